From an optimization exercise on the open Yosys and OpenROAD flow, aimed at small area; shortcuts taken in it are not production practice. RTL that was checked went through simulation tests only; none was proved equivalent to the original. Runs are listed by start time; runs that overlapped did not see each other's results, and the first one shown may already differ from the original design. The series may have gaps, and a smaller design here may also do less where the tests do not look. Only the layout flow was run in run 2; the RTL was not checked for function there. In runs 7 to 13 and 15 to 21 the design's own scripts or RTL, not TritonCTS, make the clock network. The clock input has no modelled driver; a real chip could not lean on it and would need a root buffer or a full tree.

<file path="flow/run.sh">
#!/bin/bash
# synth_recipe.tcl (not shown) runs the flow's synth.tcl, then flattens the netlist and writes it again
# the make line also repeats each setting of config.mk as NAME=value (left out here)
make -C /OpenROAD-flow-scripts/flow DESIGN_CONFIG=/design/flow/config.mk WORK_HOME=/design/flow/orfs CLKGATE_MAP_FILE= SYNTH_SCRIPT=/design/flow/synth_recipe.tcl finish
</file>
<file path="flow/config.mk">
export PLATFORM = sky130hd
export DESIGN_NAME = robot
export DESIGN_NICKNAME = robot
export VERILOG_FILES = /design/flow/design.v
export SDC_FILE = /design/flow/constraint.sdc
export NUM_CORES = 4
export LEC_CHECK = 0
export CAP_MARGIN = 20
export CORE_MARGIN = 2
export CORE_UTILIZATION = 40
export SLEW_MARGIN = 20
</file>
<file path="flow/constraint.sdc">
create_clock -name core_clock -period 10.0 [get_ports {fpgaclk}]
set_input_delay 2.0000 -clock core_clock [delete_from_list [all_inputs] [get_ports {fpgaclk}]]
set_output_delay 2.0000 -clock core_clock [all_outputs]
set_load 0.01 [all_outputs]
</file>
<file path="flow/design.v">
`timescale 1ns / 1ps
module robot(
input fpgaclk,rst,en,
input [2:0] echo,
output [2:0] trigger,led,
output wire [3:0] sig_out_R,sig_out_L
);
localparam [15:0] T_RESET = 16'h2512;    
localparam [15:0] T_JUMP  = 16'hb604;    
localparam [16:0] K_RESET = 17'h19196;   
localparam [16:0] K_TICK  = 17'h08049;   
reg [15:0] t;
reg trig;
wire t_jump = (t == T_JUMP);
always @(posedge fpgaclk or posedge rst)
    if (rst) t <= T_RESET;
    else     t <= {t[14:0], t[15] ^ t[2] ^ t_jump};
always @(posedge fpgaclk or posedge rst)
    if (rst) trig <= 1'b0;
    else     trig <= t_jump | (trig & ~(t[2] & t[6]));
assign trigger = {3{trig}};
reg [14:0] e0, e1, e2;
always @(posedge fpgaclk or posedge rst)
    if (rst) begin
        e0 <= 15'd0; e1 <= 15'd0; e2 <= 15'd0;
    end else if (trig) begin
        e0 <= 15'd0; e1 <= 15'd0; e2 <= 15'd0;
    end else begin
        if (echo[0]) e0 <= e0 + 1'b1;
        if (echo[1]) e1 <= e1 + 1'b1;
        if (echo[2]) e2 <= e2 + 1'b1;
    end
wire [2:0] obs = {e2 < 15'd550, e1 < 15'd550, e0 < 15'd550};
assign led = ~obs;
reg dirR, dirL;
always @(posedge fpgaclk) begin
    dirR <= ~obs[1] & (~obs[2] | obs[0]);
    dirL <= ~obs[1] & (~obs[0] | obs[2]);
end
reg [16:0] k;
wire tick = (k == K_TICK);
always @(posedge fpgaclk or posedge rst)
    if (rst) k <= K_RESET;
    else     k <= {k[15:0], k[16] ^ k[2] ^ tick};
reg on, on_p;                 
reg dR, dL;
reg [1:0] phR_p, phL_p;
wire [1:0] phR = on_p ? {phR_p[1] ^ phR_p[0] ^ ~dR, ~phR_p[0]} : 2'b00;
wire [1:0] phL = on_p ? {phL_p[1] ^ phL_p[0] ^ ~dL, ~phL_p[0]} : 2'b00;
always @(posedge fpgaclk or posedge rst)
    if (rst) begin
        on <= 1'b0; on_p <= 1'b0;
    end else if (tick) begin
        on <= en; on_p <= on;
    end
always @(posedge fpgaclk)
    if (tick) begin
        dR <= dirR; phR_p <= phR;
        dL <= dirL; phL_p <= phL;
    end
assign sig_out_R = {4{on_p}} & (4'b0001 << phR_p);
assign sig_out_L = {4{on_p}} & (4'b0001 << phL_p);
endmodule
</file>
==> results of run 1 <==
final timing paths:
kind / start / endpoint / slack, ns / depth (start not counted)
min reg2reg: k[1] / k[2] / 0.35 / 0
min: k[1] / k[2] / 0.35 / 0
max: e1[3] / led[1] / 5.59 / 5
max in group asynchronous: rst / k[10] / 7.36 / 3
min in group asynchronous: rst / t[7] / 2.15 / 3
max reg2reg: k[2] / phL_p[0] / 8.11 / 3
through the flow:
stage               hold WS (ns)  instance area (µm²)  util (%)
global placement          0.3487                 4096     44.33
global route              0.3532                 4304     46.58
floorplan                 0.3466                 3812         -
CTS                       0.3563                 4300     46.54
detailed placement        0.3572                 4096     44.33
finish                    0.3498                 4304     46.58
final cells by class:
cell class / instances / area (µm²)
multi-input combinational: 214 / 1435
fill: 857 / 4936
tap: 129 / 161.4
timing repair buffer: 21 / 209.0
clock buffer: 10 / 127.6
inverter: 8 / 31.28
sequential: 89 / 2263
clock inverter: 6 / 76.32
registers in the layout (all words and copies together), names as in the netlist, 2 cells and up:
register and count:
phR_p 2, k 17, e0 15, t 16
e1 15, phL_p 2, e2 15
logic make-up after synthesis:
family | synth area share, %
and+or+nand+nor | 19.43
DFF | 59.37
xor gates and xnor gates | 8.959
buffers and inverters | 2.987
AOI/OAI and AO/OA | 3.971
adders and majority gates | 3.610
muxes | 1.674
metal layers:
metal | up-vias | share of wire (%) | GRT usage [%]
met5 | - | 0 | 0
met4 | 0 | 1.3 | 4.990
met3 | 7 | 3.2 | 3.520
met2 | 30 | 45 | 21.36
met1 | 1132 | 50 | 18.30
li1 | 1153 | - | -
cell usage after synthesis, drive strengths merged, types with 2 or more instances:
| cell type | number | area (µm²) |
|---|---|---|
| mux2i | 3 | 30.03 |
| clkbuf | 10 | 37.54 |
| inv | 8 | 30.03 |
| a21oi | 7 | 35.03 |
| mux2 | 3 | 33.78 |
| xnor2 | 16 | 140.1 |
| dfstp | 13 | 341.6 |
| xor2 | 23 | 201.4 |
| o21ai | 4 | 20.02 |
| nor3 | 5 | 25.02 |
| nand2 | 13 | 48.80 |
| ha | 11 | 137.6 |
| and2 | 13 | 81.33 |
| and4 | 8 | 70.07 |
| buf | 7 | 46.29 |
| o31ai | 4 | 30.03 |
| dfxtp | 2 | 40.04 |
| a211o | 3 | 26.28 |
| nor4bb | 2 | 20.02 |
| nor2b | 3 | 18.77 |
| nor2 | 43 | 161.4 |
| edfxtp | 6 | 180.2 |
| and3 | 3 | 18.77 |
| nand3 | 17 | 97.60 |
| nand4 | 13 | 87.58 |
| or3 | 4 | 25.02 |
| dfrtp | 68 | 1702 |
| nor4 | 5 | 31.28 |
| or4 | 3 | 22.52 |
==> impl_summary.txt, run 1 <==
----------------------------------------------------
[Status]
  Status ... finished clean

[Timing]
  Worst-case setup margin in the final layout ... 5.588 ns
  Worst-margin pin slew ... slightly above 0.8 ns
  Shortest period the worst path allows ... 4.412 ns
  Upper clock frequency limit ... 0.2266 GHz
  Part of the cycle the worst path needs ... 44.12%
  Setup TNS Final ... 0 ns
  Unrepaired setup endpoints after global routing ... no
  Relative slew margins ... 45.43%
  Final Slew Violations ... 0
  Final hold violation count ... 0
  Worst clock skew ... 0.01404 ns
  Final setup fails ... 0

[Worst setup path]
  Critical path class ... reg -> out
  Critical Path Max Stage Delay ... around 0.48 ns
  Critical-path maximum fanout ... 7
  Worst-path cell with the longest stage delay ... sky130_fd_sc_hd__clkdlybuf4s50_1
  Startpoint class of the critical path ... flip-flop
  Required time reported for the critical path endpoint ... 8.00 ns
  Top cell family by delay on the critical path ... compound AO/OA/AOI/OAI gates
  Critical-path cell list ... a211o_1 -> a2111o_1 -> a211oi_2 -> inv_1 -> clkdlybuf4s50_1
  CP Data Arrival Time ... 2.41 ns
  Worst Path Buf+Inv ... 2
  Kind of capture point of the worst setup path ... output pin

[GRT]
  GRT Residual Overflow ... 0
  Number of antenna violations at the first check in global routing ... 0
  Maximum number of pins on one net before global-route repair ... 82
  Wire length of the first global-routing pass ... 11080 µm
  Overall Global Routing Usage ... a little over an eighth
  Vias in the first global route ... 2370

[Detailed routing]
  Detailed-route via count ... 2322
  Number of iterations in the first detailed-routing pass ... 4
  Post-detailed-route count of antenna-violating nets ... 0
  Detailed Route Iter0 Violations ... 96
  Routed WL per cell ... 12.99 µm
  Via count normalized by instance count ... 4.868
  # DRC ... 0
  Total length of routed wires ... 6197 µm

[Final layout]
  Share of final-layout standard cells stronger than drive strength 1 ... between 10% and 20%
  Number of non-filler instances in the completed layout ... around 480
  Area growth, synth to finish ... 12.90%
  Top library cells by usage in the layout, fill and taps aside ... sky130_fd_sc_hd__dfrtp_1 (68), sky130_fd_sc_hd__nor2_1 (43), sky130_fd_sc_hd__xor2_1 (23)
  Count of inserted antenna diode cells ... 0
  Final #Nets ... 360
  Most common cell after layout, fill and taps aside ... sky130_fd_sc_hd__dfrtp_1

[Floorplan]
  Starting density of the core ... 41.26%
  Placement Rows ... 35
  Area of the core ... 9240 µm²
  Die extent in x ... 101.6 µm
  IO Count ... 20
  Area enclosed by the die boundary ... 10330 µm²
  Vertical die dimension ... approximately 100 µm

[Clock network]
  Insertion delay of the later-clocked pin in the worst-skew pair ... 0.36 ns
  Clock root buffer ... sky130_fd_sc_hd__clkbuf_8
  Number of gates resized after cts ... 0
  Number of buffers created by CTS ... 9
  Htree depth ... 3
  Bufs on Longest Clock Path ... 2
  CTS sink cnt ... approximately 90
  Cts-stage hold buffer count ... 0
  CTS tree ... yes
  Clock transition at the registers of the reported paths ... 0.10 ns
  Post-CTS setup buffer count ... 0

[Placement]
  Placed instance count ... 461
  Port bufs ... 19
  Dpl ws ... roughly 6 ns
  Placed wire-length estimate after detailed placement ... a little under 4000 µm
  Last weighted congestion value of the routability-driven placer ... 0.7815

[Synthesis]
  Predominant post-synthesis flop cell ... sky130_fd_sc_hd__dfrtp_1
  Synth warnings ... 1
  Number of flops mapped to enable cells by yosys ... 6
  Flops & latches, synth ... 89
  Area of the mapped netlist ... 3812 µm²
  Share of synthesized registers carrying an async set or reset ... 91.01%
  Syn nets ... 345
  Distinct cell type count of the synthesized netlist ... 42
  Average cell area after synthesis ... 11.62 µm²
  Cells after synthesis ... roughly 330
  Sequential-to-total area share from yosys stat ... about three fifths

[Flow run]
  Number of maximum-capacitance violations ... 0

[Min path]
  Class of the worst hold path ... reg -> reg

----------------------------------------------------
Power of run 1 is not shown: the default activity estimate is doubtful for this run.
==> run 2: changes to the inputs <==
--- a/flow/design.v
+++ b/flow/design.v
@@ -20,15 +20,24 @@
     else     trig <= t_jump | (trig & ~(t[2] & t[6]));
 assign trigger = {3{trig}};
 reg [14:0] e0, e1, e2;
+wire [14:0] m0, m1, m2;
+genvar gi;
+generate for (gi = 0; gi < 15; gi = gi + 1) begin : g_m
+    if (gi == 0) begin : g0
+        assign m0[0] = echo[0]; assign m1[0] = echo[1]; assign m2[0] = echo[2];
+    end else begin : gn
+        assign m0[gi] = m0[gi-1] & e0[gi-1];
+        assign m1[gi] = m1[gi-1] & e1[gi-1];
+        assign m2[gi] = m2[gi-1] & e2[gi-1];
+    end
+end endgenerate
 always @(posedge fpgaclk or posedge rst)
     if (rst) begin
         e0 <= 15'd0; e1 <= 15'd0; e2 <= 15'd0;
-    end else if (trig) begin
-        e0 <= 15'd0; e1 <= 15'd0; e2 <= 15'd0;
     end else begin
-        if (echo[0]) e0 <= e0 + 1'b1;
-        if (echo[1]) e1 <= e1 + 1'b1;
-        if (echo[2]) e2 <= e2 + 1'b1;
+        e0 <= {15{~trig}} & (e0 ^ m0);
+        e1 <= {15{~trig}} & (e1 ^ m1);
+        e2 <= {15{~trig}} & (e2 ^ m2);
     end
 wire [2:0] obs = {e2 < 15'd550, e1 < 15'd550, e0 < 15'd550};
 assign led = ~obs;
--- a/flow/config.mk
+++ b/flow/config.mk
@@ -7,5 +7,5 @@
 export LEC_CHECK = 0
 export CAP_MARGIN = 20
 export CORE_MARGIN = 2
-export CORE_UTILIZATION = 40
+export CORE_UTILIZATION = 70
 export SLEW_MARGIN = 20
==> run 2 against run 1 <==
Net effect:
- still clean
- critical path depth grew 12
- fmax shrank 12%
- cell count decreased by 25%
- register-to-register slack got worse by 1.4 ns
- via count decreased by 19%
- utilization up 34 points
- critical endpoint is now e2[14]
==> impl_summary.txt, run 2 <==
----------------------------------------------------
[Detailed routing]
  Post-detailed-route count of antenna-violating nets ... 0 (unchanged)
  Via count normalized by instance count ... 5.295 (+8.8%)
  # DRC ... 0 (unchanged)
  Detailed Route Iter0 Violations ... 120 (+25%)
  Total length of routed wires ... 5154 µm (-17%)
  Number of iterations in the first detailed-routing pass ... 4 (unchanged)
  Routed WL per cell ... 14.48 µm (+11%)
  Detailed-route via count ... 1885 (-19%)

[Flow run]
  Number of maximum-capacitance violations ... 0 (unchanged)

[Clock network]
  Bufs on Longest Clock Path ... 2 (unchanged)
  Htree depth ... 3 (unchanged)
  Cts-stage hold buffer count ... 0 (unchanged)
  Number of gates resized after cts ... 0 (unchanged)
  Clock root buffer ... sky130_fd_sc_hd__clkbuf_8
  CTS tree ... yes
  Insertion delay of the later-clocked pin in the worst-skew pair ... 0.35 ns (about the same)
  CTS sink cnt ... 89 (unchanged)
  Clock transition at the registers of the reported paths ... 0.08 ns (-0.02 ns)
  Post-CTS setup buffer count ... 0 (unchanged)
  Number of buffers created by CTS ... 9 (unchanged)

[Placement]
  Area post-placement ... 3889 µm² (-5.1%)
  Placed wire-length estimate after detailed placement ... 3429 µm (-13%)
  Port bufs ... 19 (unchanged)
  Last weighted congestion value of the routability-driven placer ... 0.7080 (-9.4%)

[Worst setup path]
  Logic depth of the worst register-to-register path ... 16 (+13)
  Critical path endpoint ... e2[14]
  Worst-path cell with the longest stage delay ... sky130_fd_sc_hd__clkdlybuf4s50_1
  Startpoint class of the critical path ... input port
  Endpoint of the worst-slack reg-to-reg timing path ... e2[14]
  Required time reported for the critical path endpoint ... 10.22 ns (+2.22 ns)
  Critical path class ... in -> reg
  CP Data Arrival Time ... 5.21 ns (+2.80 ns)
  Critical-path cell list ... clkdlybuf4s50_1 -> ha_1 -> ha_1 -> ha_1 -> ha_1 -> ha_1 -> ha_1 -> ha_1 -> ha_1 -> ha_1 -> ha_1 -> ha_1 -> ha_1 -> ha_1 -> ha_1 -> xnor2_1 -> nor2_1
  Critical Path Max Stage Delay ... 0.41 ns (-0.07 ns)
  Most repeated library cell on the critical path ... sky130_fd_sc_hd__ha_1
  Startpoint of the worst register-to-register path ... e2[0]
  Setup slack on the worst flop-to-flop path ... 6.71 ns (-1.40 ns)
  Critical path launch point ... echo[2]
  Critical-path maximum fanout ... 1 (-6)
  Kind of capture point of the worst setup path ... flip-flop

[Timing]
  Final hold violation count ... 0 (unchanged)
  Worst clock skew ... 0.01037 ns (-0.003667 ns)
  Upper clock frequency limit ... 0.2003 GHz (-12%)
  Shortest period the worst path allows ... 4.993 ns (+0.5805 ns)
  Setup TNS Final ... 0 ns (unchanged)
  Relative slew margins ... 49.23% (+3.8 points)
  Unrepaired setup endpoints after global routing ... no
  Worst-margin pin slew ... 0.7557 ns (-0.05663 ns)
  Final setup fails ... 0 (unchanged)
  Part of the cycle the worst path needs ... 49.93% (+5.8 points)
  Final Slew Violations ... 0 (unchanged)

[Floorplan]
  Starting density of the core ... 71.75% (+30 points)
  IO Count ... 20 (unchanged)
  Placement Rows ... 26 (-26%)
  Vertical die dimension ... 76.12 µm (-25%)
  Area enclosed by the die boundary ... 5794 µm² (-44%)
  Area of the core ... 5075 µm² (-45%)
  Die extent in x ... 76.12 µm (-25%)

[Synthesis]
  Area share of the leading cell type in the synthesized netlist ... 46.74% (+2.1 points)
  Most common library cells after synthesis ... sky130_fd_sc_hd__dfrtp_1 (68), sky130_fd_sc_hd__ha_1 (50), sky130_fd_sc_hd__nor2b_1 (44)
  Flops & latches, synth ... 89 (unchanged)
  Distinct cell type count of the synthesized netlist ... 32 (-24%)
  Synth warnings ... 1 (unchanged)
  Syn nets ... 313 (-9.3%)
  Area of the mapped netlist ... 3641 µm² (-4.5%)
  Sequential-to-total area share from yosys stat ... 62.16% (+2.8 points)
  Cells after synthesis ... 257 (-22%)
  Share of synthesized registers carrying an async set or reset ... 91.01% (unchanged)
  Predominant post-synthesis flop cell ... sky130_fd_sc_hd__dfrtp_1
  Number of flops mapped to enable cells by yosys ... 6 (unchanged)
  Library cell occupying the most area in the post-synthesis netlist ... sky130_fd_sc_hd__dfrtp_1
  Average cell area after synthesis ... 14.17 µm² (+22%)
  Library cell with the highest instance count after synthesis ... sky130_fd_sc_hd__dfrtp_1
  Leading cell types by total area after synthesis ... sky130_fd_sc_hd__dfrtp_1 (47%), sky130_fd_sc_hd__ha_1 (17%), sky130_fd_sc_hd__dfstp_2 (9.4%), sky130_fd_sc_hd__nor2b_1 (7.6%), sky130_fd_sc_hd__edfxtp_1 (4.9%)

[Final layout]
  Most common cell after layout, fill and taps aside ... sky130_fd_sc_hd__dfrtp_1
  Non-Filler Cell Area, Final ... 4099 µm² (-4.8%)
  Registers with the highest flip-flop counts ... k: 17 flops, t: 16 flops
  Area growth, synth to finish ... 12.58%
  Share of final-layout standard cells stronger than drive strength 1 ... 13.64% (+2.7 points)
  Final #Nets ... 337 (-6.4%)
  Count of inserted antenna diode cells ... 0 (unchanged)
  Flip-flop count of the largest register, all copies and words added ... 17 (unchanged)
  Largest reg by FF count ... k
  Top library cells by usage in the layout, fill and taps aside ... sky130_fd_sc_hd__dfrtp_1 (68), sky130_fd_sc_hd__ha_1 (50), sky130_fd_sc_hd__nor2b_1 (44)

[GRT]
  Overall Global Routing Usage ... 20.33% (+6.7 points)
  Number of antenna violations at the first check in global routing ... 0 (unchanged)
  Maximum number of pins on one net before global-route repair ... 82 (unchanged)
  Vias in the first global route ... 2020 (-15%)
  GRT Residual Overflow ... 0 (unchanged)
  Wire length of the first global-routing pass ... 9128 µm (-18%)

[Min path]
  Class of the worst hold path ... reg -> reg

[Status]
  Status ... finished clean

----------------------------------------------------
-- run 2: cell count changes after synthesis, sizes merged, moves of 8 or more --
cell,before,now
xor2,23,1
nand4,13,1
nor2,43,6
ha,11,50
xnor2,16,6
nor2b,3,44
nand3,17,4
and4,8,0
-- run 2: kinds of logic (layout without fill, tap and decap cells) --
group / count (synthesis) / after routing / share of synthesized area [%]
adder cells (fa/ha/maj): 50 / 50 / 17.18
buffers and inverters: 15 / 44 / 1.856
AO/OA/AOI/OAI: 9 / 9 / 2.268
XOR/XNOR: 7 / 7 / 1.684
flip-flops: 89 / 89 / 62.16
multiplexers: 2 / 2 / 0.6185
AND/OR/NAND/NOR: 85 / 85 / 14.23
-- run 2: worst min path at each step --
stage,start,end,slack (ns),cells past startpoint
final,k[15],k[16],0.37,0
after global routing,k[15],k[16],0.38,0
after CTS,k[15],k[16],0.37,0
after detailed placement,k[15],k[16],0.36,0
after global placement,k[5],k[6],0.35,0
after floorplan,t[9],t[10],0.35,0
-- run 2: routing by layer --
metal	share of wire [%]	global-route usage [%]
met4	1.2	7.636
met3	2.8	4.621
met2	51	33.30
met5	0	0
met1	45	27.00
-- run 2: metrics by stage --
| stage | worst slack, ns | hold slack (ns) | utilization, % | std cells |
|---|---|---|---|---|
| 2_1_floorplan | 5.268 | 0.3466 | - | 257 |
| 3_3_place_gp | 4.709 | 0.3484 | 76.63 | 339 |
| 3_5_place_dp | 4.647 | 0.3596 | 76.63 | 339 |
| 4_1_cts | 5.009 | 0.3720 | 80.23 | 355 |
| 5_1_grt | 4.854 | 0.3797 | 80.77 | 356 |
| 6_report | 5.007 | 0.3701 | 80.77 | 356 |
-- run 2: critical path, delay by kind of cell --
kind	cells	cell delay, ns
xor gates and xnor gates	1	0.18
adders and majority gates	14	2.57
buffers and inverters	1	0.41
and+or+nand+nor	1	0.07
-- run 2: cell type report --
cell class | count | area, µm²
flip-flops and latches | 89 | 2263
multi-input cells | 153 | 1310
well taps | 70 | 87.58
clock inverters | 7 | 58.81
inverters | 6 | 22.52
repair buffers | 22 | 232.7
clock buffers | 9 | 123.9
fillers | 317 | 975.9
Power of run 2 is not shown: the default activity estimate is doubtful for this run.
==> run 3: changes to the inputs <==
--- a/flow/design.v
+++ b/flow/design.v
@@ -67,6 +67,8 @@
         dR <= dirR; phR_p <= phR;
         dL <= dirL; phL_p <= phL;
     end
-assign sig_out_R = {4{on_p}} & (4'b0001 << phR_p);
-assign sig_out_L = {4{on_p}} & (4'b0001 << phL_p);
+assign sig_out_R = {on_p &  phR_p[1] &  phR_p[0], on_p &  phR_p[1] & ~phR_p[0],
+                    on_p & ~phR_p[1] &  phR_p[0], on_p & ~phR_p[1] & ~phR_p[0]};
+assign sig_out_L = {on_p &  phL_p[1] &  phL_p[0], on_p &  phL_p[1] & ~phL_p[0],
+                    on_p & ~phL_p[1] &  phL_p[0], on_p & ~phL_p[1] & ~phL_p[0]};
 endmodule
--- a/flow/config.mk
+++ b/flow/config.mk
@@ -7,5 +7,5 @@
 export LEC_CHECK = 0
 export CAP_MARGIN = 20
 export CORE_MARGIN = 2
-export CORE_UTILIZATION = 70
+export CORE_UTILIZATION = 80
 export SLEW_MARGIN = 20
==> run 3 against run 2 <==
Net effect:
- non-clock buffer count shrank 1
- design area shrank 2.2%
- register-to-register slack lost 0.31 ns
- sequential share of layout area grew 1.2 points
- die area shrank 14%
- synthesized cell count shrank 3.5%
- via count grew 8.8%
- area after synthesis shrank 2.7%
- critical endpoint is now e0[13]
- highest routed layer unchanged
==> impl_summary.txt, run 3 <==
----------------------------------------------------
[Clock network]
  CTS tree ... yes
  Number of gates resized after cts ... 0 (unchanged)
  Number of buffers created by CTS ... 9 (unchanged)
  Htree depth ... 3 (unchanged)
  Clock root buffer ... sky130_fd_sc_hd__clkbuf_8
  Bufs on Longest Clock Path ... 2 (unchanged)
  Cts-stage hold buffer count ... 0 (unchanged)
  Insertion delay of the later-clocked pin in the worst-skew pair ... 0.36 ns (about the same)
  Post-CTS setup buffer count ... 0 (unchanged)
  CTS sink cnt ... 89 (unchanged)
  Clock transition at the registers of the reported paths ... 0.09 ns (about the same)

[Worst setup path]
  Critical path class ... in -> reg
  Worst-path cell with the longest stage delay ... sky130_fd_sc_hd__clkdlybuf4s50_1
  Startpoint of the worst register-to-register path ... e0[0]
  Setup slack on the worst flop-to-flop path ... 6.40 ns (-0.31 ns)
  CP Data Arrival Time ... 5.50 ns (+0.29 ns)
  Critical-path cell list ... clkdlybuf4s50_1 -> ha_1 -> ha_1 -> ha_1 -> ha_1 -> ha_1 -> ha_1 -> ha_1 -> ha_1 -> ha_1 -> ha_1 -> ha_1 -> ha_1 -> ha_1 -> ha_1 -> nor2b_1
  Startpoint class of the critical path ... input port
  Endpoint of the worst-slack reg-to-reg timing path ... e0[13]
  Critical Path Max Stage Delay ... 0.42 ns (about the same)
  Critical-path maximum fanout ... 1 (unchanged)
  Logic depth of the worst register-to-register path ... 15 (-1)
  Kind of capture point of the worst setup path ... flip-flop
  Required time reported for the critical path endpoint ... 10.22 ns (about the same)
  Most repeated library cell on the critical path ... sky130_fd_sc_hd__ha_1

[Synthesis]
  Cells after synthesis ... 248 (-3.5%)
  Distinct cell type count of the synthesized netlist ... 33 (+3.1%)
  Predominant post-synthesis flop cell ... sky130_fd_sc_hd__dfrtp_1
  Average cell area after synthesis ... 14.28 µm² (+0.82%)
  Area share of the leading cell type in the synthesized netlist ... 48.04% (+1.3 points)
  Leading cell types by total area after synthesis ... sky130_fd_sc_hd__dfrtp_1 (48%), sky130_fd_sc_hd__ha_1 (15%), sky130_fd_sc_hd__dfstp_2 (9.6%), sky130_fd_sc_hd__nor2b_1 (8.1%), sky130_fd_sc_hd__edfxtp_1 (5.1%)
  Sequential-to-total area share from yosys stat ... 63.90% (+1.7 points)
  Most common library cells after synthesis ... sky130_fd_sc_hd__dfrtp_1 (68), sky130_fd_sc_hd__nor2b_1 (46), sky130_fd_sc_hd__ha_1 (42)
  Share of synthesized registers carrying an async set or reset ... 91.01% (unchanged)
  Library cell with the highest instance count after synthesis ... sky130_fd_sc_hd__dfrtp_1
  Number of flops mapped to enable cells by yosys ... 6 (unchanged)
  Flops & latches, synth ... 89 (unchanged)
  Library cell occupying the most area in the post-synthesis netlist ... sky130_fd_sc_hd__dfrtp_1
  Area of the mapped netlist ... 3542 µm² (-2.7%)
  Syn nets ... 296 (-5.4%)
  Synth warnings ... 1 (unchanged)

[Floorplan]
  IO Count ... 20 (unchanged)
  Starting density of the core ... 81.92% (+10 points)
  Area of the core ... 4324 µm² (-15%)
  Area enclosed by the die boundary ... 4976 µm² (-14%)
  Placement Rows ... 24 (-7.7%)
  Die extent in x ... 70.54 µm (-7.3%)
  Vertical die dimension ... 70.54 µm (-7.3%)

[Placement]
  Port bufs ... 19 (unchanged)
  Placed wire-length estimate after detailed placement ... 4168 µm (+22%)
  Last weighted congestion value of the routability-driven placer ... 0.7844 (+11%)

[GRT]
  Maximum number of pins on one net before global-route repair ... 82 (unchanged)
  Number of antenna violations at the first check in global routing ... 0 (unchanged)
  Overall Global Routing Usage ... 35.86% (+16 points)
  Vias in the first global route ... 2295 (+14%)
  Wire length of the first global-routing pass ... 12630 µm (+38%)
  GRT Residual Overflow ... 0 (unchanged)

[Detailed routing]
  Post-detailed-route count of antenna-violating nets ... 0 (unchanged)
  # DRC ... 0 (unchanged)
  Total length of routed wires ... 7858 µm (+52%)
  Detailed Route Iter0 Violations ... 158 (+32%)
  Routed WL per cell ... 23.88 µm (+65%)
  Via count normalized by instance count ... 6.231 (+18%)
  Detailed-route via count ... 2050 (+8.8%)
  Number of iterations in the first detailed-routing pass ... 4 (unchanged)

[Min path]
  Worst hold path endpoint ... t[15]
  Number of cells traversed by the worst hold path ... 0 (unchanged)
  Hold path startpoint ... t[14]
  Class of the worst hold path ... reg -> reg

[Timing]
  Final Slew Violations ... 0 (unchanged)
  Relative slew margins ... 35.72% (-14 points)
  Final hold violation count ... 0 (unchanged)
  Upper clock frequency limit ... 0.1891 GHz (-5.6%)
  Final setup fails ... 0 (unchanged)
  Shortest period the worst path allows ... 5.289 ns (+0.2966 ns)
  Worst-margin pin slew ... 0.9642 ns (+0.2086 ns)
  Setup TNS Final ... 0 ns (unchanged)
  Unrepaired setup endpoints after global routing ... no
  Part of the cycle the worst path needs ... 52.89% (+3.0 points)
  Worst clock skew ... 0.01234 ns (+0.001965 ns)

[Final layout]
  Count of inserted antenna diode cells ... 0 (unchanged)
  Final #Nets ... 320 (-5.0%)
  Share of final-layout standard cells stronger than drive strength 1 ... 13.36% (-0.28 points)
  Top library cells by usage in the layout, fill and taps aside ... sky130_fd_sc_hd__dfrtp_1 (68), sky130_fd_sc_hd__nor2b_1 (46), sky130_fd_sc_hd__ha_1 (42)
  Largest reg by FF count ... k
  Finished Core Util ... 92.71% (+12 points)
  Flip-flop count of the largest register, all copies and words added ... 17 (unchanged)
  Filler instances ... 155 (-51%)
  Registers with the highest flip-flop counts ... k: 17 flops, t: 16 flops
  Area growth, synth to finish ... 13.18%
  Most common cell after layout, fill and taps aside ... sky130_fd_sc_hd__dfrtp_1

[Flow run]
  Number of maximum-capacitance violations ... 0 (unchanged)

[Status]
  Status ... finished clean

----------------------------------------------------
-- run 3: how the worst max path moves through the flow --
stage / start / to
finish: echo[0] / e0[13]
global placement: echo[0] / e0[13]
global route: echo[0] / e0[13]
floorplan: echo[0] / e0[13]
CTS: echo[0] / e0[13]
detailed placement: echo[2] / e2[13]
-- run 3: critical path: cells and delay by family --
| kind | cells | cell delay (ns) |
|---|---|---|
| fa+ha+maj | 14 | 2.89 |
| buf+inv | 1 | 0.42 |
| simple gates | 1 | 0.16 |
-- run 3: kinds of logic after synthesis --
logic type	count (synthesis)	synth area share, %
mux	2	0.6358
simple gates	87	14.70
flops	89	63.90
xor+xnor	9	2.225
compound gates	9	2.331
buf+inv	10	1.378
fa+ha+maj	42	14.84
-- run 3: layout make-up --
cell class	instances	area, µm²	area share (%)
multi-input cells	149	1230	30.68
clock buffers	11	152.6	3.808
well taps	52	65.06	1.623
clock inverters	5	85.08	2.122
inverters	2	7.507	0.1873
repair buffers	21	205.2	5.119
flip-flops and latches	89	2263	56.46
-- run 3: routing by layer --
| metal | vias up | share of wire (%) | global-route usage [%] |
|---|---|---|---|
| li1 | 892 | - | - |
| met2 | 85 | 52 | 59.43 |
| met1 | 1034 | 38 | 43.86 |
| met5 | - | 0 | 0 |
| met4 | 0 | 4.9 | 18.45 |
| met3 | 39 | 5.3 | 9.829 |
-- run 3: stage by stage --
step                instances  instance area, µm²  hold WS [ns]  worst slack, ns
global route              329                4009        0.3792            4.567
CTS                       329                4009        0.3790            4.756
floorplan                 248                3542        0.3466            5.268
global placement          313                3771        0.3488            4.679
finish                    329                4009        0.3693            4.711
detailed placement        313                3771        0.3600            4.581
Power of run 3 is not shown: the default activity estimate is doubtful for this run.
==> run 4: changes to the inputs <==
==> flow/flow/run.sh (new file) <==
#!/bin/bash
# Standard layout with two changes: port buffers use the smallest buffer
# (buf_1), and CTS inserts no dummy loads.
set -euo pipefail
cat >> config.mk <<'EOC'
export BUFFER_PORTS_ARGS = -buffer_cell sky130_fd_sc_hd__buf_1
export CTS_ARGS = -sink_clustering_enable -repair_clock_nets -dont_use_dummy_load -buf_list sky130_fd_sc_hd__clkbuf_8
EOC
bash standard.sh finish > standard_flow.log 2>&1
==> flow/standard.sh (new file) <==
#!/bin/bash
# synth_recipe.tcl (not shown) runs the flow's synth.tcl, then flattens the netlist and writes it again
# the make line also repeats each setting of config.mk as NAME=value (left out here)
make -C /OpenROAD-flow-scripts/flow DESIGN_CONFIG=/design/flow/config.mk WORK_HOME=/design/flow/orfs CLKGATE_MAP_FILE= SYNTH_SCRIPT=/design/flow/synth_recipe.tcl "${@:-finish}"
--- a/flow/config.mk
+++ b/flow/config.mk
@@ -9,3 +9,5 @@
 export CORE_MARGIN = 2
 export CORE_UTILIZATION = 80
 export SLEW_MARGIN = 20
+export BUFFER_PORTS_ARGS = -buffer_cell sky130_fd_sc_hd__buf_1
+export CTS_ARGS = -sink_clustering_enable -repair_clock_nets -dont_use_dummy_load -buf_list sky130_fd_sc_hd__clkbuf_8
removed: flow/run.sh
==> run 4 against run 3 <==
Net effect:
- cell count down 2.1%
- global-route usage is 12 points lower
- setup slack improved by 0.64 ns
- design area fell by 5.8%
- area after synthesis unchanged
- register-to-register slack better by 0.36 ns
- first-iteration DRC count down 22%
- sequential cell count is the same
- utilization down 5.4 points
- via count shrank 10%
==> impl_summary.txt, run 4 <==
----------------------------------------------------
[Final layout]
  Most common cell after layout, fill and taps aside ... sky130_fd_sc_hd__dfrtp_1
  Share of final-layout standard cells stronger than drive strength 1 ... 11.48% (-1.9 points)
  Count of inserted antenna diode cells ... 0 (unchanged)
  Final #Nets ... 320 (unchanged)
  Area growth, synth to finish ... 6.605%
  Top library cells by usage in the layout, fill and taps aside ... sky130_fd_sc_hd__dfrtp_1 (68), sky130_fd_sc_hd__nor2b_1 (46), sky130_fd_sc_hd__ha_1 (42)
  Largest reg by FF count ... k
  Flip-flop count of the largest register, all copies and words added ... 17 (unchanged)
  Registers with the highest flip-flop counts ... k: 17 flops, t: 16 flops

[Detailed routing]
  Detailed Route Iter0 Violations ... 123 (-22%)
  # DRC ... 0 (unchanged)
  Post-detailed-route count of antenna-violating nets ... 0 (unchanged)
  Total length of routed wires ... 5150 µm (-34%)
  Number of iterations in the first detailed-routing pass ... 4 (unchanged)
  Detailed-route via count ... 1837 (-10%)
  Via count normalized by instance count ... 5.705 (-8.4%)
  Routed WL per cell ... 15.99 µm (-33%)

[Placement]
  Port bufs ... 19 (unchanged)
  Placed wire-length estimate after detailed placement ... 3496 µm (-16%)
  Last weighted congestion value of the routability-driven placer ... 0.7490 (-4.5%)

[Timing]
  Final hold violation count ... 0 (unchanged)
  Setup TNS Final ... 0 ns (unchanged)
  Unrepaired setup endpoints after global routing ... no
  Upper clock frequency limit ... 0.2151 GHz (+14%)
  Part of the cycle the worst path needs ... 46.50% (-6.4 points)
  Relative slew margins ... 36.73% (+1.0 points)
  Final setup fails ... 0 (unchanged)
  Final Slew Violations ... 0 (unchanged)
  Worst-margin pin slew ... 0.9491 ns (-0.01513 ns)
  Shortest period the worst path allows ... 4.650 ns (-0.6395 ns)
  Worst clock skew ... 0.02099 ns (+0.008656 ns)

[Floorplan]
  Placement Rows ... 24 (unchanged)
  Area of the core ... 4324 µm² (unchanged)
  Starting density of the core ... 81.92% (unchanged)
  IO Count ... 20 (unchanged)
  Die extent in x ... 70.54 µm (unchanged)
  Area enclosed by the die boundary ... 4976 µm² (unchanged)
  Vertical die dimension ... 70.54 µm (unchanged)

[Synthesis]
  Flops & latches, synth ... 89 (unchanged)
  Number of flops mapped to enable cells by yosys ... 6 (unchanged)
  Library cell with the highest instance count after synthesis ... sky130_fd_sc_hd__dfrtp_1
  Most common library cells after synthesis ... sky130_fd_sc_hd__dfrtp_1 (68), sky130_fd_sc_hd__nor2b_1 (46), sky130_fd_sc_hd__ha_1 (42)
  Leading cell types by total area after synthesis ... sky130_fd_sc_hd__dfrtp_1 (48%), sky130_fd_sc_hd__ha_1 (15%), sky130_fd_sc_hd__dfstp_2 (9.6%), sky130_fd_sc_hd__nor2b_1 (8.1%), sky130_fd_sc_hd__edfxtp_1 (5.1%)
  Synth warnings ... 1 (unchanged)
  Share of synthesized registers carrying an async set or reset ... 91.01% (unchanged)
  Library cell occupying the most area in the post-synthesis netlist ... sky130_fd_sc_hd__dfrtp_1
  Average cell area after synthesis ... 14.28 µm² (unchanged)
  Predominant post-synthesis flop cell ... sky130_fd_sc_hd__dfrtp_1
  Cells after synthesis ... 248 (unchanged)
  Syn nets ... 296 (unchanged)
  Area share of the leading cell type in the synthesized netlist ... 48.04% (unchanged)
  Sequential-to-total area share from yosys stat ... 63.90% (unchanged)
  Area of the mapped netlist ... 3542 µm² (unchanged)
  Distinct cell type count of the synthesized netlist ... 33 (unchanged)

[GRT]
  GRT Residual Overflow ... 0 (unchanged)
  Vias in the first global route ... 1897 (-17%)
  Number of antenna violations at the first check in global routing ... 0 (unchanged)
  Wire length of the first global-routing pass ... 8914 µm (-29%)
  Maximum number of pins on one net before global-route repair ... 82 (unchanged)
  Overall Global Routing Usage ... 24.04% (-12 points)

[Worst setup path]
  Kind of capture point of the worst setup path ... flip-flop
  CP Data Arrival Time ... 4.87 ns (-0.63 ns)
  Critical path class ... in -> reg
  Required time reported for the critical path endpoint ... 10.22 ns (about the same)
  Startpoint class of the critical path ... input port
  Critical-path maximum fanout ... 1 (unchanged)

[Clock network]
  Bufs on Longest Clock Path ... 2 (unchanged)
  Cts-stage hold buffer count ... 0 (unchanged)
  Number of gates resized after cts ... 0 (unchanged)
  Clock root buffer ... sky130_fd_sc_hd__clkbuf_8
  CTS tree ... yes
  Htree depth ... 3 (unchanged)
  Insertion delay of the later-clocked pin in the worst-skew pair ... 0.34 ns (-0.02 ns)
  Clock transition at the registers of the reported paths ... 0.08 ns (about the same)
  Post-CTS setup buffer count ... 0 (unchanged)
  CTS sink cnt ... 89 (unchanged)
  Number of buffers created by CTS ... 9 (unchanged)

[Min path]
  Class of the worst hold path ... reg -> reg

[Status]
  Status ... finished clean

[Flow run]
  Number of maximum-capacitance violations ... 0 (unchanged)

----------------------------------------------------
-- run 4: final timing paths --
| path | cells after the start | startpoint | slack, ns | endpoint |
|---|---|---|---|---|
| max reg2reg | 16 | e0[0] | 6.76 | e0[14] |
| max | 17 | echo[0] | 5.35 | e0[14] |
| max in group asynchronous | 3 | rst | 7.44 | e0[9] |
| min in group asynchronous | 3 | rst | 1.92 | e0[6] |
| min reg2reg | 0 | k[15] | 0.36 | k[16] |
| min | 0 | k[15] | 0.36 | k[16] |
-- run 4: kinds of logic (layout without fill, tap and decap cells) --
family,Yosys count,count (layout),share of synthesized area (%)
AOI/OAI and AO/OA,9,9,2.331
xor gates and xnor gates,9,9,2.225
adders and majority gates,42,42,14.84
buffers and inverters,10,32,1.378
DFF,89,89,63.90
muxes,2,2,0.6358
and+or+nand+nor,87,87,14.70
-- run 4: area by class of cell --
| cell class | instances | area [µm²] |
|---|---|---|
| clock buffer | 9 | 123.9 |
| inverter | 2 | 7.507 |
| tap | 52 | 65.06 |
| multi-input combinational | 149 | 1230 |
| fill | 208 | 548.0 |
| timing repair buffer | 21 | 86.33 |
| sequential | 89 | 2263 |
-- run 4: worst max-delay path: stages --
cell                      delay [ns]
sky130_fd_sc_hd__buf_1          0.08
sky130_fd_sc_hd__ha_1           0.19
sky130_fd_sc_hd__ha_1           0.18
sky130_fd_sc_hd__ha_1           0.18
sky130_fd_sc_hd__ha_1           0.18
sky130_fd_sc_hd__ha_1           0.19
sky130_fd_sc_hd__ha_1           0.18
sky130_fd_sc_hd__ha_1           0.18
sky130_fd_sc_hd__ha_1           0.19
sky130_fd_sc_hd__ha_1           0.19
sky130_fd_sc_hd__ha_1           0.18
sky130_fd_sc_hd__ha_1           0.18
sky130_fd_sc_hd__ha_1           0.18
sky130_fd_sc_hd__ha_1           0.18
sky130_fd_sc_hd__ha_1           0.20
sky130_fd_sc_hd__xnor2_1        0.16
sky130_fd_sc_hd__nor2_1         0.06
-- run 4: metrics by stage --
step                      setup slack [ns]  hold WS (ns)  util [%]  instance area, µm²  std cells
final                                5.350        0.3572     87.33                3776        322
after global routing                 5.183        0.3649     87.33                3776        322
after floorplan                      5.268        0.3466         -                3542        248
after global placement               5.045        0.3486     84.46                3652        313
after detailed placement             4.993        0.3546     84.46                3652        313
after CTS                            5.350        0.3610     87.33                3776        322
-- run 4: per-layer routing --
layer / vias to the layer above / share of wire, % / track usage, %
met3: 10 / 4.2 / 9.259
met5: - / 0 / 0
li1: 889 / - / -
met4: 0 / 1.7 / 7.338
met1: 905 / 44 / 30.66
met2: 33 / 50 / 39.10
Power of run 4 is not shown: the default activity estimate is doubtful for this run.
==> run 5: changes to the inputs <==
==> flow/flow/run.sh (replaced) <==
#!/bin/bash
# Standard layout with two changes: port buffers use the smallest buffer
# (buf_1), and CTS inserts no dummy loads.
set -euo pipefail
cat >> config.mk <<'EOC'
export BUFFER_PORTS_ARGS = -buffer_cell sky130_fd_sc_hd__buf_1
export CTS_ARGS = -sink_clustering_enable -repair_clock_nets -dont_use_dummy_load
EOC
bash standard.sh finish > standard_flow.log 2>&1
--- a/flow/config.mk
+++ b/flow/config.mk
@@ -10,4 +10,4 @@
 export CORE_UTILIZATION = 80
 export SLEW_MARGIN = 20
 export BUFFER_PORTS_ARGS = -buffer_cell sky130_fd_sc_hd__buf_1
-export CTS_ARGS = -sink_clustering_enable -repair_clock_nets -dont_use_dummy_load -buf_list sky130_fd_sc_hd__clkbuf_8
+export CTS_ARGS = -sink_clustering_enable -repair_clock_nets -dont_use_dummy_load
==> run 5 against run 4 <==
Net effect:
- fmax unchanged
- global-route usage unchanged
- non-clock buffer count unchanged
- synthesized cell count unchanged
- sequential cell count unchanged
- design area unchanged
- die area unchanged
- via count unchanged
- first-iteration DRC count unchanged
==> impl_summary.txt, run 5 <==
----------------------------------------------------
[Worst setup path]
  Most repeated library cell on the critical path ... sky130_fd_sc_hd__ha_1
  Worst-path cell with the longest stage delay ... sky130_fd_sc_hd__ha_1
  Logic depth of the worst register-to-register path ... 16 (unchanged)
  Endpoint of the worst-slack reg-to-reg timing path ... e0[14]
  Startpoint class of the critical path ... input port
  Critical-path cell list ... buf_1 -> ha_1 -> ha_1 -> ha_1 -> ha_1 -> ha_1 -> ha_1 -> ha_1 -> ha_1 -> ha_1 -> ha_1 -> ha_1 -> ha_1 -> ha_1 -> ha_1 -> xnor2_1 -> nor2_1
  Required time reported for the critical path endpoint ... 10.22 ns (about the same)
  Critical Path Max Stage Delay ... 0.20 ns (about the same)
  Startpoint of the worst register-to-register path ... e0[0]
  Setup slack on the worst flop-to-flop path ... 6.76 ns (about the same)
  Critical path class ... in -> reg
  Critical-path maximum fanout ... 1 (unchanged)
  Kind of capture point of the worst setup path ... flip-flop
  CP Data Arrival Time ... 4.87 ns (about the same)

[Synthesis]
  Library cell with the highest instance count after synthesis ... sky130_fd_sc_hd__dfrtp_1
  Average cell area after synthesis ... 14.28 µm² (unchanged)
  Distinct cell type count of the synthesized netlist ... 33 (unchanged)
  Number of flops mapped to enable cells by yosys ... 6 (unchanged)
  Predominant post-synthesis flop cell ... sky130_fd_sc_hd__dfrtp_1
  Synth warnings ... 1 (unchanged)
  Cells after synthesis ... 248 (unchanged)
  Share of synthesized registers carrying an async set or reset ... 91.01% (unchanged)
  Library cell occupying the most area in the post-synthesis netlist ... sky130_fd_sc_hd__dfrtp_1
  Area of the mapped netlist ... 3542 µm² (unchanged)
  Sequential-to-total area share from yosys stat ... 63.90% (unchanged)
  Area share of the leading cell type in the synthesized netlist ... 48.04% (unchanged)
  Leading cell types by total area after synthesis ... sky130_fd_sc_hd__dfrtp_1 (48%), sky130_fd_sc_hd__ha_1 (15%), sky130_fd_sc_hd__dfstp_2 (9.6%), sky130_fd_sc_hd__nor2b_1 (8.1%), sky130_fd_sc_hd__edfxtp_1 (5.1%)
  Syn nets ... 296 (unchanged)
  Flops & latches, synth ... 89 (unchanged)
  Most common library cells after synthesis ... sky130_fd_sc_hd__dfrtp_1 (68), sky130_fd_sc_hd__nor2b_1 (46), sky130_fd_sc_hd__ha_1 (42)

[Timing]
  Relative slew margins ... 36.73% (unchanged)
  Worst-margin pin slew ... 0.9491 ns (unchanged)
  Part of the cycle the worst path needs ... 46.50% (unchanged)
  Final setup fails ... 0 (unchanged)
  Setup TNS Final ... 0 ns (unchanged)
  Final hold violation count ... 0 (unchanged)
  Upper clock frequency limit ... 0.2151 GHz (unchanged)
  Final Slew Violations ... 0 (unchanged)
  Shortest period the worst path allows ... 4.650 ns (unchanged)
  Worst clock skew ... 0.02099 ns (unchanged)
  Unrepaired setup endpoints after global routing ... no

[Detailed routing]
  Total length of routed wires ... 5150 µm (unchanged)
  Detailed-route via count ... 1837 (unchanged)
  Via count normalized by instance count ... 5.705 (unchanged)
  Number of iterations in the first detailed-routing pass ... 4 (unchanged)
  Post-detailed-route count of antenna-violating nets ... 0 (unchanged)
  Routed WL per cell ... 15.99 µm (unchanged)
  Detailed Route Iter0 Violations ... 123 (unchanged)
  # DRC ... 0 (unchanged)

[GRT]
  Wire length of the first global-routing pass ... 8914 µm (unchanged)
  Overall Global Routing Usage ... 24.04% (unchanged)
  Vias in the first global route ... 1897 (unchanged)
  GRT Residual Overflow ... 0 (unchanged)
  Number of antenna violations at the first check in global routing ... 0 (unchanged)
  Maximum number of pins on one net before global-route repair ... 82 (unchanged)

[Clock network]
  Number of gates resized after cts ... 0 (unchanged)
  Clock transition at the registers of the reported paths ... 0.08 ns (about the same)
  Number of buffers created by CTS ... 9 (unchanged)
  Post-CTS setup buffer count ... 0 (unchanged)
  Insertion delay of the later-clocked pin in the worst-skew pair ... 0.34 ns (about the same)
  Htree depth ... 3 (unchanged)
  Bufs on Longest Clock Path ... 2 (unchanged)
  Clock root buffer ... sky130_fd_sc_hd__clkbuf_8
  CTS tree ... yes
  Cts-stage hold buffer count ... 0 (unchanged)
  CTS sink cnt ... 89 (unchanged)

[Floorplan]
  Starting density of the core ... 81.92% (unchanged)
  Area enclosed by the die boundary ... 4976 µm² (unchanged)
  Placement Rows ... 24 (unchanged)
  IO Count ... 20 (unchanged)
  Area of the core ... 4324 µm² (unchanged)
  Die extent in x ... 70.54 µm (unchanged)
  Vertical die dimension ... 70.54 µm (unchanged)

[Final layout]
  Area growth, synth to finish ... 6.605% (unchanged)
  Filler instances ... 208 (unchanged)
  Share of final-layout standard cells stronger than drive strength 1 ... 11.48% (unchanged)
  Top library cells by usage in the layout, fill and taps aside ... sky130_fd_sc_hd__dfrtp_1 (68), sky130_fd_sc_hd__nor2b_1 (46), sky130_fd_sc_hd__ha_1 (42)
  Area of all sequential standard cells ... 2263 µm² (unchanged)
  Flip-flop count of the largest register, all copies and words added ... 17 (unchanged)
  Count of inserted antenna diode cells ... 0 (unchanged)
  Final #Nets ... 320 (unchanged)
  Registers with the highest flip-flop counts ... k: 17 flops, t: 16 flops
  Largest reg by FF count ... k
  Combined area of the multi-input logic cells ... 1230 µm² (unchanged)
  Most common cell after layout, fill and taps aside ... sky130_fd_sc_hd__dfrtp_1

[Min path]
  Number of cells traversed by the worst hold path ... 0 (unchanged)
  Worst hold path endpoint ... k[16]
  Hold path startpoint ... k[15]
  Class of the worst hold path ... reg -> reg

[Placement]
  Port bufs ... 19 (unchanged)
  Last weighted congestion value of the routability-driven placer ... 0.7490 (unchanged)
  Placed wire-length estimate after detailed placement ... 3496 µm (unchanged)

[Status]
  Status ... finished clean

[Flow run]
  Number of maximum-capacitance violations ... 0 (unchanged)

----------------------------------------------------
-- run 5: cell counts after synthesis --
Identical to the previous run, type by type.
-- run 5: worst max path at each step --
stage	startpoint	endpoint	slack, ns	cells after the start
final	echo[0]	e0[14]	5.35	17
after global routing	echo[0]	e0[14]	5.18	17
after CTS	echo[0]	e0[14]	5.35	17
after detailed placement	echo[0]	e0[14]	4.99	17
after global placement	echo[0]	e0[14]	5.05	17
after floorplan	echo[0]	e0[13]	5.27	15
-- run 5: final cells by class --
cell class | instances | area share, %
clock buffer | 9 | 3.280
sequential | 89 | 59.94
inverter | 2 | 0.1988
timing repair buffer | 21 | 2.286
tap | 52 | 1.723
multi-input combinational | 149 | 32.57
-- run 5: cell families after synthesis --
kind of cell	Yosys count	synth area share (%)
XOR/XNOR	9	2.225
adder cells (fa/ha/maj)	42	14.84
flip-flops	89	63.90
multiplexers	2	0.6358
AO/OA/AOI/OAI	9	2.331
buffers and inverters	10	1.378
AND/OR/NAND/NOR	87	14.70
-- run 5: metrics by stage --
step	instance area, µm²	std cells	hold WS (ns)	utilization (%)	setup slack (ns)
3_3_place_gp	3652	313	0.3486	84.46	5.045
5_1_grt	3776	322	0.3649	87.33	5.183
4_1_cts	3776	322	0.3610	87.33	5.350
2_1_floorplan	3542	248	0.3466	-	5.268
6_report	3776	322	0.3572	87.33	5.350
3_5_place_dp	3652	313	0.3546	84.46	4.993
-- run 5: metal layers --
metal | vias up | GRT usage (%) | routed length [µm]
met2 | 33 | 39.10 | 2565
li1 | 889 | - | -
met4 | 0 | 7.338 | 85
met3 | 10 | 9.259 | 216
met1 | 905 | 30.66 | 2283
met5 | - | 0 | 0
-- run 5: critical path: cells and delay by family --
kind	cells	cell delay, ns
adders and majority gates	14	2.58
and+or+nand+nor	1	0.06
buffers and inverters	1	0.08
xor gates and xnor gates	1	0.16
Power of run 5 is not shown: the default activity estimate is doubtful for this run.
==> run 6: changes to the inputs <==
--- a/flow/design.v
+++ b/flow/design.v
@@ -31,16 +31,15 @@
         assign m2[gi] = m2[gi-1] & e2[gi-1];
     end
 end endgenerate
-always @(posedge fpgaclk or posedge rst)
-    if (rst) begin
-        e0 <= 15'd0; e1 <= 15'd0; e2 <= 15'd0;
-    end else begin
-        e0 <= {15{~trig}} & (e0 ^ m0);
-        e1 <= {15{~trig}} & (e1 ^ m1);
-        e2 <= {15{~trig}} & (e2 ^ m2);
+wire eclr = trig | rst;
+always @(posedge fpgaclk)
+    begin
+        e0 <= {15{~eclr}} & (e0 ^ m0);
+        e1 <= {15{~eclr}} & (e1 ^ m1);
+        e2 <= {15{~eclr}} & (e2 ^ m2);
     end
 wire [2:0] obs = {e2 < 15'd550, e1 < 15'd550, e0 < 15'd550};
-assign led = ~obs;
+assign led = ~obs & {3{~rst}};
 reg dirR, dirL;
 always @(posedge fpgaclk) begin
     dirR <= ~obs[1] & (~obs[2] | obs[0]);
==> run 6 against run 5 <==
Net effect:
- still clean
- critical path depth did not move
- die area fell by 5.6%
- fmax fell by 3.6%
- sequential share of layout area fell by 2.8 points
- wire length rose by 7.6%
- area after synthesis fell by 5.9%
- setup slack got worse by 0.17 ns
==> impl_summary.txt, run 6 <==
----------------------------------------------------
[Status]
  Status ... finished clean

[Synthesis]
  Distinct cell type count of the synthesized netlist ... 32 (-3.0%)
  Library cell with the highest instance count after synthesis ... sky130_fd_sc_hd__dfxtp_1
  Post-synthesis adder-cell area fraction ... 15.77% (+0.93 points)
  Area share of the leading cell type in the synthesized netlist ... 28.23% (-20 points)
  Flops & latches, synth ... 89 (unchanged)
  Simple-gate share of the synthesized area ... 16.44% (+1.7 points)
  Share of synthesized registers carrying an async set or reset ... 40.45% (-51 points)
  Combinational family with the most area after synthesis ... simple AND/OR/NAND/NOR gates
  Most common library cells after synthesis ... sky130_fd_sc_hd__dfxtp_1 (47), sky130_fd_sc_hd__and2_1 (46), sky130_fd_sc_hd__ha_1 (42)
  Average cell area after synthesis ... 13.23 µm² (-7.4%)
  XOR/XNOR Fraction of Synth Area ... 2.365% (+0.14 points)
  Predominant post-synthesis flop cell ... sky130_fd_sc_hd__dfxtp_1
  Synth warnings ... 1 (unchanged)
  Share of synthesized area spent on multiplexers ... 0.6757% (+0.040 points)
  Area of the mapped netlist ... 3333 µm² (-5.9%)
  Sequential-to-total area share from yosys stat ... 61.15% (-2.8 points)
  Syn nets ... 300 (+1.4%)
  Cells after synthesis ... 252 (+1.6%)
  Number of flops mapped to enable cells by yosys ... 6 (unchanged)
  Library cell occupying the most area in the post-synthesis netlist ... sky130_fd_sc_hd__dfxtp_1
  Post-synthesis compound-gate area fraction ... 2.252% (-0.079 points)
  Leading cell types by total area after synthesis ... sky130_fd_sc_hd__dfxtp_1 (28%), sky130_fd_sc_hd__dfrtp_1 (17%), sky130_fd_sc_hd__ha_1 (16%), sky130_fd_sc_hd__dfstp_2 (10%), sky130_fd_sc_hd__and2_1 (8.6%)

[Floorplan]
  Vertical die dimension ... 68.55 µm (-2.8%)
  Area of the core ... 4000 µm² (-7.5%)
  Area enclosed by the die boundary ... 4699 µm² (-5.6%)
  Placement Rows ... 23 (-4.2%)
  Die extent in x ... 68.55 µm (-2.8%)
  IO Count ... 20 (unchanged)
  Starting density of the core ... 83.33% (+1.4 points)

[Final layout]
  Registers with the highest flip-flop counts ... k: 17 flops, t: 16 flops
  Area growth, synth to finish ... 6.944%
  Final #Nets ... 324 (+1.3%)
  Most common cell after layout, fill and taps aside ... sky130_fd_sc_hd__dfxtp_1
  Number of non-filler instances in the completed layout ... 324 (+0.62%)
  Top library cells by usage in the layout, fill and taps aside ... sky130_fd_sc_hd__dfxtp_1 (47), sky130_fd_sc_hd__and2_1 (46), sky130_fd_sc_hd__ha_1 (42)
  Largest reg by FF count ... k
  Count of inserted antenna diode cells ... 0 (unchanged)
  Flip-flop count of the largest register, all copies and words added ... 17 (unchanged)
  Filler instances ... 170 (-18%)
  Combined area of the multi-input logic cells ... 1250 µm² (+1.6%)
  Share of final-layout standard cells stronger than drive strength 1 ... 10.22% (-1.3 points)
  Area of all sequential standard cells ... 2038 µm² (-10%)

[Clock network]
  Htree depth ... 3 (unchanged)
  Clock transition at the registers of the reported paths ... 0.08 ns (about the same)
  Cts-stage hold buffer count ... 0 (unchanged)
  CTS tree ... yes
  Number of buffers created by CTS ... 9 (unchanged)
  Clock root buffer ... sky130_fd_sc_hd__clkbuf_8
  CTS sink cnt ... 89 (unchanged)
  Bufs on Longest Clock Path ... 2 (unchanged)
  Post-CTS setup buffer count ... 0 (unchanged)
  Insertion delay of the later-clocked pin in the worst-skew pair ... 0.35 ns (about the same)
  Number of gates resized after cts ... 0 (unchanged)

[Worst setup path]
  Critical path class ... in -> reg
  Critical-path maximum fanout ... 1 (unchanged)
  CP Data Arrival Time ... 5.03 ns (+0.16 ns)
  Kind of capture point of the worst setup path ... flip-flop
  Setup slack on the worst flop-to-flop path ... 6.63 ns (-0.13 ns)
  Required time reported for the critical path endpoint ... 10.21 ns (about the same)
  Startpoint class of the critical path ... input port

[Flow run]
  Number of maximum-capacitance violations ... 0 (unchanged)

[Timing]
  Relative slew margins ... 42.48% (+5.7 points)
  Final Slew Violations ... 0 (unchanged)
  Setup TNS Final ... 0 ns (unchanged)
  Worst clock skew ... 0.01643 ns (-0.004566 ns)
  Shortest period the worst path allows ... 4.825 ns (+0.1748 ns)
  Part of the cycle the worst path needs ... 48.25% (+1.7 points)
  Upper clock frequency limit ... 0.2073 GHz (-3.6%)
  Worst-margin pin slew ... 0.8563 ns (-0.09283 ns)
  Final hold violation count ... 0 (unchanged)
  Unrepaired setup endpoints after global routing ... no
  Final setup fails ... 0 (unchanged)

[GRT]
  Vias in the first global route ... 1914 (+0.90%)
  Overall Global Routing Usage ... 27.40% (+3.4 points)
  GRT Residual Overflow ... 0 (unchanged)
  Number of antenna violations at the first check in global routing ... 0 (unchanged)
  Maximum number of pins on one net before global-route repair ... 25 (-70%)
  Wire length of the first global-routing pass ... 8763 µm (-1.7%)

[Min path]
  Class of the worst hold path ... reg -> reg

[Detailed routing]
  Routed WL per cell ... 17.10 µm (+6.9%)
  Total length of routed wires ... 5539 µm (+7.6%)
  Detailed Route Iter0 Violations ... 102 (-17%)
  Via count normalized by instance count ... 5.756 (+0.90%)
  Detailed-route via count ... 1865 (+1.5%)
  Post-detailed-route count of antenna-violating nets ... 0 (unchanged)
  # DRC ... 0 (unchanged)
  Number of iterations in the first detailed-routing pass ... 6 (+2)

[Placement]
  Placed instance count ... 315 (+0.64%)
  Port bufs ... 19 (unchanged)
  Last weighted congestion value of the routability-driven placer ... 0.7659 (+2.3%)
  Placed wire-length estimate after detailed placement ... 3795 µm (+8.5%)

----------------------------------------------------
-- run 6: cell count changes after synthesis, sizes merged, moves of 3 or more --
cell / before / now
dfrtp: 68 / 23
dfxtp: 2 / 47
and2: 4 / 46
nor2b: 46 / 4
nor3: 2 / 5
-- run 6: critical path, stage by stage --
cell	delay [ns]
sky130_fd_sc_hd__buf_1	0.08
sky130_fd_sc_hd__ha_1	0.19
sky130_fd_sc_hd__ha_1	0.18
sky130_fd_sc_hd__ha_1	0.18
sky130_fd_sc_hd__ha_1	0.18
sky130_fd_sc_hd__ha_1	0.18
sky130_fd_sc_hd__ha_1	0.19
sky130_fd_sc_hd__ha_1	0.18
sky130_fd_sc_hd__ha_1	0.18
sky130_fd_sc_hd__ha_1	0.19
sky130_fd_sc_hd__ha_1	0.20
sky130_fd_sc_hd__ha_1	0.20
sky130_fd_sc_hd__ha_1	0.20
sky130_fd_sc_hd__ha_1	0.18
sky130_fd_sc_hd__ha_1	0.19
sky130_fd_sc_hd__xnor2_1	0.25
sky130_fd_sc_hd__nor3_1	0.09
-- run 6: stage by stage --
stage	utilization [%]	hold WS [ns]	cell area, µm²	setup slack [ns]
global placement	86.02	0.3523	3441	5.041
detailed placement	86.02	0.3510	3441	4.938
finish	89.11	0.3507	3565	5.175
CTS	89.11	0.3568	3565	5.197
floorplan	-	0.3454	3333	5.271
global route	89.11	0.3627	3565	5.058
-- run 6: per-layer routing --
layer | GRT usage, % | up-vias | wire length (µm)
li1 | - | 908 | -
met1 | 30.21 | 888 | 2298
met2 | 45.79 | 51 | 2772
met3 | 9.416 | 18 | 264
met4 | 16.00 | 0 | 203
met5 | 0 | - | 0
-- run 6: final timing paths --
check	startpoint	end	depth (start not counted)
max reg2reg	e1[0]	e1[14]	16
min reg2reg	t[14]	t[15]	0
max	echo[1]	e1[14]	17
max in group asynchronous	rst	k[15]	3
min	t[14]	t[15]	0
min in group asynchronous	rst	t[3]	2
-- run 6: layout make-up --
class / instances / area share [%]
Sequential cell: 89 / 57.18
Multi-Input combinational cell: 154 / 35.06
Clock buffer: 9 / 3.475
Timing Repair Buffer: 21 / 2.422
Tap cell: 50 / 1.755
Inverter: 1 / 0.1053
-- run 6: cells by family (layout without fill, tap and decap cells) --
logic type	count (synthesis)	count (layout)
AO/OA/AOI/OAI	9	9
XOR/XNOR	9	9
adder cells (fa/ha/maj)	42	42
buffers and inverters	9	31
flip-flops	89	89
multiplexers	2	2
AND/OR/NAND/NOR	92	92
Power of run 6 is not shown: the default activity estimate is doubtful for this run.
==> run 7: changes to the inputs <==
==> flow/flow/run.sh (replaced) <==
#!/bin/bash
# Standard layout with these changes: port buffers use the smallest buffer
# (buf_1); CTS inserts no dummy loads; and after CTS, flow/merge_clk.tcl
# replaces the clock tree with 3 clkbuf_16 leaf buffers fed from the clock port.
set -euo pipefail
cat >> config.mk <<EOC
export BUFFER_PORTS_ARGS = -buffer_cell sky130_fd_sc_hd__buf_1
export CTS_ARGS = -sink_clustering_enable -repair_clock_nets -dont_use_dummy_load
export POST_CTS_TCL = $PWD/flow/merge_clk.tcl
export CLK_GROUPS = 3
export CLK_LEAF_CELL = sky130_fd_sc_hd__clkbuf_16
EOC
bash standard.sh finish > standard_flow.log 2>&1
==> flow/flow/merge_clk.tcl (new file) <==
set ngroups $::env(CLK_GROUPS)
set leafcell $::env(CLK_LEAF_CELL)
set block [ord::get_db_block]
set db [ord::get_db]
set root ""
set leaves {}
foreach inst [$block getInsts] {
  set n [$inst getName]
  if {[string match "clkbuf_0_*" $n]} { set root $inst }
  if {[string match "clkbuf_*__f_*" $n]} { lappend leaves $inst }
}
puts "merge_clk: root [$root getName], [llength $leaves] leaves"
set clknet [[$root findITerm A] getNet]
set sinks {}
foreach l $leaves {
  foreach it [[[$l findITerm X] getNet] getITerms] {
    if {[$it getIoType] == "INPUT"} { lappend sinks $it }
  }
}
puts "merge_clk: [llength $sinks] sinks"
proc iterm_xy {it} {
  set r [$it getBBox]
  return [list [expr {([$r xMin] + [$r xMax]) / 2}] [expr {([$r yMin] + [$r yMax]) / 2}]]
}
set pts {}
foreach it $sinks { lappend pts [concat [iterm_xy $it] [list $it]] }
proc split_by {pts k idx} {
  set s [lsort -integer -index $idx $pts]
  set n [llength $s]
  set out {}
  for {set g 0} {$g < $k} {incr g} {
    lappend out [lrange $s [expr {$g * $n / $k}] [expr {($g + 1) * $n / $k - 1}]]
  }
  return $out
}
if {$ngroups == 4} {
  set groups {}
  foreach h [split_by $pts 2 0] { foreach q [split_by $h 2 1] { lappend groups $q } }
} else {
  set groups [split_by $pts $ngroups 0]
}
set master [$db findMaster $leafcell]
foreach l $leaves { odb::dbInst_destroy $l }
odb::dbInst_destroy $root
set gi 0
foreach g $groups {
  set sx 0
  set sy 0
  foreach p $g { set sx [expr {$sx + [lindex $p 0]}]; set sy [expr {$sy + [lindex $p 1]}] }
  set inst [odb::dbInst_create $block $master "clkleaf_$gi"]
  set net [odb::dbNet_create $block "clkleaf_net_$gi"]
  $net setSigType CLOCK
  [$inst findITerm X] connect $net
  [$inst findITerm A] connect $clknet
  foreach p $g { set it [lindex $p 2]; $it disconnect; $it connect $net }
  $inst setLocation [expr {$sx / [llength $g]}] [expr {$sy / [llength $g]}]
  $inst setPlacementStatus PLACED
  incr gi
}
foreach net [$block getNets] {
  if {[llength [$net getITerms]] == 0 && [llength [$net getBTerms]] == 0} { odb::dbNet_destroy $net }
}
detailed_placement
check_placement -verbose
estimate_parasitics -placement
set worst 0
foreach pin [get_pins -hierarchical */CLK] {
  set s [get_property $pin slew_max]
  if {$s > $worst} { set worst $s }
}
puts "merge_clk: worst flip-flop clock slew $worst"
report_clock_skew
--- a/flow/config.mk
+++ b/flow/config.mk
@@ -11,3 +11,6 @@
 export SLEW_MARGIN = 20
 export BUFFER_PORTS_ARGS = -buffer_cell sky130_fd_sc_hd__buf_1
 export CTS_ARGS = -sink_clustering_enable -repair_clock_nets -dont_use_dummy_load
+export POST_CTS_TCL = /design/flow/flow/merge_clk.tcl
+export CLK_GROUPS = 3
+export CLK_LEAF_CELL = sky130_fd_sc_hd__clkbuf_16
==> run 7 against run 6 <==
Net effect:
- die area unchanged
- sequential cell count did not move
- clock skew shrank 0.0087 ns
- global-route usage grew 0.071 points
- fmax decreased by 3.4%
- setup slack worse by 0.17 ns
- sequential share of layout area is 0.79 points higher
- critical path depth is the same
- utilization is 1.2 points lower
- area after synthesis stayed put
- critical path type unchanged
==> impl_summary.txt, run 7 <==
----------------------------------------------------
[Status]
  Status ... finished clean

[Flow run]
  Number of maximum-capacitance violations ... 0 (unchanged)

[Final layout]
  Filler instances ... 166 (-2.4%)
  Area growth, synth to finish ... 5.480%
  Flip-flop count of the largest register, all copies and words added ... 17 (unchanged)
  Top library cells by usage in the layout, fill and taps aside ... sky130_fd_sc_hd__dfxtp_1 (47), sky130_fd_sc_hd__and2_1 (46), sky130_fd_sc_hd__ha_1 (42)
  Count of inserted antenna diode cells ... 0 (unchanged)
  Largest reg by FF count ... k
  Most common cell after layout, fill and taps aside ... sky130_fd_sc_hd__dfxtp_1
  Final #Nets ... 318 (-1.9%)
  Registers with the highest flip-flop counts ... k: 17 flops, t: 16 flops
  Share of final-layout standard cells stronger than drive strength 1 ... 8.209% (-2.0 points)

[Worst setup path]
  Critical Path Max Stage Delay ... 0.24 ns (about the same)
  Critical-path maximum fanout ... 1 (unchanged)
  Most repeated library cell on the critical path ... sky130_fd_sc_hd__ha_1
  Worst Path Buf+Inv ... 1 (unchanged)
  Critical path launch point ... echo[1]
  Critical path class ... in -> reg
  Startpoint class of the critical path ... input port
  Critical-path cell list ... buf_1 -> ha_1 -> ha_1 -> ha_1 -> ha_1 -> ha_1 -> ha_1 -> ha_1 -> ha_1 -> ha_1 -> ha_1 -> ha_1 -> ha_1 -> ha_1 -> ha_1 -> xnor2_1 -> nor3_1
  Kind of capture point of the worst setup path ... flip-flop
  Top cell family by delay on the critical path ... adder cells
  Worst-path cell with the longest stage delay ... sky130_fd_sc_hd__xnor2_1
  Logic depth of the worst register-to-register path ... 16 (unchanged)
  Required time reported for the critical path endpoint ... 10.04 ns (-0.17 ns)
  Endpoint of the worst-slack reg-to-reg timing path ... e1[14]
  CP Data Arrival Time ... 5.03 ns (about the same)
  Startpoint of the worst register-to-register path ... e1[0]
  Setup slack on the worst flop-to-flop path ... 6.61 ns (-0.02 ns)

[Timing]
  Final Slew Violations ... 0 (unchanged)
  Upper clock frequency limit ... 0.2003 GHz (-3.4%)
  Worst-margin pin slew ... 0.8326 ns (-0.02367 ns)
  Relative slew margins ... 44.07% (+1.6 points)
  Setup TNS Final ... 0 ns (unchanged)
  Final hold violation count ... 0 (unchanged)
  Final setup fails ... 0 (unchanged)
  Shortest period the worst path allows ... 4.993 ns (+0.1681 ns)
  Part of the cycle the worst path needs ... 49.93% (+1.7 points)
  Unrepaired setup endpoints after global routing ... no
  Worst clock skew ... 0.007693 ns (-0.008734 ns)

[Synthesis]
  Leading cell types by total area after synthesis ... sky130_fd_sc_hd__dfxtp_1 (28%), sky130_fd_sc_hd__dfrtp_1 (17%), sky130_fd_sc_hd__ha_1 (16%), sky130_fd_sc_hd__dfstp_2 (10%), sky130_fd_sc_hd__and2_1 (8.6%)
  Most common library cells after synthesis ... sky130_fd_sc_hd__dfxtp_1 (47), sky130_fd_sc_hd__and2_1 (46), sky130_fd_sc_hd__ha_1 (42)
  Area share of the leading cell type in the synthesized netlist ... 28.23% (unchanged)
  Sequential-to-total area share from yosys stat ... 61.15% (unchanged)
  Number of flops mapped to enable cells by yosys ... 6 (unchanged)
  Area of the mapped netlist ... 3333 µm² (unchanged)
  Predominant post-synthesis flop cell ... sky130_fd_sc_hd__dfxtp_1
  Library cell with the highest instance count after synthesis ... sky130_fd_sc_hd__dfxtp_1
  Synth warnings ... 1 (unchanged)
  Library cell occupying the most area in the post-synthesis netlist ... sky130_fd_sc_hd__dfxtp_1
  Syn nets ... 300 (unchanged)
  Distinct cell type count of the synthesized netlist ... 32 (unchanged)
  Cells after synthesis ... 252 (unchanged)
  Average cell area after synthesis ... 13.23 µm² (unchanged)
  Flops & latches, synth ... 89 (unchanged)
  Share of synthesized registers carrying an async set or reset ... 40.45% (unchanged)

[Floorplan]
  Starting density of the core ... 83.33% (unchanged)
  Die extent in x ... 68.55 µm (unchanged)
  Placement Rows ... 23 (unchanged)
  Vertical die dimension ... 68.55 µm (unchanged)
  IO Count ... 20 (unchanged)
  Area enclosed by the die boundary ... 4699 µm² (unchanged)
  Area of the core ... 4000 µm² (unchanged)

[Min path]
  Hold path startpoint ... k[7]
  Number of cells traversed by the worst hold path ... 0 (unchanged)
  Worst hold path endpoint ... k[8]
  Class of the worst hold path ... reg -> reg

[Detailed routing]
  Detailed Route Iter0 Violations ... 95 (-6.9%)
  Total length of routed wires ... 5671 µm (+2.4%)
  Post-detailed-route count of antenna-violating nets ... 0 (unchanged)
  Routed WL per cell ... 17.83 µm (+4.3%)
  # DRC ... 0 (unchanged)
  Detailed-route via count ... 1885 (+1.1%)
  Via count normalized by instance count ... 5.928 (+3.0%)
  Number of iterations in the first detailed-routing pass ... 4 (-2)

[GRT]
  Wire length of the first global-routing pass ... 9128 µm (+4.2%)
  Vias in the first global route ... 1971 (+3.0%)
  Met1 track utilization from global routing ... 30.99% (+0.78 points)
  Maximum number of pins on one net before global-route repair ... 31 (+24%)
  Overall Global Routing Usage ... 27.47% (+0.071 points)
  Gr busiest metal ... met2
  Number of antenna violations at the first check in global routing ... 0 (unchanged)
  Met3 Use GR ... 6.006% (-3.4 points)
  Met2 Track Usage GR ... 49.40% (+3.6 points)
  GRT Residual Overflow ... 0 (unchanged)

[Clock network]
  CTS sink cnt ... 89 (unchanged)
  Insertion delay of the later-clocked pin in the worst-skew pair ... 0.16 ns (-0.19 ns)
  Clock transition at the registers of the reported paths ... 0.10 ns (+0.02 ns)

[Placement]
  Last weighted congestion value of the routability-driven placer ... 0.7659 (unchanged)
  Placed wire-length estimate after detailed placement ... 3795 µm (unchanged)
  Port bufs ... 19 (unchanged)

----------------------------------------------------
==> run 7: cell counts after synthesis <==
Identical to the previous run, type by type.
==> run 7: worst register-to-register path, cell delays in order, from the launching register on <==
cell and delay, ns:
sky130_fd_sc_hd__dfxtp_1 0.32, sky130_fd_sc_hd__ha_1 0.18, sky130_fd_sc_hd__ha_1 0.18, sky130_fd_sc_hd__ha_1 0.18
sky130_fd_sc_hd__ha_1 0.18, sky130_fd_sc_hd__ha_1 0.18, sky130_fd_sc_hd__ha_1 0.19, sky130_fd_sc_hd__ha_1 0.18
sky130_fd_sc_hd__ha_1 0.18, sky130_fd_sc_hd__ha_1 0.19, sky130_fd_sc_hd__ha_1 0.20, sky130_fd_sc_hd__ha_1 0.20
sky130_fd_sc_hd__ha_1 0.20, sky130_fd_sc_hd__ha_1 0.18, sky130_fd_sc_hd__ha_1 0.19, sky130_fd_sc_hd__xnor2_1 0.24
sky130_fd_sc_hd__nor3_1 0.09
==> run 7: kinds of logic (layout without fill, tap and decap cells) <==
logic type	Yosys count	in the layout	synth area share, %
xor gates and xnor gates	9	9	2.365
adders and majority gates	42	42	15.77
and+or+nand+nor	92	92	16.44
DFF	89	89	61.15
buffers and inverters	9	25	1.351
AOI/OAI and AO/OA	9	9	2.252
muxes	2	2	0.6756
==> run 7: final cells by class <==
| class | instances | area [µm²] | area share, % |
|---|---|---|---|
| buffer | 3 | 75.07 | 2.135 |
| inverter | 1 | 3.754 | 0.1068 |
| sequential | 89 | 2038 | 57.97 |
| timing repair buffer | 21 | 86.33 | 2.456 |
| tap | 50 | 62.56 | 1.779 |
| multi-input combinational | 154 | 1250 | 35.55 |
==> run 7: how the worst max path moves through the flow <==
| stage | end | depth (start not counted) | slack [ns] |
|---|---|---|---|
| after floorplan | e2[14] | 16 | 5.27 |
| after global placement | e1[14] | 17 | 5.04 |
| after detailed placement | e1[14] | 17 | 4.94 |
| after global routing | e1[14] | 17 | 4.89 |
| final | e1[14] | 17 | 5.01 |
==> run 7: through the flow <==
| step | setup slack (ns) | std cells | utilization (%) | hold WS, ns | area [µm²] |
|---|---|---|---|---|---|
| global route | 4.886 | 318 | 87.89 | 0.3809 | 3516 |
| floorplan | 5.271 | 252 | - | 0.3454 | 3333 |
| finish | 5.007 | 318 | 87.89 | 0.3706 | 3516 |
| global placement | 5.041 | 315 | 86.02 | 0.3523 | 3441 |
| detailed placement | 4.938 | 315 | 86.02 | 0.3510 | 3441 |
==> run 7: metal layers <==
metal  share of wire (%)  vias to the layer above
met5                   0                        -
met4                 3.5                        0
met3                 4.0                       18
met2                  53                       55
met1                  40                      914
li1                    -                      898
Power of run 7 is not shown: the default activity estimate is doubtful for this run.
==> run 8: changes to the inputs <==
==> flow/flow/run.sh (replaced) <==
#!/bin/bash
# Standard layout with these changes: port buffers use the smallest buffer
# (buf_1); CTS inserts no dummy loads; and after CTS, flow/merge_clk.tcl
# replaces the clock tree with 4 buf_8 leaf buffers fed from the clock port.
set -euo pipefail
cat >> config.mk <<EOC
export BUFFER_PORTS_ARGS = -buffer_cell sky130_fd_sc_hd__buf_1
export CTS_ARGS = -sink_clustering_enable -repair_clock_nets -dont_use_dummy_load
export POST_CTS_TCL = $PWD/flow/merge_clk.tcl
export CLK_GROUPS = 4
export CLK_LEAF_CELL = sky130_fd_sc_hd__buf_8
EOC
bash standard.sh finish > standard_flow.log 2>&1
--- a/flow/config.mk
+++ b/flow/config.mk
@@ -12,5 +12,5 @@
 export BUFFER_PORTS_ARGS = -buffer_cell sky130_fd_sc_hd__buf_1
 export CTS_ARGS = -sink_clustering_enable -repair_clock_nets -dont_use_dummy_load
 export POST_CTS_TCL = /design/flow/flow/merge_clk.tcl
-export CLK_GROUPS = 3
-export CLK_LEAF_CELL = sky130_fd_sc_hd__clkbuf_16
+export CLK_GROUPS = 4
+export CLK_LEAF_CELL = sky130_fd_sc_hd__buf_8
==> run 8 against run 7 <==
Net effect:
- still clean on timing, DRC and antenna
- via count decreased by 3.6%
- setup slack got worse by 0.078 ns
- synthesized cell count unchanged
- sequential cell count unchanged
- utilization down 0.38 points
- critical endpoint unchanged
- highest routed layer unchanged
==> impl_summary.txt, run 8 <==
----------------------------------------------------
[Status]
  Status ... finished clean

[Synthesis]
  Number of flops mapped to enable cells by yosys ... 6 (unchanged)
  Most common library cells after synthesis ... sky130_fd_sc_hd__dfxtp_1 (47), sky130_fd_sc_hd__and2_1 (46), sky130_fd_sc_hd__ha_1 (42)
  Flops & latches, synth ... 89 (unchanged)
  Area of the mapped netlist ... 3333 µm² (unchanged)
  Library cell occupying the most area in the post-synthesis netlist ... sky130_fd_sc_hd__dfxtp_1
  Sequential-to-total area share from yosys stat ... 61.15% (unchanged)
  Synth warnings ... 1 (unchanged)
  Syn nets ... 300 (unchanged)
  Area share of the leading cell type in the synthesized netlist ... 28.23% (unchanged)
  Library cell with the highest instance count after synthesis ... sky130_fd_sc_hd__dfxtp_1
  Leading cell types by total area after synthesis ... sky130_fd_sc_hd__dfxtp_1 (28%), sky130_fd_sc_hd__dfrtp_1 (17%), sky130_fd_sc_hd__ha_1 (16%), sky130_fd_sc_hd__dfstp_2 (10%), sky130_fd_sc_hd__and2_1 (8.6%)
  Distinct cell type count of the synthesized netlist ... 32 (unchanged)
  Share of synthesized registers carrying an async set or reset ... 40.45% (unchanged)
  Average cell area after synthesis ... 13.23 µm² (unchanged)
  Cells after synthesis ... 252 (unchanged)
  Predominant post-synthesis flop cell ... sky130_fd_sc_hd__dfxtp_1

[Placement]
  Last weighted congestion value of the routability-driven placer ... 0.7659 (unchanged)
  Placed wire-length estimate after detailed placement ... 3795 µm (unchanged)
  Port bufs ... 19 (unchanged)

[Detailed routing]
  Routed WL per cell ... 16.89 µm (-5.3%)
  Via count normalized by instance count ... 5.699 (-3.9%)
  Detailed-route via count ... 1818 (-3.6%)
  Detailed Route Iter0 Violations ... 95 (unchanged)
  # DRC ... 0 (unchanged)
  Post-detailed-route count of antenna-violating nets ... 0 (unchanged)
  Number of iterations in the first detailed-routing pass ... 4 (unchanged)
  Total length of routed wires ... 5389 µm (-5.0%)

[GRT]
  Number of antenna violations at the first check in global routing ... 0 (unchanged)
  GRT Residual Overflow ... 0 (unchanged)
  Vias in the first global route ... 1855 (-5.9%)
  Gr busiest metal ... met2
  Maximum number of pins on one net before global-route repair ... 25 (-19%)
  Met1 track utilization from global routing ... 30.99% (unchanged)
  Met3 Use GR ... 5.844% (-0.16 points)
  Wire length of the first global-routing pass ... 8597 µm (-5.8%)
  Met2 Track Usage GR ... 46.03% (-3.4 points)
  Overall Global Routing Usage ... 25.98% (-1.5 points)

[Timing]
  Final setup fails ... 0 (unchanged)
  Relative slew margins ... 41.58% (-2.5 points)
  Unrepaired setup endpoints after global routing ... no
  Upper clock frequency limit ... 0.1972 GHz (-1.5%)
  Final Slew Violations ... 0 (unchanged)
  Worst clock skew ... 0.01180 ns (+0.004104 ns)
  Setup TNS Final ... 0 ns (unchanged)
  Part of the cycle the worst path needs ... 50.71% (+0.78 points)
  Shortest period the worst path allows ... 5.071 ns (+0.07807 ns)
  Final hold violation count ... 0 (unchanged)
  Worst-margin pin slew ... 0.8696 ns (+0.03696 ns)

[Worst setup path]
  Kind of capture point of the worst setup path ... flip-flop
  Startpoint class of the critical path ... input port
  Critical-path maximum fanout ... 1 (unchanged)
  CP Data Arrival Time ... 5.09 ns (+0.06 ns)
  Critical path class ... in -> reg
  Required time reported for the critical path endpoint ... 10.02 ns (-0.02 ns)

[Floorplan]
  Area enclosed by the die boundary ... 4699 µm² (unchanged)
  Starting density of the core ... 83.33% (unchanged)
  Placement Rows ... 23 (unchanged)
  Area of the core ... 4000 µm² (unchanged)
  Die extent in x ... 68.55 µm (unchanged)
  IO Count ... 20 (unchanged)
  Vertical die dimension ... 68.55 µm (unchanged)

[Final layout]
  Area growth, synth to finish ... 5.030%
  Filler instances ... 175 (+5.4%)
  Top library cells by usage in the layout, fill and taps aside ... sky130_fd_sc_hd__dfxtp_1 (47), sky130_fd_sc_hd__and2_1 (46), sky130_fd_sc_hd__ha_1 (42)
  Count of inserted antenna diode cells ... 0 (unchanged)
  Largest reg by FF count ... k
  Registers with the highest flip-flop counts ... k: 17 flops, t: 16 flops
  Flip-flop count of the largest register, all copies and words added ... 17 (unchanged)
  Most common cell after layout, fill and taps aside ... sky130_fd_sc_hd__dfxtp_1
  Final #Nets ... 319 (+0.31%)
  Share of final-layout standard cells stronger than drive strength 1 ... 8.550% (+0.34 points)

[Min path]
  Class of the worst hold path ... reg -> reg

[Clock network]
  Insertion delay of the later-clocked pin in the worst-skew pair ... 0.14 ns (-0.02 ns)
  CTS sink cnt ... 89 (unchanged)
  Clock transition at the registers of the reported paths ... 0.11 ns (about the same)

[Flow run]
  Number of maximum-capacitance violations ... 0 (unchanged)

----------------------------------------------------
run 8: stage by stage:
step	cell area, µm²	hold slack, ns	worst slack, ns	cells	utilization, %
2_1_floorplan	3333	0.3454	5.271	252	-
3_3_place_gp	3441	0.3523	5.041	315	86.02
6_report	3501	0.3721	4.929	319	87.52
5_1_grt	3501	0.3807	4.826	319	87.52
3_5_place_dp	3441	0.3510	4.938	315	86.02
run 8: path summary, 6_finish.rpt:
path | startpoint | end | slack, ns | depth (start not counted)
min reg2reg | k[7] | k[8] | 0.37 | 0
min in group asynchronous | rst | t[6] | 2.03 | 2
min | k[7] | k[8] | 0.37 | 0
max | echo[1] | e1[14] | 4.93 | 17
max in group asynchronous | rst | k[1] | 7.26 | 3
max reg2reg | e1[0] | e1[14] | 6.55 | 16
run 8: layout make-up:
class	instances	area, µm²	share of cell area [%]
timing repair buffer	21	86.33	2.466
sequential	89	2038	58.22
multi-input combinational	154	1250	35.70
tap	50	62.56	1.787
buffer	4	60.06	1.716
inverter	1	3.754	0.1072
run 8: kinds of logic after synthesis:
group / synth area share (%)
buffers and inverters: 1.351
multiplexers: 0.6756
AND/OR/NAND/NOR: 16.44
AO/OA/AOI/OAI: 2.252
flip-flops: 61.15
XOR/XNOR: 2.365
adder cells (fa/ha/maj): 15.77
run 8: critical path: stages:
cell and delay [ns]:
sky130_fd_sc_hd__buf_1 0.08, sky130_fd_sc_hd__ha_1 0.19, sky130_fd_sc_hd__ha_1 0.18, sky130_fd_sc_hd__ha_1 0.18
sky130_fd_sc_hd__ha_1 0.18, sky130_fd_sc_hd__ha_1 0.18, sky130_fd_sc_hd__ha_1 0.19, sky130_fd_sc_hd__ha_1 0.18
sky130_fd_sc_hd__ha_1 0.18, sky130_fd_sc_hd__ha_1 0.19, sky130_fd_sc_hd__ha_1 0.20, sky130_fd_sc_hd__ha_1 0.20
sky130_fd_sc_hd__ha_1 0.20, sky130_fd_sc_hd__ha_1 0.18, sky130_fd_sc_hd__ha_1 0.20, sky130_fd_sc_hd__xnor2_1 0.28
sky130_fd_sc_hd__nor3_1 0.09
run 8: per-layer routing:
layer	routed length [µm]	share of wire [%]	up-vias
met5	0	0	-
met4	140	2.6	0
met3	187	3.5	10
met2	2746	51	43
met1	2315	43	866
li1	-	-	899
Power of run 8 is not shown: the default activity estimate is doubtful for this run.
==> run 9: changes to the inputs <==
--- a/flow/config.mk
+++ b/flow/config.mk
@@ -5,10 +5,10 @@
 export SDC_FILE = /design/flow/constraint.sdc
 export NUM_CORES = 4
 export LEC_CHECK = 0
-export CAP_MARGIN = 20
+export CAP_MARGIN = 0
 export CORE_MARGIN = 2
 export CORE_UTILIZATION = 80
-export SLEW_MARGIN = 20
+export SLEW_MARGIN = 0
 export BUFFER_PORTS_ARGS = -buffer_cell sky130_fd_sc_hd__buf_1
 export CTS_ARGS = -sink_clustering_enable -repair_clock_nets -dont_use_dummy_load
 export POST_CTS_TCL = /design/flow/flow/merge_clk.tcl
==> run 9 against run 8 <==
Net effect:
- sequential share of layout area unchanged
- largest cell class unchanged
- global-route usage stayed put
- critical endpoint unchanged
- register-to-register slack about the same
- still clean
==> impl_summary.txt, run 9 <==
----------------------------------------------------
[Synthesis]
  Area share of the leading cell type in the synthesized netlist ... 28.23% (unchanged)
  Syn nets ... 300 (unchanged)
  Area of the mapped netlist ... 3333 µm² (unchanged)
  Predominant post-synthesis flop cell ... sky130_fd_sc_hd__dfxtp_1
  Leading cell types by total area after synthesis ... sky130_fd_sc_hd__dfxtp_1 (28%), sky130_fd_sc_hd__dfrtp_1 (17%), sky130_fd_sc_hd__ha_1 (16%), sky130_fd_sc_hd__dfstp_2 (10%), sky130_fd_sc_hd__and2_1 (8.6%)
  Average cell area after synthesis ... 13.23 µm² (unchanged)
  Most common library cells after synthesis ... sky130_fd_sc_hd__dfxtp_1 (47), sky130_fd_sc_hd__and2_1 (46), sky130_fd_sc_hd__ha_1 (42)
  Sequential-to-total area share from yosys stat ... 61.15% (unchanged)
  Share of synthesized registers carrying an async set or reset ... 40.45% (unchanged)
  Number of flops mapped to enable cells by yosys ... 6 (unchanged)
  Synth warnings ... 1 (unchanged)
  Flops & latches, synth ... 89 (unchanged)
  Library cell occupying the most area in the post-synthesis netlist ... sky130_fd_sc_hd__dfxtp_1
  Library cell with the highest instance count after synthesis ... sky130_fd_sc_hd__dfxtp_1
  Distinct cell type count of the synthesized netlist ... 32 (unchanged)
  Cells after synthesis ... 252 (unchanged)

[Worst setup path]
  Logic depth of the worst register-to-register path ... 16 (unchanged)
  Critical-path maximum fanout ... 1 (unchanged)
  Worst-path cell with the longest stage delay ... sky130_fd_sc_hd__xnor2_1
  Critical Path Max Stage Delay ... 0.28 ns (about the same)
  Startpoint of the worst register-to-register path ... e1[0]
  Critical path launch point ... echo[1]
  Startpoint class of the critical path ... input port
  Kind of capture point of the worst setup path ... flip-flop
  Required time reported for the critical path endpoint ... 10.02 ns (about the same)
  Most repeated library cell on the critical path ... sky130_fd_sc_hd__ha_1
  Setup slack on the worst flop-to-flop path ... 6.55 ns (about the same)
  Critical-path cell list ... buf_1 -> ha_1 -> ha_1 -> ha_1 -> ha_1 -> ha_1 -> ha_1 -> ha_1 -> ha_1 -> ha_1 -> ha_1 -> ha_1 -> ha_1 -> ha_1 -> ha_1 -> xnor2_1 -> nor3_1
  Critical path class ... in -> reg
  Endpoint of the worst-slack reg-to-reg timing path ... e1[14]
  CP Data Arrival Time ... 5.09 ns (about the same)

[Timing]
  Final Slew Violations ... 0 (unchanged)
  Unrepaired setup endpoints after global routing ... no
  Worst clock skew ... 0.01180 ns (unchanged)
  Worst hold slack ... 0.3721 ns (unchanged)
  Part of the cycle the worst path needs ... 50.71% (unchanged)
  Upper clock frequency limit ... 0.1972 GHz (unchanged)
  Final hold violation count ... 0 (unchanged)
  Worst-margin pin slew ... 0.8696 ns (unchanged)
  Setup TNS Final ... 0 ns (unchanged)
  Relative slew margins ... 41.58% (unchanged)
  Final setup fails ... 0 (unchanged)
  Shortest period the worst path allows ... 5.071 ns (unchanged)

[GRT]
  Maximum number of pins on one net before global-route repair ... 25 (unchanged)
  Wire length of the first global-routing pass ... 8597 µm (unchanged)
  Vias in the first global route ... 1855 (unchanged)
  GRT Residual Overflow ... 0 (unchanged)
  Number of antenna violations at the first check in global routing ... 0 (unchanged)
  Overall Global Routing Usage ... 25.98% (unchanged)

[Detailed routing]
  Detailed-route via count ... 1818 (unchanged)
  Via count normalized by instance count ... 5.699 (unchanged)
  # DRC ... 0 (unchanged)
  Detailed Route Iter0 Violations ... 95 (unchanged)
  Total length of routed wires ... 5389 µm (unchanged)
  Post-detailed-route count of antenna-violating nets ... 0 (unchanged)
  Number of iterations in the first detailed-routing pass ... 4 (unchanged)
  Routed WL per cell ... 16.89 µm (unchanged)

[Floorplan]
  Area of the core ... 4000 µm² (unchanged)
  Placement Rows ... 23 (unchanged)
  Area enclosed by the die boundary ... 4699 µm² (unchanged)
  Starting density of the core ... 83.33% (unchanged)
  IO Count ... 20 (unchanged)
  Vertical die dimension ... 68.55 µm (unchanged)
  Die extent in x ... 68.55 µm (unchanged)

[Min path]
  Class of the worst hold path ... reg -> reg
  Worst hold path endpoint ... k[8]
  Number of cells traversed by the worst hold path ... 0 (unchanged)
  Hold path startpoint ... k[7]

[Final layout]
  Final #Nets ... 319 (unchanged)
  Largest reg by FF count ... k
  Area growth, synth to finish ... 5.030% (unchanged)
  Flip-flop count of the largest register, all copies and words added ... 17 (unchanged)
  Filler instances ... 175 (unchanged)
  Top library cells by usage in the layout, fill and taps aside ... sky130_fd_sc_hd__dfxtp_1 (47), sky130_fd_sc_hd__and2_1 (46), sky130_fd_sc_hd__ha_1 (42)
  Share of final-layout standard cells stronger than drive strength 1 ... 8.550% (unchanged)
  Registers with the highest flip-flop counts ... k: 17 flops, t: 16 flops
  Most common cell after layout, fill and taps aside ... sky130_fd_sc_hd__dfxtp_1
  Count of inserted antenna diode cells ... 0 (unchanged)

[Clock network]
  CTS sink cnt ... 89 (unchanged)
  Insertion delay of the later-clocked pin in the worst-skew pair ... 0.14 ns (about the same)
  Clock transition at the registers of the reported paths ... 0.11 ns (about the same)

[Placement]
  Port bufs ... 19 (unchanged)
  Placed wire-length estimate after detailed placement ... 3795 µm (unchanged)
  Last weighted congestion value of the routability-driven placer ... 0.7659 (unchanged)

[Flow run]
  Number of maximum-capacitance violations ... 0 (unchanged)

[Status]
  Status ... finished clean

----------------------------------------------------
## run 9: layout make-up
cell class	instances	area [µm²]	share of cell area (%)
Timing Repair Buffer	21	86.33	2.466
Inverter	1	3.754	0.1072
Sequential cell	89	2038	58.22
Buffer	4	60.06	1.716
Multi-Input combinational cell	154	1250	35.70
Tap cell	50	62.56	1.787
## run 9: how the worst max path moves through the flow
stage                     slack [ns]     end  cells past startpoint
after detailed placement        4.94  e1[14]                     17
final                           4.93  e1[14]                     17
after global routing            4.83  e1[14]                     17
after floorplan                 5.27  e2[14]                     16
after global placement          5.04  e1[14]                     17
## run 9: logic make-up after synthesis
logic type,synth area share [%]
buffers and inverters,1.351
flip-flops,61.15
XOR/XNOR,2.365
adder cells (fa/ha/maj),15.77
AND/OR/NAND/NOR,16.44
AO/OA/AOI/OAI,2.252
multiplexers,0.6756
## run 9: routing by layer
| metal | track usage, % | share of wire, % | vias to the layer above |
|---|---|---|---|
| met2 | 46.03 | 51 | 43 |
| li1 | - | - | 899 |
| met4 | 9.250 | 2.6 | 0 |
| met1 | 30.99 | 43 | 866 |
| met5 | 0 | 0 | - |
| met3 | 5.844 | 3.5 | 10 |
## run 9: worst max-delay path: cells and delay by family
| kind | cells | cell delay, ns |
|---|---|---|
| buffers and inverters | 1 | 0.08 |
| AND/OR/NAND/NOR | 1 | 0.09 |
| XOR/XNOR | 1 | 0.28 |
| adder cells (fa/ha/maj) | 14 | 2.63 |
## run 9: metrics by stage
| step | util [%] | std cells | setup WS (ns) | area, µm² |
|---|---|---|---|---|
| after global routing | 87.52 | 319 | 4.826 | 3501 |
| final | 87.52 | 319 | 4.929 | 3501 |
| after global placement | 86.02 | 315 | 5.041 | 3441 |
| after floorplan | - | 252 | 5.271 | 3333 |
| after detailed placement | 86.02 | 315 | 4.938 | 3441 |
Power of run 9 is not shown: the default activity estimate is doubtful for this run.
==> run 10: changes to the inputs <==
--- a/flow/config.mk
+++ b/flow/config.mk
@@ -5,10 +5,11 @@
 export SDC_FILE = /design/flow/constraint.sdc
 export NUM_CORES = 4
 export LEC_CHECK = 0
-export CAP_MARGIN = 0
+export CAP_MARGIN = 20
 export CORE_MARGIN = 2
 export CORE_UTILIZATION = 80
-export SLEW_MARGIN = 0
+export GPL_TIMING_DRIVEN = 0
+export SLEW_MARGIN = 20
 export BUFFER_PORTS_ARGS = -buffer_cell sky130_fd_sc_hd__buf_1
 export CTS_ARGS = -sink_clustering_enable -repair_clock_nets -dont_use_dummy_load
 export POST_CTS_TCL = /design/flow/flow/merge_clk.tcl
==> run 10 against run 9 <==
Net effect:
- wire length increased by 9.1%
- design area is 0.64% higher
- synthesized cell count stayed put
- first-iteration DRC count rose by 3.2%
- setup slack improved by 0.092 ns
- worst hold slack about the same
- via count grew 4.6%
- die area unchanged
- largest cell class unchanged
==> impl_summary.txt, run 10 <==
----------------------------------------------------
[Timing]
  Worst hold slack ... 0.3725 ns (+0.0003410 ns)
  Setup TNS Final ... 0 ns (unchanged)
  Upper clock frequency limit ... 0.2009 GHz (+1.9%)
  Shortest period the worst path allows ... 4.978 ns (-0.09239 ns)
  Final hold violation count ... 0 (unchanged)
  Worst clock skew ... 0.008532 ns (-0.003265 ns)
  Final Slew Violations ... 0 (unchanged)
  Worst-margin pin slew ... 0.9100 ns (+0.04039 ns)
  Unrepaired setup endpoints after global routing ... no
  Final setup fails ... 0 (unchanged)
  Relative slew margins ... 38.87% (-2.7 points)
  Part of the cycle the worst path needs ... 49.78% (-0.92 points)

[Detailed routing]
  Post-detailed-route count of antenna-violating nets ... 0 (unchanged)
  Number of iterations in the first detailed-routing pass ... 4 (unchanged)
  Routed WL per cell ... 18.14 µm (+7.4%)
  Via count normalized by instance count ... 5.867 (+3.0%)
  # DRC ... 0 (unchanged)
  Detailed Route Iter0 Violations ... 98 (+3.2%)
  Total length of routed wires ... 5878 µm (+9.1%)
  Detailed-route via count ... 1901 (+4.6%)

[Worst setup path]
  Critical path class ... in -> reg
  Worst Path Buf+Inv ... 1 (unchanged)
  Logic depth of the worst register-to-register path ... 16 (unchanged)
  Critical-path maximum fanout ... 1 (unchanged)
  Worst-path cell with the longest stage delay ... sky130_fd_sc_hd__ha_1
  Endpoint of the worst-slack reg-to-reg timing path ... e1[14]
  CP Data Arrival Time ... 5.00 ns (-0.09 ns)
  Required time reported for the critical path endpoint ... 10.02 ns (about the same)
  CP Depth ... 17 (unchanged)
  Critical Path Max Stage Delay ... 0.21 ns (-0.07 ns)
  Setup slack on the worst flop-to-flop path ... 6.65 ns (+0.10 ns)
  Top cell family by delay on the critical path ... adder cells
  Kind of capture point of the worst setup path ... flip-flop
  Startpoint class of the critical path ... input port
  Startpoint of the worst register-to-register path ... e1[0]
  Most repeated library cell on the critical path ... sky130_fd_sc_hd__ha_1
  Critical-path cell list ... buf_1 -> ha_1 -> ha_1 -> ha_1 -> ha_1 -> ha_1 -> ha_1 -> ha_1 -> ha_1 -> ha_1 -> ha_1 -> ha_1 -> ha_1 -> ha_1 -> ha_1 -> xnor2_1 -> nor3_1

[Final layout]
  Area of all sequential standard cells ... 2038 µm² (unchanged)
  Combined area of the multi-input logic cells ... 1250 µm² (unchanged)
  Flip-flop count of the largest register, all copies and words added ... 17 (unchanged)
  Top library cells by usage in the layout, fill and taps aside ... sky130_fd_sc_hd__dfxtp_1 (47), sky130_fd_sc_hd__and2_1 (46), sky130_fd_sc_hd__ha_1 (42)
  Registers with the highest flip-flop counts ... k: 17 flops, t: 16 flops
  Final #Nets ... 324 (+1.6%)
  Most common cell after layout, fill and taps aside ... sky130_fd_sc_hd__dfxtp_1
  Finished Core Util ... 88.08% (+0.56 points)
  Area growth, synth to finish ... 5.706%
  Share of final-layout standard cells stronger than drive strength 1 ... 9.124% (+0.57 points)
  Largest reg by FF count ... k
  Count of inserted antenna diode cells ... 0 (unchanged)
  Filler instances ... 179 (+2.3%)

[Min path]
  Number of cells traversed by the worst hold path ... 0 (unchanged)
  Hold path startpoint ... k[1]
  Class of the worst hold path ... reg -> reg
  Worst hold path endpoint ... k[2]

[Floorplan]
  Placement Rows ... 23 (unchanged)
  Area of the core ... 4000 µm² (unchanged)
  Area enclosed by the die boundary ... 4699 µm² (unchanged)
  IO Count ... 20 (unchanged)
  Vertical die dimension ... 68.55 µm (unchanged)
  Die extent in x ... 68.55 µm (unchanged)
  Starting density of the core ... 83.33% (unchanged)

[GRT]
  Number of antenna violations at the first check in global routing ... 0 (unchanged)
  GRT Residual Overflow ... 0 (unchanged)
  Overall Global Routing Usage ... 27.43% (+1.4 points)
  Maximum number of pins on one net before global-route repair ... 37 (+48%)
  Wire length of the first global-routing pass ... 8921 µm (+3.8%)
  Vias in the first global route ... 1894 (+2.1%)

[Synthesis]
  Most common library cells after synthesis ... sky130_fd_sc_hd__dfxtp_1 (47), sky130_fd_sc_hd__and2_1 (46), sky130_fd_sc_hd__ha_1 (42)
  Distinct cell type count of the synthesized netlist ... 32 (unchanged)
  Sequential-to-total area share from yosys stat ... 61.15% (unchanged)
  Cells after synthesis ... 252 (unchanged)
  Area of the mapped netlist ... 3333 µm² (unchanged)
  Average cell area after synthesis ... 13.23 µm² (unchanged)
  Syn nets ... 300 (unchanged)
  Predominant post-synthesis flop cell ... sky130_fd_sc_hd__dfxtp_1
  Share of synthesized registers carrying an async set or reset ... 40.45% (unchanged)
  Number of flops mapped to enable cells by yosys ... 6 (unchanged)
  Area share of the leading cell type in the synthesized netlist ... 28.23% (unchanged)
  Synth warnings ... 1 (unchanged)
  Library cell with the highest instance count after synthesis ... sky130_fd_sc_hd__dfxtp_1
  Library cell occupying the most area in the post-synthesis netlist ... sky130_fd_sc_hd__dfxtp_1
  Flops & latches, synth ... 89 (unchanged)
  Leading cell types by total area after synthesis ... sky130_fd_sc_hd__dfxtp_1 (28%), sky130_fd_sc_hd__dfrtp_1 (17%), sky130_fd_sc_hd__ha_1 (16%), sky130_fd_sc_hd__dfstp_2 (10%), sky130_fd_sc_hd__and2_1 (8.6%)

[Placement]
  Last weighted congestion value of the routability-driven placer ... 0.7486 (-2.3%)
  Port bufs ... 18 (-1)
  Placed wire-length estimate after detailed placement ... 4112 µm (+8.4%)

[Clock network]
  Insertion delay of the later-clocked pin in the worst-skew pair ... 0.14 ns (about the same)
  Clock transition at the registers of the reported paths ... 0.11 ns (about the same)
  CTS sink cnt ... 89 (unchanged)

[Flow run]
  Number of maximum-capacitance violations ... 0 (unchanged)

[Status]
  Status ... finished clean

----------------------------------------------------
[run 10: cell families (layout without fill, tap and decap cells)]
kind of cell	after synthesis	count (layout)	share of synthesized area, %
adder cells (fa/ha/maj)	42	42	15.77
AND/OR/NAND/NOR	92	92	16.44
buffers and inverters	9	31	1.351
AO/OA/AOI/OAI	9	9	2.252
flip-flops	89	89	61.15
XOR/XNOR	9	9	2.365
multiplexers	2	2	0.6756
[run 10: worst reg2reg max path, stage by stage, from the launching register on]
cell                      delay, ns
sky130_fd_sc_hd__dfxtp_1       0.32
sky130_fd_sc_hd__ha_1          0.18
sky130_fd_sc_hd__ha_1          0.19
sky130_fd_sc_hd__ha_1          0.18
sky130_fd_sc_hd__ha_1          0.18
sky130_fd_sc_hd__ha_1          0.18
sky130_fd_sc_hd__ha_1          0.19
sky130_fd_sc_hd__ha_1          0.19
sky130_fd_sc_hd__ha_1          0.19
sky130_fd_sc_hd__ha_1          0.20
sky130_fd_sc_hd__ha_1          0.19
sky130_fd_sc_hd__ha_1          0.20
sky130_fd_sc_hd__ha_1          0.19
sky130_fd_sc_hd__ha_1          0.18
sky130_fd_sc_hd__ha_1          0.21
sky130_fd_sc_hd__xnor2_1       0.19
sky130_fd_sc_hd__nor3_1        0.07
[run 10: how the worst max path moves through the flow]
| stage | from | slack, ns | to |
|---|---|---|---|
| floorplan | echo[2] | 5.27 | e2[14] |
| global placement | echo[1] | 5.05 | e1[14] |
| detailed placement | echo[1] | 4.88 | e1[14] |
| global route | echo[1] | 4.85 | e1[14] |
| finish | echo[1] | 5.02 | e1[14] |
[run 10: metal layers]
layer / vias to the layer above / GRT usage, % / wire (µm)
met5: - / 0 / 0
met4: 0 / 8.750 / 120
met3: 11 / 4.383 / 161
met2: 35 / 52.16 / 3175
met1: 947 / 31.10 / 2421
li1: 908 / - / -
[run 10: through the flow]
step | cells | setup WS [ns] | cell area [µm²]
floorplan | 252 | 5.271 | 3333
global placement | 320 | 5.047 | 3463
finish | 324 | 5.022 | 3523
global route | 324 | 4.853 | 3523
detailed placement | 320 | 4.878 | 3463
[run 10: area by class of cell]
| class | instances | area share [%] |
|---|---|---|
| Multi-Input combinational cell | 154 | 35.48 |
| Inverter | 1 | 0.1065 |
| Sequential cell | 89 | 57.85 |
| Tap cell | 50 | 1.776 |
| Timing Repair Buffer | 18 | 1.918 |
| Buffer | 12 | 2.876 |
Power of run 10 is not shown: the default activity estimate is doubtful for this run.
==> run 11: changes to the inputs <==
--- a/flow/flow/run.sh
+++ b/flow/flow/run.sh
@@ -7,6 +7,7 @@
 export BUFFER_PORTS_ARGS = -buffer_cell sky130_fd_sc_hd__buf_1
 export CTS_ARGS = -sink_clustering_enable -repair_clock_nets -dont_use_dummy_load
 export POST_CTS_TCL = $PWD/flow/merge_clk.tcl
+export PRE_GLOBAL_PLACE_TCL = $PWD/flow/remove_bufs.tcl
 export CLK_GROUPS = 4
 export CLK_LEAF_CELL = sky130_fd_sc_hd__buf_8
 EOC
==> flow/flow/remove_bufs.tcl (new file) <==
# PRE_GLOBAL_PLACE hook: with timing-driven placement off, global_place.tcl
# does not remove the buffers synthesis inserted; remove them here.
remove_buffers
--- a/flow/config.mk
+++ b/flow/config.mk
@@ -13,5 +13,6 @@
 export BUFFER_PORTS_ARGS = -buffer_cell sky130_fd_sc_hd__buf_1
 export CTS_ARGS = -sink_clustering_enable -repair_clock_nets -dont_use_dummy_load
 export POST_CTS_TCL = /design/flow/flow/merge_clk.tcl
+export PRE_GLOBAL_PLACE_TCL = /design/flow/flow/remove_bufs.tcl
 export CLK_GROUPS = 4
 export CLK_LEAF_CELL = sky130_fd_sc_hd__buf_8
==> run 11 against run 10 <==
Net effect:
- via count is 0.11% lower
- still clean
- wire length up 4.4%
- fmax is 0.19% lower
==> impl_summary.txt, run 11 <==
----------------------------------------------------
[Status]
  Status ... finished clean

[Synthesis]
  Share of synthesized registers carrying an async set or reset ... 40.45% (unchanged)
  Number of flops mapped to enable cells by yosys ... 6 (unchanged)
  Library cell with the highest instance count after synthesis ... sky130_fd_sc_hd__dfxtp_1
  Cells after synthesis ... 252 (unchanged)
  Average cell area after synthesis ... 13.23 µm² (unchanged)
  Sequential-to-total area share from yosys stat ... 61.15% (unchanged)
  Area of the mapped netlist ... 3333 µm² (unchanged)
  Library cell occupying the most area in the post-synthesis netlist ... sky130_fd_sc_hd__dfxtp_1
  Predominant post-synthesis flop cell ... sky130_fd_sc_hd__dfxtp_1
  Area share of the leading cell type in the synthesized netlist ... 28.23% (unchanged)
  Synth warnings ... 1 (unchanged)
  Most common library cells after synthesis ... sky130_fd_sc_hd__dfxtp_1 (47), sky130_fd_sc_hd__and2_1 (46), sky130_fd_sc_hd__ha_1 (42)
  Leading cell types by total area after synthesis ... sky130_fd_sc_hd__dfxtp_1 (28%), sky130_fd_sc_hd__dfrtp_1 (17%), sky130_fd_sc_hd__ha_1 (16%), sky130_fd_sc_hd__dfstp_2 (10%), sky130_fd_sc_hd__and2_1 (8.6%)
  Flops & latches, synth ... 89 (unchanged)
  Syn nets ... 300 (unchanged)
  Distinct cell type count of the synthesized netlist ... 32 (unchanged)

[Floorplan]
  Vertical die dimension ... 68.55 µm (unchanged)
  Area enclosed by the die boundary ... 4699 µm² (unchanged)
  Placement Rows ... 23 (unchanged)
  Area of the core ... 4000 µm² (unchanged)
  IO Count ... 20 (unchanged)
  Starting density of the core ... 83.33% (unchanged)
  Die extent in x ... 68.55 µm (unchanged)

[Clock network]
  Insertion delay of the later-clocked pin in the worst-skew pair ... 0.14 ns (about the same)
  CTS sink cnt ... 89 (unchanged)
  Clock transition at the registers of the reported paths ... 0.11 ns (about the same)

[Worst setup path]
  Startpoint class of the critical path ... input port
  Critical path class ... in -> reg
  Critical path launch point ... echo[1]
  CP Data Arrival Time ... 5.03 ns (+0.03 ns)
  Critical-path maximum fanout ... 1 (unchanged)
  Startpoint of the worst register-to-register path ... e1[0]
  Kind of capture point of the worst setup path ... flip-flop
  Required time reported for the critical path endpoint ... 10.04 ns (+0.02 ns)

[Placement]
  Placed wire-length estimate after detailed placement ... 3935 µm (-4.3%)
  Area post-placement ... 3433 µm² (-0.87%)
  Port bufs ... 19 (+1)
  Last weighted congestion value of the routability-driven placer ... 0.7435 (-0.68%)

[Final layout]
  Combined area of the multi-input logic cells ... 1257 µm² (+0.60%)
  Share of final-layout standard cells stronger than drive strength 1 ... 8.614% (-0.51 points)
  Filler instances ... 192 (+7.3%)
  Final #Nets ... 317 (-2.2%)
  Area of all sequential standard cells ... 2038 µm² (unchanged)
  Count of inserted antenna diode cells ... 0 (unchanged)
  Flip-flop count of the largest register, all copies and words added ... 17 (unchanged)
  Most common cell after layout, fill and taps aside ... sky130_fd_sc_hd__dfxtp_1
  Area growth, synth to finish ... 4.805%
  Largest reg by FF count ... k
  Non-Filler Cell Area, Final ... 3493 µm² (-0.85%)
  Top library cells by usage in the layout, fill and taps aside ... sky130_fd_sc_hd__dfxtp_1 (47), sky130_fd_sc_hd__and2_1 (46), sky130_fd_sc_hd__ha_1 (42)
  Registers with the highest flip-flop counts ... k: 17 flops, t: 16 flops

[Timing]
  Upper clock frequency limit ... 0.2005 GHz (-0.19%)
  Final hold violation count ... 0 (unchanged)
  Shortest period the worst path allows ... 4.988 ns (+0.009720 ns)
  Unrepaired setup endpoints after global routing ... no
  Worst clock skew ... 0.01318 ns (+0.004647 ns)
  Setup TNS Final ... 0 ns (unchanged)
  Relative slew margins ... 40.69% (+1.8 points)
  Worst-margin pin slew ... 0.8829 ns (-0.02707 ns)
  Final Slew Violations ... 0 (unchanged)
  Final setup fails ... 0 (unchanged)
  Part of the cycle the worst path needs ... 49.88% (+0.097 points)

[Detailed routing]
  Detailed-route via count ... 1899 (-0.11%)
  Detailed Route Iter0 Violations ... 147 (+50%)
  Post-detailed-route count of antenna-violating nets ... 0 (unchanged)
  Total length of routed wires ... 6137 µm (+4.4%)
  Routed WL per cell ... 19.36 µm (+6.7%)
  Via count normalized by instance count ... 5.991 (+2.1%)
  # DRC ... 0 (unchanged)
  Number of iterations in the first detailed-routing pass ... 4 (unchanged)

[Min path]
  Class of the worst hold path ... reg -> reg
  Hold path startpoint ... k[13]

[GRT]
  GRT Residual Overflow ... 0 (unchanged)
  Maximum number of pins on one net before global-route repair ... 43 (+16%)
  Vias in the first global route ... 1930 (+1.9%)
  Number of antenna violations at the first check in global routing ... 0 (unchanged)
  Overall Global Routing Usage ... 28.70% (+1.3 points)
  Wire length of the first global-routing pass ... 9315 µm (+4.4%)

[Flow run]
  Number of maximum-capacitance violations ... 0 (unchanged)

----------------------------------------------------
==> run 11: final timing paths <==
kind | cells past startpoint | end | slack (ns)
setup / recovery | 16 | e1[13] | 5.01
hold / removal | 0 | k[14] | 0.38
min in group asynchronous | 2 | k[0] | 2.20
max in group asynchronous | 2 | t[9] | 7.34
setup reg to reg | 15 | e1[13] | 6.64
hold reg to reg | 0 | k[14] | 0.38
==> run 11: worst max-delay path, cell delays in order <==
cell and delay (ns):
sky130_fd_sc_hd__buf_1 0.09, sky130_fd_sc_hd__ha_1 0.21, sky130_fd_sc_hd__ha_1 0.19, sky130_fd_sc_hd__ha_1 0.19, sky130_fd_sc_hd__ha_1 0.18, sky130_fd_sc_hd__ha_1 0.18
sky130_fd_sc_hd__ha_1 0.19, sky130_fd_sc_hd__ha_1 0.20, sky130_fd_sc_hd__ha_1 0.19, sky130_fd_sc_hd__ha_1 0.20, sky130_fd_sc_hd__ha_1 0.19, sky130_fd_sc_hd__ha_1 0.19
sky130_fd_sc_hd__ha_1 0.20, sky130_fd_sc_hd__ha_1 0.19, sky130_fd_sc_hd__ha_1 0.29, sky130_fd_sc_hd__and2_1 0.15
==> run 11: cells by family (layout without fill, tap and decap cells) <==
| logic type | count (synthesis) | count (layout) | synth area share [%] |
|---|---|---|---|
| AND/OR/NAND/NOR | 92 | 92 | 16.44 |
| flip-flops | 89 | 89 | 61.15 |
| adder cells (fa/ha/maj) | 42 | 42 | 15.77 |
| AO/OA/AOI/OAI | 9 | 9 | 2.252 |
| XOR/XNOR | 9 | 9 | 2.365 |
| buffers and inverters | 9 | 24 | 1.351 |
| multiplexers | 2 | 2 | 0.6756 |
==> run 11: cell type report <==
type	count	share of cell area, %
buffer	4	1.719
inverter	1	0.1074
multi-input combinational	154	36.00
sequential	89	58.35
tap	50	1.791
timing repair buffer	19	2.042
==> run 11: metrics by stage <==
stage	cells	util, %	setup slack, ns	hold slack [ns]
after floorplan	252	-	5.271	0.3454
after global placement	313	85.64	5.039	0.3515
after detailed placement	313	85.83	4.970	0.3511
after global routing	317	87.33	4.878	0.3831
final	317	87.33	5.012	0.3796
==> run 11: metal layers <==
metal  wire [µm]  up-vias  GRT usage (%)
met5           0        -              0
met4         274        0          16.00
met3         259       21          5.032
met2        3111       67          50.12
met1        2491      920          33.30
li1            -      891              -
Power of run 11 is not shown: the default activity estimate is doubtful for this run.
==> run 12: changes to the inputs <==
--- a/flow/flow/run.sh
+++ b/flow/flow/run.sh
@@ -1,7 +1,10 @@
 #!/bin/bash
-# Standard layout with these changes: port buffers use the smallest buffer
-# (buf_1); CTS inserts no dummy loads; and after CTS, flow/merge_clk.tcl
-# replaces the clock tree with 4 buf_8 leaf buffers fed from the clock port.
+# Standard layout (standard.sh, with the standard flow's synthesis) with these changes:
+# - port buffers use the smallest buffer (buf_1);
+# - CTS inserts no dummy loads, and after CTS flow/merge_clk.tcl replaces the
+#   clock tree with 4 buf_8 leaf buffers fed from the clock port.
+# The make output goes to standard_flow.log; each ORFS step keeps its own log
+# under orfs/logs.
 set -euo pipefail
 cat >> config.mk <<EOC
 export BUFFER_PORTS_ARGS = -buffer_cell sky130_fd_sc_hd__buf_1
==> run 12 against run 11 <==
Net effect:
- still clean
- die area did not move
- wire length did not move
- sequential share of layout area did not move
- global-route usage did not move
- register-to-register slack barely moved
- design area did not move
- cell count did not move
- synthesized cell count did not move
- highest routed layer unchanged
==> impl_summary.txt, run 12 <==
----------------------------------------------------
[Synthesis]
  Library cell occupying the most area in the post-synthesis netlist ... sky130_fd_sc_hd__dfxtp_1
  Library cell with the highest instance count after synthesis ... sky130_fd_sc_hd__dfxtp_1
  Flops & latches, synth ... 89 (unchanged)
  Distinct cell type count of the synthesized netlist ... 32 (unchanged)
  Share of synthesized registers carrying an async set or reset ... 40.45% (unchanged)
  Synth warnings ... 1 (unchanged)
  Most common library cells after synthesis ... sky130_fd_sc_hd__dfxtp_1 (47), sky130_fd_sc_hd__and2_1 (46), sky130_fd_sc_hd__ha_1 (42)
  Sequential-to-total area share from yosys stat ... 61.15% (unchanged)
  Area of the mapped netlist ... 3333 µm² (unchanged)
  Post-synthesis adder-cell area fraction ... 15.77% (unchanged)
  Area share of the leading cell type in the synthesized netlist ... 28.23% (unchanged)
  Syn nets ... 300 (unchanged)
  Leading cell types by total area after synthesis ... sky130_fd_sc_hd__dfxtp_1 (28%), sky130_fd_sc_hd__dfrtp_1 (17%), sky130_fd_sc_hd__ha_1 (16%), sky130_fd_sc_hd__dfstp_2 (10%), sky130_fd_sc_hd__and2_1 (8.6%)
  Number of flops mapped to enable cells by yosys ... 6 (unchanged)
  Combinational family with the most area after synthesis ... simple AND/OR/NAND/NOR gates
  Post-synthesis compound-gate area fraction ... 2.252% (unchanged)
  Share of synthesized area spent on multiplexers ... 0.6757% (unchanged)
  XOR/XNOR Fraction of Synth Area ... 2.365% (unchanged)
  Cells after synthesis ... 252 (unchanged)
  Simple-gate share of the synthesized area ... 16.44% (unchanged)
  Average cell area after synthesis ... 13.23 µm² (unchanged)
  Predominant post-synthesis flop cell ... sky130_fd_sc_hd__dfxtp_1

[Floorplan]
  Area of the core ... 4000 µm² (unchanged)
  Area enclosed by the die boundary ... 4699 µm² (unchanged)
  Placement Rows ... 23 (unchanged)
  IO Count ... 20 (unchanged)
  Die extent in x ... 68.55 µm (unchanged)
  Vertical die dimension ... 68.55 µm (unchanged)
  Starting density of the core ... 83.33% (unchanged)

[Worst setup path]
  Endpoint of the worst-slack reg-to-reg timing path ... e1[13]
  Kind of capture point of the worst setup path ... flip-flop
  Logic depth of the worst register-to-register path ... 15 (unchanged)
  Most repeated library cell on the critical path ... sky130_fd_sc_hd__ha_1
  Critical-path maximum fanout ... 1 (unchanged)
  Critical-path cell list ... buf_1 -> ha_1 -> ha_1 -> ha_1 -> ha_1 -> ha_1 -> ha_1 -> ha_1 -> ha_1 -> ha_1 -> ha_1 -> ha_1 -> ha_1 -> ha_1 -> ha_1 -> and2_1
  Setup slack on the worst flop-to-flop path ... 6.64 ns (about the same)
  Critical path endpoint ... e1[13]
  Critical path class ... in -> reg
  Top cell family by delay on the critical path ... adder cells
  Worst-path cell with the longest stage delay ... sky130_fd_sc_hd__ha_1
  CP Data Arrival Time ... 5.03 ns (about the same)
  Worst Path Buf+Inv ... 1 (unchanged)
  Critical Path Max Stage Delay ... 0.29 ns (about the same)
  Required time reported for the critical path endpoint ... 10.04 ns (about the same)
  CP Depth ... 16 (unchanged)
  Critical path launch point ... echo[1]
  Startpoint of the worst register-to-register path ... e1[0]
  Startpoint class of the critical path ... input port

[Timing]
  Relative slew margins ... 40.69% (unchanged)
  Upper clock frequency limit ... 0.2005 GHz (unchanged)
  Unrepaired setup endpoints after global routing ... no
  Setup TNS Final ... 0 ns (unchanged)
  Worst-margin pin slew ... 0.8829 ns (unchanged)
  Final Slew Violations ... 0 (unchanged)
  Worst clock skew ... 0.01318 ns (unchanged)
  Shortest period the worst path allows ... 4.988 ns (unchanged)
  Part of the cycle the worst path needs ... 49.88% (unchanged)
  Final hold violation count ... 0 (unchanged)
  Final setup fails ... 0 (unchanged)

[Placement]
  Last weighted congestion value of the routability-driven placer ... 0.7435 (unchanged)
  Port bufs ... 19 (unchanged)
  Placed wire-length estimate after detailed placement ... 3935 µm (unchanged)

[Detailed routing]
  Total length of routed wires ... 6137 µm (unchanged)
  Number of iterations in the first detailed-routing pass ... 4 (unchanged)
  Via count normalized by instance count ... 5.991 (unchanged)
  Detailed Route Iter0 Violations ... 147 (unchanged)
  Routed WL per cell ... 19.36 µm (unchanged)
  # DRC ... 0 (unchanged)
  Post-detailed-route count of antenna-violating nets ... 0 (unchanged)
  Detailed-route via count ... 1899 (unchanged)

[Final layout]
  Share of final-layout standard cells stronger than drive strength 1 ... 8.614% (unchanged)
  Flip-flop count of the largest register, all copies and words added ... 17 (unchanged)
  Area growth, synth to finish ... 4.805% (unchanged)
  Count of inserted antenna diode cells ... 0 (unchanged)
  Most common cell after layout, fill and taps aside ... sky130_fd_sc_hd__dfxtp_1
  Final #Nets ... 317 (unchanged)
  Top library cells by usage in the layout, fill and taps aside ... sky130_fd_sc_hd__dfxtp_1 (47), sky130_fd_sc_hd__and2_1 (46), sky130_fd_sc_hd__ha_1 (42)
  Largest reg by FF count ... k
  Registers with the highest flip-flop counts ... k: 17 flops, t: 16 flops

[GRT]
  Vias in the first global route ... 1930 (unchanged)
  Overall Global Routing Usage ... 28.70% (unchanged)
  GRT Residual Overflow ... 0 (unchanged)
  Maximum number of pins on one net before global-route repair ... 43 (unchanged)
  Wire length of the first global-routing pass ... 9315 µm (unchanged)
  Number of antenna violations at the first check in global routing ... 0 (unchanged)

[Clock network]
  CTS sink cnt ... 89 (unchanged)
  Clock transition at the registers of the reported paths ... 0.11 ns (about the same)
  Insertion delay of the later-clocked pin in the worst-skew pair ... 0.14 ns (about the same)

[Status]
  Status ... finished clean

[Flow run]
  Number of maximum-capacitance violations ... 0 (unchanged)

[Min path]
  Class of the worst hold path ... reg -> reg

----------------------------------------------------
-- run 12: logic make-up after synthesis --
family | after synthesis
AND/OR/NAND/NOR | 92
buffers and inverters | 9
flip-flops | 89
multiplexers | 2
XOR/XNOR | 9
adder cells (fa/ha/maj) | 42
AO/OA/AOI/OAI | 9
-- run 12: worst min path at each step --
stage | start | endpoint | depth (start not counted)
after floorplan | k[13] | k[14] | 0
after global placement | k[5] | k[6] | 0
after detailed placement | k[13] | k[14] | 0
after global routing | k[1] | k[2] | 0
final | k[13] | k[14] | 0
-- run 12: final cells by class --
type	count	area (µm²)
well taps	50	62.56
repair buffers	19	71.32
multi-input cells	154	1257
plain buffers	4	60.06
flip-flops and latches	89	2038
inverters	1	3.754
fillers	192	506.7
-- run 12: through the flow --
| step | hold slack (ns) | instance area, µm² | util (%) | cells | setup WS (ns) |
|---|---|---|---|---|---|
| 2_1_floorplan | 0.3454 | 3333 | - | 252 | 5.271 |
| 3_3_place_gp | 0.3515 | 3426 | 85.64 | 313 | 5.039 |
| 3_5_place_dp | 0.3511 | 3433 | 85.83 | 313 | 4.970 |
| 5_1_grt | 0.3831 | 3493 | 87.33 | 317 | 4.878 |
| 6_report | 0.3796 | 3493 | 87.33 | 317 | 5.012 |
-- run 12: routing by layer --
| metal | GRT usage, % | share of wire [%] | up-vias |
|---|---|---|---|
| met4 | 16.00 | 4.5 | 0 |
| met3 | 5.032 | 4.2 | 21 |
| li1 | - | - | 891 |
| met2 | 50.12 | 51 | 67 |
| met5 | 0 | 0 | - |
| met1 | 33.30 | 41 | 920 |
Power of run 12 is not shown: the default activity estimate is doubtful for this run.
==> run 13: changes to the inputs <==
--- a/flow/design.v
+++ b/flow/design.v
@@ -31,15 +31,16 @@
         assign m2[gi] = m2[gi-1] & e2[gi-1];
     end
 end endgenerate
-wire eclr = trig | rst;
-always @(posedge fpgaclk)
-    begin
-        e0 <= {15{~eclr}} & (e0 ^ m0);
-        e1 <= {15{~eclr}} & (e1 ^ m1);
-        e2 <= {15{~eclr}} & (e2 ^ m2);
+always @(posedge fpgaclk or posedge rst)
+    if (rst) begin
+        e0 <= 15'd0; e1 <= 15'd0; e2 <= 15'd0;
+    end else begin
+        e0 <= {15{~trig}} & (e0 ^ m0);
+        e1 <= {15{~trig}} & (e1 ^ m1);
+        e2 <= {15{~trig}} & (e2 ^ m2);
     end
 wire [2:0] obs = {e2 < 15'd550, e1 < 15'd550, e0 < 15'd550};
-assign led = ~obs & {3{~rst}};
+assign led = ~obs;
 reg dirR, dirL;
 always @(posedge fpgaclk) begin
     dirR <= ~obs[1] & (~obs[2] | obs[0]);
==> run 13 against run 12 <==
Net effect:
- still clean
- synthesized cell count is 1.6% lower
- worst hold slack worse by 0.0057 ns
- clock skew is 0.0073 ns lower
- via count is 3.4% lower
- sequential share of layout area is 2.1 points higher
- critical path type unchanged
- critical endpoint is now e0[13]
- largest cell class unchanged
==> impl_summary.txt, run 13 <==
----------------------------------------------------
[Worst setup path]
  Startpoint class of the critical path ... input port
  CP Data Arrival Time ... 4.97 ns (-0.06 ns)
  Critical path class ... in -> reg
  Kind of capture point of the worst setup path ... flip-flop
  Critical-path maximum fanout ... 1 (unchanged)
  Logic depth of the worst register-to-register path ... 15 (unchanged)
  Required time reported for the critical path endpoint ... 10.04 ns (about the same)

[Detailed routing]
  Total length of routed wires ... 5563 µm (-9.4%)
  Detailed Route Iter0 Violations ... 79 (-46%)
  Number of iterations in the first detailed-routing pass ... 4 (unchanged)
  Detailed-route via count ... 1835 (-3.4%)
  # DRC ... 0 (unchanged)
  Via count normalized by instance count ... 5.789 (-3.4%)
  Post-detailed-route count of antenna-violating nets ... 0 (unchanged)
  Routed WL per cell ... 17.55 µm (-9.4%)

[Synthesis]
  Cells after synthesis ... 248 (-1.6%)
  Area share of the leading cell type in the synthesized netlist ... 48.04% (+20 points)
  Average cell area after synthesis ... 14.28 µm² (+8.0%)
  Most common library cells after synthesis ... sky130_fd_sc_hd__dfrtp_1 (68), sky130_fd_sc_hd__nor2b_1 (46), sky130_fd_sc_hd__ha_1 (42)
  Sequential-to-total area share from yosys stat ... 63.90% (+2.8 points)
  Leading cell types by total area after synthesis ... sky130_fd_sc_hd__dfrtp_1 (48%), sky130_fd_sc_hd__ha_1 (15%), sky130_fd_sc_hd__dfstp_2 (9.6%), sky130_fd_sc_hd__nor2b_1 (8.1%), sky130_fd_sc_hd__edfxtp_1 (5.1%)
  Syn nets ... 296 (-1.3%)
  Area of the mapped netlist ... 3542 µm² (+6.3%)
  Library cell with the highest instance count after synthesis ... sky130_fd_sc_hd__dfrtp_1
  Predominant post-synthesis flop cell ... sky130_fd_sc_hd__dfrtp_1
  Share of synthesized registers carrying an async set or reset ... 91.01% (+51 points)
  Library cell occupying the most area in the post-synthesis netlist ... sky130_fd_sc_hd__dfrtp_1
  Distinct cell type count of the synthesized netlist ... 33 (+3.1%)
  Synth warnings ... 1 (unchanged)
  Flops & latches, synth ... 89 (unchanged)
  Number of flops mapped to enable cells by yosys ... 6 (unchanged)

[Placement]
  Placed wire-length estimate after detailed placement ... 3871 µm (-1.6%)
  Area post-placement ... 3689 µm² (+7.4%)
  Last weighted congestion value of the routability-driven placer ... 0.6917 (-7.0%)
  Placed instance count ... 313 (unchanged)
  Port bufs ... 19 (unchanged)

[Final layout]
  Area growth, synth to finish ... 5.828%
  Combined area of the multi-input logic cells ... 1230 µm² (-2.2%)
  Number of non-filler instances in the completed layout ... 317 (unchanged)
  Largest reg by FF count ... k
  Share of final-layout standard cells stronger than drive strength 1 ... 10.19% (+1.6 points)
  Top library cells by usage in the layout, fill and taps aside ... sky130_fd_sc_hd__dfrtp_1 (67), sky130_fd_sc_hd__nor2b_1 (46), sky130_fd_sc_hd__ha_1 (42)
  Finished Core Util ... 86.69% (-0.64 points)
  Filler instances ... 202 (+5.2%)
  Non-Filler Cell Area, Final ... 3749 µm² (+7.3%)
  Count of inserted antenna diode cells ... 0 (unchanged)
  Registers with the highest flip-flop counts ... k: 17 flops, t: 16 flops
  Area of all sequential standard cells ... 2265 µm² (+11%)
  Final #Nets ... 315 (-0.63%)
  Flip-flop count of the largest register, all copies and words added ... 17 (unchanged)
  Most common cell after layout, fill and taps aside ... sky130_fd_sc_hd__dfrtp_1

[GRT]
  Maximum number of pins on one net before global-route repair ... 46 (+7.0%)
  Vias in the first global route ... 2015 (+4.4%)
  Overall Global Routing Usage ... 25.17% (-3.5 points)
  Wire length of the first global-routing pass ... 9591 µm (+3.0%)
  GRT Residual Overflow ... 0 (unchanged)
  Number of antenna violations at the first check in global routing ... 0 (unchanged)

[Floorplan]
  Area of the core ... 4324 µm² (+8.1%)
  Area enclosed by the die boundary ... 4976 µm² (+5.9%)
  IO Count ... 20 (unchanged)
  Starting density of the core ... 81.92% (-1.4 points)
  Placement Rows ... 24 (+4.3%)
  Die extent in x ... 70.54 µm (+2.9%)
  Vertical die dimension ... 70.54 µm (+2.9%)

[Timing]
  Setup TNS Final ... 0 ns (unchanged)
  Worst-margin pin slew ... 0.9322 ns (+0.04928 ns)
  Final hold violation count ... 0 (unchanged)
  Worst clock skew ... 0.005835 ns (-0.007343 ns)
  Relative slew margins ... 37.38% (-3.3 points)
  Shortest period the worst path allows ... 4.930 ns (-0.05854 ns)
  Part of the cycle the worst path needs ... 49.30% (-0.59 points)
  Final Slew Violations ... 0 (unchanged)
  Final setup fails ... 0 (unchanged)
  Unrepaired setup endpoints after global routing ... no
  Upper clock frequency limit ... 0.2029 GHz (+1.2%)

[Min path]
  Number of cells traversed by the worst hold path ... 0 (unchanged)
  Class of the worst hold path ... reg -> reg

[Status]
  Status ... finished clean

[Clock network]
  Insertion delay of the later-clocked pin in the worst-skew pair ... 0.14 ns (about the same)
  Clock transition at the registers of the reported paths ... 0.11 ns (about the same)
  CTS sink cnt ... 89 (unchanged)

[Flow run]
  Number of maximum-capacitance violations ... 0 (unchanged)

----------------------------------------------------
## run 13: worst paths after layout
path	startpoint	end	slack (ns)
max	echo[0]	e0[13]	5.07
min	k[1]	k[2]	0.37
max reg2reg	e0[0]	e0[13]	6.62
min reg2reg	k[1]	k[2]	0.37
max in group asynchronous	rst	t[8]	7.44
min in group asynchronous	rst	e0[2]	1.90
## run 13: cell families after synthesis
kind of cell | count (synthesis) | share of synthesized area (%)
and+or+nand+nor | 87 | 14.70
muxes | 2 | 0.6358
xor gates and xnor gates | 9 | 2.225
AOI/OAI and AO/OA | 9 | 2.331
adders and majority gates | 42 | 14.84
DFF | 89 | 63.90
buffers and inverters | 10 | 1.378
## run 13: final cells by class
cell class,instances,area share (%)
Buffer,4,1.602
Inverter,2,0.2670
Multi-Input combinational cell,149,32.81
Sequential cell,89,60.41
Tap cell,52,1.736
Timing Repair Buffer,21,3.171
## run 13: metrics by stage
stage          setup WS (ns)  hold slack [ns]
3_5_place_dp           4.967           0.3576
6_report               5.071           0.3739
5_1_grt                4.914           0.3812
2_1_floorplan          5.268           0.3466
3_3_place_gp           4.986           0.3533
## run 13: critical path: stages
cell	delay, ns
sky130_fd_sc_hd__buf_1	0.07
sky130_fd_sc_hd__ha_1	0.19
sky130_fd_sc_hd__ha_1	0.18
sky130_fd_sc_hd__ha_1	0.18
sky130_fd_sc_hd__ha_1	0.19
sky130_fd_sc_hd__ha_1	0.18
sky130_fd_sc_hd__ha_1	0.19
sky130_fd_sc_hd__ha_1	0.20
sky130_fd_sc_hd__ha_1	0.20
sky130_fd_sc_hd__ha_1	0.19
sky130_fd_sc_hd__ha_1	0.20
sky130_fd_sc_hd__ha_1	0.19
sky130_fd_sc_hd__ha_1	0.19
sky130_fd_sc_hd__ha_1	0.18
sky130_fd_sc_hd__ha_1	0.29
sky130_fd_sc_hd__nor2b_1	0.14
## run 13: per-layer routing
metal  GRT usage [%]  vias up  routed length, µm
li1                -      878                  -
met1           34.34      906               2372
met2           43.19       37               2906
met3           3.276       14                172
met4           8.176        0                111
met5               0        -                  0
Power of run 13 is not shown: the default activity estimate is doubtful for this run.
==> run 14: changes to the inputs <==
--- a/flow/design.v
+++ b/flow/design.v
@@ -7,8 +7,8 @@
 );
 localparam [15:0] T_RESET = 16'h2512;    
 localparam [15:0] T_JUMP  = 16'hb604;    
-localparam [16:0] K_RESET = 17'h19196;   
-localparam [16:0] K_TICK  = 17'h08049;   
+localparam [16:0] K_RESET = 17'h11a22;   
+localparam [16:0] K_TICK  = 17'h0300e;   
 reg [15:0] t;
 reg trig;
 wire t_jump = (t == T_JUMP);
@@ -31,16 +31,15 @@
         assign m2[gi] = m2[gi-1] & e2[gi-1];
     end
 end endgenerate
-always @(posedge fpgaclk or posedge rst)
-    if (rst) begin
-        e0 <= 15'd0; e1 <= 15'd0; e2 <= 15'd0;
-    end else begin
-        e0 <= {15{~trig}} & (e0 ^ m0);
-        e1 <= {15{~trig}} & (e1 ^ m1);
-        e2 <= {15{~trig}} & (e2 ^ m2);
+wire eclr = trig | rst;
+always @(posedge fpgaclk)
+    begin
+        e0 <= {15{~eclr}} & (e0 ^ m0);
+        e1 <= {15{~eclr}} & (e1 ^ m1);
+        e2 <= {15{~eclr}} & (e2 ^ m2);
     end
 wire [2:0] obs = {e2 < 15'd550, e1 < 15'd550, e0 < 15'd550};
-assign led = ~obs;
+assign led = ~obs & {3{~rst}};
 reg dirR, dirL;
 always @(posedge fpgaclk) begin
     dirR <= ~obs[1] & (~obs[2] | obs[0]);
@@ -50,7 +49,7 @@
 wire tick = (k == K_TICK);
 always @(posedge fpgaclk or posedge rst)
     if (rst) k <= K_RESET;
-    else     k <= {k[15:0], k[16] ^ k[2] ^ tick};
+    else     k <= {k[15:0], ~(k[16] ^ k[5]) ^ tick};
 reg on, on_p;                 
 reg dR, dL;
 reg [1:0] phR_p, phL_p;
--- a/flow/config.mk
+++ b/flow/config.mk
@@ -7,7 +7,7 @@
 export LEC_CHECK = 0
 export CAP_MARGIN = 20
 export CORE_MARGIN = 2
-export CORE_UTILIZATION = 80
+export CORE_UTILIZATION = 90
 export GPL_TIMING_DRIVEN = 0
 export SLEW_MARGIN = 20
 export BUFFER_PORTS_ARGS = -buffer_cell sky130_fd_sc_hd__buf_1
==> run 14 against run 13 <==
Net effect:
- the run now fails in global placement (3_3_place_gp)
- area after synthesis decreased by 6.0%
- synthesized cell count increased by 2.0%
==> impl_summary.txt, run 14 <==
----------------------------------------------------
[Synthesis]
  Area of the mapped netlist ... 3329 µm² (-6.0%)
  Library cell occupying the most area in the post-synthesis netlist ... sky130_fd_sc_hd__dfxtp_1
  Syn nets ... 301 (+1.7%)
  Area share of the leading cell type in the synthesized netlist ... 28.26% (-20 points)
  Average cell area after synthesis ... 13.16 µm² (-7.9%)
  Flops & latches, synth ... 89 (unchanged)
  Leading cell types by total area after synthesis ... sky130_fd_sc_hd__dfxtp_1 (28%), sky130_fd_sc_hd__dfrtp_1 (19%), sky130_fd_sc_hd__ha_1 (16%), sky130_fd_sc_hd__dfstp_2 (8.7%), sky130_fd_sc_hd__and2_1 (8.6%)
  Share of synthesized registers carrying an async set or reset ... 40.45% (-51 points)
  Distinct cell type count of the synthesized netlist ... 31 (-6.1%)
  Number of flops mapped to enable cells by yosys ... 6 (unchanged)
  Sequential-to-total area share from yosys stat ... 61.14% (-2.8 points)
  Library cell with the highest instance count after synthesis ... sky130_fd_sc_hd__dfxtp_1
  Predominant post-synthesis flop cell ... sky130_fd_sc_hd__dfxtp_1
  Most common library cells after synthesis ... sky130_fd_sc_hd__dfxtp_1 (47), sky130_fd_sc_hd__and2_1 (46), sky130_fd_sc_hd__ha_1 (42)
  Synth warnings ... 1 (unchanged)
  Cells after synthesis ... 253 (+2.0%)

[Floorplan]
  Vertical die dimension ... 64.82 µm (-8.1%)
  IO Count ... 20 (unchanged)
  Placement Rows ... 22 (-8.3%)
  Die extent in x ... 64.82 µm (-8.1%)
  Starting density of the core ... 92.33% (+10 points)

[Status]
  Last stage reached ... global placement (3_3_place_gp)
  Tool error message ... [ERROR GPL-0301] Utilization 100.282 % exceeds 100%.
  Status ... did not finish

[Placement]
  Port bufs ... 19 (unchanged)

----------------------------------------------------
## run 14: cell count changes after synthesis, moves of 5 or more
cell	before	now
sky130_fd_sc_hd__dfxtp_1	2	47
sky130_fd_sc_hd__dfrtp_1	68	25
sky130_fd_sc_hd__and2_1	4	46
sky130_fd_sc_hd__nor2b_1	46	4
sky130_fd_sc_hd__nor2_1	7	12
## run 14: cells by family after synthesis
group / share of synthesized area [%]
AOI/OAI and AO/OA: 2.255
xor gates and xnor gates: 2.368
adders and majority gates: 15.78
buffers and inverters: 1.353
DFF: 61.14
muxes: 0.6764
and+or+nand+nor: 16.42
==> run 15: changes to the inputs <==
--- a/flow/config.mk
+++ b/flow/config.mk
@@ -7,7 +7,7 @@
 export LEC_CHECK = 0
 export CAP_MARGIN = 20
 export CORE_MARGIN = 2
-export CORE_UTILIZATION = 90
+export CORE_UTILIZATION = 80
 export GPL_TIMING_DRIVEN = 0
 export SLEW_MARGIN = 20
 export BUFFER_PORTS_ARGS = -buffer_cell sky130_fd_sc_hd__buf_1
==> run 15 against run 14 <==
Net effect:
- now clean on timing, DRC and antenna
- area after synthesis did not move
- synthesized cell count unchanged
==> impl_summary.txt, run 15 <==
----------------------------------------------------
[Clock network]
  CTS sink cnt ... 89
  Clock transition at the registers of the reported paths ... 0.11 ns
  Insertion delay of the later-clocked pin in the worst-skew pair ... about 0.14 ns

[Worst setup path]
  Startpoint class of the critical path ... input port
  Logic depth of the worst register-to-register path ... 16
  Worst-path cell with the longest stage delay ... sky130_fd_sc_hd__ha_1
  Worst Path Buf+Inv ... 1
  Critical-path maximum fanout ... 1
  Kind of capture point of the worst setup path ... flip-flop
  Critical path class ... in -> reg
  Critical Path Max Stage Delay ... 0.21 ns
  Top cell family by delay on the critical path ... adder cells
  CP Data Arrival Time ... 5.00 ns
  Required time reported for the critical path endpoint ... roughly 10 ns
  Most repeated library cell on the critical path ... sky130_fd_sc_hd__ha_1
  CP Depth ... 17
  Critical-path cell list ... buf_1 -> ha_1 -> ha_1 -> ha_1 -> ha_1 -> ha_1 -> ha_1 -> ha_1 -> ha_1 -> ha_1 -> ha_1 -> ha_1 -> ha_1 -> ha_1 -> ha_1 -> xnor2_1 -> nor3_1

[Floorplan]
  IO Count ... 20 (unchanged)
  Starting density of the core ... 83.23% (-9.1 points)
  Area of the core ... ~4000 µm²
  Area enclosed by the die boundary ... 4694 µm²
  Die extent in x ... 68.51 µm (+5.7%)
  Vertical die dimension ... 68.51 µm (+5.7%)
  Placement Rows ... 23 (+4.5%)

[Timing]
  Relative slew margins ... a little under 50%
  Worst clock skew ... 0.007280 ns
  Final setup fails ... 0
  Upper clock frequency limit ... 0.2006 GHz
  Unrepaired setup endpoints after global routing ... no
  Final Slew Violations ... 0
  Worst-margin pin slew ... 0.7620 ns
  Final hold violation count ... 0
  Part of the cycle the worst path needs ... 49.84%
  Setup TNS Final ... 0 ns
  Shortest period the worst path allows ... 4.984 ns

[Synthesis]
  Most common library cells after synthesis ... sky130_fd_sc_hd__dfxtp_1 (47), sky130_fd_sc_hd__and2_1 (46), sky130_fd_sc_hd__ha_1 (42)
  Leading cell types by total area after synthesis ... sky130_fd_sc_hd__dfxtp_1 (28%), sky130_fd_sc_hd__dfrtp_1 (19%), sky130_fd_sc_hd__ha_1 (16%), sky130_fd_sc_hd__dfstp_2 (8.7%), sky130_fd_sc_hd__and2_1 (8.6%)
  Predominant post-synthesis flop cell ... sky130_fd_sc_hd__dfxtp_1
  Syn nets ... 301 (unchanged)
  Library cell occupying the most area in the post-synthesis netlist ... sky130_fd_sc_hd__dfxtp_1
  Synth warnings ... 1 (unchanged)
  Sequential-to-total area share from yosys stat ... 61.14% (unchanged)
  Distinct cell type count of the synthesized netlist ... 31 (unchanged)
  Average cell area after synthesis ... 13.16 µm² (unchanged)
  Area share of the leading cell type in the synthesized netlist ... 28.26% (unchanged)
  Area of the mapped netlist ... 3329 µm² (unchanged)
  Share of synthesized registers carrying an async set or reset ... 40.45% (unchanged)
  Flops & latches, synth ... 89 (unchanged)
  Library cell with the highest instance count after synthesis ... sky130_fd_sc_hd__dfxtp_1
  Number of flops mapped to enable cells by yosys ... 6 (unchanged)
  Cells after synthesis ... 253 (unchanged)

[GRT]
  Vias in the first global route ... 1871
  Number of antenna violations at the first check in global routing ... 0
  Wire length of the first global-routing pass ... roughly 8500 µm
  GRT Residual Overflow ... 0
  Maximum number of pins on one net before global-route repair ... 43
  Overall Global Routing Usage ... 25.66%

[Placement]
  Placed instance count ... approximately 310
  Last weighted congestion value of the routability-driven placer ... 0.7200
  Placed wire-length estimate after detailed placement ... 3732 µm
  Port bufs ... 19 (unchanged)
  Area post-placement ... 3430 µm²

[Final layout]
  Largest reg by FF count ... k
  Number of non-filler instances in the completed layout ... 318
  Filler instances ... 169
  Registers with the highest flip-flop counts ... k: 17 flops, t: 16 flops
  Area growth, synth to finish ... 4.810%
  Share of final-layout standard cells stronger than drive strength 1 ... 7.836%
  Flip-flop count of the largest register, all copies and words added ... 17
  Final #Nets ... 318
  Most common cell after layout, fill and taps aside ... sky130_fd_sc_hd__dfxtp_1
  Non-Filler Cell Area, Final ... between 3000 and 4000 µm²
  Count of inserted antenna diode cells ... 0
  Top library cells by usage in the layout, fill and taps aside ... sky130_fd_sc_hd__dfxtp_1 (47), sky130_fd_sc_hd__and2_1 (46), sky130_fd_sc_hd__ha_1 (42)

[Detailed routing]
  Via count normalized by instance count ... 5.824
  Number of iterations in the first detailed-routing pass ... 5
  # DRC ... 0
  Routed WL per cell ... 17.28 µm
  Total length of routed wires ... 5494 µm
  Post-detailed-route count of antenna-violating nets ... 0
  Detailed-route via count ... approximately 1900
  Detailed Route Iter0 Violations ... ~80

[Status]
  Status ... finished clean

[Min path]
  Number of cells traversed by the worst hold path ... 0
  Class of the worst hold path ... reg -> reg

[Flow run]
  Number of maximum-capacitance violations ... 0

----------------------------------------------------
-- run 15: cell counts after synthesis --
Identical to the previous run, type by type.
-- run 15: per-stage QoR --
step / hold WS [ns] / util, % / setup slack (ns)
after floorplan: 0.3466 / - / 5.271
after global placement: 0.3501 / 85.55 / 5.044
after global routing: 0.3819 / 87.24 / 4.908
after detailed placement: 0.3577 / 85.74 / 4.937
final: 0.3778 / 87.24 / 5.016
-- run 15: worst paths after layout --
check                        start  endpoint  slack, ns
min in group asynchronous      rst      k[4]       2.18
max in group asynchronous      rst     k[10]       7.35
max reg2reg                  e1[0]    e1[14]       6.65
min reg2reg                  k[11]     k[12]       0.38
min                          k[11]     k[12]       0.38
max                        echo[1]    e1[14]       5.02
-- run 15: layout make-up --
class	instances	area, µm²	share of cell area, %
tap	50	62.56	1.793
timing repair buffer	19	71.32	2.044
inverter	1	3.754	0.1076
sequential	89	2036	58.34
multi-input combinational	155	1256	36.00
buffer	4	60.06	1.721
-- run 15: logic make-up (layout without fill, tap and decap cells) --
logic type                 Yosys count  in the layout  synth area share [%]
buffers and inverters                9             24                 1.353
DFF                                 89             89                 61.14
adders and majority gates           42             42                 15.78
muxes                                2              2                0.6764
AOI/OAI and AO/OA                    9              9                 2.255
xor gates and xnor gates             9              9                 2.368
and+or+nand+nor                     93             93                 16.42
-- run 15: routing by layer --
layer | up-vias | global-route usage, % | share of wire [%]
li1 | 893 | - | -
met1 | 903 | 29.87 | 42
met2 | 45 | 46.63 | 52
met3 | 11 | 5.682 | 3.5
met4 | 0 | 8.500 | 2.4
met5 | - | 0 | 0
Power of run 15 is not shown: the default activity estimate is doubtful for this run.
==> run 16: changes to the inputs <==
==> flow/flow/run.sh (replaced) <==
#!/bin/bash
# Layout with the standard flow (standard.sh) and these changes:
# - synthesis is the standard flow's (flow/../synth_recipe.tcl, via my_synth.tcl) except
#   that its ABC step maps with the area-oriented script flow/area.abc and
#   the adder step is off (ADDER_MAP_FILE empty), so no half-adder cells are
#   forced on the counters; registers are mapped exactly as in the standard
#   synthesis;
# - port buffers use the smallest buffer (buf_1);
# - CTS inserts no dummy loads, and after CTS flow/merge_clk.tcl replaces the
#   clock tree with 4 buf_8 leaf buffers fed from the clock port.
# The make output goes to standard_flow.log; each ORFS step keeps its own log
# under orfs/logs.
set -euo pipefail
W=$PWD
# synth_core.tcl: ORFS's synth.tcl with the ABC script replaced
sed 's|log_cmd abc {\*}\$abc_args|log_cmd abc {*}[lreplace $abc_args 1 1 $::env(MY_ABC_SCRIPT)]|' \
  "$FLOW_HOME/scripts/synth.tcl" > synth_core.tcl
grep -q 'MY_ABC_SCRIPT' synth_core.tcl
# my_synth.tcl: synth_recipe.tcl sourcing synth_core.tcl instead of synth.tcl
sed "s|source \$::env(SCRIPTS_DIR)/synth.tcl|source $W/synth_core.tcl|" synth_recipe.tcl > my_synth.tcl
grep -q "synth_core.tcl" my_synth.tcl
cat >> config.mk <<EOC
export ADDER_MAP_FILE =
export MY_ABC_SCRIPT = $W/flow/area.abc
export BUFFER_PORTS_ARGS = -buffer_cell sky130_fd_sc_hd__buf_1
export CTS_ARGS = -sink_clustering_enable -repair_clock_nets -dont_use_dummy_load
export POST_CTS_TCL = $W/flow/merge_clk.tcl
export PRE_GLOBAL_PLACE_TCL = $W/flow/remove_bufs.tcl
export CLK_GROUPS = 4
export CLK_LEAF_CELL = sky130_fd_sc_hd__buf_8
EOC
bash standard.sh SYNTH_SCRIPT="$W/my_synth.tcl" finish > standard_flow.log 2>&1
==> flow/flow/area.abc (new file) <==
strash
dch -f
amap
--- a/flow/config.mk
+++ b/flow/config.mk
@@ -10,6 +10,8 @@
 export CORE_UTILIZATION = 80
 export GPL_TIMING_DRIVEN = 0
 export SLEW_MARGIN = 20
+export ADDER_MAP_FILE =
+export MY_ABC_SCRIPT = /design/flow/flow/area.abc
 export BUFFER_PORTS_ARGS = -buffer_cell sky130_fd_sc_hd__buf_1
 export CTS_ARGS = -sink_clustering_enable -repair_clock_nets -dont_use_dummy_load
 export POST_CTS_TCL = /design/flow/flow/merge_clk.tcl
==> run 16 against run 15 <==
Net effect:
- wire length is 24% higher
- fmax is 9.3% higher
- sequential cell count stayed put
- synthesized cell count is 20% higher
- first-iteration DRC count grew to 3.5 times the previous value
- design area is 4.8% lower
- clock skew is 0.0010 ns lower
- critical endpoint unchanged
- largest cell class unchanged
- highest routed layer unchanged
==> impl_summary.txt, run 16 <==
----------------------------------------------------
[Worst setup path]
  Worst-path cell with the longest stage delay ... sky130_fd_sc_hd__nor2_1
  Setup slack on the worst flop-to-flop path ... 7.04 ns (+0.39 ns)
  Critical-path maximum fanout ... 4 (+3)
  Startpoint class of the critical path ... input port
  Required time reported for the critical path endpoint ... 10.04 ns (+0.02 ns)
  Most repeated library cell on the critical path ... sky130_fd_sc_hd__nor2_1
  Critical Path Max Stage Delay ... 0.25 ns (+0.04 ns)
  Critical path class ... in -> reg
  Kind of capture point of the worst setup path ... flip-flop
  Critical-path cell list ... buf_1 -> nand2_1 -> nor2_1 -> and2_0 -> and3_1 -> nand2_1 -> nor2_1 -> nand2_1 -> nor2_1 -> and2_0 -> nand2_1 -> nor2_1 -> nand2_1 -> nor2_1 -> nor2_1 -> a211oi_1
  Top cell family by delay on the critical path ... simple AND/OR/NAND/NOR gates
  CP Data Arrival Time ... 4.60 ns (-0.40 ns)
  Worst Path Buf+Inv ... 1 (unchanged)

[Placement]
  Placed wire-length estimate after detailed placement ... 4185 µm (+12%)
  Port bufs ... 19 (unchanged)
  Placed instance count ... 371 (+18%)
  Last weighted congestion value of the routability-driven placer ... 0.7475 (+3.8%)
  Area post-placement ... 3261 µm² (-4.9%)

[Timing]
  Final setup fails ... 0 (unchanged)
  Final Slew Violations ... 0 (unchanged)
  Unrepaired setup endpoints after global routing ... no
  Worst clock skew ... 0.006258 ns (-0.001022 ns)
  Final hold violation count ... 0 (unchanged)
  Relative slew margins ... 53.94% (+5.1 points)
  Worst-margin pin slew ... 0.6866 ns (-0.07540 ns)
  Setup TNS Final ... 0 ns (unchanged)
  Upper clock frequency limit ... 0.2194 GHz (+9.3%)
  Part of the cycle the worst path needs ... 45.59% (-4.3 points)
  Shortest period the worst path allows ... 4.559 ns (-0.4258 ns)

[Status]
  Status ... finished clean

[Floorplan]
  Area enclosed by the die boundary ... 4380 µm² (-6.7%)
  Placement Rows ... 22 (-4.3%)
  Area of the core ... 3689 µm² (-7.8%)
  Vertical die dimension ... 66.18 µm (-3.4%)
  Starting density of the core ... 83.85% (+0.62 points)
  Die extent in x ... 66.18 µm (-3.4%)
  IO Count ... 20 (unchanged)

[Detailed routing]
  Total length of routed wires ... 6817 µm (+24%)
  Routed WL per cell ... 18.18 µm (+5.2%)
  Via count normalized by instance count ... 6.104 (+4.8%)
  # DRC ... 0 (unchanged)
  Detailed Route Iter0 Violations ... 281 (+250%)
  Detailed-route via count ... 2289 (+24%)
  Number of iterations in the first detailed-routing pass ... 4 (-1)
  Post-detailed-route count of antenna-violating nets ... 0 (unchanged)

[Synthesis]
  Library cell with the highest instance count after synthesis ... sky130_fd_sc_hd__nor2_1
  Distinct cell type count of the synthesized netlist ... 27 (-13%)
  Average cell area after synthesis ... 10.17 µm² (-23%)
  Post-synthesis compound-gate area fraction ... 9.466% (+7.2 points)
  Leading cell types by total area after synthesis ... sky130_fd_sc_hd__dfxtp_1 (30%), sky130_fd_sc_hd__dfrtp_1 (20%), sky130_fd_sc_hd__dfstp_2 (9.3%), sky130_fd_sc_hd__nor2_1 (8.5%), sky130_fd_sc_hd__edfxtp_1 (5.8%)
  Sequential-to-total area share from yosys stat ... 65.82% (+4.7 points)
  Library cell occupying the most area in the post-synthesis netlist ... sky130_fd_sc_hd__dfxtp_1
  Flops & latches, synth ... 89 (unchanged)
  Share of synthesized registers carrying an async set or reset ... 40.45% (unchanged)
  Predominant post-synthesis flop cell ... sky130_fd_sc_hd__dfxtp_1
  Combinational family with the most area after synthesis ... simple AND/OR/NAND/NOR gates
  Share of synthesized area spent on multiplexers ... 0% (-0.68 points)
  Area share of the leading cell type in the synthesized netlist ... 30.42% (+2.2 points)
  Area of the mapped netlist ... 3093 µm² (-7.1%)
  Post-synthesis adder-cell area fraction ... 0% (-16 points)
  XOR/XNOR Fraction of Synth Area ... 0% (-2.4 points)
  Simple-gate share of the synthesized area ... 20.95% (+4.5 points)
  Syn nets ... 310 (+3.0%)
  Synth warnings ... 1 (unchanged)
  Number of flops mapped to enable cells by yosys ... 6 (unchanged)
  Most common library cells after synthesis ... sky130_fd_sc_hd__nor2_1 (70), sky130_fd_sc_hd__dfxtp_1 (47), sky130_fd_sc_hd__clkinv_1 (25), sky130_fd_sc_hd__dfrtp_1 (25), sky130_fd_sc_hd__nor3_1 (22)
  Cells after synthesis ... 304 (+20%)

[Final layout]
  Non-Filler Cell Area, Final ... 3321 µm² (-4.8%)
  Share of final-layout standard cells stronger than drive strength 1 ... 6.116% (-1.7 points)
  Count of inserted antenna diode cells ... 0 (unchanged)
  Number of non-filler instances in the completed layout ... 375 (+18%)
  Registers with the highest flip-flop counts ... k: 17 flops, t: 16 flops
  Flip-flop count of the largest register, all copies and words added ... 17 (unchanged)
  Finished Core Util ... 90.03% (+2.8 points)
  Largest reg by FF count ... k
  Filler instances ... 143 (-15%)
  Area growth, synth to finish ... 7.362%
  Final #Nets ... 335 (+5.3%)
  Top library cells by usage in the layout, fill and taps aside ... sky130_fd_sc_hd__nor2_1 (70), sky130_fd_sc_hd__dfxtp_1 (47), sky130_fd_sc_hd__clkinv_1 (25), sky130_fd_sc_hd__dfrtp_1 (25), sky130_fd_sc_hd__nor3_1 (22)
  Most common cell after layout, fill and taps aside ... sky130_fd_sc_hd__nor2_1

[Min path]
  Class of the worst hold path ... reg -> reg

[Flow run]
  Number of maximum-capacitance violations ... 0 (unchanged)

[Clock network]
  Insertion delay of the later-clocked pin in the worst-skew pair ... 0.14 ns (about the same)
  CTS sink cnt ... 89 (unchanged)
  Clock transition at the registers of the reported paths ... 0.11 ns (about the same)

[GRT]
  Vias in the first global route ... 2302 (+23%)
  Wire length of the first global-routing pass ... 11210 µm (+31%)
  Number of antenna violations at the first check in global routing ... 0 (unchanged)
  GRT Residual Overflow ... 0 (unchanged)
  Overall Global Routing Usage ... 35.10% (+9.4 points)
  Maximum number of pins on one net before global-route repair ... 40 (-7.0%)

----------------------------------------------------
run 16: worst register-to-register path, stage by stage, from the launching register on:
cell and delay [ns]:
sky130_fd_sc_hd__dfxtp_1 0.36, sky130_fd_sc_hd__nand2_1 0.09, sky130_fd_sc_hd__nor2_1 0.17, sky130_fd_sc_hd__and2_0 0.23, sky130_fd_sc_hd__and3_1 0.22, sky130_fd_sc_hd__nand2_1 0.09
sky130_fd_sc_hd__nor2_1 0.15, sky130_fd_sc_hd__nand2_1 0.11, sky130_fd_sc_hd__nor2_1 0.19, sky130_fd_sc_hd__and2_0 0.21, sky130_fd_sc_hd__nand2_1 0.11, sky130_fd_sc_hd__nor2_1 0.21
sky130_fd_sc_hd__nand2_1 0.15, sky130_fd_sc_hd__nor2_1 0.25, sky130_fd_sc_hd__nor2_1 0.09, sky130_fd_sc_hd__a211oi_1 0.24
run 16: per-layer routing:
metal | up-vias | wire, µm | track usage (%)
met3 | 29 | 374 | 6.985
met1 | 1071 | 2639 | 40.17
met2 | 112 | 3485 | 62.25
li1 | 1077 | - | -
met4 | 0 | 317 | 17.35
met5 | - | 0 | 0
run 16: kinds of logic after synthesis:
kind of cell    count (synthesis)
compound gates                 45
buf+inv                        28
flops                          89
simple gates                  142
run 16: final cells by class:
type	count	area (µm²)	share of cell area [%]
Tap cell	48	60.06	1.809
Sequential cell	89	2036	61.30
Inverter	25	93.84	2.826
Timing Repair Buffer	22	123.9	3.730
Buffer	4	60.06	1.809
Multi-Input combinational cell	187	947.2	28.52
run 16: stage by stage:
stage,hold WS (ns),worst slack (ns)
2_1_floorplan,0.3464,5.831
3_3_place_gp,0.3510,5.488
3_5_place_dp,0.3576,5.481
5_1_grt,0.3786,5.057
6_report,0.3826,5.441
run 16: final timing paths:
| kind | start | cells after the start | endpoint |
|---|---|---|---|
| setup / recovery | echo[1] | 16 | e1[14] |
| hold / removal | k[11] | 0 | k[12] |
| setup reg to reg | e1[0] | 15 | e1[14] |
| hold reg to reg | k[11] | 0 | k[12] |
| max in group asynchronous | rst | 3 | k[5] |
| min in group asynchronous | rst | 2 | t[12] |
Power of run 16 is not shown: the default activity estimate is doubtful for this run.
==> run 17: changes to the inputs <==
--- a/flow/flow/run.sh
+++ b/flow/flow/run.sh
@@ -25,7 +25,7 @@
 export BUFFER_PORTS_ARGS = -buffer_cell sky130_fd_sc_hd__buf_1
 export CTS_ARGS = -sink_clustering_enable -repair_clock_nets -dont_use_dummy_load
 export POST_CTS_TCL = $W/flow/merge_clk.tcl
-export PRE_GLOBAL_PLACE_TCL = $W/flow/remove_bufs.tcl
+export PRE_GLOBAL_PLACE_TCL = $W/flow/pre_place.tcl
 export CLK_GROUPS = 4
 export CLK_LEAF_CELL = sky130_fd_sc_hd__buf_8
 EOC
==> flow/flow/pre_place.tcl (new file) <==
# PRE_GLOBAL_PLACE hook.
# 2. The area-oriented synthesis maps every gate at its smallest size; give
#    the drivers of high-fanout nets a larger size of the same cell, so that
#    repair_design does not have to add buffer trees on those nets.
remove_buffers
foreach net [get_nets *] {
  set drvr [get_pins -quiet -of_objects $net -filter "direction == output"]
  if {[llength $drvr] != 1} { continue }
  set loads [llength [get_pins -quiet -of_objects $net -filter "direction == input"]]
  if {$loads < 12} { continue }
  set inst [get_cells -of_objects $drvr]
  set ref [get_property $inst ref_name]
  if {![regexp {^(sky130_fd_sc_hd__[a-z0-9]+)_([0-9]+)$} $ref -> base size]} { continue }
  if {[string match "*df*" $base]} { continue }
  set want [expr {$loads >= 30 ? 4 : 2}]
  if {$size >= $want} { continue }
  set new ""
  foreach s [list $want 2] {
    if {$s > $size && [llength [get_lib_cells -quiet */${base}_$s]] > 0} { set new ${base}_$s; break }
  }
  if {$new ne ""} {
    puts "pre_place: [get_full_name $inst] $ref -> $new ($loads loads)"
    replace_cell $inst $new
  }
}
--- a/flow/config.mk
+++ b/flow/config.mk
@@ -15,6 +15,6 @@
 export BUFFER_PORTS_ARGS = -buffer_cell sky130_fd_sc_hd__buf_1
 export CTS_ARGS = -sink_clustering_enable -repair_clock_nets -dont_use_dummy_load
 export POST_CTS_TCL = /design/flow/flow/merge_clk.tcl
-export PRE_GLOBAL_PLACE_TCL = /design/flow/flow/remove_bufs.tcl
+export PRE_GLOBAL_PLACE_TCL = /design/flow/flow/pre_place.tcl
 export CLK_GROUPS = 4
 export CLK_LEAF_CELL = sky130_fd_sc_hd__buf_8
removed: flow/flow/remove_bufs.tcl
==> run 17 against run 16 <==
Net effect:
- design area fell by 1.2%
- synthesized cell count did not move
- area after synthesis did not move
- cell count fell by 0.53%
- via count fell by 2.7%
- first-iteration DRC count fell by 32%
- largest cell class unchanged
==> impl_summary.txt, run 17 <==
----------------------------------------------------
[Status]
  Status ... finished clean

[Timing]
  Setup TNS Final ... 0 ns (unchanged)
  Worst clock skew ... 0.01133 ns (+0.005073 ns)
  Final hold violation count ... 0 (unchanged)
  Upper clock frequency limit ... 0.2155 GHz (-1.8%)
  Worst-margin pin slew ... 0.5576 ns (-0.1290 ns)
  Final setup fails ... 0 (unchanged)
  Part of the cycle the worst path needs ... 46.41% (+0.83 points)
  Final Slew Violations ... 0 (unchanged)
  Relative slew margins ... 62.49% (+8.5 points)
  Unrepaired setup endpoints after global routing ... no
  Shortest period the worst path allows ... 4.641 ns (+0.08255 ns)
  Worst-case setup margin in the final layout ... 5.359 ns (-0.08255 ns)

[Final layout]
  Area growth, synth to finish ... 6.068%
  Top library cells by usage in the layout, fill and taps aside ... sky130_fd_sc_hd__nor2_1 (70), sky130_fd_sc_hd__dfxtp_1 (47), sky130_fd_sc_hd__dfrtp_1 (25)
  Largest reg by FF count ... k
  Share of final-layout standard cells stronger than drive strength 1 ... 5.846% (-0.27 points)
  Final #Nets ... 333 (-0.60%)
  Flip-flop count of the largest register, all copies and words added ... 17 (unchanged)
  Count of inserted antenna diode cells ... 0 (unchanged)
  Most common cell after layout, fill and taps aside ... sky130_fd_sc_hd__nor2_1
  Registers with the highest flip-flop counts ... k: 17 flops, t: 16 flops

[Min path]
  Worst hold path endpoint ... k[12]
  Class of the worst hold path ... reg -> reg
  Hold path startpoint ... k[11]
  Number of cells traversed by the worst hold path ... 0 (unchanged)

[Worst setup path]
  CP Data Arrival Time ... 2.64 ns (-1.96 ns)
  Critical-path cell list ... buf_1 -> nor2_1 -> buf_1
  Setup slack on the worst flop-to-flop path ... 7.06 ns (+0.02 ns)
  Critical Path Max Stage Delay ... 0.33 ns (+0.08 ns)
  Critical-path maximum fanout ... 5 (+1)
  Critical path class ... in -> out
  Kind of capture point of the worst setup path ... output pin
  Most repeated library cell on the critical path ... sky130_fd_sc_hd__buf_1
  Endpoint of the worst-slack reg-to-reg timing path ... e0[14]
  Logic depth of the worst register-to-register path ... 15 (unchanged)
  Startpoint of the worst register-to-register path ... e0[1]
  Startpoint class of the critical path ... input port
  Worst-path cell with the longest stage delay ... sky130_fd_sc_hd__buf_1
  Required time reported for the critical path endpoint ... 8.00 ns (-2.04 ns)
  Worst Path Buf+Inv ... 2 (+1)
  Top cell family by delay on the critical path ... buffers and inverters

[Detailed routing]
  Detailed-route via count ... 2227 (-2.7%)
  Top layer in use ... met4
  Detailed Route Iter0 Violations ... 190 (-32%)
  Post-detailed-route count of antenna-violating nets ... 0 (unchanged)
  Number of iterations in the first detailed-routing pass ... 4 (unchanged)
  # DRC ... 0 (unchanged)
  Routed wl met2 ... 3356 µm (-3.7%)
  Via count normalized by instance count ... 5.971 (-2.2%)
  Total met3 wirelength after detailed routing ... 228 µm (-39%)
  Total length of routed wires ... 6347 µm (-6.9%)
  Routed WL per cell ... 17.02 µm (-6.4%)
  DRT met1 WL ... 2646 µm (+0.27%)

[Floorplan]
  Die extent in x ... 66.18 µm (unchanged)
  Area enclosed by the die boundary ... 4380 µm² (unchanged)
  Vertical die dimension ... 66.18 µm (unchanged)
  IO Count ... 20 (unchanged)
  Starting density of the core ... 83.85% (unchanged)
  Area of the core ... 3689 µm² (unchanged)
  Placement Rows ... 22 (unchanged)

[Clock network]
  Insertion delay of the later-clocked pin in the worst-skew pair ... 0.14 ns (about the same)
  Clock transition at the registers of the reported paths ... 0.11 ns (about the same)
  CTS sink cnt ... 89 (unchanged)

[Synthesis]
  Library cell with the highest instance count after synthesis ... sky130_fd_sc_hd__nor2_1
  Most common library cells after synthesis ... sky130_fd_sc_hd__nor2_1 (70), sky130_fd_sc_hd__dfxtp_1 (47), sky130_fd_sc_hd__clkinv_1 (25), sky130_fd_sc_hd__dfrtp_1 (25), sky130_fd_sc_hd__nor3_1 (22)
  Synth warnings ... 1 (unchanged)
  Sequential-to-total area share from yosys stat ... 65.82% (unchanged)
  Area share of the leading cell type in the synthesized netlist ... 30.42% (unchanged)
  Area of the mapped netlist ... 3093 µm² (unchanged)
  Leading cell types by total area after synthesis ... sky130_fd_sc_hd__dfxtp_1 (30%), sky130_fd_sc_hd__dfrtp_1 (20%), sky130_fd_sc_hd__dfstp_2 (9.3%), sky130_fd_sc_hd__nor2_1 (8.5%), sky130_fd_sc_hd__edfxtp_1 (5.8%)
  Flops & latches, synth ... 89 (unchanged)
  Distinct cell type count of the synthesized netlist ... 27 (unchanged)
  Syn nets ... 310 (unchanged)
  Library cell occupying the most area in the post-synthesis netlist ... sky130_fd_sc_hd__dfxtp_1
  Share of synthesized registers carrying an async set or reset ... 40.45% (unchanged)
  Predominant post-synthesis flop cell ... sky130_fd_sc_hd__dfxtp_1
  Number of flops mapped to enable cells by yosys ... 6 (unchanged)
  Average cell area after synthesis ... 10.17 µm² (unchanged)
  Cells after synthesis ... 304 (unchanged)

[GRT]
  GRT Residual Overflow ... 0 (unchanged)
  Vias in the first global route ... 2146 (-6.8%)
  Maximum number of pins on one net before global-route repair ... 46 (+15%)
  Overall Global Routing Usage ... 32.34% (-2.8 points)
  Number of antenna violations at the first check in global routing ... 0 (unchanged)
  Wire length of the first global-routing pass ... 10350 µm (-7.6%)

[Placement]
  Port bufs ... 19 (unchanged)
  Placed wire-length estimate after detailed placement ... 4032 µm (-3.7%)
  Last weighted congestion value of the routability-driven placer ... 0.7500 (+0.33%)
  Dpl ws ... 5.446 ns (-0.03545 ns)

[Flow run]
  Number of maximum-capacitance violations ... 0 (unchanged)

----------------------------------------------------
[run 17: cell counts after synthesis]
No cell type changed its count.
[run 17: per-layer routing]
layer	vias to the layer above	GRT usage, %
met1	1081	40.24
met4	0	8.163
met2	59	58.25
met3	16	5.792
li1	1071	-
met5	-	0
[run 17: logic make-up after synthesis]
family                 after synthesis  share of synthesized area, %
AO/OA/AOI/OAI                       45                         9.466
buffers and inverters               28                         3.762
flip-flops                          89                         65.82
AND/OR/NAND/NOR                    142                         20.95
[run 17: cell type report]
| cell class | instances | area, µm² |
|---|---|---|
| flip-flops and latches | 89 | 2036 |
| multi-input cells | 187 | 949.7 |
| fillers | 162 | 407.9 |
| inverters | 25 | 98.84 |
| repair buffers | 20 | 76.32 |
| plain buffers | 4 | 60.06 |
| well taps | 48 | 60.06 |
[run 17: worst max-delay path by stage]
stage	start	endpoint	slack [ns]	cells past startpoint
floorplan	rst	led[0]	5.83	1
global placement	rst	led[2]	5.48	3
detailed placement	rst	led[2]	5.45	3
global route	echo[0]	e0[14]	5.11	16
finish	rst	led[1]	5.36	3
[run 17: metrics by stage]
stage | area [µm²] | hold WS, ns | util, % | std cells
after floorplan | 3093 | 0.3464 | - | 304
after global placement | 3209 | 0.3512 | 87.01 | 368
after detailed placement | 3221 | 0.3587 | 87.31 | 369
after global routing | 3281 | 0.3860 | 88.94 | 373
final | 3281 | 0.3786 | 88.94 | 373
Power of run 17 is not shown: the default activity estimate is doubtful for this run.
==> run 18: changes to the inputs <==
--- a/flow/design.v
+++ b/flow/design.v
@@ -1,3 +1,37 @@
+`timescale 1ns / 1ps
+module echo_count_next (
+    input  [14:0] s,
+    input         echo,
+    input         clr,
+    output [14:0] d
+);
+    wire [15:0] c;                   
+    wire [14:0] x;
+    assign c[0] = echo;
+    genvar i;
+    generate for (i = 0; i < 15; i = i + 1) begin : g_bit
+        if (i % 2 == 0) begin : g_even
+            g_nand2 u_c (.A(c[i]), .B(s[i]), .Y(c[i+1]));
+            g_o21ai u_x (.A1(s[i]), .A2(c[i]), .B1(c[i+1]), .Y(x[i]));   
+            g_nor2  u_d (.A(clr), .B(x[i]), .Y(d[i]));
+        end else begin : g_odd
+            g_nor2  u_c (.A(c[i]), .B(s[i]), .Y(c[i+1]));
+            g_a211o u_d (.A1(s[i]), .A2(c[i]), .B1(c[i+1]), .C1(clr), .X(d[i]));
+        end
+    end endgenerate
+endmodule
+module g_nand2 (input A, input B, output Y);
+    assign Y = ~(A & B);
+endmodule
+module g_nor2 (input A, input B, output Y);
+    assign Y = ~(A | B);
+endmodule
+module g_o21ai (input A1, input A2, input B1, output Y);
+    assign Y = ~((A1 | A2) & B1);
+endmodule
+module g_a211o (input A1, input A2, input B1, input C1, output X);
+    assign X = (A1 & A2) | B1 | C1;
+endmodule
 `timescale 1ns / 1ps
 module robot(
 input fpgaclk,rst,en,
@@ -19,25 +53,19 @@
     if (rst) trig <= 1'b0;
     else     trig <= t_jump | (trig & ~(t[2] & t[6]));
 assign trigger = {3{trig}};
-reg [14:0] e0, e1, e2;
-wire [14:0] m0, m1, m2;
-genvar gi;
-generate for (gi = 0; gi < 15; gi = gi + 1) begin : g_m
-    if (gi == 0) begin : g0
-        assign m0[0] = echo[0]; assign m1[0] = echo[1]; assign m2[0] = echo[2];
-    end else begin : gn
-        assign m0[gi] = m0[gi-1] & e0[gi-1];
-        assign m1[gi] = m1[gi-1] & e1[gi-1];
-        assign m2[gi] = m2[gi-1] & e2[gi-1];
-    end
-end endgenerate
+localparam [14:0] EINV = 15'b010101010101010;
+reg  [14:0] s0, s1, s2;
+wire [14:0] d0, d1, d2;
+wire [14:0] e0 = s0 ^ EINV, e1 = s1 ^ EINV, e2 = s2 ^ EINV;
 wire eclr = trig | rst;
-always @(posedge fpgaclk)
-    begin
-        e0 <= {15{~eclr}} & (e0 ^ m0);
-        e1 <= {15{~eclr}} & (e1 ^ m1);
-        e2 <= {15{~eclr}} & (e2 ^ m2);
-    end
+echo_count_next u_e0 (.s(s0), .echo(echo[0]), .clr(eclr), .d(d0));
+echo_count_next u_e1 (.s(s1), .echo(echo[1]), .clr(eclr), .d(d1));
+echo_count_next u_e2 (.s(s2), .echo(echo[2]), .clr(eclr), .d(d2));
+always @(posedge fpgaclk) begin
+    s0 <= d0;
+    s1 <= d1;
+    s2 <= d2;
+end
 wire [2:0] obs = {e2 < 15'd550, e1 < 15'd550, e0 < 15'd550};
 assign led = ~obs & {3{~rst}};
 reg dirR, dirL;
==> flow/flow/run.sh (replaced) <==
#!/bin/bash
# Layout with the standard flow (standard.sh) and these changes:
# - synthesis is the standard flow's (synth_recipe.tcl, via my_synth.tcl) except that
#   * the gate modules g_* of rtl/counter.v (the echo counters' next-state
#     logic) become the sky130 cells of the same function and pin names, so
#     that netlist is kept as written;
#   * its ABC step maps with the area-oriented script flow/area.abc, and the
#     adder step is off (ADDER_MAP_FILE empty);
#   registers are mapped exactly as in the standard synthesis;
# - port buffers use the smallest buffer (buf_1);
# - CTS inserts no dummy loads, and after CTS flow/merge_clk.tcl replaces the
#   clock tree with 4 buf_8 leaf buffers fed from the clock port.
# The make output goes to standard_flow.log; each ORFS step keeps its own log
# under orfs/logs.
set -euo pipefail
W=$PWD
# synth_core.tcl: ORFS's synth.tcl with the cell mapping of the g_* modules
# added after the design is read, and the ABC script replaced
python3 - "$FLOW_HOME/scripts/synth.tcl" synth_core.tcl <<'EOP'
import sys
s = open(sys.argv[1]).read()
top = "hierarchy -check -top $::env(DESIGN_NAME)\n"
assert s.count(top) == 1
s = s.replace(top, top + """foreach {m c} $::env(MY_CELL_MAP) { chtype -map $m $c }
hierarchy -check -top $::env(DESIGN_NAME)
""")
abc = "log_cmd abc {*}$abc_args"
assert s.count(abc) == 1
s = s.replace(abc, "log_cmd abc {*}[lreplace $abc_args 1 1 $::env(MY_ABC_SCRIPT)]")
open(sys.argv[2], "w").write(s)
EOP
# my_synth.tcl: synth_recipe.tcl sourcing synth_core.tcl instead of synth.tcl
sed "s|source \$::env(SCRIPTS_DIR)/synth.tcl|source $W/synth_core.tcl|" synth_recipe.tcl > my_synth.tcl
grep -q "synth_core.tcl" my_synth.tcl
cat >> config.mk <<EOC
export ADDER_MAP_FILE =
export MY_ABC_SCRIPT = $W/flow/area.abc
export MY_CELL_MAP = g_nand2 sky130_fd_sc_hd__nand2_1 g_nor2 sky130_fd_sc_hd__nor2_1 g_o21ai sky130_fd_sc_hd__o21ai_0 g_a211o sky130_fd_sc_hd__a211o_1
export BUFFER_PORTS_ARGS = -buffer_cell sky130_fd_sc_hd__buf_1
export CTS_ARGS = -sink_clustering_enable -repair_clock_nets -dont_use_dummy_load
export POST_CTS_TCL = $W/flow/merge_clk.tcl
export PRE_GLOBAL_PLACE_TCL = $W/flow/pre_place.tcl
export CLK_GROUPS = 4
export CLK_LEAF_CELL = sky130_fd_sc_hd__buf_8
EOC
bash standard.sh SYNTH_SCRIPT="$W/my_synth.tcl" finish > standard_flow.log 2>&1
==> flow/flow/area.abc (replaced) <==
strash
dch -f
amap
strash
dch -f
amap
strash
dch -f
amap
--- a/flow/config.mk
+++ b/flow/config.mk
@@ -12,6 +12,7 @@
 export SLEW_MARGIN = 20
 export ADDER_MAP_FILE =
 export MY_ABC_SCRIPT = /design/flow/flow/area.abc
+export MY_CELL_MAP = g_nand2 sky130_fd_sc_hd__nand2_1 g_nor2 sky130_fd_sc_hd__nor2_1 g_o21ai sky130_fd_sc_hd__o21ai_0 g_a211o sky130_fd_sc_hd__a211o_1
 export BUFFER_PORTS_ARGS = -buffer_cell sky130_fd_sc_hd__buf_1
 export CTS_ARGS = -sink_clustering_enable -repair_clock_nets -dont_use_dummy_load
 export POST_CTS_TCL = /design/flow/flow/merge_clk.tcl
==> run 18 against run 17 <==
Net effect:
- still clean on timing, DRC and antenna
- die area fell by 1.4%
- fmax is 0.71% higher
- worst hold slack got worse by 0.0041 ns
- cell count is 5.4% lower
- critical path type unchanged
- critical endpoint is now led[2]
==> impl_summary.txt, run 18 <==
----------------------------------------------------
[Detailed routing]
  Routed WL per cell ... 17.11 µm (+0.54%)
  Detailed-route via count ... 2140 (-3.9%)
  Post-detailed-route count of antenna-violating nets ... 0 (unchanged)
  # DRC ... 0 (unchanged)
  Detailed Route Iter0 Violations ... 155 (-18%)
  Via count normalized by instance count ... 6.062 (+1.5%)
  Total length of routed wires ... 6039 µm (-4.9%)
  Number of iterations in the first detailed-routing pass ... 5 (+1)

[Timing]
  Worst clock skew ... 0.01196 ns (+0.0006296 ns)
  Setup TNS Final ... 0 ns (unchanged)
  Final Slew Violations ... 0 (unchanged)
  Final setup fails ... 0 (unchanged)
  Upper clock frequency limit ... 0.2170 GHz (+0.71%)
  Shortest period the worst path allows ... 4.608 ns (-0.03279 ns)
  Worst-margin pin slew ... 0.4835 ns (-0.07405 ns)
  Unrepaired setup endpoints after global routing ... no
  Part of the cycle the worst path needs ... 46.08% (-0.33 points)
  Final hold violation count ... 0 (unchanged)
  Relative slew margins ... 67.31% (+4.8 points)

[Synthesis]
  Distinct cell type count of the synthesized netlist ... 31 (+15%)
  Flops & latches, synth ... 89 (unchanged)
  Predominant post-synthesis flop cell ... sky130_fd_sc_hd__dfxtp_1
  Average cell area after synthesis ... 10.69 µm² (+5.1%)
  Area share of the leading cell type in the synthesized netlist ... 30.88% (+0.46 points)
  Cells after synthesis ... 285 (-6.3%)
  Most common library cells after synthesis ... sky130_fd_sc_hd__nor2_1 (64), sky130_fd_sc_hd__dfxtp_1 (47), sky130_fd_sc_hd__dfrtp_1 (25), sky130_fd_sc_hd__nand2_1 (25), sky130_fd_sc_hd__o21ai_0 (24)
  Number of flops mapped to enable cells by yosys ... 6 (unchanged)
  Share of synthesized registers carrying an async set or reset ... 40.45% (unchanged)
  Area of the mapped netlist ... 3047 µm² (-1.5%)
  Sequential-to-total area share from yosys stat ... 66.82% (+1.0 points)
  Leading cell types by total area after synthesis ... sky130_fd_sc_hd__dfxtp_1 (31%), sky130_fd_sc_hd__dfrtp_1 (21%), sky130_fd_sc_hd__dfstp_2 (9.5%), sky130_fd_sc_hd__nor2_1 (7.9%), sky130_fd_sc_hd__a211o_1 (6.3%)
  Synth warnings ... 1 (unchanged)
  Library cell occupying the most area in the post-synthesis netlist ... sky130_fd_sc_hd__dfxtp_1
  Library cell with the highest instance count after synthesis ... sky130_fd_sc_hd__nor2_1
  Syn nets ... 291 (-6.1%)

[Placement]
  Port bufs ... 19 (unchanged)
  Placed wire-length estimate after detailed placement ... 3770 µm (-6.5%)
  Last weighted congestion value of the routability-driven placer ... 0.7131 (-4.9%)

[Final layout]
  Largest reg by FF count ... k
  Share of final-layout standard cells stronger than drive strength 1 ... 5.574% (-0.27 points)
  Area growth, synth to finish ... 5.791%
  Flip-flop count of the largest register, all copies and words added ... 17 (unchanged)
  Registers with the highest flip-flop counts ... k: 17 flops, t: 16 flops
  Top library cells by usage in the layout, fill and taps aside ... sky130_fd_sc_hd__nor2_1 (64), sky130_fd_sc_hd__dfxtp_1 (47), sky130_fd_sc_hd__nand2_1 (25), sky130_fd_sc_hd__dfrtp_1 (25), sky130_fd_sc_hd__o21ai_0 (24)
  Count of inserted antenna diode cells ... 0 (unchanged)
  Most common cell after layout, fill and taps aside ... sky130_fd_sc_hd__nor2_1
  Final #Nets ... 313 (-6.0%)

[Worst setup path]
  Critical path class ... in -> out
  Required time reported for the critical path endpoint ... 8.00 ns (about the same)
  Critical path endpoint ... led[2]
  CP Data Arrival Time ... 2.61 ns (-0.03 ns)
  Startpoint of the worst register-to-register path ... s1[0]
  Critical-path maximum fanout ... 5 (unchanged)
  Startpoint class of the critical path ... input port
  Critical path launch point ... rst
  Endpoint of the worst-slack reg-to-reg timing path ... s1[14]
  Kind of capture point of the worst setup path ... output pin
  Logic depth of the worst register-to-register path ... 17 (+2)
  Setup slack on the worst flop-to-flop path ... 7.01 ns (-0.05 ns)

[Floorplan]
  Placement Rows ... 22 (unchanged)
  Area of the core ... 3661 µm² (-0.75%)
  Die extent in x ... 65.71 µm (-0.71%)
  Starting density of the core ... 83.22% (-0.63 points)
  IO Count ... 20 (unchanged)
  Vertical die dimension ... 65.71 µm (-0.71%)
  Area enclosed by the die boundary ... 4318 µm² (-1.4%)

[GRT]
  Maximum number of pins on one net before global-route repair ... 46 (unchanged)
  Wire length of the first global-routing pass ... 9729 µm (-6.0%)
  Number of antenna violations at the first check in global routing ... 0 (unchanged)
  Overall Global Routing Usage ... 30.47% (-1.9 points)
  Vias in the first global route ... 2159 (+0.61%)
  GRT Residual Overflow ... 0 (unchanged)

[Flow run]
  Number of maximum-capacitance violations ... 0 (unchanged)

[Clock network]
  Clock transition at the registers of the reported paths ... 0.10 ns (about the same)
  CTS sink cnt ... 89 (unchanged)
  Insertion delay of the later-clocked pin in the worst-skew pair ... 0.14 ns (about the same)

[Min path]
  Hold path startpoint ... k[11]
  Class of the worst hold path ... reg -> reg

[Status]
  Status ... finished clean

----------------------------------------------------
## run 18: critical path, cell delays in order
cell                     delay [ns]
sky130_fd_sc_hd__buf_1         0.17
sky130_fd_sc_hd__nor2_1        0.22
sky130_fd_sc_hd__buf_1         0.22
## run 18: cells by family (layout without fill, tap and decap cells)
family                 count (synthesis)  in the layout  synth area share (%)
AOI/OAI and AO/OA                     62             62                 14.09
and+or+nand+nor                      114            114                 16.26
DFF                                   89             89                 66.82
buffers and inverters                 20             40                 2.834
## run 18: worst min-delay path by stage
stage                     slack (ns)     to  cells after the start
after floorplan                 0.35   k[8]                      0
after detailed placement        0.36  k[12]                      0
after global placement          0.35  t[12]                      0
after global routing            0.38  k[12]                      0
final                           0.37  k[12]                      0
## run 18: stage by stage
step / std cells / util (%) / area [µm²] / hold WS (ns) / worst slack (ns)
2_1_floorplan: 285 / - / 3047 / 0.3461 / 5.822
3_3_place_gp: 349 / 86.40 / 3163 / 0.3534 / 5.563
3_5_place_dp: 349 / 86.40 / 3163 / 0.3613 / 5.424
5_1_grt: 353 / 88.04 / 3223 / 0.3788 / 4.999
6_report: 353 / 88.04 / 3223 / 0.3745 / 5.392
## run 18: layout make-up
cell class | count | area, µm²
Buffer | 4 | 60.06
Fill cell | 157 | 437.9
Timing Repair Buffer | 19 | 71.32
Sequential cell | 89 | 2036
Tap cell | 48 | 60.06
Inverter | 17 | 68.82
Multi-Input combinational cell | 176 | 927.1
## run 18: metal layers
layer / global-route usage [%] / routed length (µm) / share of wire (%)
met1: 33.61 / 2439 / 40
met2: 55.43 / 3166 / 52
met3: 7.192 / 215 / 3.6
met4: 13.28 / 218 / 3.6
met5: 0 / 0 / 0
Power of run 18 is not shown: the default activity estimate is doubtful for this run.
==> run 19: changes to the inputs <==
--- a/flow/design.v
+++ b/flow/design.v
@@ -33,6 +33,25 @@
     assign X = (A1 & A2) | B1 | C1;
 endmodule
 `timescale 1ns / 1ps
+module shift_next #(
+    parameter N = 16,
+    parameter [N-1:0] Z = {N{1'b0}}
+) (
+    input          rst,
+    input          nrst,
+    input  [N-1:0] s,
+    output [N-1:1] d
+);
+    genvar i;
+    generate for (i = 1; i < N; i = i + 1) begin : g_st
+        if (Z[i]) begin : g_one
+            g_nand2 u (.A(nrst), .B(s[i-1]), .Y(d[i]));    
+        end else begin : g_zero
+            g_nor2  u (.A(rst), .B(s[i-1]), .Y(d[i]));     
+        end
+    end endgenerate
+endmodule
+`timescale 1ns / 1ps
 module robot(
 input fpgaclk,rst,en,
 input [2:0] echo,
@@ -43,12 +62,17 @@
 localparam [15:0] T_JUMP  = 16'hb604;    
 localparam [16:0] K_RESET = 17'h11a22;   
 localparam [16:0] K_TICK  = 17'h0300e;   
-reg [15:0] t;
+localparam [15:0] TP = 16'haaaa;
+localparam [15:0] TZ = T_RESET ^ TP;     
+wire nrst = ~rst;
+reg  [15:0] ts;
+wire [15:1] tsd;
+wire [15:0] t = ts ^ TP;
 reg trig;
 wire t_jump = (t == T_JUMP);
-always @(posedge fpgaclk or posedge rst)
-    if (rst) t <= T_RESET;
-    else     t <= {t[14:0], t[15] ^ t[2] ^ t_jump};
+shift_next #(.N(16), .Z(TZ)) u_t (.rst(rst), .nrst(nrst), .s(ts), .d(tsd));
+always @(posedge fpgaclk)
+    ts <= {tsd, rst ? TZ[0] : t[15] ^ t[2] ^ t_jump};
 always @(posedge fpgaclk or posedge rst)
     if (rst) trig <= 1'b0;
     else     trig <= t_jump | (trig & ~(t[2] & t[6]));
@@ -73,11 +97,15 @@
     dirR <= ~obs[1] & (~obs[2] | obs[0]);
     dirL <= ~obs[1] & (~obs[0] | obs[2]);
 end
-reg [16:0] k;
+localparam [16:0] KP = 17'h0aaaa;
+localparam [16:0] KZ = K_RESET ^ KP;     
+reg  [16:0] ks;
+wire [16:1] ksd;
+wire [16:0] k = ks ^ KP;
 wire tick = (k == K_TICK);
-always @(posedge fpgaclk or posedge rst)
-    if (rst) k <= K_RESET;
-    else     k <= {k[15:0], ~(k[16] ^ k[5]) ^ tick};
+shift_next #(.N(17), .Z(KZ)) u_k (.rst(rst), .nrst(nrst), .s(ks), .d(ksd));
+always @(posedge fpgaclk)
+    ks <= {ksd, rst ? KZ[0] : ~(k[16] ^ k[5]) ^ tick};
 reg on, on_p;                 
 reg dR, dL;
 reg [1:0] phR_p, phL_p;
==> run 19 against run 18 <==
Net effect:
- first-iteration DRC count down 9.7%
- die area down 1.8%
- register-to-register slack better by 0.17 ns
- critical path depth unchanged
- via count up 2.1%
==> impl_summary.txt, run 19 <==
----------------------------------------------------
[GRT]
  Vias in the first global route ... 1967 (-8.9%)
  GRT Residual Overflow ... 0 (unchanged)
  Wire length of the first global-routing pass ... 8707 µm (-11%)
  Overall Global Routing Usage ... 26.51% (-4.0 points)
  Maximum number of pins on one net before global-route repair ... 46 (unchanged)
  Number of antenna violations at the first check in global routing ... 0 (unchanged)

[Final layout]
  Count of inserted antenna diode cells ... 0 (unchanged)
  Share of final-layout standard cells stronger than drive strength 1 ... 1.770% (-3.8 points)
  Most common cell after layout, fill and taps aside ... sky130_fd_sc_hd__nor2_1
  Flip-flop count of the largest register, all copies and words added ... 17 (unchanged)
  Final #Nets ... 347 (+11%)
  Area of all sequential standard cells ... 1857 µm² (-8.8%)
  Area growth, synth to finish ... 5.779% (about the same)
  Largest reg by FF count ... ks
  Registers with the highest flip-flop counts ... ks: 17 flops, ts: 16 flops
  Top library cells by usage in the layout, fill and taps aside ... sky130_fd_sc_hd__nor2_1 (83), sky130_fd_sc_hd__dfxtp_1 (80), sky130_fd_sc_hd__nand2_1 (42)
  Number of non-filler instances in the completed layout ... 387 (+9.6%)
  Combined area of the multi-input logic cells ... 1062 µm² (+15%)
  Non-Filler Cell Area, Final ... 3161 µm² (-1.9%)
  Filler instances ... 179 (+14%)

[Synthesis]
  Average cell area after synthesis ... 9.366 µm² (-12%)
  Synth warnings ... 1 (unchanged)
  Area of the mapped netlist ... 2988 µm² (-1.9%)
  Post-synthesis compound-gate area fraction ... 14.32% (+0.24 points)
  XOR/XNOR Fraction of Synth Area ... 0% (unchanged)
  Distinct cell type count of the synthesized netlist ... 26 (-16%)
  Cells after synthesis ... 319 (+12%)
  Number of flops mapped to enable cells by yosys ... 6 (unchanged)
  Post-synthesis adder-cell area fraction ... 0% (unchanged)
  Library cell with the highest instance count after synthesis ... sky130_fd_sc_hd__nor2_1
  Flops & latches, synth ... 89 (unchanged)
  Simple-gate share of the synthesized area ... 21.15% (+4.9 points)
  Combinational family with the most area after synthesis ... simple AND/OR/NAND/NOR gates
  Syn nets ... 325 (+12%)
  Sequential-to-total area share from yosys stat ... 62.14% (-4.7 points)
  Predominant post-synthesis flop cell ... sky130_fd_sc_hd__dfxtp_1
  Leading cell types by total area after synthesis ... sky130_fd_sc_hd__dfxtp_1 (54%), sky130_fd_sc_hd__nor2_1 (10%), sky130_fd_sc_hd__a211o_1 (6.2%), sky130_fd_sc_hd__edfxtp_1 (6.0%), sky130_fd_sc_hd__nand2_1 (5.3%)
  Library cell occupying the most area in the post-synthesis netlist ... sky130_fd_sc_hd__dfxtp_1
  Most common library cells after synthesis ... sky130_fd_sc_hd__nor2_1 (83), sky130_fd_sc_hd__dfxtp_1 (80), sky130_fd_sc_hd__nand2_1 (42)
  Area share of the leading cell type in the synthesized netlist ... 53.60% (+23 points)
  Share of synthesized area spent on multiplexers ... 0% (unchanged)
  Share of synthesized registers carrying an async set or reset ... 3.371% (-37 points)

[Worst setup path]
  Required time reported for the critical path endpoint ... 8.00 ns (about the same)
  Endpoint of the worst-slack reg-to-reg timing path ... s1[14]
  Setup slack on the worst flop-to-flop path ... 7.18 ns (+0.17 ns)
  Kind of capture point of the worst setup path ... output pin
  Critical-path maximum fanout ... 23 (+18)
  Critical path class ... in -> out
  CP Data Arrival Time ... 3.04 ns (+0.43 ns)
  Startpoint class of the critical path ... input port
  Startpoint of the worst register-to-register path ... s1[0]
  Logic depth of the worst register-to-register path ... 17 (unchanged)

[Placement]
  Placed instance count ... 383 (+9.7%)
  Last weighted congestion value of the routability-driven placer ... 0.7284 (+2.1%)
  Area post-placement ... 3100 µm² (-2.0%)
  Placed wire-length estimate after detailed placement ... 3300 µm (-12%)
  Port bufs ... 19 (unchanged)

[Timing]
  Final hold violation count ... 0 (unchanged)
  Part of the cycle the worst path needs ... 50.36% (+4.3 points)
  Shortest period the worst path allows ... 5.036 ns (+0.4273 ns)
  Relative slew margins ... 33.75% (-34 points)
  Final setup fails ... 0 (unchanged)
  Setup TNS Final ... 0 ns (unchanged)
  Worst clock skew ... 0.008970 ns (-0.002991 ns)
  Unrepaired setup endpoints after global routing ... no
  Upper clock frequency limit ... 0.1986 GHz (-8.5%)
  Final Slew Violations ... 0 (unchanged)
  Worst-margin pin slew ... 0.9938 ns (+0.5102 ns)

[Floorplan]
  Area of the core ... 3633 µm² (-0.75%)
  Area enclosed by the die boundary ... 4240 µm² (-1.8%)
  IO Count ... 20 (unchanged)
  Die extent in x ... 65.12 µm (-0.91%)
  Starting density of the core ... 82.23% (-0.99 points)
  Placement Rows ... 22 (unchanged)
  Vertical die dimension ... 65.12 µm (-0.91%)

[Detailed routing]
  Detailed-route via count ... 2186 (+2.1%)
  Total length of routed wires ... 5252 µm (-13%)
  Post-detailed-route count of antenna-violating nets ... 0 (unchanged)
  Number of iterations in the first detailed-routing pass ... 4 (-1)
  Via count normalized by instance count ... 5.649 (-6.8%)
  Detailed Route Iter0 Violations ... 140 (-9.7%)
  Routed WL per cell ... 13.57 µm (-21%)
  # DRC ... 0 (unchanged)

[Clock network]
  CTS sink cnt ... 89 (unchanged)
  Clock transition at the registers of the reported paths ... 0.11 ns (about the same)
  Insertion delay of the later-clocked pin in the worst-skew pair ... 0.14 ns (about the same)

[Min path]
  Hold path startpoint ... ks[2]
  Number of cells traversed by the worst hold path ... 1 (+1)
  Class of the worst hold path ... reg -> reg
  Worst hold path endpoint ... ks[3]

[Flow run]
  Number of maximum-capacitance violations ... 0 (unchanged)

[Status]
  Status ... finished clean

----------------------------------------------------
[run 19: cell count changes in the layout (fill, tap and decap cells not counted), moves of 11 or more]
| cell | previous run | this run |
|---|---|---|
| sky130_fd_sc_hd__nand2_1 | 25 | 42 |
| sky130_fd_sc_hd__nor2_1 | 64 | 83 |
| sky130_fd_sc_hd__dfstp_2 | 11 | 0 |
| sky130_fd_sc_hd__dfxtp_1 | 47 | 80 |
| sky130_fd_sc_hd__dfrtp_1 | 25 | 3 |
[run 19: final cells by class]
class / instances / area share (%)
Sequential cell: 89 / 58.75
Multi-Input combinational cell: 214 / 33.61
Timing Repair Buffer: 19 / 2.257
Buffer: 4 / 1.900
Tap cell: 48 / 1.900
Inverter: 13 / 1.584
[run 19: kinds of logic after synthesis]
logic type / Yosys count
buffers and inverters: 16
AND/OR/NAND/NOR: 152
AO/OA/AOI/OAI: 62
flip-flops: 89
[run 19: stage by stage]
stage	util [%]	hold WS (ns)	setup WS [ns]
global route	86.98	0.4170	4.864
finish	86.98	0.3999	4.964
floorplan	-	0.3614	5.822
detailed placement	85.33	0.3745	4.951
global placement	85.33	0.3680	5.026
[run 19: worst max-delay path, stage by stage]
cell                      delay (ns)
sky130_fd_sc_hd__buf_1          0.72
sky130_fd_sc_hd__nor2b_1        0.14
sky130_fd_sc_hd__buf_1          0.17
[run 19: worst max path at each step]
stage	from	endpoint	slack [ns]	depth (start not counted)
detailed placement	rst	led[1]	4.95	3
global placement	rst	led[2]	5.03	3
finish	rst	led[1]	4.96	3
floorplan	rst	led[1]	5.82	1
global route	rst	led[1]	4.86	3
[run 19: routing by layer]
metal,up-vias,GRT usage (%),part of all wire [%],wire length (µm)
li1,1132,-,-,-
met1,1013,33.76,45,2354
met2,32,47.81,52,2737
met3,9,4.623,1.8,97
met4,0,5.469,1.2,63
met5,-,0,0,0
Power of run 19 is not shown: the default activity estimate is doubtful for this run.
==> run 20: changes to the inputs <==
--- a/flow/flow/run.sh
+++ b/flow/flow/run.sh
@@ -6,7 +6,9 @@
 #     that netlist is kept as written;
 #   * its ABC step maps with the area-oriented script flow/area.abc, and the
 #     adder step is off (ADDER_MAP_FILE empty);
-#   registers are mapped exactly as in the standard synthesis;
+#   registers are mapped exactly as in the standard synthesis, and get the
+#   instance names it gives them (standard synthesis run first, into
+#   orfs_std, log std_synth.log);
 # - port buffers use the smallest buffer (buf_1);
 # - CTS inserts no dummy loads, and after CTS flow/merge_clk.tcl replaces the
 #   clock tree with 4 buf_8 leaf buffers fed from the clock port.
@@ -14,6 +16,10 @@
 # under orfs/logs.
 set -euo pipefail
 W=$PWD
+# The standard synthesis, unchanged, for the register names (see below).
+bash standard.sh WORK_HOME="$W/orfs_std" synth > std_synth.log 2>&1
+STD_NETLIST=$W/orfs_std/results/$FLOW_PLATFORM/robot/base/1_2_yosys.v
+test -s "$STD_NETLIST"
 # synth_core.tcl: ORFS's synth.tcl with the cell mapping of the g_* modules
 # added after the design is read, and the ABC script replaced
 python3 - "$FLOW_HOME/scripts/synth.tcl" synth_core.tcl <<'EOP'
@@ -29,9 +35,12 @@
 s = s.replace(abc, "log_cmd abc {*}[lreplace $abc_args 1 1 $::env(MY_ABC_SCRIPT)]")
 open(sys.argv[2], "w").write(s)
 EOP
-# my_synth.tcl: synth_recipe.tcl sourcing synth_core.tcl instead of synth.tcl
+# my_synth.tcl: synth_recipe.tcl sourcing synth_core.tcl instead of synth.tcl,
+# and afterwards giving the registers the standard synthesis's instance names
+# (flow/fix_names.py checks that they are the same registers and cell types).
 sed "s|source \$::env(SCRIPTS_DIR)/synth.tcl|source $W/synth_core.tcl|" synth_recipe.tcl > my_synth.tcl
 grep -q "synth_core.tcl" my_synth.tcl
+echo "exec python3 $W/flow/fix_names.py $STD_NETLIST \$::env(RESULTS_DIR)/1_2_yosys.v >@ stdout" >> my_synth.tcl
 cat >> config.mk <<EOC
 export ADDER_MAP_FILE =
 export MY_ABC_SCRIPT = $W/flow/area.abc
==> flow/flow/fix_names.py (new file) <==
"""Give the registers of our synthesis netlist the instance names the
standard synthesis gave them.

Yosys names a register after its RTL signal plus a suffix for the internal
cell type it had when registers were renamed (e.g. \\on$_DFFE_PP0P_); the
suffix can differ between the two syntheses (e.g. the enable polarity), since
the logic around the register is optimised differently. The registers are the
same, signal by signal and cell type by cell type; this checks that and
renames ours. Usage: fix_names.py STANDARD_NETLIST OUR_NETLIST (rewritten).
"""
import re
import sys

FF = re.compile(r'^(\s*)(sky130_fd_sc_hd__(?:df|edf|sdf)\w*)(\s+)(\\\S+|\S+)(\s+\()', re.M)


def regs(text):
    return [(m.group(2), m.group(4)) for m in FF.finditer(text)]


def base(name):
    return name.split('$')[0]


std_text = open(sys.argv[1]).read()
our_text = open(sys.argv[2]).read()
std = {}
for cell, name in regs(std_text):
    assert base(name) not in std, name
    std[base(name)] = (cell, name)
ours = regs(our_text)
assert len(ours) == len(std), (len(ours), len(std))
assert len({base(n) for _, n in ours}) == len(ours)
for cell, name in ours:
    scell, sname = std[base(name)]
    assert scell.rsplit('_', 1)[0] == cell.rsplit('_', 1)[0], (cell, name, scell, sname)


def sub(m):
    new = std[base(m.group(4))][1]
    if new != m.group(4):
        print(f"fix_names: {m.group(4)} -> {new}")
    return m.group(1) + m.group(2) + m.group(3) + new + m.group(5)


open(sys.argv[2], 'w').write(FF.sub(sub, our_text))
==> run 20 against run 19 <==
Net effect:
- first-iteration DRC count stayed put
- wire length is the same
- highest routed layer unchanged
- register-to-register slack is essentially flat
- utilization is the same
- sequential cell count unchanged
- still clean on timing, DRC and antenna
- fmax unchanged
- area after synthesis stayed put
- setup slack stayed put
- via count unchanged
- critical path type unchanged
- design area unchanged
- cell count is the same
- global-route usage unchanged
==> impl_summary.txt, run 20 <==
----------------------------------------------------
[Status]
  Status ... finished clean

[Placement]
  Placed wire-length estimate after detailed placement ... 3300 µm (unchanged)
  Last weighted congestion value of the routability-driven placer ... 0.7284 (unchanged)
  Port bufs ... 19 (unchanged)
  Placed instance count ... 383 (unchanged)

[Timing]
  Worst clock skew ... 0.008970 ns (unchanged)
  Setup TNS Final ... 0 ns (unchanged)
  Final setup fails ... 0 (unchanged)
  Final Slew Violations ... 0 (unchanged)
  Shortest period the worst path allows ... 5.036 ns (unchanged)
  Relative slew margins ... 33.75% (unchanged)
  Unrepaired setup endpoints after global routing ... no
  Final hold violation count ... 0 (unchanged)
  Upper clock frequency limit ... 0.1986 GHz (unchanged)
  Worst-margin pin slew ... 0.9938 ns (unchanged)
  Part of the cycle the worst path needs ... 50.36% (unchanged)

[Synthesis]
  Flops & latches, synth ... 89 (unchanged)
  Predominant post-synthesis flop cell ... sky130_fd_sc_hd__dfxtp_1
  Average cell area after synthesis ... 9.366 µm² (unchanged)
  Leading cell types by total area after synthesis ... sky130_fd_sc_hd__dfxtp_1 (54%), sky130_fd_sc_hd__nor2_1 (10%), sky130_fd_sc_hd__a211o_1 (6.2%), sky130_fd_sc_hd__edfxtp_1 (6.0%), sky130_fd_sc_hd__nand2_1 (5.3%)
  Cells after synthesis ... 319 (unchanged)
  Library cell occupying the most area in the post-synthesis netlist ... sky130_fd_sc_hd__dfxtp_1
  Most common library cells after synthesis ... sky130_fd_sc_hd__nor2_1 (83), sky130_fd_sc_hd__dfxtp_1 (80), sky130_fd_sc_hd__nand2_1 (42)
  Sequential-to-total area share from yosys stat ... 62.14% (unchanged)
  Area of the mapped netlist ... 2988 µm² (unchanged)
  Area share of the leading cell type in the synthesized netlist ... 53.60% (unchanged)
  Share of synthesized registers carrying an async set or reset ... 3.371% (unchanged)
  Synth warnings ... 1 (unchanged)
  Distinct cell type count of the synthesized netlist ... 26 (unchanged)
  Syn nets ... 325 (unchanged)
  Number of flops mapped to enable cells by yosys ... 6 (unchanged)
  Library cell with the highest instance count after synthesis ... sky130_fd_sc_hd__nor2_1

[GRT]
  Vias in the first global route ... 1967 (unchanged)
  Wire length of the first global-routing pass ... 8707 µm (unchanged)
  GRT Residual Overflow ... 0 (unchanged)
  Maximum number of pins on one net before global-route repair ... 46 (unchanged)
  Overall Global Routing Usage ... 26.51% (unchanged)
  Number of antenna violations at the first check in global routing ... 0 (unchanged)

[Floorplan]
  Area of the core ... 3633 µm² (unchanged)
  Placement Rows ... 22 (unchanged)
  IO Count ... 20 (unchanged)
  Die extent in x ... 65.12 µm (unchanged)
  Area enclosed by the die boundary ... 4240 µm² (unchanged)
  Starting density of the core ... 82.23% (unchanged)
  Vertical die dimension ... 65.12 µm (unchanged)

[Flow run]
  Number of maximum-capacitance violations ... 0 (unchanged)

[Final layout]
  Most common cell after layout, fill and taps aside ... sky130_fd_sc_hd__nor2_1
  Top library cells by usage in the layout, fill and taps aside ... sky130_fd_sc_hd__nor2_1 (83), sky130_fd_sc_hd__dfxtp_1 (80), sky130_fd_sc_hd__nand2_1 (42)
  Share of final-layout standard cells stronger than drive strength 1 ... 1.770% (unchanged)
  Registers with the highest flip-flop counts ... ks: 17 flops, ts: 16 flops
  Final #Nets ... 347 (unchanged)
  Largest reg by FF count ... ks
  Number of non-filler instances in the completed layout ... 387 (unchanged)
  Count of inserted antenna diode cells ... 0 (unchanged)
  Area growth, synth to finish ... 5.779% (unchanged)
  Flip-flop count of the largest register, all copies and words added ... 17 (unchanged)

[Worst setup path]
  Kind of capture point of the worst setup path ... output pin
  Critical Path Max Stage Delay ... 0.72 ns (about the same)
  Critical path class ... in -> out
  Critical-path cell list ... buf_1 -> nor2b_1 -> buf_1
  Critical path launch point ... rst
  Startpoint of the worst register-to-register path ... s1[0]
  Most repeated library cell on the critical path ... sky130_fd_sc_hd__buf_1
  Setup slack on the worst flop-to-flop path ... 7.18 ns (about the same)
  Critical-path maximum fanout ... 23 (unchanged)
  Startpoint class of the critical path ... input port
  Critical path endpoint ... led[1]
  Worst-path cell with the longest stage delay ... sky130_fd_sc_hd__buf_1
  CP Data Arrival Time ... 3.04 ns (about the same)
  Endpoint of the worst-slack reg-to-reg timing path ... s1[14]
  Logic depth of the worst register-to-register path ... 17 (unchanged)
  Required time reported for the critical path endpoint ... 8.00 ns (about the same)

[Detailed routing]
  Detailed Route Iter0 Violations ... 140 (unchanged)
  Via count normalized by instance count ... 5.649 (unchanged)
  Number of iterations in the first detailed-routing pass ... 4 (unchanged)
  Post-detailed-route count of antenna-violating nets ... 0 (unchanged)
  # DRC ... 0 (unchanged)
  Total length of routed wires ... 5252 µm (unchanged)
  Routed WL per cell ... 13.57 µm (unchanged)
  Detailed-route via count ... 2186 (unchanged)

[Min path]
  Hold path startpoint ... ks[2]
  Class of the worst hold path ... reg -> reg

[Clock network]
  Insertion delay of the later-clocked pin in the worst-skew pair ... 0.14 ns (about the same)
  CTS sink cnt ... 89 (unchanged)
  Clock transition at the registers of the reported paths ... 0.11 ns (about the same)

----------------------------------------------------
## run 20: worst min-delay path by stage
stage,cells past startpoint,to,slack (ns)
after floorplan,1,ks[3],0.36
after global placement,1,ks[3],0.37
after detailed placement,1,ts[9],0.37
after global routing,1,ts[9],0.42
final,1,ks[3],0.40
## run 20: layer usage
metal	part of all wire (%)	track usage, %	up-vias
met4	1.2	5.469	0
met5	0	0	-
met2	52	47.81	32
li1	-	-	1132
met3	1.8	4.623	9
met1	45	33.76	1013
## run 20: critical path, delay by kind of cell
| family | cells | cell delay (ns) |
|---|---|---|
| simple gates | 1 | 0.14 |
| buf+inv | 2 | 0.89 |
## run 20: final cells by class
class                   count  area, µm²
multi-input cells         214       1062
well taps                  48      60.06
inverters                  13      50.05
fillers                   179      473.0
plain buffers               4      60.06
repair buffers             19      71.32
flip-flops and latches     89       1857
## run 20: metrics by stage
step	setup WS [ns]	hold slack, ns	util (%)	cell area [µm²]
global placement	5.026	0.3680	85.33	3100
floorplan	5.822	0.3614	-	2988
global route	4.864	0.4170	86.98	3161
detailed placement	4.951	0.3745	85.33	3100
finish	4.964	0.3999	86.98	3161
## run 20: cell families (layout without fill, tap and decap cells)
logic type      Yosys count  in the layout  share of synthesized area, %
compound gates           62             62                         14.32
buf+inv                  16             36                         2.387
flops                    89             89                         62.14
simple gates            152            152                         21.15
Power of run 20 is not shown: the default activity estimate is doubtful for this run.
==> run 21: changes to the inputs <==
==> flow/flow/area.abc (replaced) <==
strash
dch -f
amap
strash
dch -f
amap
strash
dch -f
amap
strash
dch -f
amap
==> run 21 against run 20 <==
Net effect:
- critical endpoint is now led[0]
- cell count rose by 0.52%
- via count rose by 6.0%
- synthesized cell count rose by 0.31%
- highest routed layer unchanged
- utilization rose by 0.31 points
- sequential share of layout area fell by 0.21 points
- area after synthesis did not move
- global-route usage rose by 4.6 points
- largest cell class unchanged
- die area did not move
==> impl_summary.txt, run 21 <==
----------------------------------------------------
[Synthesis]
  Synth warnings ... 1 (unchanged)
  Sequential-to-total area share from yosys stat ... 62.14% (unchanged)
  Most common library cells after synthesis ... sky130_fd_sc_hd__dfxtp_1 (80), sky130_fd_sc_hd__nor2_1 (80), sky130_fd_sc_hd__nand2_1 (44)
  Syn nets ... 326 (+0.31%)
  XOR/XNOR Fraction of Synth Area ... 0% (unchanged)
  Predominant post-synthesis flop cell ... sky130_fd_sc_hd__dfxtp_1
  Post-synthesis compound-gate area fraction ... 14.20% (-0.13 points)
  Number of flops mapped to enable cells by yosys ... 6 (unchanged)
  Share of synthesized registers carrying an async set or reset ... 3.371% (unchanged)
  Leading cell types by total area after synthesis ... sky130_fd_sc_hd__dfxtp_1 (54%), sky130_fd_sc_hd__nor2_1 (10%), sky130_fd_sc_hd__a211o_1 (6.2%), sky130_fd_sc_hd__edfxtp_1 (6.0%), sky130_fd_sc_hd__nand2_1 (5.5%)
  Average cell area after synthesis ... 9.337 µm² (-0.31%)
  Area of the mapped netlist ... 2988 µm² (unchanged)
  Cells after synthesis ... 320 (+0.31%)
  Post-synthesis adder-cell area fraction ... 0% (unchanged)
  Distinct cell type count of the synthesized netlist ... 26 (unchanged)
  Combinational family with the most area after synthesis ... simple AND/OR/NAND/NOR gates
  Flops & latches, synth ... 89 (unchanged)
  Share of synthesized area spent on multiplexers ... 0% (unchanged)
  Area share of the leading cell type in the synthesized netlist ... 53.60% (unchanged)
  Simple-gate share of the synthesized area ... 21.02% (-0.13 points)
  Library cell occupying the most area in the post-synthesis netlist ... sky130_fd_sc_hd__dfxtp_1

[Worst setup path]
  CP Data Arrival Time ... 3.03 ns (about the same)
  Logic depth of the worst register-to-register path ... 17 (unchanged)
  Startpoint class of the critical path ... input port
  Worst Path Buf+Inv ... 2 (unchanged)
  Critical-path maximum fanout ... 23 (unchanged)
  Critical path class ... in -> out
  Kind of capture point of the worst setup path ... output pin
  Top cell family by delay on the critical path ... buffers and inverters
  Critical-path cell list ... buf_1 -> nor2_1 -> buf_1
  Critical Path Max Stage Delay ... 0.74 ns (+0.02 ns)
  Most repeated library cell on the critical path ... sky130_fd_sc_hd__buf_1
  Required time reported for the critical path endpoint ... 8.00 ns (about the same)
  CP Depth ... 3 (unchanged)
  Worst-path cell with the longest stage delay ... sky130_fd_sc_hd__buf_1

[Detailed routing]
  Routed WL per cell ... 15.52 µm (+14%)
  Total length of routed wires ... 6038 µm (+15%)
  Number of iterations in the first detailed-routing pass ... 5 (+1)
  Detailed Route Iter0 Violations ... 236 (+69%)
  Via count normalized by instance count ... 5.959 (+5.5%)
  Detailed-route via count ... 2318 (+6.0%)
  # DRC ... 0 (unchanged)
  Post-detailed-route count of antenna-violating nets ... 0 (unchanged)

[Placement]
  Placed instance count ... 385 (+0.52%)
  Placed wire-length estimate after detailed placement ... 3635 µm (+10%)
  Port bufs ... 19 (unchanged)
  Area post-placement ... 3112 µm² (+0.36%)
  Last weighted congestion value of the routability-driven placer ... 0.7298 (+0.19%)

[GRT]
  Met1 track utilization from global routing ... 35.10% (+1.3 points)
  Vias in the first global route ... 2305 (+17%)
  Overall Global Routing Usage ... 31.13% (+4.6 points)
  Gr busiest metal ... met2
  Met2 Track Usage GR ... 56.96% (+9.1 points)
  Number of antenna violations at the first check in global routing ... 0 (unchanged)
  GRT Residual Overflow ... 0 (unchanged)
  Met3 Use GR ... 6.849% (+2.2 points)
  Wire length of the first global-routing pass ... 10140 µm (+16%)
  Maximum number of pins on one net before global-route repair ... 46 (unchanged)

[Clock network]
  CTS sink cnt ... 89 (unchanged)
  Insertion delay of the later-clocked pin in the worst-skew pair ... 0.14 ns (about the same)
  Clock transition at the registers of the reported paths ... 0.11 ns (about the same)

[Floorplan]
  Vertical die dimension ... 65.12 µm (unchanged)
  Area of the core ... 3633 µm² (unchanged)
  IO Count ... 20 (unchanged)
  Die extent in x ... 65.12 µm (unchanged)
  Area enclosed by the die boundary ... 4240 µm² (unchanged)
  Placement Rows ... 22 (unchanged)
  Starting density of the core ... 82.23% (unchanged)

[Timing]
  Shortest period the worst path allows ... 5.028 ns (-0.007440 ns)
  Unrepaired setup endpoints after global routing ... no
  Part of the cycle the worst path needs ... 50.28% (-0.074 points)
  Upper clock frequency limit ... 0.1989 GHz (+0.15%)
  Setup TNS Final ... 0 ns (unchanged)
  Worst clock skew ... 0.006061 ns (-0.002909 ns)
  Final Slew Violations ... 0 (unchanged)
  Relative slew margins ... 31.83% (-1.9 points)
  Worst-margin pin slew ... 1.023 ns (+0.02884 ns)
  Final setup fails ... 0 (unchanged)
  Final hold violation count ... 0 (unchanged)

[Final layout]
  Number of non-filler instances in the completed layout ... 389 (+0.52%)
  Top library cells by usage in the layout, fill and taps aside ... sky130_fd_sc_hd__nor2_1 (80), sky130_fd_sc_hd__dfxtp_1 (80), sky130_fd_sc_hd__nand2_1 (44)
  Flip-flop count of the largest register, all copies and words added ... 17 (unchanged)
  Area growth, synth to finish ... 6.156%
  Largest reg by FF count ... ks
  Count of inserted antenna diode cells ... 0 (unchanged)
  Final #Nets ... 349 (+0.58%)
  Non-Filler Cell Area, Final ... 3172 µm² (+0.36%)
  Share of final-layout standard cells stronger than drive strength 1 ... 2.346% (+0.58 points)
  Registers with the highest flip-flop counts ... ks: 17 flops, ts: 16 flops

[Status]
  Status ... finished clean

[Flow run]
  Number of maximum-capacitance violations ... 0 (unchanged)

[Min path]
  Class of the worst hold path ... reg -> reg
  Number of cells traversed by the worst hold path ... 1 (unchanged)

----------------------------------------------------
[run 21: worst reg2reg max path, delay by kind of cell (launching register included)]
| family | cells | cell delay, ns |
|---|---|---|
| and+or+nand+nor | 16 | 2.38 |
| DFF | 1 | 0.35 |
| AOI/OAI and AO/OA | 1 | 0.09 |
[run 21: through the flow]
stage	hold WS [ns]	utilization [%]	worst slack, ns
finish	0.4118	87.29	4.972
global route	0.4222	87.29	4.891
detailed placement	0.3773	85.64	4.989
global placement	0.3697	85.33	4.997
floorplan	0.3663	-	5.822
[run 21: kinds of logic after synthesis]
group | count (synthesis)
buffers and inverters | 18
flip-flops | 89
AO/OA/AOI/OAI | 62
AND/OR/NAND/NOR | 151
[run 21: worst paths after layout]
kind,to,slack (ns),from
min,ks[15],0.41,ks[14]
max reg2reg,s1[14],7.05,s1[0]
min reg2reg,ks[15],0.41,ks[14]
min in group asynchronous,on_p,2.26,rst
max,led[0],4.97,rst
max in group asynchronous,trig,7.53,rst
[run 21: per-layer routing]
layer  routed length, µm  up-vias
li1                    -     1136
met1                2423     1099
met2                3162       59
met3                 257       24
met4                 195        0
met5                   0        -
[run 21: area by class of cell]
class                   count  area (µm²)
flip-flops and latches     89        1857
multi-input cells         213        1061
plain buffers               4       60.06
fillers                   188       461.7
inverters                  15       57.56
repair buffers             20       76.32
well taps                  48       60.06
Power of run 21 is not shown: the default activity estimate is doubtful for this run.

==> re-timing with driven ports <==
Ports are ideal in the flow. The routed layouts listed here were re-timed in OpenROAD.
Step 1 assumes that a clkbuf_16 drives the clock port and a buf_2 every other input.
Step 2 also shifts input and output timing later by t, the mid clock arrival at the registers, as if the neighbouring blocks saw the same clock.
a / b / c = ideal / step 1 / step 2; a / b = the first two.
| run | shift t [ns] | setup WS [ns] | worst setup path after step 2 | clock arrival spread, ns | worst register clock-pin slew, ns |
|---|---|---|---|---|---|
| run 1 | 0.379 | 5.588 / 5.557 / 5.936 | register to output | 0.015 / 0.014 | 0.10 / 0.10 |
| run 2 | 0.375 | 5.007 / 5.009 / 4.634 | input to register | 0.013 / 0.012 | 0.09 / 0.09 |
| run 3 | 0.380 | 4.711 / 4.710 / 4.330 | input to register | 0.013 / 0.012 | 0.09 / 0.09 |
| run 4 | 0.360 | 5.350 / 5.355 / 4.994 | input to register | 0.020 / 0.021 | 0.08 / 0.08 |
| run 5 | 0.360 | 5.350 / 5.355 / 4.994 | input to register | 0.020 / 0.021 | 0.08 / 0.08 |
| run 6 | 0.370 | 5.175 / 5.183 / 4.812 | input to register | 0.017 / 0.017 | 0.08 / 0.08 |
| run 7 | 0.221 | 5.007 / 5.044 / 4.823 | input to register | 0.009 / 0.008 | 0.10 / 0.10 |
| run 8 | 0.207 | 4.929 / 4.974 / 4.767 | input to register | 0.012 / 0.013 | 0.12 / 0.12 |
| run 9 | 0.207 | 4.929 / 4.974 / 4.767 | input to register | 0.012 / 0.013 | 0.12 / 0.12 |
| run 10 | 0.202 | 5.022 / 5.069 / 4.867 | input to register | 0.009 / 0.009 | 0.11 / 0.11 |
| run 11 | 0.206 | 5.012 / 5.058 / 4.852 | input to register | 0.014 / 0.014 | 0.12 / 0.12 |
| run 12 | 0.206 | 5.012 / 5.058 / 4.852 | input to register | 0.014 / 0.014 | 0.12 / 0.12 |
| run 13 | 0.201 | 5.071 / 5.109 / 4.908 | input to register | 0.007 / 0.006 | 0.11 / 0.11 |
| run 15 | 0.204 | 5.016 / 5.063 / 4.860 | input to register | 0.008 / 0.007 | 0.11 / 0.11 |
| run 16 | 0.204 | 5.441 / 5.477 / 5.285 | input to register | 0.007 / 0.007 | 0.11 / 0.11 |
| run 17 | 0.204 | 5.359 / 5.316 / 5.316 | input to output | 0.012 / 0.011 | 0.11 / 0.11 |
| run 18 | 0.204 | 5.392 / 5.366 / 5.253 | input to register | 0.012 / 0.012 | 0.12 / 0.12 |
| run 19 | 0.200 | 4.964 / 4.937 / 4.937 | input to output | 0.009 / 0.009 | 0.11 / 0.11 |
| run 20 | 0.200 | 4.964 / 4.937 / 4.937 | input to output | 0.009 / 0.009 | 0.11 / 0.11 |
| run 21 | 0.204 | 4.972 / 4.944 / 4.944 | input to output | 0.006 / 0.006 | 0.11 / 0.11 |
After both steps every run listed still meets setup and hold. For run 3, which loses most, drivers alone change the setup slack by -0.001 ns; drivers and shift together by -0.381 ns.
